What follows belongs to an exercise in optimizing a design on an open flow for small area and a short achievable clock period; a production flow would make more cautious choices.
RTL that was checked went through simulation tests only; none was proved equivalent to the original.
The runs stand in the order in which they began. Some may have run side by side, so a run need not build on the results above it, and the first need not be the original design.
Some runs may be left out. An edit can pass the tests and still lose a function that they never use.
Only the layout flow was run in runs 2 to 11, 14, 18 and 19; the RTL was not checked for function there.
Power figures rest on the tool's default switching activity, not on a simulated workload.

===== design.v =====
module adler32 (
  input         rst_n, clk,
  input         size_valid,
  input  [31:0] size,
  input         data_start,
  input  [ 7:0] data,
  output        checksum_valid,
  output [31:0] checksum
);
  wire latch_size, upd_data, dec_cnt, clr_data;
  controller ctl( rst_n, clk, size_valid, data_start,
    last_data, checksum_valid, latch_size, upd_data,
    dec_cnt, clr_data );
  datapath datap( rst_n, clk, size, latch_size, data,
    upd_data, clr_data, dec_cnt, last_data, checksum );
endmodule
module controller (
  input      rst_n, clk,
  input      size_valid,
  input      data_start,
  input      last_data,
  output reg checksum_valid,
  output reg latch_size,
  output reg upd_data,
  output reg dec_cnt,
  output reg clr_data
);
  localparam WAIT_ON_SIZE       = 0;
  localparam WAIT_ON_DATA_START = 1;
  localparam GET_DATA           = 2;
  localparam DELIVER_CHECKSUM   = 3;
  reg [1:0] cstate, nstate;
  always @( posedge clk )
    if( !rst_n )
      cstate <= WAIT_ON_SIZE;
    else
      cstate <= nstate;
  always @*
  begin
    latch_size     <= 0;
    checksum_valid <= 0;
    upd_data       <= 0;
    dec_cnt        <= 0;
    clr_data       <= 0;
    case( cstate )
      WAIT_ON_SIZE : begin
        clr_data     <= 1;
        if( size_valid ) begin
          latch_size <= 1;
          if( data_start )
            nstate   <= GET_DATA;
          else
            nstate   <= WAIT_ON_DATA_START;
        end
        else begin
          nstate     <= WAIT_ON_SIZE;
        end
      end  
      WAIT_ON_DATA_START : begin
        clr_data <= 1;
        if( data_start )
          nstate <= GET_DATA;
        else
          nstate <= WAIT_ON_DATA_START;
      end  
      GET_DATA : begin
        upd_data <= 1;
        dec_cnt  <= 1;
        if( last_data )
          nstate <= DELIVER_CHECKSUM;
        else
          nstate <= GET_DATA;
      end  
      DELIVER_CHECKSUM : begin
        checksum_valid <= 1;
        nstate         <= WAIT_ON_SIZE;
      end  
      default: begin
        nstate <= WAIT_ON_SIZE;
      end
    endcase
  end
endmodule
module datapath (
  input         rst_n, clk,
  input  [31:0] size,
  input         latch_size,
  input  [ 7:0] data,
  input         upd_data,
  input         clr_data,
  input         dec_cnt,
  output        last_data,
  output [31:0] checksum
);
  reg  [15:0] A, B;
  reg  [31:0] size_cnt;
  wire [15:0] modulo_add_A, modulo_add_B;
  assign checksum = { B, A };
  always @( posedge clk )
    if( !rst_n )
      A <= 1;
    else
      if( clr_data )
        A <= 1;
      else
        if( upd_data )
          A <= modulo_add_A;
        else
          A <= A;
  always @( posedge clk )
    if( !rst_n )
      B <= 0;
    else
      if( clr_data )
        B <= 0;
      else
        if( upd_data )
          B <= modulo_add_B;
        else
          B <= B;
  always @( posedge clk )
    if( !rst_n )
      size_cnt <= 32'hffffffff;
    else
      if( latch_size )
        size_cnt <= size;
      else
        if( dec_cnt )
          size_cnt <= size_cnt - 1;
        else
          size_cnt <= size_cnt;
  assign last_data = ( size_cnt == 32'h00000001 );
  modulo_sum sum_A (
    A, {8'h00, data}, modulo_add_A );
  modulo_sum sum_B (
    B, modulo_add_A, modulo_add_B );
endmodule
module modulo_sum(
  input      [15:0] a, b,
  output reg [15:0] sum
);
  reg [16:0] tmp_sum;
  always @( a, b ) begin
    tmp_sum = a + b;
    if( tmp_sum >= 65521 )
      sum = tmp_sum - 65521;
    else
      sum = tmp_sum;
  end
endmodule

===== run.sh =====
#!/bin/bash
# synth_recipe.tcl (not shown) runs the flow's synth.tcl, then flattens the netlist and writes it again
# the make line also repeats each setting of config.mk as NAME=value (left out here)
make -C /OpenROAD-flow-scripts/flow DESIGN_CONFIG=/design/flow/config.mk WORK_HOME=/design/flow/orfs CLKGATE_MAP_FILE= SYNTH_SCRIPT=/design/flow/synth_recipe.tcl finish

===== config.mk =====
export PLATFORM = sky130hd
export DESIGN_NAME = adler32
export DESIGN_NICKNAME = adler32
export VERILOG_FILES = /design/flow/design.v
export SDC_FILE = /design/flow/constraint.sdc
export NUM_CORES = 4
export LEC_CHECK = 0
export CAP_MARGIN = 20
export CORE_MARGIN = 2
export CORE_UTILIZATION = 40
export SLEW_MARGIN = 20

===== constraint.sdc =====
create_clock -name core_clock -period 6.5 [get_ports {clk}]
set_input_delay 1.3000 -clock core_clock [delete_from_list [all_inputs] [get_ports {clk}]]
set_output_delay 1.3000 -clock core_clock [all_outputs]
set_load 0.01 [all_outputs]

==> results of run 1 <==
[cells in the final DEF, fill, tap and decap left out, types with 13 or more instances in the layout]
cell type,synthesis,final
clkdlybuf4s50_1,0,71
nor2_1,88,85
ha_1,32,23
buf_4,2,122
and3_1,14,13
nand2_1,70,68
xor2_1,24,20
nand3_1,25,25
nor3_1,34,31
inv_1,16,15
a21oi_1,38,35
o21ai_0,36,35
dfxtp_1,66,66
xnor2_1,25,20
[cell type report]
cell class	count	area, um2
clock buffer	10	229.0
clock inverter	6	90.09
fill	1194	5266
inverter	16	60.06
multi-input combinational	576	4217
sequential	66	1321
tap	176	220.2
timing repair buffer	202	1734
[what timing repair did]
action,4_1_cts,5_1_grt
buffers inserted,21,10
gates resized for setup,47,35
hold endpoints to repair,0,0
pin swaps,34,33
setup endpoints to repair,15,16
[worst max-delay path by stage]
stage	startpoint	end	cells past startpoint
after floorplan	data[0]	datap.B[6]$_SDFFE_PP0P_	22
after global placement	data[0]	datap.B[6]$_SDFFE_PP0P_	22
after detailed placement	data[0]	datap.B[6]$_SDFFE_PP0P_	22
after CTS	data[0]	datap.B[4]$_SDFFE_PP0P_	25
after global routing	data[0]	datap.B[8]$_SDFFE_PP0P_	23
final	data[0]	datap.B[6]$_SDFFE_PP0P_	23
[cell usage after synthesis, drive strengths merged (7+ instances only)]
master   instances
a221o            7
clkbuf          27
and3            15
a21oi           38
nor2            88
mux2i            8
and2             9
or3              7
a21o             8
nand4           10
nand2           70
ha              32
o21ai           45
o211ai          11
xor2            24
buf              8
nand2b          12
a211oi          11
nor3            35
inv             16
dfxtp           66
o2111ai         10
xnor2           28
nand3           26
[routing by layer]
metal | part of all wire | wire length (um)
met1 | 0.46 | 7783
met5 | 0 | 0
met3 | 0.040 | 679
met2 | 0.49 | 8314
met4 | 0.017 | 291
[worst register-to-register path: cells and delay by family, from the launching register on]
family                     cells  cell delay [ps]
buffers and inverters          2              220
AOI/OAI and AO/OA              6             1370
and+or+nand+nor                7             1620
xor gates and xnor gates       1              210
DFF                            1              320
adders and majority gates      4             1170
muxes                          2              580
[flip-flops by register name, summed over array words and instances (netlist names)]
name	count
datap.B	16
datap.size_cnt	32
ctl.cstate	2
datap.A	16
[cells by family after synthesis]
group	synth area share
buffers and inverters	0.03844
xor gates and xnor gates	0.08955
and+or+nand+nor	0.2808
AOI/OAI and AO/OA	0.2398
muxes	0.02133
adders and majority gates	0.08251
DFF	0.2475
[metrics by stage]
step | utilization | setup TNS (ps) | hold WS, ps
3_3_place_gp | 0.5255 | -8012 | 488.8
2_1_floorplan | - | 0 | 469.2
5_1_grt | 0.5991 | -414.4 | 558.5
6_report | 0.5991 | 0 | 515.9
4_1_cts | 0.5792 | 0 | 524.9
3_5_place_dp | 0.5255 | -8057 | 506.8
[power breakdown]
part,leakage (nW),internal (mW),total [mW],switching (mW)
Sequential,0.540,0.424,0.442,0.0186
Clock,0.153,0.337,0.535,0.198
Combinational,2.49,0.145,0.290,0.145
Total,3.19,0.906,1.27,0.361
==> results.json, run 1 <==
{
  "die_y_um": 119.5,
  "die_width_um": 119.5,
  "dp_slack_ps": -627.1,
  "dieArea_um2": 14280,
  "globalplace.congestion": 0.9069,
  "cp_data_arrival_time_ps": 6610,
  "busiest_layer": "met2",
  "path_delay_family": "simple AND/OR/NAND/NOR gates",
  "drt_first_pass_iters": 5,
  "core-area_um2": 13140,
  "cts_tree": "done",
  "power_mw": 1.267,
  "clock-root-buffer": "clkbuf_16",
  "clk_pin_slew_ps": 60,
  "seq_area_frac_synth": 0.2475,
  "hold_start": "datap.A[0]$_SDFFE_PP1P_",
  "numCtsBuffers": 9,
  "cap_violations": 0,
  "ys_async_sr_fraction": 0,
  "vias": 5776,
  "instances_no_fill": 1052,
  "std_cell_rows": 42,
  "port_buffers": 76,
  "slew_viol_final": 0,
  "synth_cell_type_count": 77,
  "crit_type": "primary input to register",
  "clk_latency_ps": 350,
  "avgSynthCellArea_um2": 7.702,
  "initial_utilization": 0.4063,
  "leakagePower_nw": 3.187,
  "path_cells": "dlymetal6s2s_1 > ha_2 > fa_2 > a211oi_4 > o211ai_1 > mux2i_1 > o21ai_2 > nor3b_4 > a31oi_4 > xnor2_2 > ha_2 > inv_2 > fa_2 > nand3b_1 > buf_6 > a211oi_4 > or3_4 > and3_4 > nand4_4 > or4_4 > o21ai_4 > mux2_4 > nand2_1",
  "grt_pass1_vias": 5616,
  "synth.area.top_cells": "dfxtp_1 (25%), ha_1 (7.5%), nor2_1 (6.2%), nand2_1 (4.9%), xnor2_1 (4.1%)",
  "fin_area_um2": 7871,
  "grt.total_usage": 0.2365,
  "layout_setup_ws_ps": 176.0,
  "global_route.overflow_total": 0,
  "min_path_type": "register to register",
  "finalHoldViolCount": 0,
  "gr-usage-met2": 0.3986,
  "hold_buffers": 0,
  "period_minus_slack_ps": 6324,
  "synth_ff_type": "dfxtp_1",
  "syn-instance-count": 693,
  "syn_to_final_growth_pct": 47.47,
  "yosys.area.top_type": "dfxtp_1",
  "ant_nets": 0,
  "status": "finished clean",
  "clk_path_buf_depth": 2,
  "cp_slowest_cell": "or4_4",
  "grt_pass1_wl_um": 27260,
  "hold_depth": 2,
  "post-synth-top-area-fraction": 0.2475,
  "drt_iter0_drc": 348,
  "drc": 0,
  "grt_antenna_before_repair": 0,
  "r2r_slack_ps": 940,
  "path_buf_inv": 3,
  "synth-edff-count": 0,
  "start_kind": "primary input",
  "min_to": "datap.A[0]$_SDFFE_PP1P_",
  "drive_gt1_frac": 0.2557,
  "ios": 77,
  "r2r-start": "datap.A[0]$_SDFFE_PP1P_",
  "wl_per_cell_um": 16.23,
  "htree_num_levels": 3,
  "reg2reg_to": "datap.B[6]$_SDFFE_PP0P_",
  "grt_max_degree": 37,
  "dp_cells": 1007,
  "reg2regPathDepth": 22,
  "finalSetupViolCount": 0,
  "critPathCaptureType": "register",
  "detailed_place.area_um2": 6904,
  "tightest_slew_ps": 1015,
  "fin_crit_sh": 0.9729,
  "grtUsageMet1": 0.3097,
  "vias_per_cell": 5.490,
  "met3_usage": 0.04040,
  "vdd_drop_max_mv": 0.1117,
  "skew_ps": 5.746,
  "dpl.hpwl_um": 12150,
  "synth_area_um2": 5338,
  "wirelength_um": 17070,
  "critPathRequiredTime_ps": 6790,
  "p_per_area_nw_per_um2": 161.0,
  "layout.nets": 949,
  "ys_seq_elements": 66,
  "crit_fanout": 7,
  "ys.warnings.count": 4,
  "cts_sinks": 66,
  "n_antenna_cell": 0,
  "max_stage_delay_ps": 590,
  "max_clock_freq_mhz": 158.1,
  "synthesis.nets": 771,
  "max-slew-margin-rel": 0.3218
}
==> run 2, diff against run 1 <==
==> design.v (replaced) <==
module adler32 (
  input         rst_n, clk,
  input         size_valid,
  input  [31:0] size,
  input         data_start,
  input  [ 7:0] data,
  output        checksum_valid,
  output [31:0] checksum
);
  wire busy, in_data, last_data;
  controller ctl( rst_n, clk, size_valid, data_start,
    last_data, checksum_valid, busy, in_data );
  datapath datap( clk, size, busy, data, in_data, last_data, checksum );
endmodule
module controller (
  input      rst_n, clk,
  input      size_valid,
  input      data_start,
  input      last_data,
  output reg checksum_valid,
  output     busy,
  output reg in_data
);
  reg wait_ds;
  wire idle = ~(wait_ds | in_data | checksum_valid);
  wire go   = idle & size_valid;
  assign busy = wait_ds | in_data;
  always @( posedge clk ) begin
    wait_ds        <= rst_n & ( go & ~data_start | wait_ds & ~data_start );
    in_data        <= rst_n & ( ( go | wait_ds ) & data_start | in_data & ~last_data );
    checksum_valid <= rst_n & in_data & last_data;
  end
endmodule
module datapath (
  input         clk,
  input  [31:0] size,
  input         busy,
  input  [ 7:0] data,
  input         in_data,
  output        last_data,
  output [31:0] checksum
);
  reg  [15:0] A, B;
  reg  [31:0] size_cnt;
  assign checksum  = { B, A };
  assign last_data = ( size_cnt == 32'h00000001 );
  always @( posedge clk )
    if( !busy )
      size_cnt <= size;
    else if( in_data )
      size_cnt <= size_cnt - 1'b1;
  wire [16:0] ab   = A + B;
  wire [16:0] ab15 = A + B + 17'd15;
  wire [15:0] P    = ab15[16] ? ab15[15:0] : ab[15:0];
  wire [15:0] nA, nB;
  modadd8 addA ( A, data, nA );    
  modadd8 addB ( P, data, nB );    
  always @( posedge clk ) begin
    A <= in_data ? nA : 16'd1;
    B <= in_data ? nB : 16'd0;
  end
endmodule
module modadd8 (
  input  [15:0] x,
  input  [ 7:0] d,
  output [15:0] y
);
  wire [8:0] lo  = x[7:0] + d;           
  wire [8:0] lo2 = lo[7:0] + 9'd15;      
  wire       c   = lo[8];
  wire       c2  = lo2[8];
  wire       hff = &x[15:8];
  wire       hfe = ( x[15:8] == 8'hfe );
  wire       wrap = hff & ( c | c2 ) | hfe & c & c2;
  wire [7:0] hi  = x[15:8] + c;
  assign y = wrap ? { 8'h00, lo2[7:0] } : { hi, lo[7:0] };
endmodule
==> run 2 against run 1 <==
Flip-flop and latch count up 1. Sequential power up 23%. Largest power group is now sequential cells. Total power up 22%. Routed wire length down 11%. Highest routed layer unchanged. Hold slack better by 78 ps. Clock skew about the same. Cell count down 13%.
==> results.json, run 2 <==
{
  "status": "finished clean",
  "n_antenna_cell": 0,
  "globalplace.congestion": 0.9274,
  "start_kind": "register",
  "hold_ws_ps": 593.9,
  "max_clock_freq_mhz": 166.9,
  "critPathCaptureType": "register",
  "die_width_um": 123.1,
  "grt_max_degree": 65,
  "clock-root-buffer": "clkbuf_16",
  "largest_reg_flops": 32,
  "critPathRequiredTime_ps": 6720,
  "ys_async_sr_fraction": 0,
  "vias": 5210,
  "cp_slowest_cell": "fa_1",
  "period_minus_slack_ps": 5990,
  "avgSynthCellArea_um2": 8.655,
  "path_cells": "ha_1 > inv_1 > fa_1 > nand2b_1 > a21o_1 > a21o_1 > a211oi_1 > o2111ai_2 > nor4_4 > xnor2_2 > xnor2_1 > ha_1 > inv_1 > fa_1 > ha_1 > and3_1 > or2_2 > nor3_1 > o311a_1 > a21o_1 > o211a_2 > nand2_2 > and3_1",
  "dieArea_um2": 15140,
  "synth_cell_type_count": 74,
  "synth_area_um2": 5669,
  "reg_top3": "datap.size_cnt x32, datap.A x16, datap.B x16",
  "synth.area.top_cells": "edfxtp_1 (17%), dfxtp_1 (12%), ha_1 (9.3%), xnor2_1 (7.4%), a21oi_1 (5.6%)",
  "power_mw": 1.546,
  "cts_tree": "done",
  "path_delay_family": "compound AO/OA/AOI/OAI gates",
  "global_route.overflow_total": 0,
  "synthesis.nets": 744,
  "drive_gt1_frac": 0.07123,
  "ys.warnings.count": 2,
  "ios": 77,
  "rsz0062_at_grt": "false",
  "synth-edff-count": 32,
  "vdd_drop_max_mv": 0.1107,
  "grt_pass1_vias": 4978,
  "port_buffers": 76,
  "dpl.hpwl_um": 11820,
  "core-area_um2": 13880,
  "clk_latency_ps": 340,
  "grt_pass1_wl_um": 24280,
  "grt.total_usage": 0.2035,
  "p_per_area_nw_per_um2": 223.5,
  "wirelength_um": 15200,
  "r2r_slack_ps": 510,
  "cap_violations": 0,
  "syn_to_final_growth_pct": 22.00,
  "fill_cells": 1321,
  "dp_slack_ps": 477.9,
  "skew_ps": 5.457,
  "leakagePower_nw": 2.715,
  "initial_utilization": 0.4084,
  "fin_crit_sh": 0.9216,
  "drt_first_pass_iters": 5,
  "numCtsBuffers": 9,
  "vias_per_cell": 5.725,
  "min_path_type": "register to register",
  "slew_viol_final": 0,
  "syn-instance-count": 655,
  "crit_fanout": 15,
  "tightest_slew_ps": 870.6,
  "ys_seq_elements": 67,
  "seq_area_frac_synth": 0.2931,
  "htree_num_levels": 3,
  "final_cell_mix": "clkdlybuf4s50_1 (76), nor2_1 (75), a21oi_1 (63), xnor2_1 (47), ha_1 (42)",
  "path_buf_inv": 2,
  "post-synth-top-area-fraction": 0.1695,
  "finalSetupViolCount": 0,
  "clk_path_buf_depth": 2,
  "ant_nets": 0,
  "synth_ff_type": "dfxtp_1",
  "max-slew-margin-rel": 0.4188,
  "drt_iter0_drc": 256,
  "regMostFlops": "datap.size_cnt",
  "synth_commonest_cells": "nor2_1 (75), a21oi_1 (63), xnor2_1 (48), ha_1 (42), nand2_1 (36)",
  "drc": 0,
  "grt_antenna_before_repair": 0,
  "finalHoldViolCount": 0,
  "layout_setup_ws_ps": 509.5,
  "yosys.area.top_type": "edfxtp_1",
  "std_cell_rows": 43,
  "clk_pin_slew_ps": 60,
  "cp_data_arrival_time_ps": 6210,
  "synth.most_common_cell": "nor2_1",
  "max_stage_delay_ps": 490,
  "wl_per_cell_um": 16.71,
  "layout.cells.most_common": "clkdlybuf4s50_1",
  "cts_sinks": 67,
  "fin_tns_setup_ps": 0,
  "die_y_um": 123.1,
  "fin_util": 0.4983,
  "layout.nets": 814,
  "crit_type": "register to register"
}
-- run 2: changes by cell type after synthesis, moves of 13 or more --
cell,previous run,this run
a21oi_1,38,63
clkbuf_1,27,12
dfxtp_1,66,35
edfxtp_1,0,32
nand2_1,70,36
nor2_1,88,75
nor3_1,34,15
o21ai_0,36,13
xnor2_1,25,48
-- run 2: worst paths after layout --
kind,start,to,cells after the start
worst max-delay path,datap.A[0]$_SDFF_PN1_,datap.B[9]$_SDFF_PP0_,23
worst min register to register,ctl.wait_ds$_DFF_P_,ctl.wait_ds$_DFF_P_,2
worst max register to register,datap.A[0]$_SDFF_PN1_,datap.B[9]$_SDFF_PP0_,23
worst min-delay path,ctl.wait_ds$_DFF_P_,ctl.wait_ds$_DFF_P_,2
-- run 2: area by class of cell --
type                            count  area [um2]  area share
Clock buffer                       10       250.2     0.03618
Clock inverter                      6       70.07     0.01013
Inverter                           25       93.84     0.01357
Multi-Input combinational cell    539        3802      0.5497
Sequential cell                    67        1662      0.2402
Tap cell                          180       225.2     0.03256
Timing Repair Buffer               83       813.3      0.1176
-- run 2: through the flow --
stage,area (um2),std cells
finish,6917,910
floorplan,5669,655
global placement,6571,892
global route,6917,910
detailed placement,6571,892
CTS,6892,908
-- run 2: worst register-to-register path: cells and delay by family (launching register included) --
kind	cells	cell delay (ps)
AND/OR/NAND/NOR	7	1650
buffers and inverters	2	120
adder cells (fa/ha/maj)	5	1580
XOR/XNOR	2	410
flip-flops	1	360
AO/OA/AOI/OAI	7	1780
-- run 2: timing repair --
| action | CTS | global route |
|---|---|---|
| gates resized for setup | 0 | 1 |
| setup endpoints to repair | 0 | 12 |
| hold buffers | 0 | 0 |
| setup buffers | 0 | 2 |
-- run 2: cells by family (layout without fill, tap and decap cells) --
family,Yosys count,after routing,synth area share
XOR/XNOR,71,71,0.1137
adder cells (fa/ha/maj),45,45,0.1033
AND/OR/NAND/NOR,236,236,0.2169
flip-flops,67,67,0.2931
AO/OA/AOI/OAI,181,181,0.2245
multiplexers,6,6,0.01059
buffers and inverters,49,124,0.03796
-- run 2: per-layer routing --
layer  share of wire  vias to the layer above  track usage
li1                -                     2599            -
met2            0.47                      139       0.3343
met5               0                        -            0
met1            0.46                     2444       0.2709
met3           0.044                       28      0.02721
met4           0.023                        0      0.08026
-- run 2: report_power, final --
part / internal, mW / switching [mW] / total (mW)
clock network: 0.324 / 0.197 / 0.520
logic: 0.214 / 0.266 / 0.480
registers: 0.497 / 0.0483 / 0.545
==> run 3, diff against run 2 <==
--- a/config.mk
+++ b/config.mk
@@ -10,2 +10,3 @@
 export CORE_UTILIZATION = 40
+export SETUP_SLACK_MARGIN = 3.0
 export SLEW_MARGIN = 20
==> run 3 against run 2 <==
Cell count up 3.7%. Sequential share of layout area down 2.6 points. Clock power up 1%. Combinational power up 41%. Critical endpoint is now datap.B[2]$_SDFF_PN0_. Total power up 13%. Sequential power up 0.9%. Still clean. Largest cell class unchanged. Non-clock buffer count up 32. Global-route usage up 1.6 points. Setup slack better by 500 ps. Critical path type unchanged.
==> results.json, run 3 <==
{
  "status": "finished clean",
  "clock-root-buffer": "clkbuf_16",
  "largest_reg_flops": 32,
  "synth_commonest_cells": "nor2_1 (75), a21oi_1 (63), xnor2_1 (48), ha_1 (42), nand2_1 (36)",
  "rsz0062_at_grt": "true",
  "cap_violations": 0,
  "drt_iter0_drc": 440,
  "critPathCaptureType": "register",
  "yosys.area.top_type": "edfxtp_1",
  "tightest_slew_ps": 882.6,
  "global_route.overflow_total": 0,
  "leakagePower_nw": 2.990,
  "vias_per_cell": 5.771,
  "crit_type": "register to register",
  "drive_gt1_frac": 0.2277,
  "hold_depth": 2,
  "cts_sinks": 67,
  "cp-startpoint": "datap.B[1]$_SDFF_PN0_",
  "final_cell_mix": "clkdlybuf4s50_1 (75), nor2_1 (73), a21oi_1 (47), xnor2_1 (41), nand2_1 (34)",
  "ys.warnings.count": 2,
  "finalHoldViolCount": 0,
  "die_width_um": 123.1,
  "finalSetupViolCount": 0,
  "slew_viol_final": 0,
  "instances_no_fill": 944,
  "dieArea_um2": 15140,
  "ant_nets": 0,
  "cts_tree": "done",
  "start_kind": "register",
  "ys_async_sr_fraction": 0,
  "cp_data_arrival_time_ps": 5730,
  "globalplace.congestion": 0.9674,
  "synth.most_common_cell": "nor2_1",
  "core-area_um2": 13880,
  "skew_ps": 5.126,
  "port_buffers": 76,
  "r2r-start": "datap.B[1]$_SDFF_PN0_",
  "numCtsBuffers": 9,
  "period_minus_slack_ps": 5486,
  "critPathRequiredTime_ps": 6750,
  "reg2regPathDepth": 26,
  "synth.area.top_cells": "edfxtp_1 (17%), dfxtp_1 (12%), ha_1 (9.3%), xnor2_1 (7.4%), a21oi_1 (5.6%)",
  "hold_start": "ctl.wait_ds$_DFF_P_",
  "n_antenna_cell": 0,
  "layout.cells.most_common": "clkdlybuf4s50_1",
  "wirelength_um": 16910,
  "fin_crit_sh": 0.8440,
  "die_y_um": 123.1,
  "vias": 5448,
  "fin_area_um2": 7802,
  "drc": 0,
  "grt_antenna_before_repair": 0,
  "synth_area_um2": 5669,
  "min_path_type": "register to register",
  "wl_per_cell_um": 17.91,
  "ys_seq_elements": 67,
  "dpl.hpwl_um": 12380,
  "power_mw": 1.754,
  "avgSynthCellArea_um2": 8.655,
  "max_clock_freq_mhz": 182.3,
  "layout.nets": 848,
  "dp_cells": 888,
  "clk_pin_slew_ps": 60,
  "seq_area_frac_synth": 0.2931,
  "reg_top3": "datap.size_cnt x32, datap.A x16, datap.B x16",
  "clk_latency_ps": 340,
  "regMostFlops": "datap.size_cnt",
  "post-synth-top-area-fraction": 0.1695,
  "htree_num_levels": 3,
  "initial_utilization": 0.4084,
  "max-slew-margin-rel": 0.4108,
  "crit_fanout": 8,
  "vdd_drop_max_mv": 0.1336,
  "grt_max_degree": 65,
  "synthesis.nets": 744,
  "ios": 77,
  "clk_path_buf_depth": 2,
  "grt.total_usage": 0.2195,
  "std_cell_rows": 43,
  "detailed_place.area_um2": 6665,
  "grt_pass1_wl_um": 25940,
  "syn_to_final_growth_pct": 37.63,
  "synth_cell_type_count": 74,
  "synth_ff_type": "dfxtp_1",
  "grt_pass1_vias": 5098,
  "hold_buffers": 0,
  "synth-edff-count": 32,
  "drt_first_pass_iters": 5,
  "fin_tns_setup_ps": 0,
  "syn-instance-count": 655,
  "p_per_area_nw_per_um2": 224.8
}
## run 3: through the flow
step | util | hold WS [ps] | setup slack, ps
finish | 0.5621 | 590.1 | 1014
global route | 0.5621 | 619.6 | 807.7
CTS | 0.5240 | 586.8 | 1121
detailed placement | 0.4802 | 576.9 | 729.3
global placement | 0.4802 | 565.6 | 720.7
floorplan | - | 504.4 | 1484
## run 3: cell type report
class	instances	area, um2
clock buffers	9	225.2
repair buffers	115	1072
inverters	25	93.84
flip-flops and latches	67	1670
fillers	1257	6078
multi-input cells	541	4423
clock inverters	7	92.59
well taps	180	225.2
## run 3: what timing repair did
item,CTS,global route
resized for setup,33,66
endpoints found under the setup margin,32,32
cloned,1,1
buffers inserted,17,20
pin swaps,30,35
## run 3: kinds of logic (layout without fill, tap and decap cells)
group / after synthesis / after routing / share of synthesized area
compound gates: 181 / 183 / 0.2245
fa+ha+maj: 45 / 45 / 0.1033
buf+inv: 49 / 156 / 0.03796
mux: 6 / 6 / 0.01059
xor+xnor: 71 / 71 / 0.1137
simple gates: 236 / 236 / 0.2169
flops: 67 / 67 / 0.2931
## run 3: where the power goes
group | internal [mW] | total, mW | switching [mW]
clock network | 0.335 | 0.526 | 0.191
logic | 0.327 | 0.678 | 0.351
registers | 0.497 | 0.550 | 0.0527
total | 1.16 | 1.75 | 0.595
## run 3: path summary, 6_finish.rpt
check	slack (ps)	endpoint
max	1010	datap.B[2]$_SDFF_PN0_
min	590	ctl.wait_ds$_DFF_P_
max reg2reg	1010	datap.B[2]$_SDFF_PN0_
min reg2reg	590	ctl.wait_ds$_DFF_P_
## run 3: metal layers
metal / up-vias / global-route usage / part of all wire
met5: - / 0 / 0
li1: 2656 / - / -
met4: 0 / 0.06747 / 0.026
met3: 32 / 0.03644 / 0.044
met1: 2608 / 0.2945 / 0.46
met2: 152 / 0.3619 / 0.47
## run 3: worst max-delay path, stage by stage (launching register included)
cell	delay, ps
dfxtp_1	410
inv_1	100
fa_2	380
nand2b_4	180
a21o_4	240
buf_6	120
a221oi_4	260
or2_4	190
nand3_4	80
nor4_4	370
xnor2_2	160
buf_6	160
mux2i_4	250
buf_6	130
ha_4	180
a21o_1	190
a21oi_2	150
buf_4	150
xnor2_4	80
and3_4	180
or2_4	260
nor3_4	170
o311a_1	210
a21o_1	190
o211a_4	240
nand3_2	90
mux2i_2	250
==> run 4, diff against run 3 <==
--- a/design.v
+++ b/design.v
@@ -51,5 +51,11 @@
       size_cnt <= size_cnt - 1'b1;
-  wire [16:0] ab   = A + B;
-  wire [16:0] ab15 = A + B + 17'd15;
-  wire [15:0] P    = ab15[16] ? ab15[15:0] : ab[15:0];
+  wire [15:0] k15 = 16'h000f;
+  wire [15:0] ab, ab15;
+  wire        ab_co, ab15_co;
+  wire [15:0] cs_s = A ^ B ^ k15;
+  wire [16:0] cs_c = { ( A & B ) | ( ( A | B ) & k15 ), 1'b0 };
+  ksadd #(16) add_ab   ( A, B, ab, ab_co );
+  ksadd #(16) add_ab15 ( cs_s, cs_c[15:0], ab15, ab15_co );
+  wire        sel = ab15_co | cs_c[16];
+  wire [15:0] P   = sel ? ab15 : ab;
   wire [15:0] nA, nB;
@@ -67,11 +73,65 @@
 );
-  wire [8:0] lo  = x[7:0] + d;           
-  wire [8:0] lo2 = lo[7:0] + 9'd15;      
-  wire       c   = lo[8];
-  wire       c2  = lo2[8];
-  wire       hff = &x[15:8];
-  wire       hfe = ( x[15:8] == 8'hfe );
-  wire       wrap = hff & ( c | c2 ) | hfe & c & c2;
-  wire [7:0] hi  = x[15:8] + c;
-  assign y = wrap ? { 8'h00, lo2[7:0] } : { hi, lo[7:0] };
+  wire [7:0] lo, s15, hi1;
+  wire       c, c15, hi1_co;
+  wire [7:0] k   = 8'h0f;
+  wire [7:0] cs_s = x[7:0] ^ d ^ k;
+  wire [8:0] cs_c = { ( x[7:0] & d ) | ( ( x[7:0] | d ) & k ), 1'b0 };
+  ksadd #(8) add_lo  ( x[7:0], d, lo, c );
+  ksadd #(8) add_l15 ( cs_s, cs_c[7:0], s15, c15 );
+  inc   #(8) inc_hi  ( x[15:8], hi1 );
+  wire       ge256 = c15 | cs_c[8];
+  wire       ge512 = c15 & cs_c[8];
+  wire       hff   = &x[15:8];
+  wire       hfe   = ( x[15:8] == 8'hfe );
+  wire       wrap  = hff & ge256 | hfe & ge512;
+  wire [7:0] hi    = c ? hi1 : x[15:8];
+  assign y = wrap ? { 8'h00, s15 } : { hi, lo };
 endmodule
+module ksadd #( parameter W = 16 ) (
+  input  [W-1:0] a, b,
+  output [W-1:0] s,
+  output         co
+);
+  localparam L = $clog2( W );
+  wire [W-1:0] g [0:L];
+  wire [W-1:0] p [0:L];
+  assign g[0] = a & b;
+  assign p[0] = a ^ b;
+  genvar i, j;
+  generate
+    for( j = 0; j < L; j = j + 1 ) begin : lvl
+      for( i = 0; i < W; i = i + 1 ) begin : bt
+        if( i >= ( 1 << j ) ) begin : mrg
+          assign g[j+1][i] = g[j][i] | p[j][i] & g[j][i-(1<<j)];
+          assign p[j+1][i] = p[j][i] & p[j][i-(1<<j)];
+        end else begin : pas
+          assign g[j+1][i] = g[j][i];
+          assign p[j+1][i] = p[j][i];
+        end
+      end
+    end
+  endgenerate
+  assign s  = p[0] ^ { g[L][W-2:0], 1'b0 };
+  assign co = g[L][W-1];
+endmodule
+module inc #( parameter W = 8 ) (
+  input  [W-1:0] a,
+  output [W-1:0] s
+);
+  localparam L = $clog2( W );
+  wire [W-1:0] t [0:L];
+  assign t[0] = a;
+  genvar i, j;
+  generate
+    for( j = 0; j < L; j = j + 1 ) begin : lvl
+      for( i = 0; i < W; i = i + 1 ) begin : bt
+        if( i >= ( 1 << j ) ) begin : mrg
+          assign t[j+1][i] = t[j][i] & t[j][i-(1<<j)];
+        end else begin : pas
+          assign t[j+1][i] = t[j][i];
+        end
+      end
+    end
+  endgenerate
+  assign s = a ^ { t[L][W-2:0], 1'b1 };
+endmodule
==> run 4 against run 3 <==
Synthesized cell count rose by 18%. Global-route usage fell by 0.78 points. Utilization fell by 1.2 points. Register-to-register slack improved by 530 ps. Fmax rose by 11%. Clock power rose by 5.3%. Cell count rose by 19%. Count of clock-buffer cells in the layout did not move. Flip-flop and latch count did not move. Synthesized area rose by 18%. Sequential power barely moved. Largest cell class unchanged.
==> results.json, run 4 <==
{
  "layout.nets": 1040,
  "dieArea_um2": 17790,
  "wirelength_um": 18810,
  "start_kind": "register",
  "final_cell_mix": "clkdlybuf4s50_1 (69), inv_1 (67), nor2_1 (67), ha_1 (59), xnor2_1 (58)",
  "synth_commonest_cells": "inv_1 (83), ha_1 (77), nor2_1 (77), xnor2_1 (59), a21oi_1 (57)",
  "global_route.overflow_total": 0,
  "htree_num_levels": 3,
  "power_mw": 1.976,
  "seq_area_frac_synth": 0.2482,
  "m1WireLength_um": 8698,
  "grt.total_usage": 0.2118,
  "ys_async_sr_fraction": 0,
  "vdd_drop_max_mv": 0.1360,
  "largest_reg_flops": 32,
  "grt_max_degree": 65,
  "critPathCaptureType": "register",
  "crit_fanout": 5,
  "grt_pass1_vias": 6079,
  "grt_antenna_before_repair": 0,
  "ios": 77,
  "clk_path_buf_depth": 2,
  "clock-root-buffer": "clkbuf_16",
  "clk_latency_ps": 350,
  "wl_met2_um": 8965,
  "wl_per_cell_um": 16.77,
  "synth.area.top_cells": "ha_1 (14%), edfxtp_1 (14%), dfxtp_1 (10%), xnor2_1 (7.7%), fa_1 (6.6%)",
  "rsz0062_at_grt": "true",
  "finalSetupViolCount": 0,
  "syn_to_final_growth_pct": 35.25,
  "dp_slack_ps": 1085,
  "fin_tns_setup_ps": 0,
  "core-area_um2": 16470,
  "vias_per_cell": 5.283,
  "regMostFlops": "datap.size_cnt",
  "max-slew-margin-rel": 0.5738,
  "drive_gt1_frac": 0.2140,
  "cap_violations": 0,
  "dpl.hpwl_um": 14050,
  "period_minus_slack_ps": 4953,
  "synthesis.nets": 918,
  "drt_iter0_drc": 273,
  "drc": 0,
  "tightest_slew_ps": 639.3,
  "synth_area_um2": 6695,
  "syn-instance-count": 775,
  "synth-edff-count": 32,
  "p_per_area_nw_per_um2": 218.2,
  "crit_type": "register to register",
  "cts_sinks": 67,
  "synth_ff_type": "dfxtp_1",
  "min_path_type": "register to register",
  "avgSynthCellArea_um2": 8.639,
  "synth_cell_type_count": 74,
  "cts_tree": "done",
  "ys_seq_elements": 67,
  "vias": 5927,
  "synth.most_common_cell": "inv_1",
  "globalplace.congestion": 0.8850,
  "std_cell_rows": 47,
  "ys.warnings.count": 5,
  "drt_first_pass_iters": 4,
  "top_layer_used": "met4",
  "grt_pass1_wl_um": 29960,
  "post-synth-top-area-fraction": 0.1439,
  "finalHoldViolCount": 0,
  "layout_setup_ws_ps": 1547,
  "die_y_um": 133.4,
  "die_width_um": 133.4,
  "fin_crit_sh": 0.7620,
  "numCtsBuffers": 9,
  "n_antenna_cell": 0,
  "skew_ps": 12.33,
  "dr_wl_met3_um": 733,
  "max_clock_freq_mhz": 201.9,
  "critPathRequiredTime_ps": 6720,
  "initial_utilization": 0.4066,
  "yosys.area.top_type": "ha_1",
  "port_buffers": 76,
  "slew_viol_final": 0,
  "layout.cells.most_common": "clkdlybuf4s50_1",
  "reg_top3": "datap.size_cnt x32, datap.A x16, datap.B x16",
  "clk_pin_slew_ps": 70,
  "status": "finished clean",
  "ant_nets": 0,
  "cp_data_arrival_time_ps": 5180,
  "leakagePower_nw": 3.587
}
run 4: final cells by class:
cell class                      count  area (um2)
Inverter                           84       336.6
Tap cell                          220       275.3
Clock buffer                        9       225.2
Timing Repair Buffer              129        1255
Clock inverter                      7       106.4
Fill cell                        1475        7411
Sequential cell                    67        1690
Multi-Input combinational cell    606        5166
run 4: per-layer routing:
| layer | vias to the layer above | track usage |
|---|---|---|
| li1 | 2947 | - |
| met1 | 2816 | 0.2760 |
| met2 | 139 | 0.3548 |
| met3 | 25 | 0.03349 |
| met4 | 0 | 0.07920 |
| met5 | - | 0 |
run 4: worst paths after layout:
check | startpoint | end | slack [ps] | cells after the start
max | datap.A[4]$_SDFF_PN0_ | datap.B[15]$_SDFF_PP0_ | 1550 | 20
min | ctl.wait_ds$_DFF_P_ | ctl.wait_ds$_DFF_P_ | 530 | 2
max reg2reg | datap.A[4]$_SDFF_PN0_ | datap.B[15]$_SDFF_PP0_ | 1550 | 20
min reg2reg | ctl.wait_ds$_DFF_P_ | ctl.wait_ds$_DFF_P_ | 530 | 2
run 4: worst max-delay path: stages, from the launching register on:
cell and delay, ps:
dfxtp_2 400, ha_1 220, inv_1 80, fa_2 590, nor3b_1 90, o21ba_2 220
o31a_4 360, a211oi_4 320, buf_12 170, xnor2_4 120, ha_2 220, inv_2 40
fa_2 370, o21ai_4 160, a31oi_4 110, o21ba_4 220, or4b_4 510, a2bb2o_4 220
and3_4 200, nand3_2 60, nor3b_2 160
run 4: cell families after synthesis:
logic type / share of synthesized area
multiplexers: 0.01663
AND/OR/NAND/NOR: 0.1820
buffers and inverters: 0.05812
XOR/XNOR: 0.1099
adder cells (fa/ha/maj): 0.2097
flip-flops: 0.2482
AO/OA/AOI/OAI: 0.1755
run 4: report_power, final:
part	internal, mW	switching, mW
combinational	0.424	0.451
clock	0.343	0.212
sequential	0.498	0.0481
run 4: what timing repair did:
action,4_1_cts,5_1_grt
gates resized for setup,52,76
pin swaps,20,39
gates cloned,2,0
endpoints found under the setup margin,32,32
hold buffers,0,0
buffers inserted,24,23
run 4: per-stage QoR:
step                      cell area (um2)  std cells  hold slack (ps)    util
after floorplan                      6914        775            489.6       -
after global placement               7886       1057            506.5  0.4790
after detailed placement             7886       1057            516.4  0.4790
after CTS                            8610       1099            526.6  0.5229
after global routing                 9055       1122            553.3  0.5499
final                                9055       1122            527.2  0.5499
==> run 5, diff against run 4 <==
--- a/design.v
+++ b/design.v
@@ -51,14 +51,30 @@
       size_cnt <= size_cnt - 1'b1;
-  wire [15:0] k15 = 16'h000f;
-  wire [15:0] ab, ab15;
-  wire        ab_co, ab15_co;
-  wire [15:0] cs_s = A ^ B ^ k15;
-  wire [16:0] cs_c = { ( A & B ) | ( ( A | B ) & k15 ), 1'b0 };
-  ksadd #(16) add_ab   ( A, B, ab, ab_co );
-  ksadd #(16) add_ab15 ( cs_s, cs_c[15:0], ab15, ab15_co );
-  wire        sel = ab15_co | cs_c[16];
-  wire [15:0] P   = sel ? ab15 : ab;
   wire [15:0] nA, nB;
-  modadd8 addA ( A, data, nA );    
-  modadd8 addB ( P, data, nB );    
+  modadd8 addA ( A, data, nA );
+  wire [7:0] E;
+  wire       Ec;
+  ksadd #(8) add_e ( A[7:0], B[7:0], 1'b0, E, Ec );
+  wire [7:0] S0, S1, S2;         
+  wire       S0c, S1c, S2c;      
+  ksadd #(8) add_s0 ( A[15:8], B[15:8], Ec,   S0, S0c );
+  ksadd #(8) add_s1 ( A[15:8], B[15:8], 1'b1, S1, S1c );   
+  wire [8:0] Sp  = { S0c, S0 };
+  wire [9:0] Sp1 = Sp + 10'd1;
+  wire [9:0] Sp2 = Sp + 10'd2;
+  wire [9:0] Z0 = E + data;
+  wire [9:0] Z1 = E + data + 10'd15;
+  wire [9:0] Z2 = E + data + 10'd30;
+  function [9:0] pick;    
+    input [1:0] q;
+    input [9:0] a0, a1, a2;
+    pick = q[1] ? a2 : q[0] ? a1 : a0;
+  endfunction
+  wire [9:0] H0 = pick( Z0[9:8], { 1'b0, Sp }, Sp1, Sp2 );
+  wire [9:0] H1 = pick( Z1[9:8], { 1'b0, Sp }, Sp1, Sp2 );
+  wire [9:0] H2 = pick( Z2[9:8], { 1'b0, Sp }, Sp1, Sp2 );
+  wire       ge2 = H2[9];
+  wire       ge1 = H1[9] | H1[8];
+  assign nB = ge2 ? { H2[7:0], Z2[7:0] } :
+              ge1 ? { H1[7:0], Z1[7:0] } :
+                    { H0[7:0], Z0[7:0] };
   always @( posedge clk ) begin
@@ -73,20 +89,14 @@
 );
-  wire [7:0] lo, s15, hi1;
-  wire       c, c15, hi1_co;
-  wire [7:0] k   = 8'h0f;
-  wire [7:0] cs_s = x[7:0] ^ d ^ k;
-  wire [8:0] cs_c = { ( x[7:0] & d ) | ( ( x[7:0] | d ) & k ), 1'b0 };
-  ksadd #(8) add_lo  ( x[7:0], d, lo, c );
-  ksadd #(8) add_l15 ( cs_s, cs_c[7:0], s15, c15 );
-  inc   #(8) inc_hi  ( x[15:8], hi1 );
-  wire       ge256 = c15 | cs_c[8];
-  wire       ge512 = c15 & cs_c[8];
-  wire       hff   = &x[15:8];
-  wire       hfe   = ( x[15:8] == 8'hfe );
-  wire       wrap  = hff & ge256 | hfe & ge512;
-  wire [7:0] hi    = c ? hi1 : x[15:8];
-  assign y = wrap ? { 8'h00, s15 } : { hi, lo };
+  wire [8:0] lo  = x[7:0] + d;
+  wire [9:0] s15 = x[7:0] + d + 10'd15;
+  wire       hff  = &x[15:8];
+  wire       hfe  = ( x[15:8] == 8'hfe );
+  wire       wrap = hff & ( s15[9] | s15[8] ) | hfe & s15[9];
+  wire [7:0] hi1  = x[15:8] + 1'b1;
+  wire [7:0] hi   = lo[8] ? hi1 : x[15:8];
+  assign y = wrap ? { 8'h00, s15[7:0] } : { hi, lo[7:0] };
 endmodule
-module ksadd #( parameter W = 16 ) (
+module ksadd #( parameter W = 8 ) (
   input  [W-1:0] a, b,
+  input          ci,
   output [W-1:0] s,
@@ -98,3 +108,3 @@
   assign g[0] = a & b;
-  assign p[0] = a ^ b;
+  assign p[0] = a | b;
   genvar i, j;
@@ -113,25 +123,5 @@
   endgenerate
-  assign s  = p[0] ^ { g[L][W-2:0], 1'b0 };
-  assign co = g[L][W-1];
+  wire [W:0] c = { g[L] | p[L] & { W{ci} }, ci };
+  assign s  = ( a ^ c[W-1:0] ) ^ b;
+  assign co = c[W];
 endmodule
-module inc #( parameter W = 8 ) (
-  input  [W-1:0] a,
-  output [W-1:0] s
-);
-  localparam L = $clog2( W );
-  wire [W-1:0] t [0:L];
-  assign t[0] = a;
-  genvar i, j;
-  generate
-    for( j = 0; j < L; j = j + 1 ) begin : lvl
-      for( i = 0; i < W; i = i + 1 ) begin : bt
-        if( i >= ( 1 << j ) ) begin : mrg
-          assign t[j+1][i] = t[j][i] & t[j][i-(1<<j)];
-        end else begin : pas
-          assign t[j+1][i] = t[j][i];
-        end
-      end
-    end
-  endgenerate
-  assign s = a ^ { t[L][W-2:0], 1'b1 };
-endmodule
--- a/config.mk
+++ b/config.mk
@@ -10,3 +10,2 @@
 export CORE_UTILIZATION = 40
-export SETUP_SLACK_MARGIN = 3.0
 export SLEW_MARGIN = 20
==> run 5 against run 4 <==
Routed wire length shrank 15%. Critical path depth grew 3. Total power shrank 13%. Hold slack gained 67 ps. Combinational power shrank 31%. Flip-flop and latch count is the same. Still clean. Synthesized cell count shrank 7.1%. Clock skew shrank 5.8 ps. Count of clock-buffer cells in the layout is the same. Synthesized area shrank 11%. Sequential power grew 1%. First-iteration DRC count grew 15%.
==> results.json, run 5 <==
{
  "status": "finished clean",
  "multiInputGateArea_um2": 4071,
  "slew_viol_final": 0,
  "critPathCaptureType": "register",
  "crit_fanout": 9,
  "fin_tns_setup_ps": 0,
  "std_cell_rows": 44,
  "ys_seq_elements": 67,
  "grt_pass1_wl_um": 27010,
  "max_stage_delay_ps": 590,
  "synth-edff-count": 32,
  "seqPwrFrac": 0.322,
  "synthesis.nets": 810,
  "hold_buffers": 0,
  "synth.area.top_cells": "edfxtp_1 (16%), dfxtp_1 (12%), xnor2_1 (8.9%), ha_1 (7.9%), nor2_1 (6.9%)",
  "htree_num_levels": 3,
  "min_path_type": "register to register",
  "clk_latency_ps": 340,
  "path_cells": "ha_1 > inv_1 > maj3_1 > o21ai_0 > maj3_1 > a21oi_1 > nor2_1 > maj3_1 > maj3_1 > xnor2_1 > ha_1 > o21a_1 > a22o_1 > a31o_1 > nor4_1 > o211a_2 > o31ai_2 > a32o_1 > nor4_4 > or2_1 > a21oi_1 > a311o_1 > o22ai_1",
  "clock-root-buffer": "clkbuf_16",
  "combinationalPowerShare": 0.350,
  "skew_ps": 6.500,
  "regArea_um2": 1662,
  "ios": 77,
  "rsz0062_at_grt": "false",
  "vias_per_cell": 5.622,
  "n_antenna_cell": 0,
  "drc": 0,
  "global_route.overflow_total": 0,
  "ys_async_sr_fraction": 0,
  "ys.warnings.count": 3,
  "post_cts_resized": 0,
  "power_mw": 1.722,
  "clk_path_buf_depth": 2,
  "cts_sinks": 67,
  "globalplace.congestion": 0.8557,
  "critPathRequiredTime_ps": 6760,
  "grt_max_degree": 65,
  "initial_utilization": 0.4103,
  "die_width_um": 126.3,
  "vdd_drop_max_mv": 0.1232,
  "syn-instance-count": 720,
  "p_sw_mw": 0.5870,
  "finalSetupViolCount": 0,
  "yosys.area.top_type": "edfxtp_1",
  "fin_util": 0.4953,
  "seq_area_frac_synth": 0.2776,
  "synth_area_um2": 5986,
  "cap_violations": 0,
  "final_cell_mix": "nor2_1 (110), clkdlybuf4s50_1 (76), xnor2_1 (61), a21oi_1 (49), nand2_1 (47)",
  "cp_data_arrival_time_ps": 6280,
  "dieArea_um2": 15960,
  "post-synth-top-area-fraction": 0.1605,
  "core-area_um2": 14590,
  "cts_tree": "done",
  "clk_pin_slew_ps": 60,
  "p_int_mw": 1.135,
  "tightest_slew_ps": 875.2,
  "p_per_area_nw_per_um2": 238.3,
  "syn_to_final_growth_pct": 20.71,
  "start_kind": "register",
  "drt_iter0_drc": 314,
  "dpl.hpwl_um": 12520,
  "avgSynthCellArea_um2": 8.314,
  "drt_first_pass_iters": 5,
  "synth.most_common_cell": "nor2_1",
  "wl_per_cell_um": 16.51,
  "numCtsBuffers": 9,
  "largest_reg_flops": 32,
  "synth_ff_type": "dfxtp_1",
  "max-slew-margin-rel": 0.4073,
  "layout.nets": 875,
  "swShare": 0.3409,
  "grt_antenna_before_repair": 0,
  "cts_setup_buffers": 0,
  "crit_top_cell": "maj3_1",
  "grt.total_usage": 0.2079,
  "drive_gt1_frac": 0.05443,
  "regMostFlops": "datap.size_cnt",
  "period_minus_slack_ps": 6015,
  "vias": 5476,
  "die_y_um": 126.3,
  "reg_top3": "datap.size_cnt x32, datap.A x16, datap.B x16",
  "max_clock_freq_mhz": 166.2,
  "synth_commonest_cells": "nor2_1 (110), xnor2_1 (61), a21oi_1 (49), nand2_1 (47)",
  "layout.cells.most_common": "nor2_1",
  "synth_cell_type_count": 81,
  "fin_crit_sh": 0.9254,
  "cp_slowest_cell": "nor4_1",
  "wirelength_um": 16080,
  "finalHoldViolCount": 0,
  "clock_power_share": 0.328,
  "leakagePower_nw": 2.616,
  "grt_pass1_vias": 5555,
  "fill_cells": 1382,
  "crit_type": "register to register",
  "port_buffers": 76,
  "ant_nets": 0
}
run 5: worst paths after layout:
| check | from | cells after the start | to | slack [ps] |
|---|---|---|---|---|
| worst min register to register | ctl.wait_ds$_DFF_P_ | 2 | ctl.wait_ds$_DFF_P_ | 590 |
| worst max-delay path | datap.A[0]$_SDFF_PN1_ | 23 | datap.B[9]$_SDFF_PN0_ | 480 |
| worst min-delay path | ctl.wait_ds$_DFF_P_ | 2 | ctl.wait_ds$_DFF_P_ | 590 |
| worst max register to register | datap.A[0]$_SDFF_PN1_ | 23 | datap.B[9]$_SDFF_PN0_ | 480 |
run 5: cell families (layout without fill, tap and decap cells):
| logic type | Yosys count | count (layout) | synth area share |
|---|---|---|---|
| mux | 9 | 9 | 0.01547 |
| simple gates | 270 | 270 | 0.2199 |
| fa+ha+maj | 52 | 52 | 0.1162 |
| buf+inv | 63 | 133 | 0.04348 |
| compound gates | 176 | 176 | 0.2046 |
| flops | 67 | 67 | 0.2776 |
| xor+xnor | 83 | 83 | 0.1227 |
run 5: worst max-delay path, delay by kind of cell (launching register included):
kind                     cells  cell delay [ps]
adder cells (fa/ha/maj)      6             1810
flip-flops                   1              340
XOR/XNOR                     1              140
buffers and inverters        1               90
AND/OR/NAND/NOR              4             1410
AO/OA/AOI/OAI               11             2160
run 5: layout make-up:
type,instances,share of cell area
flip-flops and latches,67,0.2300
repair buffers,78,0.1074
well taps,184,0.03186
multi-input cells,590,0.5635
clock inverters,7,0.01593
clock buffers,9,0.03117
inverters,39,0.02026
run 5: per-layer routing:
layer | vias to the layer above | global-route usage | share of wire
met5 | - | 0 | 0
met4 | 0 | 0.07951 | 0.020
li1 | 2722 | - | -
met3 | 21 | 0.03332 | 0.047
met1 | 2601 | 0.2653 | 0.45
met2 | 132 | 0.3542 | 0.48
run 5: power by group through the flow:
stage	sequential [mW]	clock, mW	combinational [mW]
final	0.554	0.565	0.603
after global routing	0.562	0.595	0.676
after CTS	0.554	0.578	0.601
after detailed placement	0.562	0	0.597
after global placement	0.560	0	0.587
after floorplan	0.551	0	0.450
run 5: through the flow:
stage          instance area [um2]  worst slack, ps  cells  hold WS (ps)
2_1_floorplan                 5986             1096    720         541.7
3_5_place_dp                  6883            567.9    958         572.2
3_3_place_gp                  6883            691.8    958         563.6
6_report                      7226            484.7    974         593.9
4_1_cts                       7223            538.9    974         587.2
5_1_grt                       7226            66.78    974         639.3
==> run 6, diff against run 5 <==
--- a/design.v
+++ b/design.v
@@ -47,34 +47,38 @@
   always @( posedge clk )
-    if( !busy )
-      size_cnt <= size;
-    else if( in_data )
-      size_cnt <= size_cnt - 1'b1;
-  wire [15:0] nA, nB;
+    size_cnt <= busy ? size_cnt - in_data : size;
+  wire [15:0] nA;
   modadd8 addA ( A, data, nA );
-  wire [7:0] E;
-  wire       Ec;
-  ksadd #(8) add_e ( A[7:0], B[7:0], 1'b0, E, Ec );
-  wire [7:0] S0, S1, S2;         
-  wire       S0c, S1c, S2c;      
-  ksadd #(8) add_s0 ( A[15:8], B[15:8], Ec,   S0, S0c );
-  ksadd #(8) add_s1 ( A[15:8], B[15:8], 1'b1, S1, S1c );   
-  wire [8:0] Sp  = { S0c, S0 };
-  wire [9:0] Sp1 = Sp + 10'd1;
-  wire [9:0] Sp2 = Sp + 10'd2;
-  wire [9:0] Z0 = E + data;
-  wire [9:0] Z1 = E + data + 10'd15;
-  wire [9:0] Z2 = E + data + 10'd30;
-  function [9:0] pick;    
+  wire [7:0] al = A[7:0], bl = B[7:0];
+  wire [7:0] x1 = al ^ bl, g1 = al & bl;
+  wire [7:0] s1 = x1 ^ data;                      
+  wire [8:0] c1 = { g1 | ( x1 & data ), 1'b0 };
+  wire [9:0] Z0, Z1, Z2;
+  csadd #( 8'd0  ) z0 ( s1, c1, Z0 );
+  csadd #( 8'd15 ) z1 ( s1, c1, Z1 );
+  csadd #( 8'd30 ) z2 ( s1, c1, Z2 );
+  wire [9:0] S0, S1, S2, S3;
+  ks #(8) hs0 ( A[15:8], B[15:8], 1'b0, S0 );
+  ks #(8) hs1 ( A[15:8], B[15:8], 1'b1, S1 );
+  wire [7:0] x2 = A[15:8] ^ B[15:8] ^ 8'h02;
+  wire [8:0] c2 = { ( A[15:8] & B[15:8] ) | ( ( A[15:8] | B[15:8] ) & 8'h02 ), 1'b0 };
+  ks #(9) hs2 ( { 1'b0, x2 }, c2, 1'b0, S2 );
+  ks #(9) hs3 ( { 1'b0, x2 }, c2, 1'b1, S3 );
+  function [9:0] pick;
     input [1:0] q;
-    input [9:0] a0, a1, a2;
-    pick = q[1] ? a2 : q[0] ? a1 : a0;
+    input [9:0] a0, a1, a2, a3;
+    case( q )
+      2'd0: pick = a0;
+      2'd1: pick = a1;
+      2'd2: pick = a2;
+      default: pick = a3;
+    endcase
   endfunction
-  wire [9:0] H0 = pick( Z0[9:8], { 1'b0, Sp }, Sp1, Sp2 );
-  wire [9:0] H1 = pick( Z1[9:8], { 1'b0, Sp }, Sp1, Sp2 );
-  wire [9:0] H2 = pick( Z2[9:8], { 1'b0, Sp }, Sp1, Sp2 );
+  wire [9:0] H0 = pick( Z0[9:8], S0, S1, S2, S3 );
+  wire [9:0] H1 = pick( Z1[9:8], S0, S1, S2, S3 );
+  wire [9:0] H2 = pick( Z2[9:8], S0, S1, S2, S3 );
   wire       ge2 = H2[9];
   wire       ge1 = H1[9] | H1[8];
-  assign nB = ge2 ? { H2[7:0], Z2[7:0] } :
-              ge1 ? { H1[7:0], Z1[7:0] } :
-                    { H0[7:0], Z0[7:0] };
+  wire [15:0] nB = ge2 ? { H2[7:0], Z2[7:0] } :
+                   ge1 ? { H1[7:0], Z1[7:0] } :
+                         { H0[7:0], Z0[7:0] };
   always @( posedge clk ) begin
@@ -83,2 +87,13 @@
   end
+endmodule
+module csadd #( parameter [7:0] K = 8'd0 ) (
+  input  [7:0] s,
+  input  [8:0] c,
+  output [9:0] z
+);
+  wire [8:0] s2 = { c[8], s ^ c[7:0] ^ K };
+  wire [9:0] c2 = { c[8] & 1'b0, ( s & c[7:0] ) | ( ( s | c[7:0] ) & K ), 1'b0 };
+  wire [9:0] zz;
+  ks #(9) add ( s2, c2[8:0], 1'b0, zz );
+  assign z = zz;
 endmodule
@@ -98,7 +113,6 @@
 endmodule
-module ksadd #( parameter W = 8 ) (
+module ks #( parameter W = 8 ) (
   input  [W-1:0] a, b,
   input          ci,
-  output [W-1:0] s,
-  output         co
+  output [9:0]   s
 );
@@ -108,3 +122,3 @@
   assign g[0] = a & b;
-  assign p[0] = a | b;
+  assign p[0] = a ^ b;
   genvar i, j;
@@ -124,4 +138,4 @@
   wire [W:0] c = { g[L] | p[L] & { W{ci} }, ci };
-  assign s  = ( a ^ c[W-1:0] ) ^ b;
-  assign co = c[W];
+  wire [W:0] r = { c[W], p[0] ^ c[W-1:0] };
+  assign s = r;
 endmodule
==> flow/run.sh (new file) <==
#!/bin/bash
# The standard ORFS layout with two changes:
#  - Yosys's full/half-adder extraction is off (ADDER_MAP_FILE empty), so
#    ABC maps all of the arithmetic itself;
#  - ports are buffered with buf_2 instead of the default delay buffer.
set -u
export ADDER_MAP_FILE=
export BUFFER_PORTS_ARGS="-buffer_cell sky130_fd_sc_hd__buf_2"
bash standard.sh > standard.log 2>&1
==> standard.sh (new file) <==
#!/bin/bash
# synth_recipe.tcl (not shown) runs the flow's synth.tcl, then flattens the netlist and writes it again
# the make line also repeats each setting of config.mk as NAME=value (left out here)
make -C /OpenROAD-flow-scripts/flow DESIGN_CONFIG=/design/flow/config.mk WORK_HOME=/design/flow/orfs CLKGATE_MAP_FILE= SYNTH_SCRIPT=/design/flow/synth_recipe.tcl "${@:-finish}"
--- a/config.mk
+++ b/config.mk
@@ -7,2 +7,3 @@
 export LEC_CHECK = 0
+export ABC_AREA = 1
 export CAP_MARGIN = 20
@@ -10,2 +11,3 @@
 export CORE_UTILIZATION = 40
+export SETUP_SLACK_MARGIN = 2.5
 export SLEW_MARGIN = 20
removed: run.sh
==> run 6 against run 5 <==
Combinational power up 13%. Critical path depth down 3. Largest cell class unchanged. Cell count up 43%. Routed wire length up 11%. Via count up 27%.
==> results.json, run 6 <==
{
  "status": "finished clean",
  "hold_ws_ps": 474.6,
  "swShare": 0.4208,
  "drc": 0,
  "yosys.area.top_type": "dfxtp_1",
  "fin_tns_setup_ps": 0,
  "synth-edff-count": 0,
  "clock_power_share": 0.278,
  "detailed_place.area_um2": 6898,
  "layout_setup_ws_ps": 2800,
  "ys_async_sr_fraction": 0,
  "cts_tree": "done",
  "layout.nets": 1223,
  "seqPwrFrac": 0.307,
  "port_buffers": 76,
  "crit_fanout": 16,
  "period_minus_slack_ps": 3700,
  "p_per_area_nw_per_um2": 230.0,
  "p_sw_mw": 0.6936,
  "core-area_um2": 15310,
  "numCtsBuffers": 9,
  "die_y_um": 129.8,
  "clk_latency_ps": 340,
  "dpl.hpwl_um": 14170,
  "synth_commonest_cells": "nand2_1 (334), nor2_1 (142), inv_1 (114), nand3_1 (106), dfxtp_1 (67)",
  "layout.cells.most_common": "nand2_1",
  "skew_ps": 9.659,
  "syn-instance-count": 1106,
  "cts_sinks": 67,
  "synth-xor-area-share": 0.07609,
  "power_mw": 1.648,
  "clock-root-buffer": "clkbuf_16",
  "syn_to_final_growth_pct": 13.20,
  "tightest_slew_ps": 893.8,
  "drive_gt1_frac": 0.1650,
  "dp_slack_ps": 2488,
  "ys_seq_elements": 67,
  "synth_area_um2": 6331,
  "hold_buffers": 0,
  "die_width_um": 129.8,
  "drt_first_pass_iters": 7,
  "rsz0062_at_grt": "false",
  "grt_antenna_before_repair": 0,
  "std_cell_rows": 45,
  "cts_setup_buffers": 0,
  "min_path_type": "register to register",
  "clk_path_buf_depth": 2,
  "dp_cells": 1379,
  "post-synth-top-area-fraction": 0.2119,
  "synth-adder-area-share": 0,
  "largest_reg_flops": 32,
  "slew_viol_final": 0,
  "ys.warnings.count": 4,
  "dieArea_um2": 16850,
  "n_antenna_cell": 0,
  "synthMuxAreaShare": 0,
  "synth_top_family_by_area": "simple AND/OR/NAND/NOR gates",
  "grt_pass1_wl_um": 30080,
  "vdd_drop_max_mv": 0.1352,
  "p_int_mw": 0.9548,
  "cp_data_arrival_time_ps": 3890,
  "regMostFlops": "datap.size_cnt",
  "vias": 6965,
  "finalHoldViolCount": 0,
  "globalplace.congestion": 0.9235,
  "max-slew-margin-rel": 0.4005,
  "max_clock_freq_mhz": 270.3,
  "final_cell_mix": "nand2_1 (334), nor2_1 (141), inv_1 (114), nand3_1 (106), buf_2 (76)",
  "synth_ff_type": "dfxtp_1",
  "ios": 77,
  "synth_cell_type_count": 44,
  "vias_per_cell": 5.000,
  "wl_per_cell_um": 12.83,
  "cap_violations": 0,
  "post_cts_resized": 0,
  "synth_compound_area_frac": 0.1097,
  "synth_simple_gate_area_share": 0.5038,
  "grt_pass1_vias": 6465,
  "crit_type": "primary input to register",
  "htree_num_levels": 3,
  "clk_pin_slew_ps": 60,
  "fin_util": 0.4680,
  "synth.area.top_cells": "dfxtp_1 (21%), nand2_1 (20%), nor2_1 (8.4%), nand3_1 (8.4%), inv_1 (6.8%)",
  "synth.most_common_cell": "nand2_1",
  "wirelength_um": 17870,
  "drt_iter0_drc": 618,
  "start_kind": "primary input",
  "global_route.overflow_total": 0,
  "combinationalPowerShare": 0.415,
  "reg_top3": "datap.size_cnt x32, datap.A x16, datap.B x16",
  "fin_crit_sh": 0.5692,
  "seq_area_frac_synth": 0.2119,
  "critPathRequiredTime_ps": 6690,
  "initial_utilization": 0.4134,
  "avgSynthCellArea_um2": 5.724,
  "critPathCaptureType": "register",
  "grt_max_degree": 35,
  "instances_no_fill": 1393,
  "leakagePower_nw": 3.790,
  "ant_nets": 0,
  "grt.total_usage": 0.2210,
  "synthesis.nets": 1150,
  "fin_area_um2": 7167,
  "finalSetupViolCount": 0
}
==> run 6: cell types whose count changed after synthesis, sizes merged, moves of 38 or more <==
cell	delta
inv	+102
xnor2	-51
nand3	+97
nor2	+53
nand2	+321
ha	-38
==> run 6: layer usage <==
| layer | part of all wire | track usage | routed length [um] | up-vias |
|---|---|---|---|---|
| met3 | 0.056 | 0.03403 | 1004 | 28 |
| met5 | 0 | 0 | 0 | - |
| met1 | 0.47 | 0.2920 | 8413 | 3034 |
| met2 | 0.45 | 0.3677 | 8038 | 213 |
| met4 | 0.023 | 0.07653 | 417 | 0 |
| li1 | - | - | - | 3690 |
==> run 6: worst paths after layout <==
path,depth (start not counted),slack [ps],from,endpoint
setup / recovery,20,2800,data[1],datap.B[8]$_SDFF_PN0_
hold / removal,2,470,datap.size_cnt[5]$_DFF_P_,datap.size_cnt[5]$_DFF_P_
setup reg to reg,19,3470,datap.A[1]$_SDFF_PN0_,datap.B[8]$_SDFF_PN0_
hold reg to reg,2,470,datap.size_cnt[5]$_DFF_P_,datap.size_cnt[5]$_DFF_P_
==> run 6: worst max-delay path, cell delays in order <==
cell and delay, ps:
buf_2 130, inv_1 60, o21ai_1 210, nand3_1 200, nand2_1 130, nand2_1 60
nand2_1 110, nand2_1 90, nand2_1 100, nand2_1 70, nand2_2 90, nand2_1 90
nand2_4 190, inv_2 150, nand2_2 230, nand3_4 250, nand2_2 210, nor2_1 50
nor2_1 90, nor2_1 50
==> run 6: logic make-up after synthesis <==
kind of cell | count (synthesis)
and+or+nand+nor | 709
AOI/OAI and AO/OA | 118
buffers and inverters | 157
xor gates and xnor gates | 55
DFF | 67
==> run 6: area by class of cell <==
cell class / instances / area [um2]
multi-input combinational: 882 / 4368
clock inverter: 2 / 12.51
timing repair buffer: 78 / 395.4
tap: 211 / 264.0
fill: 1698 / 8148
sequential: 67 / 1341
inverter: 141 / 529.3
clock buffer: 12 / 256.5
==> run 6: power groups by stage <==
stage | registers [mW] | clock network, mW | logic (mW)
6_report | 0.507 | 0.458 | 0.684
2_1_floorplan | 0.510 | 0 | 0.524
3_5_place_dp | 0.515 | 0 | 0.676
4_1_cts | 0.507 | 0.466 | 0.680
3_3_place_gp | 0.516 | 0 | 0.675
5_1_grt | 0.515 | 0.485 | 0.779
==> run 7, diff against run 6 <==
--- a/config.mk
+++ b/config.mk
@@ -11,3 +11,2 @@
 export CORE_UTILIZATION = 40
-export SETUP_SLACK_MARGIN = 2.5
 export SLEW_MARGIN = 20
==> run 7 against run 6 <==
Still clean. Synthesized area stayed put. First-iteration DRC count unchanged. Routed wire length is the same.
==> results.json, run 7 <==
{
  "synth_cell_type_count": 44,
  "period_minus_slack_ps": 3700,
  "syn-instance-count": 1106,
  "leakagePower_nw": 3.790,
  "seqPwrFrac": 0.307,
  "largest_reg_flops": 32,
  "n_antenna_cell": 0,
  "reg_top3": "datap.size_cnt x32, datap.A x16, datap.B x16",
  "cp_slowest_cell": "nand3_4",
  "hold_buffers": 0,
  "path_cells": "buf_2 > inv_1 > o21ai_1 > nand3_1 > nand2_1 > nand2_1 > nand2_1 > nand2_1 > nand2_1 > nand2_1 > nand2_2 > nand2_1 > nand2_4 > inv_2 > nand2_2 > nand3_4 > nand2_2 > nor2_1 > nor2_1 > nor2_1",
  "hold_depth": 2,
  "ys_seq_elements": 67,
  "fin_crit_sh": 0.5692,
  "synth_ff_type": "dfxtp_1",
  "drive_gt1_frac": 0.1650,
  "layout.cells.most_common": "nand2_1",
  "clk_pin_slew_ps": 60,
  "avgSynthCellArea_um2": 5.724,
  "crit_top_cell": "nand2_1",
  "drt_first_pass_iters": 7,
  "wl_per_cell_um": 12.83,
  "regMostFlops": "datap.size_cnt",
  "crit_fanout": 16,
  "slew_viol_final": 0,
  "synth-edff-count": 0,
  "combinationalPowerShare": 0.415,
  "drt_iter0_drc": 618,
  "finalSetupViolCount": 0,
  "die_y_um": 129.8,
  "std_cell_rows": 45,
  "wirelength_um": 17870,
  "clk_path_buf_depth": 2,
  "seq_area_frac_synth": 0.2119,
  "max-slew-margin-rel": 0.4005,
  "grt_pass1_vias": 6465,
  "synth.most_common_cell": "nand2_1",
  "grt.total_usage": 0.2210,
  "global_route.overflow_total": 0,
  "cts_sinks": 67,
  "clock-root-buffer": "clkbuf_16",
  "p_per_area_nw_per_um2": 230.0,
  "ios": 77,
  "critPathCaptureType": "register",
  "initial_utilization": 0.4134,
  "vias": 6965,
  "swShare": 0.4208,
  "fill_cells": 1698,
  "vdd_drop_max_mv": 0.1352,
  "cts_setup_buffers": 0,
  "p_int_mw": 0.9548,
  "cts_tree": "done",
  "power_mw": 1.648,
  "synth_area_um2": 6331,
  "min_path_type": "register to register",
  "numCtsBuffers": 9,
  "skew_ps": 9.659,
  "drc": 0,
  "grt_max_degree": 35,
  "clock_power_share": 0.278,
  "cp_data_arrival_time_ps": 3890,
  "finalHoldViolCount": 0,
  "max_clock_freq_mhz": 270.3,
  "ant_nets": 0,
  "layout.nets": 1223,
  "tightest_slew_ps": 893.8,
  "status": "finished clean",
  "reg2regPathDepth": 19,
  "synth.area.top_cells": "dfxtp_1 (21%), nand2_1 (20%), nor2_1 (8.4%), nand3_1 (8.4%), inv_1 (6.8%)",
  "fin_tns_setup_ps": 0,
  "clk_latency_ps": 340,
  "die_width_um": 129.8,
  "syn_to_final_growth_pct": 13.20,
  "crit_type": "primary input to register",
  "globalplace.congestion": 0.9235,
  "grt_pass1_wl_um": 30080,
  "multiInputGateArea_um2": 4368,
  "start_kind": "primary input",
  "vias_per_cell": 5.000,
  "ys.warnings.count": 4,
  "regArea_um2": 1341,
  "core-area_um2": 15310,
  "critPathRequiredTime_ps": 6690,
  "dieArea_um2": 16850,
  "rsz0062_at_grt": "false",
  "yosys.area.top_type": "dfxtp_1",
  "dpl.hpwl_um": 14170,
  "fin_util": 0.4680,
  "post_cts_resized": 0,
  "synthesis.nets": 1150,
  "final_cell_mix": "nand2_1 (334), nor2_1 (141), inv_1 (114), nand3_1 (106), buf_2 (76)",
  "ys_async_sr_fraction": 0,
  "grt_antenna_before_repair": 0,
  "htree_num_levels": 3,
  "p_sw_mw": 0.6936,
  "max_stage_delay_ps": 250,
  "port_buffers": 76,
  "cap_violations": 0,
  "post-synth-top-area-fraction": 0.2119,
  "synth_commonest_cells": "nand2_1 (334), nor2_1 (142), inv_1 (114), nand3_1 (106), dfxtp_1 (67)"
}
==> run 7: cell counts in the layout (fill, tap and decap cells not counted) <==
Identical to the previous run, type by type.
==> run 7: power groups by stage <==
stage / sequential [mW] / clock (mW) / combinational, mW
floorplan: 0.510 / 0 / 0.524
global placement: 0.516 / 0 / 0.675
detailed placement: 0.515 / 0 / 0.676
CTS: 0.507 / 0.466 / 0.680
global route: 0.515 / 0.485 / 0.779
finish: 0.507 / 0.458 / 0.684
==> run 7: cell families after synthesis <==
logic type | count (synthesis) | synth area share
simple gates | 709 | 0.5038
buf+inv | 157 | 0.09862
flops | 67 | 0.2119
compound gates | 118 | 0.1097
xor+xnor | 55 | 0.07609
==> run 7: area by class of cell <==
class | instances | share of cell area
Timing Repair Buffer | 78 | 0.05517
Inverter | 141 | 0.07385
Multi-Input combinational cell | 882 | 0.6095
Tap cell | 211 | 0.03684
Clock buffer | 12 | 0.03579
Clock inverter | 2 | 0.001746
Sequential cell | 67 | 0.1872
==> run 7: through the flow <==
stage          hold slack, ps  instance area, um2  worst slack [ps]  cells
2_1_floorplan           446.7                6331              3398   1106
3_3_place_gp            462.7                6898              2577   1379
3_5_place_dp            472.4                6898              2488   1379
4_1_cts                 477.8                7167              2831   1393
5_1_grt                 505.0                7167              2507   1393
6_report                474.6                7167              2800   1393
==> run 7: metal layers <==
| metal | GRT usage | routed length (um) |
|---|---|---|
| met5 | 0 | 0 |
| met4 | 0.07653 | 417 |
| met3 | 0.03403 | 1004 |
| met2 | 0.3677 | 8038 |
| met1 | 0.2920 | 8413 |
==> run 7: worst paths after layout <==
check | startpoint | endpoint | slack [ps]
setup / recovery | data[1] | datap.B[8]$_SDFF_PN0_ | 2800
hold / removal | datap.size_cnt[5]$_DFF_P_ | datap.size_cnt[5]$_DFF_P_ | 470
setup reg to reg | datap.A[1]$_SDFF_PN0_ | datap.B[8]$_SDFF_PN0_ | 3470
hold reg to reg | datap.size_cnt[5]$_DFF_P_ | datap.size_cnt[5]$_DFF_P_ | 470
==> run 7: worst max-delay path: cells and delay by family <==
| family | cells | cell delay [ps] |
|---|---|---|
| buf+inv | 3 | 340 |
| simple gates | 16 | 2010 |
| compound gates | 1 | 210 |
==> run 8, diff against run 7 <==
--- a/design.v
+++ b/design.v
@@ -104,4 +104,7 @@
 );
-  wire [8:0] lo  = x[7:0] + d;
-  wire [9:0] s15 = x[7:0] + d + 10'd15;
+  wire [9:0] lo, s15;
+  ks #(8) add_lo ( x[7:0], d, 1'b0, lo );
+  wire [7:0] cs_s = x[7:0] ^ d ^ 8'h0f;
+  wire [8:0] cs_c = { ( x[7:0] & d ) | ( ( x[7:0] | d ) & 8'h0f ), 1'b0 };
+  ks #(9) add_15 ( { 1'b0, cs_s }, cs_c, 1'b0, s15 );
   wire       hff  = &x[15:8];
==> run 8 against run 7 <==
Still clean. Count of clock-buffer cells in the layout fell by 3. Clock skew rose by 3.2 ps. Routed wire length fell by 6.1%. Setup slack got worse by 210 ps. Total power fell by 2.4%. Critical path type unchanged. Critical endpoint is now datap.B[1]$_SDFF_PN0_.
==> results.json, run 8 <==
{
  "synthesis.nets": 1134,
  "period_minus_slack_ps": 3912,
  "ys.warnings.count": 4,
  "leakagePower_nw": 3.735,
  "path_delay_family": "simple AND/OR/NAND/NOR gates",
  "htree_num_levels": 3,
  "reg2reg_to": "datap.B[1]$_SDFF_PN0_",
  "instances_no_fill": 1355,
  "synth_commonest_cells": "nand2_1 (350), nor2_1 (140), inv_1 (131), nand3_1 (97), dfxtp_1 (67)",
  "cts_setup_buffers": 0,
  "core-area_um2": 15150,
  "ys_async_sr_fraction": 0,
  "crit_cells": 18,
  "dp_cells": 1339,
  "wl_per_cell_um": 12.39,
  "start_kind": "primary input",
  "max-slew-margin-rel": 0.5100,
  "min_path_type": "register to register",
  "seq_area_frac_synth": 0.2177,
  "avgSynthCellArea_um2": 5.653,
  "reg2regPathDepth": 17,
  "n_antenna_cell": 0,
  "synth_cell_type_count": 46,
  "fin_crit_sh": 0.6018,
  "yosys.area.top_type": "dfxtp_1",
  "critPathRequiredTime_ps": 6740,
  "ant_nets": 0,
  "die_width_um": 128.1,
  "cp_slowest_cell": "nand3_2",
  "cts_sinks": 67,
  "cap_violations": 0,
  "final_cell_mix": "nand2_1 (350), nor2_1 (139), inv_1 (131), nand3_1 (97), buf_2 (76)",
  "vdd_drop_max_mv": 0.1174,
  "global_route.overflow_total": 0,
  "path_buf_inv": 3,
  "grt_pass1_wl_um": 28080,
  "wirelength_um": 16790,
  "skew_ps": 12.84,
  "r2r_slack_ps": 3220,
  "fin_util": 0.4643,
  "cts_tree": "done",
  "finalSetupViolCount": 0,
  "clk_pin_slew_ps": 60,
  "grt_max_degree": 39,
  "setup.worst_path.end": "datap.B[1]$_SDFF_PN0_",
  "drt_first_pass_iters": 6,
  "port_buffers": 76,
  "post-synth-top-area-fraction": 0.2177,
  "initial_utilization": 0.4069,
  "layout.cells.most_common": "nand2_1",
  "numCtsBuffers": 9,
  "post_cts_resized": 0,
  "synth.area.top_cells": "dfxtp_1 (22%), nand2_1 (21%), nor2_1 (8.5%), inv_1 (8.0%), nand3_1 (7.9%)",
  "path_cells": "buf_2 > inv_1 > o21ai_1 > nand3_1 > nand3_1 > nand2_1 > a21oi_1 > nand2_1 > nand2_2 > nand2_1 > nand2_2 > inv_1 > nand2_1 > nand3_2 > nand2_1 > nand3_1 > nand2_1 > nor2_1",
  "syn-instance-count": 1090,
  "ios": 77,
  "crit_type": "primary input to register",
  "layout.nets": 1206,
  "drt_iter0_drc": 345,
  "rsz0062_at_grt": "false",
  "r2r-start": "datap.A[3]$_SDFF_PN0_",
  "slew_viol_final": 0,
  "cp-startpoint": "data[3]",
  "regMostFlops": "datap.size_cnt",
  "dieArea_um2": 16410,
  "dpl.hpwl_um": 13280,
  "vias_per_cell": 4.908,
  "fin_tns_setup_ps": 0,
  "crit_top_cell": "nand2_1",
  "critPathCaptureType": "register",
  "synth-edff-count": 0,
  "p_per_area_nw_per_um2": 228.9,
  "tightest_slew_ps": 730.6,
  "syn_to_final_growth_pct": 14.11,
  "crit_fanout": 21,
  "die_y_um": 128.1,
  "clk_latency_ps": 350,
  "max_clock_freq_mhz": 255.6,
  "grt_pass1_vias": 6006,
  "grt.total_usage": 0.2111,
  "drc": 0,
  "synth_area_um2": 6162,
  "status": "finished clean",
  "finalHoldViolCount": 0,
  "std_cell_rows": 45,
  "ys_seq_elements": 67,
  "max_stage_delay_ps": 460,
  "globalplace.congestion": 0.8848,
  "clk_path_buf_depth": 2,
  "cp_data_arrival_time_ps": 4150,
  "vias": 6651,
  "drive_gt1_frac": 0.1397,
  "grt_antenna_before_repair": 0,
  "clock-root-buffer": "clkbuf_16",
  "hold_buffers": 0,
  "synth.most_common_cell": "nand2_1",
  "largest_reg_flops": 32,
  "synth_ff_type": "dfxtp_1",
  "reg_top3": "datap.size_cnt x32, datap.A x16, datap.B x16"
}
-- run 8: cell families after synthesis --
logic type,synth area share
DFF,0.2177
xor gates and xnor gates,0.08812
buffers and inverters,0.09990
and+or+nand+nor,0.4938
AOI/OAI and AO/OA,0.1005
-- run 8: how the worst min path moves through the flow --
stage / from / end / slack, ps / depth (start not counted)
after global placement: datap.size_cnt[3]$_DFF_P_ / datap.size_cnt[3]$_DFF_P_ / 470 / 2
after detailed placement: datap.size_cnt[3]$_DFF_P_ / datap.size_cnt[3]$_DFF_P_ / 470 / 2
after CTS: datap.size_cnt[3]$_DFF_P_ / datap.size_cnt[3]$_DFF_P_ / 480 / 2
final: datap.size_cnt[3]$_DFF_P_ / datap.size_cnt[3]$_DFF_P_ / 470 / 2
after floorplan: datap.size_cnt[5]$_DFF_P_ / datap.size_cnt[5]$_DFF_P_ / 450 / 2
after global routing: datap.size_cnt[5]$_DFF_P_ / datap.size_cnt[5]$_DFF_P_ / 500 / 2
-- run 8: metrics by stage --
stage	hold WS, ps	instance area (um2)	setup slack [ps]	power [mW]
after CTS	477.0	7032	2670	1.617
final	470.0	7032	2588	1.610
after global placement	466.7	6701	2457	1.055
after global routing	499.3	7032	2279	1.721
after detailed placement	465.5	6701	2321	1.054
after floorplan	447.1	6162	3396	0.9261
-- run 8: worst reg2reg max path, cell delays in order, from the launching register on --
cell,delay [ps]
dfxtp_1,440
nand2_1,120
o21ai_1,160
nand3_1,240
nand3_1,200
nand2_1,120
a21oi_1,140
nand2_1,80
nand2_2,80
nand2_1,70
nand2_2,230
inv_1,110
nand2_1,300
nand3_2,460
nand2_1,220
nand3_1,80
nand2_1,60
nor2_1,40
-- run 8: power breakdown --
group | internal (mW) | switching [mW]
Sequential | 0.451 | 0.0436
Clock | 0.343 | 0.216
Combinational | 0.187 | 0.369
Total | 0.981 | 0.628
-- run 8: cell type report --
class	count	area, um2
Fill cell	1663	8114
Multi-Input combinational cell	866	4208
Sequential cell	67	1341
Inverter	141	529.3
Timing Repair Buffer	77	387.9
Tap cell	188	235.2
Clock buffer	9	225.2
Clock inverter	7	105.1
-- run 8: per-layer routing --
layer	share of wire	up-vias	track usage	wire length (um)
met5	0	-	0	0
met4	0.029	0	0.08791	486
met3	0.038	31	0.02504	635
met2	0.44	143	0.3444	7434
met1	0.49	2863	0.2827	8232
li1	-	3614	-	-
==> run 9, diff against run 8 <==
--- a/config.mk
+++ b/config.mk
@@ -11,2 +11,3 @@
 export CORE_UTILIZATION = 40
+export SETUP_SLACK_MARGIN = 3.0
 export SLEW_MARGIN = 20
==> run 9 against run 8 <==
Still clean. Critical path depth rose by 2. Setup slack improved by 610 ps. Non-clock buffer count rose by 7. Final area rose by 3.4%. Synthesized area did not move. Routed wire length rose by 3.2%. Total power rose by 1.6%. Cell count rose by 0.74%. Clock skew rose by 0.69 ps. Critical endpoint is now datap.B[5]$_SDFF_PN0_. Largest cell class unchanged. Highest routed layer unchanged.
==> results.json, run 9 <==
{
  "status": "finished clean",
  "layout_setup_ws_ps": 3197,
  "grt_pass1_vias": 6024,
  "synth.area.top_cells": "dfxtp_1 (22%), nand2_1 (21%), nor2_1 (8.5%), inv_1 (8.0%), nand3_1 (7.9%)",
  "slew_viol_final": 0,
  "synth_commonest_cells": "nand2_1 (350), nor2_1 (140), inv_1 (131), nand3_1 (97), dfxtp_1 (67)",
  "critPathRequiredTime_ps": 6740,
  "tightest_slew_ps": 731.7,
  "synthesis.nets": 1134,
  "drive_gt1_frac": 0.1589,
  "clk_pin_slew_ps": 60,
  "leakagePower_nw": 3.845,
  "layout.nets": 1216,
  "post-synth-top-area-fraction": 0.2177,
  "p_int_mw": 0.9903,
  "fin_tns_setup_ps": 0,
  "hold_ws_ps": 470.0,
  "global_route.overflow_total": 0,
  "wirelength_um": 17330,
  "std_cell_rows": 45,
  "swShare": 0.3945,
  "port_buffers": 76,
  "period_minus_slack_ps": 3303,
  "n_antenna_cell": 0,
  "skew_ps": 13.52,
  "vias_per_cell": 4.990,
  "regMostFlops": "datap.size_cnt",
  "synth_cell_type_count": 46,
  "grtUsageMet1": 0.2855,
  "seq_area_frac_synth": 0.2177,
  "hold_start": "datap.size_cnt[3]$_DFF_P_",
  "max-slew-margin-rel": 0.5092,
  "instances_no_fill": 1365,
  "start_kind": "primary input",
  "cp-startpoint": "data[2]",
  "syn-instance-count": 1090,
  "min_path_type": "register to register",
  "die_width_um": 128.1,
  "crit_top_cell": "nand2_1",
  "syn_to_final_growth_pct": 17.99,
  "clk_latency_ps": 350,
  "cts_sinks": 67,
  "seqPwrFrac": 0.303,
  "regArea_um2": 1341,
  "max_stage_delay_ps": 250,
  "cp_data_arrival_time_ps": 3550,
  "dp_cells": 1339,
  "grt_max_degree": 39,
  "vias": 6812,
  "r2r-start": "ctl.in_data$_DFF_P_",
  "critPathCaptureType": "register",
  "cts_tree": "done",
  "busiest_layer": "met2",
  "path_buf_inv": 3,
  "synth_area_um2": 6162,
  "grt_pass1_wl_um": 28230,
  "globalplace.congestion": 0.8848,
  "ys_async_sr_fraction": 0,
  "p_per_area_nw_per_um2": 224.9,
  "fill_cells": 1637,
  "dieArea_um2": 16410,
  "initial_utilization": 0.4069,
  "grt.total_usage": 0.2125,
  "dp_slack_ps": 2321,
  "core-area_um2": 15150,
  "ant_nets": 0,
  "largest_reg_flops": 32,
  "dpl.hpwl_um": 13280,
  "p_sw_mw": 0.6452,
  "crit_type": "primary input to register",
  "grt_antenna_before_repair": 0,
  "vdd_drop_max_mv": 0.1186,
  "synth_ff_type": "dfxtp_1",
  "layout.cells.most_common": "nand2_1",
  "met3_usage": 0.02504,
  "fin_crit_sh": 0.5082,
  "finalSetupViolCount": 0,
  "clock_power_share": 0.342,
  "rsz0062_at_grt": "true",
  "gr-usage-met2": 0.3460,
  "clock-root-buffer": "clkbuf_16",
  "reg_top3": "datap.size_cnt x32, datap.A x16, datap.B x16",
  "yosys.area.top_type": "dfxtp_1",
  "avgSynthCellArea_um2": 5.653,
  "numCtsBuffers": 9,
  "ios": 77,
  "synth-edff-count": 0,
  "drc": 0,
  "power_mw": 1.635,
  "drt_iter0_drc": 481,
  "synth.most_common_cell": "nand2_1",
  "ys.warnings.count": 4,
  "path_delay_family": "simple AND/OR/NAND/NOR gates",
  "drt_first_pass_iters": 5,
  "combinationalPowerShare": 0.355,
  "crit_fanout": 14,
  "die_y_um": 128.1,
  "cp_slowest_cell": "nand3_4",
  "final_cell_mix": "nand2_1 (346), nor2_1 (138), inv_1 (131), nand3_1 (94), buf_2 (76)",
  "max_clock_freq_mhz": 302.7,
  "wl_per_cell_um": 12.69,
  "cap_violations": 0,
  "multiInputGateArea_um2": 4385,
  "finalHoldViolCount": 0,
  "clk_path_buf_depth": 2,
  "htree_num_levels": 3,
  "path_cells": "buf_2 > inv_1 > o21ai_2 > nand3_2 > nand2_2 > nand2_1 > nand2_2 > nand3_1 > nand2_2 > nand2_1 > nand2_1 > nand2_1 > nand2_4 > nand3_4 > nand3_4 > nor2_1 > nor2_1 > nand2_1 > nand2_1 > inv_1",
  "ys_seq_elements": 67
}
-- run 9: worst register-to-register path, stage by stage, from the launching register on --
cell and delay [ps]:
dfxtp_1 670, inv_2 370, nor2_1 170, inv_1 80, or2_1 280, nor2_2 160
inv_2 90, nor2_1 180, nand4_1 170, nor2_1 250, nand3_1 160, nor4_1 290
xor2_1 180, nand2_1 60, nand2_1 70
-- run 9: routing by layer --
layer	up-vias	part of all wire
li1	3643	-
met4	0	0.027
met5	-	0
met1	2956	0.48
met3	31	0.049
met2	182	0.44
-- run 9: repair_timing --
item	CTS	global route
endpoints found under the setup margin	23	27
buffers inserted	0	7
gates cloned	1	2
pin swaps	1	4
resized for setup	5	29
hold buffers	0	0
-- run 9: logic make-up after synthesis --
kind of cell,Yosys count,synth area share
compound gates,109,0.1005
xor+xnor,62,0.08812
buf+inv,157,0.09990
flops,67,0.2177
simple gates,695,0.4938
-- run 9: area by class of cell --
type / instances / area share
multi-input combinational: 869 / 0.6032
clock buffer: 9 / 0.03098
sequential: 67 / 0.1845
clock inverter: 7 / 0.01446
timing repair buffer: 84 / 0.06109
tap: 188 / 0.03235
inverter: 141 / 0.07348
-- run 9: worst paths after layout --
check,end,slack [ps],cells past startpoint
hold reg to reg,datap.size_cnt[3]$_DFF_P_,470,2
setup reg to reg,datap.size_cnt[31]$_DFF_P_,3260,14
setup / recovery,datap.B[5]$_SDFF_PN0_,3200,20
hold / removal,datap.size_cnt[3]$_DFF_P_,470,2
-- run 9: power groups by stage --
stage | registers (mW) | clock network [mW] | logic (mW)
global route | 0.502 | 0.585 | 0.658
global placement | 0.504 | 0 | 0.551
CTS | 0.495 | 0.569 | 0.553
floorplan | 0.496 | 0 | 0.430
finish | 0.495 | 0.560 | 0.581
detailed placement | 0.504 | 0 | 0.551
-- run 9: stage by stage --
| stage | area, um2 | util |
|---|---|---|
| finish | 7271 | 0.4801 |
| global route | 7271 | 0.4801 |
| CTS | 7064 | 0.4664 |
| detailed placement | 6701 | 0.4425 |
| global placement | 6701 | 0.4425 |
| floorplan | 6162 | - |
==> run 10, diff against run 9 <==
--- a/design.v
+++ b/design.v
@@ -58,27 +58,14 @@
   csadd #( 8'd30 ) z2 ( s1, c1, Z2 );
-  wire [9:0] S0, S1, S2, S3;
-  ks #(8) hs0 ( A[15:8], B[15:8], 1'b0, S0 );
-  ks #(8) hs1 ( A[15:8], B[15:8], 1'b1, S1 );
-  wire [7:0] x2 = A[15:8] ^ B[15:8] ^ 8'h02;
-  wire [8:0] c2 = { ( A[15:8] & B[15:8] ) | ( ( A[15:8] | B[15:8] ) & 8'h02 ), 1'b0 };
-  ks #(9) hs2 ( { 1'b0, x2 }, c2, 1'b0, S2 );
-  ks #(9) hs3 ( { 1'b0, x2 }, c2, 1'b1, S3 );
-  function [9:0] pick;
-    input [1:0] q;
-    input [9:0] a0, a1, a2, a3;
-    case( q )
-      2'd0: pick = a0;
-      2'd1: pick = a1;
-      2'd2: pick = a2;
-      default: pick = a3;
-    endcase
-  endfunction
-  wire [9:0] H0 = pick( Z0[9:8], S0, S1, S2, S3 );
-  wire [9:0] H1 = pick( Z1[9:8], S0, S1, S2, S3 );
-  wire [9:0] H2 = pick( Z2[9:8], S0, S1, S2, S3 );
-  wire       ge2 = H2[9];
-  wire       ge1 = H1[9] | H1[8];
-  wire [15:0] nB = ge2 ? { H2[7:0], Z2[7:0] } :
-                   ge1 ? { H1[7:0], Z1[7:0] } :
-                         { H0[7:0], Z0[7:0] };
+  wire [9:0] S0 = A[15:8] + B[15:8];
+  wire [9:0] S1 = S0 + 10'd1;
+  wire [9:0] S2 = S0 + 10'd2;
+  wire [9:0] S3 = S0 + 10'd3;
+  wire [3:0] f1 = { S3[9] | S3[8], S2[9] | S2[8], S1[9] | S1[8], S0[9] | S0[8] };
+  wire [3:0] f2 = { S3[9], S2[9], S1[9], S0[9] };
+  wire       ge1 = f1[Z1[9:8]];
+  wire       ge2 = f2[Z2[9:8]];
+  wire [1:0] q  = ge2 ? Z2[9:8] : ge1 ? Z1[9:8] : Z0[9:8];
+  wire [7:0] lo = ge2 ? Z2[7:0] : ge1 ? Z1[7:0] : Z0[7:0];
+  wire [7:0] hi = q[1] ? ( q[0] ? S3[7:0] : S2[7:0] ) : ( q[0] ? S1[7:0] : S0[7:0] );
+  wire [15:0] nB = { hi, lo };
   always @( posedge clk ) begin
==> run 10 against run 9 <==
Die area shrank 6.0%. Synthesized cell count shrank 10%. Clock power shrank 12%. Global-route usage shrank 1.2 points. Routed wire length shrank 13%. Flip-flop and latch count is the same. Sequential share of layout area grew 0.65 points. Via count shrank 7.7%. First-iteration DRC count shrank 20%. Critical path depth is the same. Combinational power grew 120%. Largest cell class unchanged. Largest power group unchanged. Highest routed layer unchanged.
==> results.json, run 10 <==
{
  "status": "finished clean",
  "std_cell_rows": 43,
  "synth_ff_type": "dfxtp_1",
  "layout.nets": 1118,
  "largest_reg_flops": 32,
  "regArea_um2": 1343,
  "finalHoldViolCount": 0,
  "ys_async_sr_fraction": 0,
  "grt_pass1_wl_um": 24960,
  "crit_top_cell": "nand2_4",
  "clk_path_buf_depth": 2,
  "vias_per_cell": 4.999,
  "start_kind": "primary input",
  "tightest_slew_ps": 716.6,
  "synth.most_common_cell": "nand2_1",
  "syn_to_final_growth_pct": 21.68,
  "clk_pin_slew_ps": 60,
  "vias": 6289,
  "ant_nets": 0,
  "critPathCaptureType": "register",
  "r2r-start": "datap.A[8]$_SDFFE_PP0P_",
  "leakagePower_nw": 3.615,
  "synth_area_um2": 5778,
  "detailed_place.area_um2": 6324,
  "reg_top3": "datap.size_cnt x32, datap.A x16, datap.B x16",
  "period_minus_slack_ps": 3329,
  "max_stage_delay_ps": 240,
  "critPathRequiredTime_ps": 6730,
  "min_path_type": "register to register",
  "grt_max_degree": 30,
  "skew_ps": 4.454,
  "dpl.hpwl_um": 11350,
  "synth.area.top_cells": "dfxtp_1 (23%), nand2_1 (18%), nand3_1 (8.1%), nor2_1 (7.7%), inv_1 (7.3%)",
  "synth_top_family_by_area": "simple AND/OR/NAND/NOR gates",
  "dp_slack_ps": 2608,
  "fin_tns_setup_ps": 0,
  "fin_area_um2": 7030,
  "grt_antenna_before_repair": 0,
  "slew_viol_final": 0,
  "crit_type": "primary input to register",
  "synth_commonest_cells": "nand2_1 (272), nor2_1 (119), inv_1 (112), nand3_1 (94), dfxtp_1 (67)",
  "fin_crit_sh": 0.5121,
  "synthMuxAreaShare": 0,
  "finalSetupViolCount": 0,
  "globalplace.congestion": 0.9062,
  "synthesis.nets": 1020,
  "cp_slowest_cell": "a21oi_2",
  "synth_simple_gate_area_share": 0.4937,
  "numCtsBuffers": 9,
  "rsz0062_at_grt": "true",
  "reg2reg_to": "datap.B[14]$_SDFF_PN0_",
  "synth-xor-area-share": 0.03941,
  "p_per_area_nw_per_um2": 330.4,
  "post-synth-top-area-fraction": 0.2321,
  "dp_cells": 1222,
  "drt_first_pass_iters": 5,
  "synth_compound_area_frac": 0.1323,
  "seq_area_frac_synth": 0.2321,
  "grt.total_usage": 0.2004,
  "cap_violations": 0,
  "ys_seq_elements": 67,
  "layout_setup_ws_ps": 3171,
  "drt_iter0_drc": 383,
  "path_cells": "buf_2 > nand3_2 > nand2_2 > inv_2 > nand2_2 > inv_1 > nand3_1 > nand2_4 > a21oi_1 > nand2_1 > a21oi_2 > inv_2 > nand3_4 > nand2_4 > nand2_4 > nand3_4 > nand2_4 > nand2_1 > a21oi_1 > nor2_1",
  "ios": 77,
  "path_buf_inv": 4,
  "hold_buffers": 0,
  "drc": 0,
  "dieArea_um2": 15420,
  "layout.cells.most_common": "nand2_1",
  "synth-edff-count": 0,
  "r2r_slack_ps": 3630,
  "wl_per_cell_um": 12.04,
  "hold_start": "datap.size_cnt[5]$_DFF_P_",
  "die_y_um": 124.2,
  "initial_utilization": 0.4131,
  "multiInputGateArea_um2": 4115,
  "ys.warnings.count": 4,
  "cts_tree": "done",
  "clock-root-buffer": "clkbuf_16",
  "core-area_um2": 13990,
  "n_antenna_cell": 0,
  "synth-adder-area-share": 0,
  "cts_sinks": 67,
  "max_clock_freq_mhz": 300.4,
  "power_mw": 2.323,
  "reg2regPathDepth": 19,
  "cp_data_arrival_time_ps": 3560,
  "die_width_um": 124.2,
  "port_buffers": 76,
  "fill_cells": 1485,
  "vdd_drop_max_mv": 0.1659,
  "grt_pass1_vias": 5637,
  "global_route.overflow_total": 0,
  "yosys.area.top_type": "dfxtp_1",
  "htree_num_levels": 3,
  "max-slew-margin-rel": 0.5193,
  "drive_gt1_frac": 0.2449,
  "syn-instance-count": 976,
  "final_cell_mix": "nand2_1 (258), nor2_1 (113), inv_1 (112), nand3_1 (82), buf_2 (76)",
  "avgSynthCellArea_um2": 5.920,
  "crit_fanout": 8,
  "wirelength_um": 15150,
  "synth_cell_type_count": 49,
  "min_to": "datap.size_cnt[5]$_DFF_P_",
  "instances_no_fill": 1258,
  "regMostFlops": "datap.size_cnt",
  "path_delay_family": "simple AND/OR/NAND/NOR gates",
  "hold_depth": 2,
  "clk_latency_ps": 340
}
-- run 10: cell types whose count changed after synthesis, moves of 6 or more --
cell     before  now
inv_2         9   23
xnor2_1      15    6
a31oi_1      10   22
nor2_2       20    6
nand3_2       5   12
nand4_1      29    6
nand2_1     350  272
a21oi_1      38   44
nor3_1        9   17
xor2_1       47   20
inv_1       131  112
nor2_1      140  119
nand2_2      19   30
-- run 10: per-stage QoR --
stage	hold WS [ps]	util
after global routing	507.1	0.5026
after detailed placement	475.3	0.4521
final	478.5	0.5026
after global placement	458.4	0.4521
after floorplan	446.7	-
after CTS	483.4	0.4751
-- run 10: kinds of logic (layout without fill, tap and decap cells) --
| group | count (synthesis) | after routing |
|---|---|---|
| flops | 67 | 67 |
| compound gates | 132 | 132 |
| buf+inv | 149 | 248 |
| simple gates | 602 | 605 |
| xor+xnor | 26 | 26 |
-- run 10: repair_timing --
| item | CTS | global route |
|---|---|---|
| setup buffers | 2 | 16 |
| cloned | 0 | 3 |
| pin swaps | 0 | 12 |
| gates resized for setup | 3 | 58 |
| endpoints found under the setup margin | 4 | 26 |
-- run 10: layout make-up --
cell class | instances | share of cell area
Clock buffer | 13 | 0.03702
Clock inverter | 2 | 0.004983
Inverter | 137 | 0.07421
Multi-Input combinational cell | 763 | 0.5853
Sequential cell | 67 | 0.1910
Tap cell | 180 | 0.03203
Timing Repair Buffer | 96 | 0.07546
-- run 10: per-layer routing --
metal / global-route usage / vias up / share of wire
met1: 0.2677 / 2774 / 0.48
met3: 0.03709 / 14 / 0.051
li1: - / 3354 / -
met2: 0.3309 / 147 / 0.46
met4: 0.05337 / 0 / 0.0099
met5: 0 / - / 0
-- run 10: worst reg2reg max path: cells and delay by family (launching register included) --
family	cells	cell delay [ps]
AO/OA/AOI/OAI	1	150
buffers and inverters	2	120
flip-flops	1	350
AND/OR/NAND/NOR	16	2160
-- run 10: report_power, final --
group | internal [mW] | switching, mW
Clock | 0.315 | 0.180
Sequential | 0.473 | 0.0579
Combinational | 0.465 | 0.832
-- run 10: worst max path at each step --
stage,cells past startpoint,endpoint,from,slack (ps)
floorplan,18,datap.B[10]$_SDFF_PN0_,data[5],3260
global placement,20,datap.B[14]$_SDFF_PN0_,data[4],2630
detailed placement,22,datap.B[14]$_SDFF_PN0_,data[4],2610
CTS,22,datap.B[14]$_SDFF_PN0_,data[4],3030
global route,24,datap.B[9]$_SDFF_PN0_,data[1],2940
finish,20,datap.B[9]$_SDFF_PN0_,data[2],3170
==> run 11, diff against run 10 <==
--- a/config.mk
+++ b/config.mk
@@ -11,3 +11,3 @@
 export CORE_UTILIZATION = 40
-export SETUP_SLACK_MARGIN = 3.0
+export SETUP_SLACK_MARGIN = 3.6
 export SLEW_MARGIN = 20
==> run 11 against run 10 <==
Combinational power is 56% higher. Count of clock-buffer cells in the layout fell by 2. Routed wire length is 30% higher. Sequential share of layout area decreased by 4.0 points. Utilization rose by 14 points. Clock power about the same. Critical path type unchanged. Critical endpoint is now datap.B[15]$_SDFF_PN0_. Largest cell class unchanged. Highest routed layer unchanged.
==> results.json, run 11 <==
{
  "ios": 77,
  "avgSynthCellArea_um2": 5.920,
  "wirelength_um": 19720,
  "grt_pass1_wl_um": 29450,
  "yosys.area.top_type": "dfxtp_1",
  "numCtsBuffers": 9,
  "slew_viol_final": 0,
  "vdd_drop_max_mv": 0.1567,
  "synth-edff-count": 0,
  "globalplace.congestion": 0.9057,
  "ys.warnings.count": 4,
  "crit_fanout": 6,
  "cp_data_arrival_time_ps": 3600,
  "hold_buffers": 0,
  "leakagePower_nw": 4.365,
  "crit_type": "primary input to register",
  "grt_antenna_before_repair": 0,
  "reg2reg_to": "datap.B[15]$_SDFF_PN0_",
  "critPathCaptureType": "register",
  "synth.area.top_cells": "dfxtp_1 (23%), nand2_1 (18%), nand3_1 (8.1%), nor2_1 (7.7%), inv_1 (7.3%)",
  "ys_seq_elements": 67,
  "path_delay_family": "simple AND/OR/NAND/NOR gates",
  "reg2regPathDepth": 19,
  "path_cells": "buf_4 > inv_2 > nand3_2 > nand2_2 > a21oi_1 > nor2_4 > nand2_2 > nor3_1 > nand2_1 > o211ai_1 > nand3_4 > buf_12 > buf_4 > nand3_2 > nand3_1 > nand3_1 > a21oi_2",
  "syn-instance-count": 976,
  "seq_area_frac_synth": 0.2321,
  "r2r_slack_ps": 3420,
  "htree_num_levels": 3,
  "min_path_type": "register to register",
  "grt_max_degree": 41,
  "drive_gt1_frac": 0.4356,
  "skew_ps": 5.623,
  "critPathRequiredTime_ps": 6700,
  "cp_slowest_cell": "nor2_4",
  "synth_cell_type_count": 49,
  "post-synth-top-area-fraction": 0.2321,
  "start_kind": "primary input",
  "r2r-start": "datap.A[9]$_SDFFE_PP0P_",
  "path_buf_inv": 4,
  "synth.most_common_cell": "nand2_1",
  "fin_tns_setup_ps": 0,
  "cts_tree": "done",
  "fin_crit_sh": 0.5225,
  "vias": 7061,
  "global_route.overflow_total": 0,
  "setup.worst_path.end": "datap.B[15]$_SDFF_PN0_",
  "finalSetupViolCount": 0,
  "synth_ff_type": "dfxtp_1",
  "status": "finished clean",
  "cap_violations": 0,
  "hold_ws_ps": 470.9,
  "period_minus_slack_ps": 3396,
  "syn_to_final_growth_pct": 54.63,
  "drt_first_pass_iters": 7,
  "n_antenna_cell": 0,
  "drc": 0,
  "die_y_um": 124.2,
  "dp_slack_ps": 2560,
  "grt.total_usage": 0.2410,
  "synth_commonest_cells": "nand2_1 (272), nor2_1 (119), inv_1 (112), nand3_1 (94), dfxtp_1 (67)",
  "max_clock_freq_mhz": 294.5,
  "grt_pass1_vias": 6342,
  "dieArea_um2": 15420,
  "ant_nets": 0,
  "power_mw": 3.068,
  "die_width_um": 124.2,
  "cts_sinks": 67,
  "clk_path_buf_depth": 2,
  "clk_latency_ps": 340,
  "core-area_um2": 13990,
  "crit_cells": 17,
  "p_per_area_nw_per_um2": 343.4,
  "ys_async_sr_fraction": 0,
  "reg_top3": "datap.size_cnt x32, datap.A x16, datap.B x16",
  "layout_setup_ws_ps": 3104,
  "max-slew-margin-rel": 0.3980,
  "synthesis.nets": 1020,
  "synth_area_um2": 5778,
  "final_cell_mix": "nand2_1 (203), nor2_1 (96), inv_1 (93), buf_4 (89), buf_2 (68)",
  "drt_iter0_drc": 586,
  "clock-root-buffer": "clkbuf_16",
  "initial_utilization": 0.4131,
  "max_stage_delay_ps": 240,
  "layout.nets": 1203,
  "clk_pin_slew_ps": 60,
  "vias_per_cell": 5.254,
  "wl_per_cell_um": 14.68,
  "dpl.hpwl_um": 11850,
  "port_buffers": 76,
  "largest_reg_flops": 32,
  "cp-startpoint": "data[7]",
  "finalHoldViolCount": 0,
  "regMostFlops": "datap.size_cnt",
  "tightest_slew_ps": 897.4,
  "rsz0062_at_grt": "true",
  "std_cell_rows": 43,
  "layout.cells.most_common": "nand2_1"
}
[run 11: repair_timing]
item                                    CTS  global route
resized for setup                       175           111
cloned                                    5             0
endpoints found under the hold margin     0             0
buffers inserted                         63            39
pin swaps                                59            71
endpoints found under the setup margin   35            34
[run 11: logic make-up after synthesis]
| logic type | after synthesis | share of synthesized area |
|---|---|---|
| flops | 67 | 0.2321 |
| buf+inv | 149 | 0.1024 |
| simple gates | 602 | 0.4937 |
| compound gates | 132 | 0.1323 |
| xor+xnor | 26 | 0.03941 |
[run 11: where the power goes]
group | internal [mW] | switching (mW)
combinational | 0.789 | 1.24
sequential | 0.473 | 0.0659
clock | 0.305 | 0.192
[run 11: how the worst min path moves through the flow]
| stage | cells after the start | from | slack [ps] | to |
|---|---|---|---|---|
| global placement | 2 | datap.size_cnt[7]$_DFF_P_ | 460 | datap.size_cnt[7]$_DFF_P_ |
| global route | 2 | datap.size_cnt[7]$_DFF_P_ | 500 | datap.size_cnt[7]$_DFF_P_ |
| floorplan | 2 | datap.size_cnt[7]$_DFF_P_ | 450 | datap.size_cnt[7]$_DFF_P_ |
| CTS | 2 | datap.size_cnt[7]$_DFF_P_ | 470 | datap.size_cnt[7]$_DFF_P_ |
| finish | 2 | datap.size_cnt[7]$_DFF_P_ | 470 | datap.size_cnt[7]$_DFF_P_ |
| detailed placement | 2 | datap.size_cnt[5]$_DFF_P_ | 470 | datap.size_cnt[5]$_DFF_P_ |
[run 11: per-stage QoR]
stage / utilization / instance area (um2) / instances
after detailed placement: 0.4729 / 6615 / 1221
after global routing: 0.6387 / 8935 / 1344
after CTS: 0.5853 / 8188 / 1305
after floorplan: - / 6077 / 976
after global placement: 0.4729 / 6615 / 1221
final: 0.6387 / 8935 / 1344
[run 11: worst register-to-register path, delay by kind of cell, from the launching register on]
family,cells,cell delay (ps)
compound gates,2,290
buf+inv,3,400
flops,1,480
simple gates,14,1760
[run 11: routing by layer]
layer / share of wire / track usage / up-vias / wire length [um]
li1: - / - / 3541 / -
met1: 0.42 / 0.3006 / 3215 / 8285
met2: 0.49 / 0.4095 / 231 / 9717
met3: 0.049 / 0.04029 / 74 / 968
met4: 0.038 / 0.1011 / 0 / 752
met5: 0 / 0 / - / 0
[run 11: area by class of cell]
class                           instances  area, um2
Tap cell                              180      225.2
Fill cell                            1223       5054
Clock inverter                          5      52.55
Timing Repair Buffer                  179       1320
Timing Repair inverter                  1      8.758
Inverter                              137      574.3
Clock buffer                           11      242.7
Multi-Input combinational cell        764       5164
Sequential cell                        67       1348
==> run 12, diff against run 11 <==
--- a/design.v
+++ b/design.v
@@ -108,3 +108,3 @@
 );
-  localparam L = $clog2( W );
+  localparam L = ( W > 16 ) ? 5 : ( W > 8 ) ? 4 : ( W > 4 ) ? 3 : ( W > 2 ) ? 2 : 1;
   wire [W-1:0] g [0:L];
--- a/config.mk
+++ b/config.mk
@@ -11,3 +11,3 @@
 export CORE_UTILIZATION = 40
-export SETUP_SLACK_MARGIN = 3.6
+export SETUP_SLACK_MARGIN = 3.0
 export SLEW_MARGIN = 20
==> run 12 against run 11 <==
Combinational power down 36%. First-iteration DRC count down 35%. Routed wire length down 23%. Setup slack better by 67 ps. Clock skew down 1.2 ps. Flip-flop and latch count unchanged. Critical path depth up 3. Die area unchanged. Hold slack better by 7.6 ps. Utilization down 14 points. Count of clock-buffer cells in the layout up 2. Largest cell class unchanged.
==> results.json, run 12 <==
{
  "min_path_type": "register to register",
  "clock-root-buffer": "clkbuf_16",
  "htree_num_levels": 3,
  "final_cell_mix": "nand2_1 (258), nor2_1 (113), inv_1 (112), nand3_1 (82), buf_2 (76)",
  "drt_first_pass_iters": 5,
  "power_mw": 2.323,
  "drt_iter0_drc": 383,
  "grt_pass1_vias": 5637,
  "avgSynthCellArea_um2": 5.920,
  "largest_reg_flops": 32,
  "wirelength_um": 15150,
  "synth.area.top_cells": "dfxtp_1 (23%), nand2_1 (18%), nand3_1 (8.1%), nor2_1 (7.7%), inv_1 (7.3%)",
  "synth_area_um2": 5778,
  "start_kind": "primary input",
  "n_antenna_cell": 0,
  "status": "finished clean",
  "die_width_um": 124.2,
  "seq_area_frac_synth": 0.2321,
  "synth_commonest_cells": "nand2_1 (272), nor2_1 (119), inv_1 (112), nand3_1 (94), dfxtp_1 (67)",
  "finalSetupViolCount": 0,
  "tightest_slew_ps": 716.6,
  "dp_cells": 1222,
  "p_per_area_nw_per_um2": 330.4,
  "cp_data_arrival_time_ps": 3560,
  "grt_pass1_wl_um": 24960,
  "period_minus_slack_ps": 3329,
  "slew_viol_final": 0,
  "numCtsBuffers": 9,
  "dieArea_um2": 15420,
  "max_stage_delay_ps": 240,
  "synth_ff_type": "dfxtp_1",
  "ant_nets": 0,
  "grt_max_degree": 30,
  "cts_sinks": 67,
  "clk_path_buf_depth": 2,
  "synth.most_common_cell": "nand2_1",
  "skew_ps": 4.454,
  "hold_ws_ps": 478.5,
  "syn-instance-count": 976,
  "port_buffers": 76,
  "cp_slowest_cell": "a21oi_2",
  "ios": 77,
  "synth_cell_type_count": 49,
  "instances_no_fill": 1258,
  "vias_per_cell": 4.999,
  "max_clock_freq_mhz": 300.4,
  "crit_top_cell": "nand2_4",
  "fin_tns_setup_ps": 0,
  "path_delay_family": "simple AND/OR/NAND/NOR gates",
  "die_y_um": 124.2,
  "path_cells": "buf_2 > nand3_2 > nand2_2 > inv_2 > nand2_2 > inv_1 > nand3_1 > nand2_4 > a21oi_1 > nand2_1 > a21oi_2 > inv_2 > nand3_4 > nand2_4 > nand2_4 > nand3_4 > nand2_4 > nand2_1 > a21oi_1 > nor2_1",
  "crit_type": "primary input to register",
  "reg_top3": "datap.size_cnt x32, datap.A x16, datap.B x16",
  "max-slew-margin-rel": 0.5193,
  "critPathCaptureType": "register",
  "crit_fanout": 8,
  "layout.nets": 1118,
  "cp-startpoint": "data[2]",
  "core-area_um2": 13990,
  "regMostFlops": "datap.size_cnt",
  "clk_latency_ps": 340,
  "wl_per_cell_um": 12.04,
  "yosys.area.top_type": "dfxtp_1",
  "globalplace.congestion": 0.9062,
  "layout.cells.most_common": "nand2_1",
  "detailed_place.area_um2": 6324,
  "hold_start": "datap.size_cnt[5]$_DFF_P_",
  "syn_to_final_growth_pct": 21.68,
  "fin_area_um2": 7030,
  "critPathRequiredTime_ps": 6730,
  "drive_gt1_frac": 0.2449,
  "clk_pin_slew_ps": 60,
  "drc": 0,
  "grt.total_usage": 0.2004,
  "ys_seq_elements": 67,
  "fin_crit_sh": 0.5121,
  "cts_tree": "done",
  "std_cell_rows": 43,
  "hold_buffers": 0,
  "leakagePower_nw": 3.615,
  "ys_async_sr_fraction": 0,
  "synth-edff-count": 0,
  "cap_violations": 0,
  "global_route.overflow_total": 0,
  "rsz0062_at_grt": "true",
  "grt_antenna_before_repair": 0,
  "synthesis.nets": 1020,
  "vias": 6289,
  "post-synth-top-area-fraction": 0.2321,
  "ys.warnings.count": 4,
  "finalHoldViolCount": 0,
  "dpl.hpwl_um": 11350,
  "r2r-start": "datap.A[8]$_SDFFE_PP0P_",
  "path_buf_inv": 4,
  "vdd_drop_max_mv": 0.1659,
  "initial_utilization": 0.4131
}
-- run 12: path summary, 6_finish.rpt --
kind                          endpoint  slack (ps)  cells after the start
max              datap.B[9]$_SDFF_PN0_        3170                     20
min          datap.size_cnt[5]$_DFF_P_         480                      2
max reg2reg     datap.B[14]$_SDFF_PN0_        3630                     19
min reg2reg  datap.size_cnt[5]$_DFF_P_         480                      2
-- run 12: timing repair --
action,CTS,global route
cloned,0,3
buffers inserted,2,16
setup endpoints to repair,4,26
pin swaps,0,12
gates resized for setup,3,58
-- run 12: area by class of cell --
cell class,instances,area (um2)
fillers,1485,6958
multi-input cells,763,4115
flip-flops and latches,67,1343
repair buffers,96,530.5
inverters,137,521.8
clock buffers,13,260.3
well taps,180,225.2
clock inverters,2,35.03
-- run 12: cells by family after synthesis --
family | synth area share
AO/OA/AOI/OAI | 0.1323
AND/OR/NAND/NOR | 0.4937
buffers and inverters | 0.1024
flip-flops | 0.2321
XOR/XNOR | 0.03941
-- run 12: per-layer routing --
| layer | GRT usage | up-vias | share of wire |
|---|---|---|---|
| met5 | 0 | - | 0 |
| met4 | 0.05337 | 0 | 0.0099 |
| met3 | 0.03709 | 14 | 0.051 |
| met2 | 0.3309 | 147 | 0.46 |
| met1 | 0.2677 | 2774 | 0.48 |
| li1 | - | 3354 | - |
-- run 12: worst min-delay path: cells and delay by family (launching register included) --
| family | cells | cell delay [ps] |
|---|---|---|
| DFF | 1 | 310 |
| and+or+nand+nor | 1 | 60 |
| AOI/OAI and AO/OA | 1 | 60 |
-- run 12: power breakdown --
part | internal, mW | total [mW] | switching [mW] | leakage, nW
sequential | 0.473 | 0.531 | 0.0579 | 0.555
combinational | 0.465 | 1.30 | 0.832 | 2.91
clock | 0.315 | 0.495 | 0.180 | 0.146
total | 1.25 | 2.32 | 1.07 | 3.61
-- run 12: per-stage QoR --
step	setup slack, ps	util
after floorplan	3257	-
after global placement	2626	0.4521
after detailed placement	2608	0.4521
after CTS	3032	0.4751
after global routing	2945	0.5026
final	3171	0.5026
==> run 13, diff against run 12 <==
--- a/config.mk
+++ b/config.mk
@@ -10,4 +10,5 @@
 export CORE_MARGIN = 2
-export CORE_UTILIZATION = 40
-export SETUP_SLACK_MARGIN = 3.0
+export CORE_UTILIZATION = 65
+export CTS_BUF_LIST = sky130_fd_sc_hd__clkbuf_8
+export SETUP_SLACK_MARGIN = 3.2
 export SLEW_MARGIN = 20
==> run 13 against run 12 <==
Still clean. Synthesized cell count unchanged. Critical path depth down 1. Register-to-register slack got worse by 480 ps. Synthesized area did not move. Cell count is 3.7% lower. Combinational power increased by 41%. Setup slack worse by 370 ps. Critical path type unchanged. Largest cell class unchanged. Largest power group unchanged.
==> results.json, run 13 <==
{
  "dieArea_um2": 9660,
  "die_width_um": 98.29,
  "grt_antenna_before_repair": 0,
  "cts_sinks": 67,
  "period_minus_slack_ps": 3699,
  "clk_path_buf_depth": 2,
  "r2r-start": "datap.A[11]$_SDFFE_PP0P_",
  "wirelength_um": 22660,
  "seq_area_frac_synth": 0.2321,
  "core-area_um2": 8678,
  "tightest_slew_ps": 783.7,
  "p_sw_mw": 1.473,
  "syn-instance-count": 976,
  "ant_nets": 0,
  "largest_reg_flops": 32,
  "synth-edff-count": 0,
  "htree_num_levels": 3,
  "max_clock_freq_mhz": 270.4,
  "synthMuxAreaShare": 0,
  "dpl.hpwl_um": 11230,
  "synth_cell_type_count": 49,
  "p_per_area_nw_per_um2": 361.9,
  "fin_area_um2": 7689,
  "synth-adder-area-share": 0,
  "layout.cells.most_common": "nand2_1",
  "r2r_slack_ps": 3150,
  "hold_buffers": 0,
  "vias_per_cell": 6.407,
  "grt_max_degree": 41,
  "wl_per_cell_um": 18.72,
  "setup.worst_path.end": "datap.B[13]$_SDFF_PN0_",
  "synth-xor-area-share": 0.03941,
  "synth_simple_gate_area_share": 0.4937,
  "die_y_um": 98.29,
  "global_route.overflow_total": 0,
  "critPathRequiredTime_ps": 6770,
  "synth.area.top_cells": "dfxtp_1 (23%), nand2_1 (18%), nand3_1 (8.1%), nor2_1 (7.7%), inv_1 (7.3%)",
  "port_buffers": 76,
  "reg2regPathDepth": 17,
  "synth_commonest_cells": "nand2_1 (272), nor2_1 (119), inv_1 (112), nand3_1 (94), dfxtp_1 (67)",
  "globalplace.congestion": 0.9519,
  "regMostFlops": "datap.size_cnt",
  "cts_tree": "done",
  "finalHoldViolCount": 0,
  "synth_compound_area_frac": 0.1323,
  "instances_no_fill": 1211,
  "synth_ff_type": "dfxtp_1",
  "grt_pass1_vias": 5619,
  "std_cell_rows": 34,
  "combinationalPowerShare": 0.658,
  "n_antenna_cell": 0,
  "synth.most_common_cell": "nand2_1",
  "clk_latency_ps": 380,
  "dp_cells": 1149,
  "reg_top3": "datap.size_cnt x32, datap.A x16, datap.B x16",
  "ys.warnings.count": 4,
  "avgSynthCellArea_um2": 5.920,
  "ys_seq_elements": 67,
  "layout.nets": 1142,
  "cp-startpoint": "data[7]",
  "drt_iter0_drc": 1194,
  "ys_async_sr_fraction": 0,
  "cap_violations": 0,
  "grt.total_usage": 0.3090,
  "critPathCaptureType": "register",
  "crit_type": "primary input to register",
  "clk_pin_slew_ps": 80,
  "clock-root-buffer": "clkbuf_8",
  "p_int_mw": 1.309,
  "skew_ps": 13.10,
  "max-slew-margin-rel": 0.4743,
  "seqPwrFrac": 0.193,
  "status": "finished clean",
  "fill_cells": 485,
  "vias": 7759,
  "drc": 0,
  "synth_top_family_by_area": "simple AND/OR/NAND/NOR gates",
  "post-synth-top-area-fraction": 0.2321,
  "syn_to_final_growth_pct": 33.07,
  "clock_power_share": 0.149,
  "finalSetupViolCount": 0,
  "yosys.area.top_type": "dfxtp_1",
  "ios": 77,
  "drt_first_pass_iters": 8,
  "numCtsBuffers": 9,
  "leakagePower_nw": 3.867,
  "drive_gt1_frac": 0.3364,
  "fin_crit_sh": 0.5691,
  "start_kind": "primary input",
  "grt_pass1_wl_um": 24960,
  "synth_area_um2": 5778,
  "initial_utilization": 0.6658,
  "rsz0062_at_grt": "true",
  "fin_tns_setup_ps": 0,
  "vdd_drop_max_mv": 0.2167,
  "reg2reg_to": "datap.B[13]$_SDFF_PN0_",
  "detailed_place.area_um2": 6226,
  "final_cell_mix": "nand2_1 (221), inv_1 (104), nor2_1 (103), nand3_1 (71), buf_2 (69)",
  "crit_fanout": 7,
  "synthesis.nets": 1020,
  "slew_viol_final": 0,
  "min_path_type": "register to register",
  "cp_data_arrival_time_ps": 3970,
  "swShare": 0.5294
}
## run 13: area by class of cell
class                           count  area, um2  share of cell area
Sequential cell                    67       1343              0.1746
Tap cell                          108      135.1             0.01758
Clock buffer                        9      123.9             0.01611
Multi-Input combinational cell    763       4697              0.6109
Timing Repair Buffer              120      754.5             0.09813
Clock inverter                      7      98.84             0.01286
Inverter                          137      536.8             0.06981
## run 13: power by group through the flow
stage               Clock [mW]  Sequential (mW)  Combinational [mW]
detailed placement           0            0.539                1.12
finish                   0.414            0.538                1.83
global route             0.427            0.543                1.91
global placement             0            0.538                1.11
floorplan                    0            0.540               0.914
CTS                      0.407            0.530                1.23
## run 13: routing by layer
| layer | global-route usage | vias to the layer above | routed length, um |
|---|---|---|---|
| met5 | 0 | - | 0 |
| li1 | - | 3404 | - |
| met2 | 0.5024 | 703 | 10210 |
| met3 | 0.05727 | 242 | 2627 |
| met1 | 0.4162 | 3410 | 7936 |
| met4 | 0.09800 | 0 | 1892 |
## run 13: through the flow
step,hold WS [ps],power (mW),utilization,setup slack [ps]
2_1_floorplan,446.7,1.454,-,3257
5_1_grt,519.8,2.882,0.8860,2824
3_3_place_gp,460.7,1.646,0.7174,2576
4_1_cts,483.3,2.166,0.7695,3166
3_5_place_dp,472.5,1.657,0.7174,2538
6_report,486.5,2.783,0.8860,2801
## run 13: cell families (layout without fill, tap and decap cells)
kind of cell,Yosys count,count (layout)
DFF,67,67
xor gates and xnor gates,26,26
buffers and inverters,149,273
AOI/OAI and AO/OA,132,132
and+or+nand+nor,602,605
## run 13: how the worst min path moves through the flow
| stage | to | slack [ps] | depth (start not counted) | start |
|---|---|---|---|---|
| after floorplan | datap.size_cnt[7]$_DFF_P_ | 450 | 2 | datap.size_cnt[7]$_DFF_P_ |
| final | datap.size_cnt[5]$_DFF_P_ | 490 | 2 | datap.size_cnt[5]$_DFF_P_ |
| after CTS | datap.size_cnt[5]$_DFF_P_ | 480 | 2 | datap.size_cnt[5]$_DFF_P_ |
| after detailed placement | datap.size_cnt[5]$_DFF_P_ | 470 | 2 | datap.size_cnt[5]$_DFF_P_ |
| after global placement | datap.size_cnt[5]$_DFF_P_ | 460 | 2 | datap.size_cnt[5]$_DFF_P_ |
| after global routing | datap.size_cnt[7]$_DFF_P_ | 520 | 2 | datap.size_cnt[7]$_DFF_P_ |
## run 13: critical path, cell delays in order
cell     delay, ps
buf_4          130
nand3_1        110
nand2_1         80
nand2_1        180
nand2_1        120
nand2_2        120
nand2_4        100
nor2_4         250
a31oi_2        180
nand2_1        120
nand2_1         90
nand2_4        130
nand2_2         80
nand3_4        200
buf_6          190
nand3_4        140
inv_4          130
nand3_1        120
a21oi_1        210
## run 13: repair_timing
item                                    in CTS  in global routing
pin swaps                                    6                 61
cloned                                       2                  1
endpoints found under the setup margin      24                 33
buffers inserted                            10                 33
gates resized for setup                     31                190
==> run 14, diff against run 13 <==
--- a/design.v
+++ b/design.v
@@ -9,6 +9,6 @@
 );
-  wire busy, in_data, last_data;
+  wire busy, in_data, first, last_data;
   controller ctl( rst_n, clk, size_valid, data_start,
-    last_data, checksum_valid, busy, in_data );
-  datapath datap( clk, size, busy, data, in_data, last_data, checksum );
+    last_data, checksum_valid, busy, in_data, first );
+  datapath datap( clk, size, busy, data, in_data, first, last_data, checksum );
 endmodule
@@ -21,7 +21,9 @@
   output     busy,
-  output reg in_data
+  output reg in_data,
+  output reg first
 );
   reg wait_ds;
-  wire idle = ~(wait_ds | in_data | checksum_valid);
-  wire go   = idle & size_valid;
+  wire idle  = ~(wait_ds | in_data | checksum_valid);
+  wire go    = idle & size_valid;
+  wire start = ( go | wait_ds ) & data_start;
   assign busy = wait_ds | in_data;
@@ -29,3 +31,4 @@
     wait_ds        <= rst_n & ( go & ~data_start | wait_ds & ~data_start );
-    in_data        <= rst_n & ( ( go | wait_ds ) & data_start | in_data & ~last_data );
+    in_data        <= rst_n & ( start | in_data & ~last_data );
+    first          <= rst_n & start;
     checksum_valid <= rst_n & in_data & last_data;
@@ -39,2 +42,3 @@
   input         in_data,
+  input         first,
   output        last_data,
@@ -44,2 +48,4 @@
   reg  [31:0] size_cnt;
+  wire [15:0] Ae = first ? 16'd1 : A;
+  wire [15:0] Be = first ? 16'd0 : B;
   assign checksum  = { B, A };
@@ -49,4 +55,4 @@
   wire [15:0] nA;
-  modadd8 addA ( A, data, nA );
-  wire [7:0] al = A[7:0], bl = B[7:0];
+  modadd8 addA ( Ae, data, nA );
+  wire [7:0] al = Ae[7:0], bl = Be[7:0];
   wire [7:0] x1 = al ^ bl, g1 = al & bl;
@@ -58,3 +64,3 @@
   csadd #( 8'd30 ) z2 ( s1, c1, Z2 );
-  wire [9:0] S0 = A[15:8] + B[15:8];
+  wire [9:0] S0 = Ae[15:8] + Be[15:8];
   wire [9:0] S1 = S0 + 10'd1;
@@ -71,4 +77,4 @@
   always @( posedge clk ) begin
-    A <= in_data ? nA : 16'd1;
-    B <= in_data ? nB : 16'd0;
+    A <= nA;
+    B <= nB;
   end
--- a/config.mk
+++ b/config.mk
@@ -10,5 +10,4 @@
 export CORE_MARGIN = 2
-export CORE_UTILIZATION = 65
-export CTS_BUF_LIST = sky130_fd_sc_hd__clkbuf_8
-export SETUP_SLACK_MARGIN = 3.2
+export CORE_UTILIZATION = 40
+export SETUP_SLACK_MARGIN = 3.0
 export SLEW_MARGIN = 20
==> run 14 against run 13 <==
Still clean on timing, DRC and antenna. Flip-flop and latch count increased by 1. Routed wire length decreased by 24%. Count of clock-buffer cells in the layout unchanged. Non-clock buffer count decreased by 27. Synthesized area increased by 2.6%. Clock skew decreased by 5.3 ps. Critical path type unchanged.
==> results.json, run 14 <==
{
  "port_buffers": 76,
  "cap_violations": 0,
  "regArea_um2": 1363,
  "vias": 6639,
  "period_minus_slack_ps": 3340,
  "clock-root-buffer": "clkbuf_16",
  "fin_area_um2": 7116,
  "synthesis.nets": 1061,
  "n_antenna_cell": 0,
  "multiInputGateArea_um2": 4262,
  "synth_commonest_cells": "nand2_1 (317), nor2_1 (121), inv_1 (108), nand3_1 (104), dfxtp_1 (68)",
  "syn_to_final_growth_pct": 20.05,
  "max_clock_freq_mhz": 299.4,
  "fin_tns_setup_ps": 0,
  "std_cell_rows": 44,
  "initial_utilization": 0.4094,
  "regMostFlops": "datap.size_cnt",
  "synth-edff-count": 0,
  "min_path_type": "register to register",
  "finalHoldViolCount": 0,
  "drt_iter0_drc": 451,
  "vias_per_cell": 5.115,
  "layout_setup_ws_ps": 3160,
  "synth.most_common_cell": "nand2_1",
  "status": "finished clean",
  "cp_data_arrival_time_ps": 3580,
  "crit_fanout": 6,
  "grt_pass1_vias": 5878,
  "largest_reg_flops": 32,
  "path_cells": "buf_2 > nand3_1 > o21ai_0 > nor2_1 > nor2_4 > inv_2 > nor2_1 > nor2_2 > o21ai_1 > a21oi_2 > inv_1 > nand3_4 > nand2_4 > nand2_4 > nand3_4 > nand2_4 > nand2_1 > nand3_1 > nand2_1",
  "detailed_place.area_um2": 6442,
  "die_y_um": 125.7,
  "layout.cells.most_common": "nand2_1",
  "core-area_um2": 14480,
  "crit_type": "primary input to register",
  "skew_ps": 7.849,
  "slew_viol_final": 0,
  "cts_sinks": 68,
  "critPathCaptureType": "register",
  "ys_async_sr_fraction": 0,
  "fin_crit_sh": 0.5138,
  "die_width_um": 125.7,
  "htree_num_levels": 3,
  "grt_pass1_wl_um": 27810,
  "dieArea_um2": 15810,
  "max_stage_delay_ps": 240,
  "finalSetupViolCount": 0,
  "post-synth-top-area-fraction": 0.2297,
  "fill_cells": 1548,
  "grt_antenna_before_repair": 0,
  "clk_latency_ps": 340,
  "syn-instance-count": 1017,
  "final_cell_mix": "nand2_1 (301), nor2_1 (113), inv_1 (102), nand3_1 (93), buf_2 (76)",
  "ys_seq_elements": 68,
  "global_route.overflow_total": 0,
  "dpl.hpwl_um": 13190,
  "seq_area_frac_synth": 0.2297,
  "synth_ff_type": "dfxtp_1",
  "dp_cells": 1264,
  "globalplace.congestion": 0.9133,
  "ant_nets": 0,
  "clk_path_buf_depth": 2,
  "dp_slack_ps": 2631,
  "tightest_slew_ps": 939.9,
  "synth_area_um2": 5927,
  "synth.area.top_cells": "dfxtp_1 (23%), nand2_1 (20%), nand3_1 (8.8%), nor2_1 (7.7%), inv_1 (6.8%)",
  "r2r_slack_ps": 3330,
  "grt.total_usage": 0.2131,
  "synth_cell_type_count": 49,
  "drive_gt1_frac": 0.2235,
  "numCtsBuffers": 9,
  "yosys.area.top_type": "dfxtp_1",
  "grt_max_degree": 41,
  "hold_buffers": 0,
  "instances_no_fill": 1298,
  "crit_top_cell": "nand2_4",
  "cp_slowest_cell": "nor2_1",
  "path_delay_family": "simple AND/OR/NAND/NOR gates",
  "clk_pin_slew_ps": 60,
  "start_kind": "primary input",
  "wirelength_um": 17260,
  "ios": 77,
  "avgSynthCellArea_um2": 5.828,
  "cts_tree": "done",
  "ys.warnings.count": 4,
  "drc": 0,
  "wl_per_cell_um": 13.30,
  "path_buf_inv": 3,
  "rsz0062_at_grt": "true",
  "max-slew-margin-rel": 0.3727,
  "reg_top3": "datap.size_cnt x32, datap.A x16, datap.B x16",
  "drt_first_pass_iters": 5,
  "critPathRequiredTime_ps": 6740,
  "layout.nets": 1154
}
## run 14: changes by cell type after synthesis, sizes merged, moves of 5 or more
cell / delta
a21oi: -12
nand2: +43
inv: -11
nand3: +5
a31oi: -5
xor2: +10
xnor2: +10
nor3: -6
nand4: +5
## run 14: area by class of cell
class / count / area share
Multi-Input combinational cell: 812 / 0.5989
Sequential cell: 68 / 0.1915
Timing Repair Buffer: 93 / 0.07139
Inverter: 126 / 0.06840
Clock buffer: 9 / 0.03165
Clock inverter: 6 / 0.005803
Tap cell: 184 / 0.03235
## run 14: layer usage
layer / up-vias / wire length [um] / part of all wire / GRT usage
met5: - / 0 / 0 / 0
met4: 0 / 420 / 0.024 / 0.07124
met3: 32 / 863 / 0.050 / 0.03908
met2: 185 / 7437 / 0.43 / 0.3300
met1: 2947 / 8540 / 0.49 / 0.2987
li1: 3475 / - / - / -
## run 14: final timing paths
kind,start,endpoint,cells past startpoint
min,datap.size_cnt[3]$_DFF_P_,datap.size_cnt[3]$_DFF_P_,2
max,data[7],datap.B[11]$_DFF_P_,19
max reg2reg,ctl.first$_DFF_P_,datap.B[2]$_DFF_P_,23
min reg2reg,datap.size_cnt[3]$_DFF_P_,datap.size_cnt[3]$_DFF_P_,2
## run 14: repair_timing
item                       CTS  global route
setup endpoints to repair    9            27
setup buffers                0            16
cloned                       0             3
pin swaps                    0            15
gates resized for setup      2            69
## run 14: cells by family (layout without fill, tap and decap cells)
family	Yosys count	count (layout)	share of synthesized area
and+or+nand+nor	642	645	0.4847
adders and majority gates	1	1	0.001689
xor gates and xnor gates	46	46	0.06924
AOI/OAI and AO/OA	120	120	0.1163
DFF	68	68	0.2297
buffers and inverters	140	234	0.09837
## run 14: worst min-delay path: stages, from the launching register on
cell     delay, ps
dfxtp_1        310
nand2_1         60
a31oi_1         60
## run 14: per-stage QoR
stage	hold slack, ps	utilization
after floorplan	447.4	-
after global placement	459.4	0.4450
after detailed placement	459.2	0.4450
after CTS	470.6	0.4639
after global routing	515.6	0.4914
final	470.9	0.4914
Power of run 14 is not shown: default switching activity piles up to over one toggle a cycle in this logic, so the estimate is an artifact.
==> run 15, diff against run 14 <==
--- a/design.v
+++ b/design.v
@@ -9,6 +9,6 @@
 );
-  wire busy, in_data, first, last_data;
+  wire busy, in_data, last_data;
   controller ctl( rst_n, clk, size_valid, data_start,
-    last_data, checksum_valid, busy, in_data, first );
-  datapath datap( clk, size, busy, data, in_data, first, last_data, checksum );
+    last_data, checksum_valid, busy, in_data );
+  datapath datap( clk, size, busy, data, in_data, last_data, checksum );
 endmodule
@@ -21,9 +21,7 @@
   output     busy,
-  output reg in_data,
-  output reg first
+  output reg in_data
 );
   reg wait_ds;
-  wire idle  = ~(wait_ds | in_data | checksum_valid);
-  wire go    = idle & size_valid;
-  wire start = ( go | wait_ds ) & data_start;
+  wire idle = ~(wait_ds | in_data | checksum_valid);
+  wire go   = idle & size_valid;
   assign busy = wait_ds | in_data;
@@ -31,4 +29,3 @@
     wait_ds        <= rst_n & ( go & ~data_start | wait_ds & ~data_start );
-    in_data        <= rst_n & ( start | in_data & ~last_data );
-    first          <= rst_n & start;
+    in_data        <= rst_n & ( ( go | wait_ds ) & data_start | in_data & ~last_data );
     checksum_valid <= rst_n & in_data & last_data;
@@ -42,3 +39,2 @@
   input         in_data,
-  input         first,
   output        last_data,
@@ -48,4 +44,2 @@
   reg  [31:0] size_cnt;
-  wire [15:0] Ae = first ? 16'd1 : A;
-  wire [15:0] Be = first ? 16'd0 : B;
   assign checksum  = { B, A };
@@ -55,4 +49,4 @@
   wire [15:0] nA;
-  modadd8 addA ( Ae, data, nA );
-  wire [7:0] al = Ae[7:0], bl = Be[7:0];
+  modadd8 addA ( A, data, nA );
+  wire [7:0] al = A[7:0], bl = B[7:0];
   wire [7:0] x1 = al ^ bl, g1 = al & bl;
@@ -64,3 +58,3 @@
   csadd #( 8'd30 ) z2 ( s1, c1, Z2 );
-  wire [9:0] S0 = Ae[15:8] + Be[15:8];
+  wire [9:0] S0 = A[15:8] + B[15:8];
   wire [9:0] S1 = S0 + 10'd1;
@@ -77,4 +71,4 @@
   always @( posedge clk ) begin
-    A <= nA;
-    B <= nB;
+    A <= in_data ? nA : 16'd1;
+    B <= in_data ? nB : 16'd0;
   end
--- a/config.mk
+++ b/config.mk
@@ -11,3 +11,3 @@
 export CORE_UTILIZATION = 40
-export SETUP_SLACK_MARGIN = 3.0
+export SETUP_SLACK_MARGIN = 3.25
 export SLEW_MARGIN = 20
==> run 15 against run 14 <==
Synthesized cell count fell by 4.0%. Fmax about the same. Largest cell class unchanged. First-iteration DRC count down 8.2%. Utilization grew 7.3 points. Routed wire length shrank 4.3%. Still clean. Setup slack barely moved. Final area rose by 11%.
==> results.json, run 15 <==
{
  "skew_ps": 4.212,
  "drt_iter0_drc": 414,
  "synth_cell_type_count": 49,
  "synth_ff_type": "dfxtp_1",
  "final_cell_mix": "nand2_1 (220), nor2_1 (105), inv_1 (104), buf_2 (69), dfxtp_1 (66)",
  "hold_start": "datap.size_cnt[5]$_DFF_P_",
  "critPathCaptureType": "register",
  "max-slew-margin-rel": 0.4677,
  "clk_pin_slew_ps": 60,
  "post-synth-top-area-fraction": 0.2321,
  "drc": 0,
  "globalplace.congestion": 0.9062,
  "clock-root-buffer": "clkbuf_16",
  "syn_to_final_growth_pct": 36.53,
  "finalHoldViolCount": 0,
  "drt_first_pass_iters": 7,
  "ios": 77,
  "crit_top_cell": "nand2_4",
  "p_sw_mw": 1.274,
  "vdd_drop_max_mv": 0.1780,
  "drive_gt1_frac": 0.3342,
  "hold_depth": 2,
  "port_buffers": 76,
  "p_per_area_nw_per_um2": 339.7,
  "cp_data_arrival_time_ps": 3580,
  "regMostFlops": "datap.size_cnt",
  "busiest_layer": "met2",
  "fin_crit_sh": 0.5138,
  "grt_max_degree": 30,
  "ant_nets": 0,
  "htree_num_levels": 3,
  "finalSetupViolCount": 0,
  "syn-instance-count": 976,
  "max_stage_delay_ps": 220,
  "crit_fanout": 8,
  "r2r-start": "datap.A[3]$_SDFF_PN0_",
  "largest_reg_flops": 32,
  "clk_path_buf_depth": 2,
  "min_to": "datap.size_cnt[5]$_DFF_P_",
  "synth_area_um2": 5778,
  "tightest_slew_ps": 793.5,
  "cts_sinks": 67,
  "grt_pass1_vias": 5756,
  "synth-xor-area-share": 0.03941,
  "dpl.hpwl_um": 11350,
  "start_kind": "primary input",
  "numCtsBuffers": 9,
  "fin_tns_setup_ps": 0,
  "dieArea_um2": 15420,
  "ys.warnings.count": 4,
  "synth_simple_gate_area_share": 0.4937,
  "wirelength_um": 16520,
  "initial_utilization": 0.4131,
  "std_cell_rows": 43,
  "layout.nets": 1138,
  "leakagePower_nw": 3.906,
  "wl_per_cell_um": 12.92,
  "clk_latency_ps": 340,
  "synth-edff-count": 0,
  "ys_async_sr_fraction": 0,
  "synth_compound_area_frac": 0.1323,
  "min_path_type": "register to register",
  "cts_tree": "done",
  "seq_area_frac_synth": 0.2321,
  "ys_seq_elements": 67,
  "cp_slowest_cell": "a21oi_4",
  "die_y_um": 124.2,
  "cap_violations": 0,
  "critPathRequiredTime_ps": 6740,
  "power_mw": 2.680,
  "fill_cells": 1353,
  "seqPwrFrac": 0.198,
  "vias": 6523,
  "grtUsageMet1": 0.2708,
  "synth.most_common_cell": "nand2_1",
  "path_cells": "buf_8 > inv_4 > o21ai_4 > nand3_4 > inv_1 > nand3_4 > nand2_4 > nor2_4 > a21oi_4 > nand3_4 > nand2_4 > nand2_4 > nand3_4 > nand2_4 > nand2_4 > nand3_4 > nand2_4 > nand2_1 > a21oi_1 > nor2_1",
  "synthMuxAreaShare": 0,
  "rsz0062_at_grt": "true",
  "grt_antenna_before_repair": 0,
  "gr-usage-met2": 0.3354,
  "reg2reg_to": "datap.B[9]$_SDFF_PN0_",
  "r2r_slack_ps": 3580,
  "grt.total_usage": 0.2042,
  "vias_per_cell": 5.104,
  "combinationalPowerShare": 0.616,
  "die_width_um": 124.2,
  "max_clock_freq_mhz": 299.4,
  "n_antenna_cell": 0,
  "status": "finished clean",
  "met3_usage": 0.03892,
  "synth_commonest_cells": "nand2_1 (272), nor2_1 (119), inv_1 (112), nand3_1 (94), dfxtp_1 (67)",
  "synth_top_family_by_area": "simple AND/OR/NAND/NOR gates",
  "p_int_mw": 1.406,
  "layout.cells.most_common": "nand2_1",
  "yosys.area.top_type": "dfxtp_1",
  "slew_viol_final": 0,
  "core-area_um2": 13990,
  "swShare": 0.4754,
  "clock_power_share": 0.186,
  "reg2regPathDepth": 23,
  "period_minus_slack_ps": 3340,
  "crit_type": "primary input to register",
  "reg_top3": "datap.size_cnt x32, datap.A x16, datap.B x16",
  "synthesis.nets": 1020,
  "synth.area.top_cells": "dfxtp_1 (23%), nand2_1 (18%), nand3_1 (8.1%), nor2_1 (7.7%), inv_1 (7.3%)",
  "grt_pass1_wl_um": 25430,
  "avgSynthCellArea_um2": 5.920,
  "synth-adder-area-share": 0,
  "global_route.overflow_total": 0
}
==> run 15: critical path, delay by kind of cell <==
kind / cells / cell delay, ps
simple gates: 14 / 1480
compound gates: 3 / 530
buf+inv: 3 / 250
==> run 15: cell type report <==
cell class / count / area, um2 / share of cell area
Multi-Input combinational cell: 762 / 4720 / 0.5983
Clock inverter: 2 / 35.03 / 0.004441
Timing Repair Buffer: 117 / 764.5 / 0.09691
Sequential cell: 67 / 1345 / 0.1705
Clock buffer: 13 / 260.3 / 0.03299
Tap cell: 180 / 225.2 / 0.02855
Inverter: 137 / 539.3 / 0.06836
==> run 15: worst max-delay path by stage <==
| stage | start | end | slack [ps] |
|---|---|---|---|
| after floorplan | data[5] | datap.B[10]$_SDFF_PN0_ | 3260 |
| after global placement | data[4] | datap.B[14]$_SDFF_PN0_ | 2630 |
| after detailed placement | data[4] | datap.B[14]$_SDFF_PN0_ | 2610 |
| after CTS | data[7] | datap.B[10]$_SDFF_PN0_ | 3250 |
| after global routing | data[3] | datap.B[9]$_SDFF_PN0_ | 3030 |
| final | data[5] | datap.B[9]$_SDFF_PN0_ | 3160 |
==> run 15: through the flow <==
stage / std cells / worst slack [ps] / hold WS (ps) / instance area, um2 / utilization
2_1_floorplan: 976 / 3257 / 446.7 / 5778 / -
3_3_place_gp: 1222 / 2626 / 458.4 / 6324 / 0.4521
3_5_place_dp: 1222 / 2608 / 475.3 / 6324 / 0.4521
4_1_cts: 1249 / 3252 / 483.4 / 6864 / 0.4907
5_1_grt: 1278 / 3030 / 507.1 / 7889 / 0.5640
6_report: 1278 / 3160 / 478.9 / 7889 / 0.5640
==> run 15: kinds of logic after synthesis <==
logic type	count (synthesis)
compound gates	132
simple gates	602
buf+inv	149
xor+xnor	26
flops	67
==> run 15: power by group through the flow <==
| stage | sequential, mW | combinational (mW) | clock [mW] |
|---|---|---|---|
| floorplan | 0.540 | 0.914 | 0 |
| global placement | 0.539 | 1.13 | 0 |
| detailed placement | 0.539 | 1.12 | 0 |
| CTS | 0.530 | 1.24 | 0.512 |
| global route | 0.542 | 1.81 | 0.524 |
| finish | 0.531 | 1.65 | 0.498 |
==> run 15: timing repair <==
action / 4_1_cts / 5_1_grt
pin swaps: 9 / 57
buffers inserted: 11 / 28
gates resized for setup: 35 / 200
cloned: 1 / 1
setup endpoints to repair: 20 / 34
hold buffers: 0 / 0
==> run 15: routing by layer <==
| metal | vias up | share of wire | wire [um] |
|---|---|---|---|
| met1 | 2953 | 0.45 | 7436 |
| met4 | 0 | 0.019 | 313 |
| li1 | 3396 | - | - |
| met3 | 25 | 0.054 | 890 |
| met5 | - | 0 | 0 |
| met2 | 149 | 0.48 | 7874 |
==> run 16, diff against run 15 <==
--- a/config.mk
+++ b/config.mk
@@ -11,3 +11,3 @@
 export CORE_UTILIZATION = 40
-export SETUP_SLACK_MARGIN = 3.25
+export SETUP_SLACK_MARGIN = 3.1
 export SLEW_MARGIN = 20
==> run 16 against run 15 <==
Global-route usage shrank 0.38 points. Cell count shrank 1.6%. Combinational power shrank 21%. Utilization shrank 5.7 points. Flip-flop and latch count is the same. Count of clock-buffer cells in the layout is the same. Clock skew shrank 0.91 ps. Hold slack is essentially flat. Critical endpoint unchanged. Largest power group unchanged.
==> results.json, run 16 <==
{
  "p_int_mw": 1.258,
  "largest_reg_flops": 32,
  "core-area_um2": 13990,
  "grt_antenna_before_repair": 0,
  "synth.area.top_cells": "dfxtp_1 (23%), nand2_1 (18%), nand3_1 (8.1%), nor2_1 (7.7%), inv_1 (7.3%)",
  "syn_to_final_growth_pct": 22.82,
  "swShare": 0.4613,
  "slew_viol_final": 0,
  "leakagePower_nw": 3.625,
  "synth_commonest_cells": "nand2_1 (272), nor2_1 (119), inv_1 (112), nand3_1 (94), dfxtp_1 (67)",
  "critPathRequiredTime_ps": 6730,
  "die_width_um": 124.2,
  "synth_area_um2": 5778,
  "ys.warnings.count": 4,
  "drt_iter0_drc": 435,
  "p_per_area_nw_per_um2": 329.1,
  "grt_pass1_wl_um": 24960,
  "n_antenna_cell": 0,
  "syn-instance-count": 976,
  "wirelength_um": 15260,
  "port_buffers": 76,
  "max_clock_freq_mhz": 301.3,
  "max-slew-margin-rel": 0.5179,
  "wl_per_cell_um": 12.14,
  "synthesis.nets": 1020,
  "std_cell_rows": 43,
  "dieArea_um2": 15420,
  "fin_tns_setup_ps": 0,
  "globalplace.congestion": 0.9062,
  "cts_sinks": 67,
  "synth-adder-area-share": 0,
  "yosys.area.top_type": "dfxtp_1",
  "skew_ps": 3.305,
  "dp_slack_ps": 2608,
  "die_y_um": 124.2,
  "synth.most_common_cell": "nand2_1",
  "clk_pin_slew_ps": 60,
  "synth-xor-area-share": 0.03941,
  "cp_data_arrival_time_ps": 3550,
  "synth_ff_type": "dfxtp_1",
  "ys_seq_elements": 67,
  "crit_fanout": 8,
  "start_kind": "primary input",
  "grt.total_usage": 0.2004,
  "finalSetupViolCount": 0,
  "seqPwrFrac": 0.227,
  "clk_latency_ps": 340,
  "clock_power_share": 0.212,
  "ant_nets": 0,
  "ios": 77,
  "dpl.hpwl_um": 11350,
  "avgSynthCellArea_um2": 5.920,
  "grt_max_degree": 30,
  "synth_top_family_by_area": "simple AND/OR/NAND/NOR gates",
  "min_path_type": "register to register",
  "vias": 6304,
  "fin_util": 0.5073,
  "numCtsBuffers": 9,
  "ys_async_sr_fraction": 0,
  "htree_num_levels": 3,
  "tightest_slew_ps": 718.7,
  "post-synth-top-area-fraction": 0.2321,
  "finalHoldViolCount": 0,
  "initial_utilization": 0.4131,
  "synth_compound_area_frac": 0.1323,
  "synthMuxAreaShare": 0,
  "clock-root-buffer": "clkbuf_16",
  "detailed_place.area_um2": 6324,
  "fin_crit_sh": 0.5106,
  "clk_path_buf_depth": 2,
  "seq_area_frac_synth": 0.2321,
  "combinationalPowerShare": 0.560,
  "grt_pass1_vias": 5636,
  "drt_first_pass_iters": 5,
  "layout_setup_ws_ps": 3181,
  "synth-edff-count": 0,
  "synth_cell_type_count": 49,
  "regMostFlops": "datap.size_cnt",
  "fin_area_um2": 7097,
  "period_minus_slack_ps": 3319,
  "cap_violations": 0,
  "global_route.overflow_total": 0,
  "layout.cells.most_common": "nand2_1",
  "rsz0062_at_grt": "true",
  "reg_top3": "datap.size_cnt x32, datap.A x16, datap.B x16",
  "drc": 0,
  "layout.nets": 1117,
  "crit_type": "primary input to register",
  "vias_per_cell": 5.015,
  "cts_tree": "done",
  "p_sw_mw": 1.078,
  "status": "finished clean",
  "drive_gt1_frac": 0.2516,
  "synth_simple_gate_area_share": 0.4937,
  "final_cell_mix": "nand2_1 (253), nor2_1 (112), inv_1 (112), nand3_1 (80), buf_2 (75)",
  "vdd_drop_max_mv": 0.1718,
  "critPathCaptureType": "register"
}
-- run 16: per-layer routing --
layer	up-vias	track usage	part of all wire
met5	-	0	0
met4	0	0.05197	0.014
met3	14	0.03663	0.050
met2	149	0.3316	0.46
met1	2784	0.2680	0.48
li1	3357	-	-
-- run 16: timing repair --
item	in CTS	in global routing
hold buffers	0	0
endpoints found under the setup margin	8	33
gates cloned	0	3
pin swaps	0	13
resized for setup	9	68
buffers inserted	2	15
-- run 16: cell families (layout without fill, tap and decap cells) --
logic type      after synthesis  in the layout
simple gates                602            605
buf+inv                     149            247
compound gates              132            132
flops                        67             67
xor+xnor                     26             26
-- run 16: cell type report --
cell class,instances,area [um2]
clock buffer,13,260.3
timing repair buffer,95,525.5
tap,180,225.2
inverter,137,524.3
sequential,67,1343
clock inverter,2,35.03
multi-input combinational,763,4184
fill,1478,6892
-- run 16: final timing paths --
path	start	to	slack (ps)	cells after the start
hold / removal	datap.size_cnt[5]$_DFF_P_	datap.size_cnt[5]$_DFF_P_	480	2
setup reg to reg	ctl.in_data$_DFF_P_	datap.size_cnt[31]$_DFF_P_	3630	17
setup / recovery	data[2]	datap.B[9]$_SDFF_PN0_	3180	20
hold reg to reg	datap.size_cnt[5]$_DFF_P_	datap.size_cnt[5]$_DFF_P_	480	2
-- run 16: power groups by stage --
stage          combinational (mW)  sequential [mW]  clock [mW]
4_1_cts                      1.15            0.530       0.512
2_1_floorplan               0.914            0.540           0
6_report                     1.31            0.531       0.496
3_5_place_dp                 1.12            0.539           0
3_3_place_gp                 1.13            0.539           0
5_1_grt                      1.48            0.541       0.522
-- run 16: through the flow --
stage,hold WS (ps),std cells,total power [mW]
after floorplan,446.7,976,1.454
after global placement,458.4,1222,1.674
after detailed placement,475.3,1222,1.663
after CTS,483.4,1239,2.190
after global routing,507.1,1257,2.545
final,478.8,1257,2.336
-- run 16: worst max-delay path: stages --
cell	delay [ps]
buf_2	150
nand3_4	110
nand2_2	90
inv_2	40
nand2_2	120
inv_1	80
nand3_1	110
nand2_4	90
a21oi_1	220
nand2_1	100
a21oi_2	240
inv_2	70
nand3_4	140
nand2_4	90
nand2_4	90
nand3_4	130
nand2_4	120
nand2_1	70
a21oi_1	130
nor2_1	60
==> run 17, diff against run 16 <==
--- a/config.mk
+++ b/config.mk
@@ -11,3 +11,4 @@
 export CORE_UTILIZATION = 40
-export SETUP_SLACK_MARGIN = 3.1
+export CTS_BUF_LIST = sky130_fd_sc_hd__clkbuf_4
+export SETUP_SLACK_MARGIN = 3.0
 export SLEW_MARGIN = 20
==> run 17 against run 16 <==
Clock skew increased by 5.2 ps. Sequential power about the same. Still clean. Clock power decreased by 45%. Count of clock-buffer cells in the layout decreased by 2. Synthesized area unchanged. Largest cell class unchanged. Register-to-register slack got worse by 30 ps. Critical endpoint is now datap.B[14]$_SDFF_PN0_. Combinational power decreased by 9%.
==> results.json, run 17 <==
{
  "drt_iter0_drc": 397,
  "avgSynthCellArea_um2": 5.920,
  "vias_per_cell": 4.981,
  "largest_reg_flops": 32,
  "core-area_um2": 13990,
  "cp_data_arrival_time_ps": 3610,
  "port_buffers": 76,
  "reg_top3": "datap.size_cnt x32, datap.A x16, datap.B x16",
  "max-slew-margin-rel": 0.5247,
  "htree_num_levels": 3,
  "synth_area_um2": 5778,
  "die_y_um": 124.2,
  "max_clock_freq_mhz": 307.0,
  "slew_viol_final": 0,
  "grt_pass1_vias": 5599,
  "path_buf_inv": 1,
  "layout.cells.most_common": "nand2_1",
  "cts_sinks": 67,
  "path_delay_family": "simple AND/OR/NAND/NOR gates",
  "p_per_area_nw_per_um2": 302.8,
  "synth_cell_type_count": 49,
  "grt_antenna_before_repair": 0,
  "dr_wl_met3_um": 860,
  "ys_seq_elements": 67,
  "synth.area.top_cells": "dfxtp_1 (23%), nand2_1 (18%), nand3_1 (8.1%), nor2_1 (7.7%), inv_1 (7.3%)",
  "regArea_um2": 1343,
  "std_cell_rows": 43,
  "fin_area_um2": 6581,
  "synthesis.nets": 1020,
  "final_cell_mix": "nand2_1 (270), nor2_1 (119), inv_1 (112), nand3_1 (90), buf_2 (76)",
  "numCtsBuffers": 9,
  "ys_async_sr_fraction": 0,
  "cp_slowest_cell": "a21oi_2",
  "ys.warnings.count": 4,
  "clk_path_buf_depth": 2,
  "layout_setup_ws_ps": 3242,
  "path_cells": "buf_2 > a21oi_1 > nand3_1 > nand2_1 > nor2_1 > a21oi_2 > nand2_2 > nand2_2 > nand2_2 > nand2_2 > nand2_2 > nand2_1 > nand3_2 > nand2_4 > nand2_2 > nand3_4 > nand2_4 > nand2_1 > nand3_1 > a21oi_1",
  "dp_slack_ps": 2608,
  "wirelength_um": 14690,
  "layout.nets": 1102,
  "m1WireLength_um": 7070,
  "fin_crit_sh": 0.5012,
  "finalHoldViolCount": 0,
  "crit_fanout": 12,
  "top_layer_used": "met4",
  "hold_ws_ps": 486.0,
  "min_path_type": "register to register",
  "vias": 6187,
  "seq_area_frac_synth": 0.2321,
  "drt_first_pass_iters": 7,
  "critPathRequiredTime_ps": 6850,
  "dieArea_um2": 15420,
  "drc": 0,
  "leakagePower_nw": 3.426,
  "cts_tree": "done",
  "yosys.area.top_type": "dfxtp_1",
  "clock-root-buffer": "clkbuf_4",
  "start_kind": "primary input",
  "initial_utilization": 0.4131,
  "hold_buffers": 0,
  "die_width_um": 124.2,
  "synth_commonest_cells": "nand2_1 (272), nor2_1 (119), inv_1 (112), nand3_1 (94), dfxtp_1 (67)",
  "post-synth-top-area-fraction": 0.2321,
  "skew_ps": 8.548,
  "synth_ff_type": "dfxtp_1",
  "ant_nets": 0,
  "clk_latency_ps": 440,
  "syn-instance-count": 976,
  "instances_no_fill": 1242,
  "multiInputGateArea_um2": 3944,
  "grt_max_degree": 30,
  "drive_gt1_frac": 0.2034,
  "synth-edff-count": 0,
  "fill_cells": 1538,
  "regMostFlops": "datap.size_cnt",
  "status": "finished clean",
  "clk_pin_slew_ps": 110,
  "tightest_slew_ps": 708.6,
  "period_minus_slack_ps": 3258,
  "critPathCaptureType": "register",
  "dpl.hpwl_um": 11350,
  "finalSetupViolCount": 0,
  "dp_cells": 1222,
  "max_stage_delay_ps": 210,
  "grt_pass1_wl_um": 24820,
  "vdd_drop_max_mv": 0.1467,
  "ios": 77,
  "n_antenna_cell": 0,
  "crit_type": "primary input to register",
  "globalplace.congestion": 0.9062,
  "grt.total_usage": 0.1991,
  "fin_tns_setup_ps": 0,
  "wl_per_cell_um": 11.83,
  "crit_top_cell": "nand2_2",
  "synth.most_common_cell": "nand2_1",
  "wl_met2_um": 6594,
  "rsz0062_at_grt": "true",
  "global_route.overflow_total": 0,
  "cap_violations": 0,
  "detailed_place.area_um2": 6324,
  "syn_to_final_growth_pct": 13.90
}
-- run 17: cell counts after synthesis --
No cell type changed its count.
-- run 17: timing repair --
action / CTS / global route
gates resized for setup: 0 / 20
setup buffers: 0 / 4
setup endpoints to repair: 0 / 22
-- run 17: cells by family after synthesis --
group,after synthesis,share of synthesized area
buffers and inverters,149,0.1024
and+or+nand+nor,602,0.4937
DFF,67,0.2321
AOI/OAI and AO/OA,132,0.1323
xor gates and xnor gates,26,0.03941
-- run 17: worst reg2reg max path: cells and delay by family, from the launching register on --
| kind | cells | cell delay (ps) |
|---|---|---|
| and+or+nand+nor | 16 | 2180 |
| DFF | 1 | 370 |
| AOI/OAI and AO/OA | 1 | 150 |
| buffers and inverters | 2 | 120 |
-- run 17: per-stage QoR --
| step | util | power (mW) |
|---|---|---|
| floorplan | - | 1.454 |
| global placement | 0.4521 | 1.674 |
| detailed placement | 0.4521 | 1.663 |
| CTS | 0.4610 | 1.953 |
| global route | 0.4705 | 2.199 |
| finish | 0.4705 | 1.993 |
-- run 17: layer usage --
metal | global-route usage | vias to the layer above
li1 | - | 3316
met1 | 0.2669 | 2699
met2 | 0.3272 | 158
met3 | 0.03846 | 14
met4 | 0.05126 | 0
met5 | 0 | -
-- run 17: path summary, 6_finish.rpt --
| check | cells past startpoint | start | end | slack [ps] |
|---|---|---|---|---|
| setup / recovery | 20 | data[1] | datap.B[14]$_SDFF_PN0_ | 3240 |
| hold reg to reg | 2 | datap.size_cnt[5]$_DFF_P_ | datap.size_cnt[5]$_DFF_P_ | 490 |
| setup reg to reg | 19 | datap.A[8]$_SDFFE_PP0P_ | datap.B[14]$_SDFF_PN0_ | 3600 |
| hold / removal | 2 | datap.size_cnt[5]$_DFF_P_ | datap.size_cnt[5]$_DFF_P_ | 490 |
-- run 17: final cells by class --
cell class	count	area share
well taps	180	0.03422
inverters	137	0.07890
clock buffers	11	0.01255
clock inverters	4	0.006464
flip-flops and latches	67	0.2040
multi-input cells	761	0.5992
repair buffers	82	0.06464
-- run 17: power breakdown --
part           internal, mW  switching [mW]  leakage (nW)  total [mW]
Clock                 0.121           0.154        0.0718       0.275
Combinational         0.405           0.782          2.80        1.19
Sequential            0.472          0.0581         0.555       0.530
==> run 18, diff against run 17 <==
--- a/design.v
+++ b/design.v
@@ -58,14 +58,27 @@
   csadd #( 8'd30 ) z2 ( s1, c1, Z2 );
-  wire [9:0] S0 = A[15:8] + B[15:8];
-  wire [9:0] S1 = S0 + 10'd1;
-  wire [9:0] S2 = S0 + 10'd2;
-  wire [9:0] S3 = S0 + 10'd3;
-  wire [3:0] f1 = { S3[9] | S3[8], S2[9] | S2[8], S1[9] | S1[8], S0[9] | S0[8] };
-  wire [3:0] f2 = { S3[9], S2[9], S1[9], S0[9] };
-  wire       ge1 = f1[Z1[9:8]];
-  wire       ge2 = f2[Z2[9:8]];
-  wire [1:0] q  = ge2 ? Z2[9:8] : ge1 ? Z1[9:8] : Z0[9:8];
-  wire [7:0] lo = ge2 ? Z2[7:0] : ge1 ? Z1[7:0] : Z0[7:0];
-  wire [7:0] hi = q[1] ? ( q[0] ? S3[7:0] : S2[7:0] ) : ( q[0] ? S1[7:0] : S0[7:0] );
-  wire [15:0] nB = { hi, lo };
+  wire [9:0] S0, S1, S2, S3;
+  ks #(8) hs0 ( A[15:8], B[15:8], 1'b0, S0 );
+  ks #(8) hs1 ( A[15:8], B[15:8], 1'b1, S1 );
+  wire [7:0] x2 = A[15:8] ^ B[15:8] ^ 8'h02;
+  wire [8:0] c2 = { ( A[15:8] & B[15:8] ) | ( ( A[15:8] | B[15:8] ) & 8'h02 ), 1'b0 };
+  ks #(9) hs2 ( { 1'b0, x2 }, c2, 1'b0, S2 );
+  ks #(9) hs3 ( { 1'b0, x2 }, c2, 1'b1, S3 );
+  function [9:0] pick;
+    input [1:0] q;
+    input [9:0] a0, a1, a2, a3;
+    case( q )
+      2'd0: pick = a0;
+      2'd1: pick = a1;
+      2'd2: pick = a2;
+      default: pick = a3;
+    endcase
+  endfunction
+  wire [9:0] H0 = pick( Z0[9:8], S0, S1, S2, S3 );
+  wire [9:0] H1 = pick( Z1[9:8], S0, S1, S2, S3 );
+  wire [9:0] H2 = pick( Z2[9:8], S0, S1, S2, S3 );
+  wire       ge2 = H2[9];
+  wire       ge1 = H1[9] | H1[8];
+  wire [15:0] nB = ge2 ? { H2[7:0], Z2[7:0] } :
+                   ge1 ? { H1[7:0], Z1[7:0] } :
+                         { H0[7:0], Z0[7:0] };
   always @( posedge clk ) begin
==> flow/run.sh (replaced) <==
#!/bin/bash
# The standard ORFS layout with two changes:
#  - Yosys's full/half-adder extraction is off (ADDER_MAP_FILE empty), so
#    ABC maps all of the arithmetic itself;
#  - ports are buffered with buf_1 instead of the default delay buffer.
set -u
export ADDER_MAP_FILE=
export BUFFER_PORTS_ARGS="-buffer_cell sky130_fd_sc_hd__buf_1"
bash standard.sh > standard.log 2>&1
--- a/config.mk
+++ b/config.mk
@@ -11,4 +11,3 @@
 export CORE_UTILIZATION = 40
-export CTS_BUF_LIST = sky130_fd_sc_hd__clkbuf_4
-export SETUP_SLACK_MARGIN = 3.0
+export SETUP_SLACK_MARGIN = 3.2
 export SLEW_MARGIN = 20
==> run 18 against run 17 <==
First-iteration DRC count increased by 34%. Still clean on timing, DRC and antenna. Non-clock buffer count is 18 higher. Synthesized area is 6.6% higher. Critical path type unchanged. Sequential power decreased by 6.2%. Largest cell class unchanged. Flip-flop and latch count did not move. Largest power group unchanged. Register-to-register slack worse by 60 ps.
==> results.json, run 18 <==
{
  "grt_pass1_wl_um": 29170,
  "regArea_um2": 1343,
  "n_antenna_cell": 0,
  "synth-edff-count": 0,
  "hold_buffers": 0,
  "drt_first_pass_iters": 5,
  "fin_area_um2": 7730,
  "clk_latency_ps": 350,
  "skew_ps": 11.65,
  "regMostFlops": "datap.size_cnt",
  "clk_path_buf_depth": 2,
  "cts_sinks": 67,
  "synthesis.nets": 1134,
  "max-slew-margin-rel": 0.5402,
  "drc": 0,
  "wirelength_um": 18260,
  "final_cell_mix": "nand2_1 (310), nor2_1 (125), inv_1 (123), nand3_1 (82), buf_1 (68)",
  "avgSynthCellArea_um2": 5.653,
  "ios": 77,
  "synth_simple_gate_area_share": 0.4938,
  "syn-instance-count": 1090,
  "htree_num_levels": 3,
  "layout.nets": 1235,
  "die_width_um": 128.1,
  "cp_data_arrival_time_ps": 3420,
  "synth-xor-area-share": 0.08812,
  "vdd_drop_max_mv": 0.1286,
  "clock-root-buffer": "clkbuf_16",
  "post-synth-top-area-fraction": 0.2177,
  "grt_antenna_before_repair": 0,
  "synthMuxAreaShare": 0,
  "fin_tns_setup_ps": 0,
  "max_clock_freq_mhz": 312.4,
  "cts_tree": "done",
  "critPathCaptureType": "register",
  "synth.area.top_cells": "dfxtp_1 (22%), nand2_1 (21%), nor2_1 (8.5%), inv_1 (8.0%), nand3_1 (7.9%)",
  "fin_crit_sh": 0.4924,
  "start_kind": "primary input",
  "ys_seq_elements": 67,
  "crit_fanout": 6,
  "largest_reg_flops": 32,
  "vias": 6941,
  "numCtsBuffers": 9,
  "vias_per_cell": 5.019,
  "synth.most_common_cell": "nand2_1",
  "ys_async_sr_fraction": 0,
  "p_per_area_nw_per_um2": 226.7,
  "grt_max_degree": 39,
  "synth_commonest_cells": "nand2_1 (350), nor2_1 (140), inv_1 (131), nand3_1 (97), dfxtp_1 (67)",
  "global_route.overflow_total": 0,
  "slew_viol_final": 0,
  "min_path_type": "register to register",
  "clk_pin_slew_ps": 60,
  "reg_top3": "datap.size_cnt x32, datap.A x16, datap.B x16",
  "wl_per_cell_um": 13.20,
  "synth_area_um2": 6162,
  "grt_pass1_vias": 6250,
  "r2r_slack_ps": 3540,
  "leakagePower_nw": 3.778,
  "dpl.hpwl_um": 13180,
  "dieArea_um2": 16410,
  "rsz0062_at_grt": "true",
  "layout.cells.most_common": "nand2_1",
  "synth-adder-area-share": 0,
  "status": "finished clean",
  "grt.total_usage": 0.2197,
  "die_y_um": 128.1,
  "ys.warnings.count": 4,
  "syn_to_final_growth_pct": 25.44,
  "yosys.area.top_type": "dfxtp_1",
  "synth_top_family_by_area": "simple AND/OR/NAND/NOR gates",
  "detailed_place.area_um2": 6606,
  "ant_nets": 0,
  "core-area_um2": 15150,
  "initial_utilization": 0.4069,
  "drive_gt1_frac": 0.1791,
  "crit_type": "primary input to register",
  "hold_ws_ps": 469.4,
  "period_minus_slack_ps": 3201,
  "tightest_slew_ps": 685.5,
  "critPathRequiredTime_ps": 6720,
  "multiInputGateArea_um2": 4765,
  "std_cell_rows": 45,
  "seq_area_frac_synth": 0.2177,
  "synth_cell_type_count": 46,
  "synth_ff_type": "dfxtp_1",
  "finalSetupViolCount": 0,
  "globalplace.congestion": 0.8999,
  "port_buffers": 76,
  "fill_cells": 1552,
  "cap_violations": 0,
  "drt_iter0_drc": 531,
  "synth_compound_area_frac": 0.1005,
  "finalHoldViolCount": 0
}
-- run 18: logic make-up after synthesis --
family | after synthesis
AND/OR/NAND/NOR | 695
buffers and inverters | 157
AO/OA/AOI/OAI | 109
flip-flops | 67
XOR/XNOR | 62
-- run 18: metrics by stage --
step	setup WS (ps)	std cells	utilization	total power, mW
finish	3299	1383	0.5104	1.752
floorplan	3396	1090	-	0.9261
detailed placement	2248	1339	0.4362	1.047
CTS	3202	1366	0.4765	1.664
global placement	2388	1339	0.4362	1.048
global route	3113	1383	0.5104	1.864
-- run 18: worst max-delay path, stage by stage --
cell and delay, ps:
clkbuf_2 150, nand3_2 160, nand2_2 150, nand2_4 90, nand2_4 90, nand2_2 100, nand2_4 110, nand2_1 60
nor2_2 140, nand2_4 90, nand2_2 100, nand2_2 90, nand2_4 140, o211ai_4 180, buf_4 210, nand4_1 90
nand2_1 60, nand2_1 50, nor2_1 40
-- run 18: final timing paths --
path                             start                    endpoint  depth (start not counted)
max                            data[4]      datap.B[10]$_SDFF_PN0_                         19
max reg2reg        ctl.in_data$_DFF_P_  datap.size_cnt[31]$_DFF_P_                         14
min reg2reg  datap.size_cnt[5]$_DFF_P_   datap.size_cnt[5]$_DFF_P_                          2
min          datap.size_cnt[5]$_DFF_P_   datap.size_cnt[5]$_DFF_P_                          2
-- run 18: cell type report --
cell class	count	share of cell area
clock buffer	9	0.02914
clock inverter	6	0.01473
inverter	141	0.07025
multi-input combinational	872	0.6164
sequential	67	0.1737
tap	188	0.03043
timing repair buffer	100	0.06539
-- run 18: timing repair --
item	CTS	global route
buffers inserted	8	15
pin swaps	6	35
gates cloned	4	2
gates resized for setup	30	120
setup endpoints to repair	30	37
-- run 18: per-layer routing --
metal | vias to the layer above | track usage | routed length, um
met5 | - | 0 | 0
met4 | 0 | 0.07369 | 410
met3 | 37 | 0.02838 | 1003
met2 | 212 | 0.3684 | 8525
met1 | 3002 | 0.2917 | 8320
li1 | 3690 | - | -
-- run 18: where the power goes --
part	internal, mW	total (mW)	switching, mW
clock network	0.374	0.580	0.206
logic	0.240	0.676	0.436
registers	0.451	0.497	0.0451
==> run 19, diff against run 18 <==
--- a/design.v
+++ b/design.v
@@ -9,6 +9,6 @@
 );
-  wire busy, in_data, last_data;
+  wire busy, in_data, cnt_zero;
   controller ctl( rst_n, clk, size_valid, data_start,
-    last_data, checksum_valid, busy, in_data );
-  datapath datap( clk, size, busy, data, in_data, last_data, checksum );
+    cnt_zero, checksum_valid, busy, in_data );
+  datapath datap( clk, size, busy, data, in_data, cnt_zero, checksum );
 endmodule
@@ -18,15 +18,16 @@
   input      data_start,
-  input      last_data,
-  output reg checksum_valid,
+  input      cnt_zero,
+  output     checksum_valid,
   output     busy,
-  output reg in_data
+  output     in_data
 );
-  reg wait_ds;
-  wire idle = ~(wait_ds | in_data | checksum_valid);
+  reg wait_ds, active;
+  wire idle = ~( wait_ds | active );
   wire go   = idle & size_valid;
-  assign busy = wait_ds | in_data;
+  assign busy           = wait_ds | active;
+  assign in_data        = active & ~cnt_zero;
+  assign checksum_valid = active & cnt_zero;
   always @( posedge clk ) begin
-    wait_ds        <= rst_n & ( go & ~data_start | wait_ds & ~data_start );
-    in_data        <= rst_n & ( ( go | wait_ds ) & data_start | in_data & ~last_data );
-    checksum_valid <= rst_n & in_data & last_data;
+    wait_ds <= rst_n & ( go & ~data_start | wait_ds & ~data_start );
+    active  <= rst_n & ( ( go | wait_ds ) & data_start | in_data );
   end
@@ -39,3 +40,3 @@
   input         in_data,
-  output        last_data,
+  output        cnt_zero,
   output [31:0] checksum
@@ -45,3 +46,3 @@
   assign checksum  = { B, A };
-  assign last_data = ( size_cnt == 32'h00000001 );
+  assign cnt_zero  = ( size_cnt == 32'h00000000 );
   always @( posedge clk )
@@ -58,27 +59,14 @@
   csadd #( 8'd30 ) z2 ( s1, c1, Z2 );
-  wire [9:0] S0, S1, S2, S3;
-  ks #(8) hs0 ( A[15:8], B[15:8], 1'b0, S0 );
-  ks #(8) hs1 ( A[15:8], B[15:8], 1'b1, S1 );
-  wire [7:0] x2 = A[15:8] ^ B[15:8] ^ 8'h02;
-  wire [8:0] c2 = { ( A[15:8] & B[15:8] ) | ( ( A[15:8] | B[15:8] ) & 8'h02 ), 1'b0 };
-  ks #(9) hs2 ( { 1'b0, x2 }, c2, 1'b0, S2 );
-  ks #(9) hs3 ( { 1'b0, x2 }, c2, 1'b1, S3 );
-  function [9:0] pick;
-    input [1:0] q;
-    input [9:0] a0, a1, a2, a3;
-    case( q )
-      2'd0: pick = a0;
-      2'd1: pick = a1;
-      2'd2: pick = a2;
-      default: pick = a3;
-    endcase
-  endfunction
-  wire [9:0] H0 = pick( Z0[9:8], S0, S1, S2, S3 );
-  wire [9:0] H1 = pick( Z1[9:8], S0, S1, S2, S3 );
-  wire [9:0] H2 = pick( Z2[9:8], S0, S1, S2, S3 );
-  wire       ge2 = H2[9];
-  wire       ge1 = H1[9] | H1[8];
-  wire [15:0] nB = ge2 ? { H2[7:0], Z2[7:0] } :
-                   ge1 ? { H1[7:0], Z1[7:0] } :
-                         { H0[7:0], Z0[7:0] };
+  wire [9:0] S0 = A[15:8] + B[15:8];
+  wire [9:0] S1 = S0 + 10'd1;
+  wire [9:0] S2 = S0 + 10'd2;
+  wire [9:0] S3 = S0 + 10'd3;
+  wire [3:0] f1 = { S3[9] | S3[8], S2[9] | S2[8], S1[9] | S1[8], S0[9] | S0[8] };
+  wire [3:0] f2 = { S3[9], S2[9], S1[9], S0[9] };
+  wire       ge1 = f1[Z1[9:8]];
+  wire       ge2 = f2[Z2[9:8]];
+  wire [1:0] q  = ge2 ? Z2[9:8] : ge1 ? Z1[9:8] : Z0[9:8];
+  wire [7:0] lo = ge2 ? Z2[7:0] : ge1 ? Z1[7:0] : Z0[7:0];
+  wire [7:0] hi = q[1] ? ( q[0] ? S3[7:0] : S2[7:0] ) : ( q[0] ? S1[7:0] : S0[7:0] );
+  wire [15:0] nB = { hi, lo };
   always @( posedge clk ) begin
--- a/config.mk
+++ b/config.mk
@@ -11,3 +11,3 @@
 export CORE_UTILIZATION = 40
-export SETUP_SLACK_MARGIN = 3.2
+export SETUP_SLACK_MARGIN = 3.0
 export SLEW_MARGIN = 20
==> run 19 against run 18 <==
Hold slack better by 6.8 ps. Setup slack lost 200 ps. Sequential share of layout area grew 0.74 points. Global-route usage is 1.6 points lower. Critical path depth is 1 higher. Cell count is 6.0% lower. Critical path type unchanged. Critical endpoint is now datap.B[9]$_SDFF_PP0_. Highest routed layer unchanged.
==> results.json, run 19 <==
{
  "r2r_slack_ps": 3580,
  "fin_crit_sh": 0.5238,
  "grt_max_degree": 25,
  "synth-adder-area-share": 0,
  "max-slew-margin-rel": 0.5668,
  "rsz0062_at_grt": "true",
  "cp_slowest_cell": "o21ai_4",
  "yosys.area.top_type": "dfxtp_1",
  "wirelength_um": 16870,
  "finalHoldViolCount": 0,
  "top_layer_used": "met4",
  "die_y_um": 125.8,
  "largest_reg_flops": 32,
  "synthMuxAreaShare": 0,
  "ant_nets": 0,
  "synth-edff-count": 0,
  "port_buffers": 76,
  "reg_top3": "datap.size_cnt x32, datap.A x16, datap.B x16",
  "reg2regPathDepth": 17,
  "leakagePower_nw": 3.456,
  "min_to": "datap.size_cnt[31]$_DFF_P_",
  "cts_tree": "done",
  "synth_ff_type": "dfxtp_1",
  "grt_antenna_before_repair": 0,
  "skew_ps": 6.585,
  "synth.area.top_cells": "dfxtp_1 (22%), nand2_1 (17%), nor2_1 (9.0%), inv_1 (8.4%), nand3_1 (7.5%)",
  "n_antenna_cell": 0,
  "regMostFlops": "datap.size_cnt",
  "power_mw": 2.436,
  "min_path_type": "register to register",
  "synth_compound_area_frac": 0.1306,
  "synth-xor-area-share": 0.04387,
  "m1WireLength_um": 7531,
  "grt.total_usage": 0.2039,
  "r2r-start": "datap.A[14]$_SDFFE_PP0P_",
  "synth_area_um2": 5932,
  "die_width_um": 125.8,
  "critPathCaptureType": "register",
  "cts_sinks": 66,
  "initial_utilization": 0.4081,
  "critPathRequiredTime_ps": 6740,
  "crit_top_cell": "nand2_4",
  "hold_depth": 2,
  "drive_gt1_frac": 0.2034,
  "vias": 6542,
  "core-area_um2": 14530,
  "drc": 0,
  "clock-root-buffer": "clkbuf_16",
  "grt_pass1_vias": 5665,
  "numCtsBuffers": 9,
  "syn-instance-count": 1010,
  "clk_pin_slew_ps": 60,
  "path_cells": "buf_2 > inv_2 > o21ai_4 > nand3_4 > inv_1 > nand3_2 > nand2_4 > nor2_4 > a21oi_4 > nand2_2 > nand2_4 > nand2_4 > nand2_2 > nand3_4 > nand3b_1 > nand3_4 > nand2_4 > nand2_1 > a21oi_1 > nor2_1",
  "post-synth-top-area-fraction": 0.2227,
  "finalSetupViolCount": 0,
  "clk_path_buf_depth": 2,
  "max_clock_freq_mhz": 293.7,
  "synth_simple_gate_area_share": 0.4988,
  "syn_to_final_growth_pct": 22.99,
  "ys.warnings.count": 4,
  "ys_async_sr_fraction": 0,
  "wl_met2_um": 7969,
  "fin_tns_setup_ps": 0,
  "synth_commonest_cells": "nand2_1 (267), nor2_1 (143), inv_1 (132), nand3_1 (89), dfxtp_1 (66)",
  "htree_num_levels": 3,
  "dr_wl_met3_um": 896,
  "dieArea_um2": 15820,
  "reg2reg_to": "datap.B[15]$_SDFF_PP0_",
  "drt_first_pass_iters": 5,
  "vias_per_cell": 5.032,
  "status": "finished clean",
  "clk_latency_ps": 350,
  "dp_cells": 1262,
  "start_kind": "primary input",
  "wl_per_cell_um": 12.98,
  "grt_pass1_wl_um": 26320,
  "synth_top_family_by_area": "simple AND/OR/NAND/NOR gates",
  "period_minus_slack_ps": 3405,
  "ios": 77,
  "instances_no_fill": 1300,
  "synth_cell_type_count": 50,
  "cap_violations": 0,
  "cp_data_arrival_time_ps": 3640,
  "dpl.hpwl_um": 12770,
  "ys_seq_elements": 66,
  "globalplace.congestion": 0.9645,
  "layout_setup_ws_ps": 3095,
  "fill_cells": 1536,
  "dp_slack_ps": 2456,
  "hold_start": "datap.size_cnt[31]$_DFF_P_",
  "layout.nets": 1155,
  "layout.cells.most_common": "nand2_1",
  "synthesis.nets": 1054,
  "vdd_drop_max_mv": 0.1294,
  "std_cell_rows": 44,
  "avgSynthCellArea_um2": 5.873,
  "tightest_slew_ps": 645.8,
  "p_per_area_nw_per_um2": 333.8,
  "slew_viol_final": 0,
  "final_cell_mix": "nand2_1 (247), nor2_1 (132), inv_1 (127), nand3_1 (73), buf_1 (68)",
  "drt_iter0_drc": 491,
  "synth.most_common_cell": "nand2_1",
  "global_route.overflow_total": 0,
  "seq_area_frac_synth": 0.2227,
  "crit_fanout": 5,
  "crit_type": "primary input to register",
  "max_stage_delay_ps": 200
}
-- run 19: cell count changes after synthesis, moves of 10 or more --
cell     change
nand2_1     -83
nand2_2     +19
nand4_1     -24
nor2_2      -10
xor2_1      -28
-- run 19: per-layer routing --
layer,global-route usage,up-vias
met1,0.2696,2880
met5,0,-
li1,-,3447
met4,0.09244,0
met3,0.02846,33
met2,0.3313,182
-- run 19: how the worst max path moves through the flow --
stage | startpoint | end | slack, ps | cells past startpoint
detailed placement | data[2] | datap.A[11]$_SDFFE_PP0P_ | 2460 | 21
floorplan | data[5] | datap.B[9]$_SDFF_PP0_ | 3200 | 21
finish | data[5] | datap.B[9]$_SDFF_PP0_ | 3100 | 20
CTS | data[3] | datap.B[9]$_SDFF_PP0_ | 3020 | 22
global placement | data[2] | datap.A[11]$_SDFFE_PP0P_ | 2470 | 21
global route | data[5] | datap.B[9]$_SDFF_PP0_ | 2910 | 22
-- run 19: cell families (layout without fill, tap and decap cells) --
| family | count (synthesis) | after routing |
|---|---|---|
| AND/OR/NAND/NOR | 627 | 631 |
| buffers and inverters | 160 | 262 |
| AO/OA/AOI/OAI | 129 | 129 |
| flip-flops | 66 | 66 |
| XOR/XNOR | 28 | 28 |
-- run 19: power by group --
| group | internal [mW] | switching, mW |
|---|---|---|
| combinational | 0.470 | 0.915 |
| sequential | 0.465 | 0.0579 |
| clock | 0.335 | 0.193 |
| total | 1.27 | 1.17 |
-- run 19: metrics by stage --
stage               hold WS, ps  cell area [um2]    util
floorplan                 437.3             5932       -
finish                    476.2             7296  0.5020
global route              490.5             7296  0.5020
CTS                       476.7             6764  0.4654
global placement          459.7             6412  0.4412
detailed placement        473.1             6412  0.4412
-- run 19: worst max-delay path, delay by kind of cell --
family          cells  cell delay (ps)
simple gates       14             1500
compound gates      3              520
buf+inv             3              320
-- run 19: layout make-up --
cell class,instances,area [um2],area share
Multi-Input combinational cell,788,4405,0.6038
Sequential cell,66,1321,0.1811
Inverter,150,571.8,0.07837
Timing Repair Buffer,96,447.9,0.06140
Tap cell,184,230.2,0.03156
Clock buffer,9,225.2,0.03087
Clock inverter,7,93.84,0.01286
-- run 19: repair_timing --
action	4_1_cts	5_1_grt
endpoints found under the hold margin	0	0
hold buffers	0	0
endpoints found under the setup margin	24	42
resized for setup	9	98
buffers inserted	1	17
pin swaps	3	17
gates cloned	0	4
==> run 20, diff against run 19 <==
--- a/design.v
+++ b/design.v
@@ -9,6 +9,6 @@
 );
-  wire busy, in_data, cnt_zero;
+  wire busy, in_data, last_data;
   controller ctl( rst_n, clk, size_valid, data_start,
-    cnt_zero, checksum_valid, busy, in_data );
-  datapath datap( clk, size, busy, data, in_data, cnt_zero, checksum );
+    last_data, checksum_valid, busy, in_data );
+  datapath datap( clk, size, busy, data, in_data, last_data, checksum );
 endmodule
@@ -18,16 +18,15 @@
   input      data_start,
-  input      cnt_zero,
-  output     checksum_valid,
+  input      last_data,
+  output reg checksum_valid,
   output     busy,
-  output     in_data
+  output reg in_data
 );
-  reg wait_ds, active;
-  wire idle = ~( wait_ds | active );
+  reg wait_ds;
+  wire idle = ~(wait_ds | in_data | checksum_valid);
   wire go   = idle & size_valid;
-  assign busy           = wait_ds | active;
-  assign in_data        = active & ~cnt_zero;
-  assign checksum_valid = active & cnt_zero;
+  assign busy = wait_ds | in_data;
   always @( posedge clk ) begin
-    wait_ds <= rst_n & ( go & ~data_start | wait_ds & ~data_start );
-    active  <= rst_n & ( ( go | wait_ds ) & data_start | in_data );
+    wait_ds        <= rst_n & ( go & ~data_start | wait_ds & ~data_start );
+    in_data        <= rst_n & ( ( go | wait_ds ) & data_start | in_data & ~last_data );
+    checksum_valid <= rst_n & in_data & last_data;
   end
@@ -40,3 +39,3 @@
   input         in_data,
-  output        cnt_zero,
+  output        last_data,
   output [31:0] checksum
@@ -46,3 +45,3 @@
   assign checksum  = { B, A };
-  assign cnt_zero  = ( size_cnt == 32'h00000000 );
+  assign last_data = ( size_cnt == 32'h00000001 );
   always @( posedge clk )
==> run 20 against run 19 <==
Hold slack worse by 5.9 ps. Utilization is 0.082 points lower. Cell count is 3.2% lower. Routed wire length is 10% lower. Synthesized cell count is 3.4% lower. Die area is 2.5% lower. First-iteration DRC count is 27% lower. Total power is 3.1% lower. Clock power is 3% lower. Non-clock buffer count stayed put. Count of clock-buffer cells in the layout is 2 higher. Flip-flop and latch count is 1 higher. Critical endpoint is now datap.B[14]$_SDFF_PN0_.
==> results.json, run 20 <==
{
  "globalplace.congestion": 0.9130,
  "synth.area.top_cells": "dfxtp_1 (23%), nand2_1 (18%), nand3_1 (8.1%), nor2_1 (7.7%), inv_1 (7.3%)",
  "skew_ps": 11.54,
  "path_cells": "clkbuf_2 > inv_2 > o21ai_4 > inv_2 > nand2_2 > nand2_2 > nand3_2 > nand2_1 > nor2_1 > nand3_2 > nand2_1 > nand2_1 > nand2_2 > inv_2 > nand2_2 > nand3_4 > buf_12 > nand3_4 > nand2_4 > nand2_1 > nand3_1 > a21oi_1",
  "instances_no_fill": 1258,
  "grt.total_usage": 0.2003,
  "synth_commonest_cells": "nand2_1 (272), nor2_1 (119), inv_1 (112), nand3_1 (94), dfxtp_1 (67)",
  "wl_per_cell_um": 12.04,
  "fill_cells": 1487,
  "avgSynthCellArea_um2": 5.920,
  "p_per_area_nw_per_um2": 336.7,
  "vdd_drop_max_mv": 0.1672,
  "rsz0062_at_grt": "true",
  "drc": 0,
  "dieArea_um2": 15420,
  "grt_antenna_before_repair": 0,
  "leakagePower_nw": 3.411,
  "vias": 6231,
  "global_route.overflow_total": 0,
  "ys.warnings.count": 4,
  "tightest_slew_ps": 717.6,
  "ios": 77,
  "critPathRequiredTime_ps": 6740,
  "fin_crit_sh": 0.5092,
  "max-slew-margin-rel": 0.5187,
  "layout.nets": 1119,
  "synth_area_um2": 5778,
  "cts_tree": "done",
  "max_stage_delay_ps": 180,
  "die_y_um": 124.2,
  "dp_slack_ps": 2495,
  "numCtsBuffers": 9,
  "dpl.hpwl_um": 11240,
  "clock-root-buffer": "clkbuf_16",
  "drive_gt1_frac": 0.1883,
  "die_width_um": 124.2,
  "largest_reg_flops": 32,
  "cts_sinks": 67,
  "n_antenna_cell": 0,
  "cap_violations": 0,
  "clk_latency_ps": 350,
  "yosys.area.top_type": "dfxtp_1",
  "core-area_um2": 13990,
  "syn-instance-count": 976,
  "synth_cell_type_count": 49,
  "crit_type": "primary input to register",
  "max_clock_freq_mhz": 302.1,
  "post-synth-top-area-fraction": 0.2321,
  "finalHoldViolCount": 0,
  "crit_fanout": 8,
  "grt_max_degree": 30,
  "reg_top3": "datap.size_cnt x32, datap.A x16, datap.B x16",
  "syn_to_final_growth_pct": 21.33,
  "initial_utilization": 0.4131,
  "layout.cells.most_common": "nand2_1",
  "status": "finished clean",
  "synth.most_common_cell": "nand2_1",
  "drt_first_pass_iters": 5,
  "cp_slowest_cell": "buf_12",
  "dp_cells": 1222,
  "wirelength_um": 15150,
  "ys_seq_elements": 67,
  "grt_pass1_wl_um": 24760,
  "ant_nets": 0,
  "cp_data_arrival_time_ps": 3550,
  "period_minus_slack_ps": 3310,
  "htree_num_levels": 3,
  "synth_ff_type": "dfxtp_1",
  "grt_pass1_vias": 5581,
  "std_cell_rows": 43,
  "finalSetupViolCount": 0,
  "ys_async_sr_fraction": 0,
  "synth-edff-count": 0,
  "critPathCaptureType": "register",
  "final_cell_mix": "nand2_1 (254), nor2_1 (112), inv_1 (112), nand3_1 (82), buf_1 (68)",
  "slew_viol_final": 0,
  "regMostFlops": "datap.size_cnt",
  "clk_path_buf_depth": 2,
  "start_kind": "primary input",
  "fin_tns_setup_ps": 0,
  "seq_area_frac_synth": 0.2321,
  "min_path_type": "register to register",
  "port_buffers": 76,
  "vias_per_cell": 4.953,
  "layout_setup_ws_ps": 3190,
  "synthesis.nets": 1020,
  "clk_pin_slew_ps": 50,
  "drt_iter0_drc": 359,
  "hold_buffers": 0
}
run 20: changes by cell type after synthesis, moves of 4 or more:
cell      change
nand2_1       +5
nand3b_1      -6
nand2_2       -8
nor2_2        -4
nand3_1       +5
inv_1        -20
nor2_1       -24
a31oi_1       +4
inv_2         +8
run 20: routing by layer:
layer,global-route usage,vias to the layer above,part of all wire
li1,-,3355,-
met1,0.2628,2718,0.49
met2,0.3238,137,0.45
met3,0.04167,21,0.043
met4,0.07303,0,0.018
met5,0,-,0
run 20: kinds of logic after synthesis:
kind of cell	share of synthesized area
AO/OA/AOI/OAI	0.1323
flip-flops	0.2321
XOR/XNOR	0.03941
AND/OR/NAND/NOR	0.4937
buffers and inverters	0.1024
run 20: layout make-up:
| class | count | area [um2] | share of cell area |
|---|---|---|---|
| repair buffers | 96 | 460.4 | 0.06568 |
| multi-input cells | 764 | 4163 | 0.5938 |
| clock buffers | 11 | 232.7 | 0.03320 |
| clock inverters | 3 | 65.06 | 0.009281 |
| flip-flops and latches | 67 | 1343 | 0.1915 |
| inverters | 137 | 521.8 | 0.07442 |
| well taps | 180 | 225.2 | 0.03213 |
run 20: through the flow:
step / util / hold slack (ps) / power (mW) / instance area, um2
finish: 0.5012 / 470.3 / 2.361 / 7010
global route: 0.5012 / 512.8 / 2.565 / 7010
CTS: 0.4692 / 476.0 / 2.181 / 6564
detailed placement: 0.4453 / 469.1 / 1.651 / 6228
global placement: 0.4453 / 458.6 / 1.661 / 6228
floorplan: - / 446.7 / 1.454 / 5778
run 20: critical path: cells and delay by family:
family	cells	cell delay, ps
buffers and inverters	5	480
AO/OA/AOI/OAI	2	310
AND/OR/NAND/NOR	15	1460
run 20: final timing paths:
kind	from	end	slack, ps	cells after the start
setup / recovery	data[4]	datap.B[14]$_SDFF_PN0_	3190	22
setup reg to reg	datap.A[9]$_SDFFE_PP0P_	datap.B[14]$_SDFF_PN0_	3650	20
hold / removal	datap.size_cnt[5]$_DFF_P_	datap.size_cnt[5]$_DFF_P_	470	2
hold reg to reg	datap.size_cnt[5]$_DFF_P_	datap.size_cnt[5]$_DFF_P_	470	2
run 20: timing repair:
action | in CTS | in global routing
cloned | 0 | 4
resized for setup | 6 | 75
buffers inserted | 2 | 16
pin swaps | 0 | 12
setup endpoints to repair | 8 | 29
run 20: where the power goes:
part / internal, mW / total [mW] / leakage [nW] / switching [mW]
logic: 0.475 / 1.32 / 2.71 / 0.844
registers: 0.473 / 0.532 / 0.555 / 0.0585
clock network: 0.331 / 0.510 / 0.145 / 0.179
total: 1.28 / 2.36 / 3.41 / 1.08
==> run 21, diff against run 20 <==
--- a/config.mk
+++ b/config.mk
@@ -11,2 +11,3 @@
 export CORE_UTILIZATION = 40
+export PLACE_DENSITY = 0.75
 export SETUP_SLACK_MARGIN = 3.0
==> run 21 against run 20 <==
Synthesized cell count stayed put. Still clean. Clock power about the same. Global-route usage fell by 0.56 points. Critical path depth shrank 2. Via count increased by 3.1%. Count of clock-buffer cells in the layout down 2. Register-to-register slack better by 20 ps. Sequential share of layout area up 0.39 points. Die area stayed put. Largest cell class unchanged. First-iteration DRC count is 3.9% higher. Final area down 2.1%. Synthesized area stayed put.
==> results.json, run 21 <==
{
  "ys.warnings.count": 4,
  "crit_fanout": 9,
  "fin_util": 0.4906,
  "synth_ff_type": "dfxtp_1",
  "post-synth-top-area-fraction": 0.2321,
  "port_buffers": 76,
  "max_clock_freq_mhz": 298.2,
  "ios": 77,
  "syn-instance-count": 976,
  "hold_ws_ps": 471.1,
  "drt_first_pass_iters": 7,
  "globalplace.congestion": 0.9591,
  "clock-root-buffer": "clkbuf_16",
  "clk_pin_slew_ps": 60,
  "grt.total_usage": 0.1947,
  "leakagePower_nw": 3.343,
  "wirelength_um": 14860,
  "drive_gt1_frac": 0.1707,
  "cp_slowest_cell": "a21oi_1",
  "max-slew-margin-rel": 0.5123,
  "fill_cells": 1433,
  "ys_async_sr_fraction": 0,
  "vdd_drop_max_mv": 0.1601,
  "syn_to_final_growth_pct": 18.77,
  "setup.worst_path.end": "datap.B[14]$_SDFF_PN0_",
  "tightest_slew_ps": 727.1,
  "die_width_um": 124.2,
  "synthesis.nets": 1020,
  "min_path_type": "register to register",
  "vias": 6424,
  "skew_ps": 4.252,
  "drt_iter0_drc": 373,
  "dieArea_um2": 15420,
  "finalSetupViolCount": 0,
  "r2r-start": "datap.A[9]$_SDFFE_PP0P_",
  "synth_cell_type_count": 49,
  "avgSynthCellArea_um2": 5.920,
  "vias_per_cell": 5.131,
  "global_route.overflow_total": 0,
  "hold_buffers": 0,
  "critPathCaptureType": "register",
  "cts_tree": "done",
  "hold_start": "datap.size_cnt[5]$_DFF_P_",
  "max_stage_delay_ps": 180,
  "rsz0062_at_grt": "true",
  "cts_sinks": 67,
  "std_cell_rows": 43,
  "path_cells": "clkbuf_2 > nand3_2 > nand2_2 > inv_2 > nand2_2 > nand2_2 > nand2_2 > inv_2 > a21oi_4 > inv_2 > nand2_1 > nand2_1 > nand2_1 > o211ai_1 > nand3_4 > buf_4 > nand3_4 > inv_2 > nand3_1 > a21oi_1",
  "wl_per_cell_um": 11.87,
  "reg2reg_to": "datap.B[9]$_SDFF_PN0_",
  "r2r_slack_ps": 3670,
  "grt_antenna_before_repair": 0,
  "grt_max_degree": 41,
  "synth.area.top_cells": "dfxtp_1 (23%), nand2_1 (18%), nand3_1 (8.1%), nor2_1 (7.7%), inv_1 (7.3%)",
  "cp-startpoint": "data[2]",
  "n_antenna_cell": 0,
  "path_delay_family": "simple AND/OR/NAND/NOR gates",
  "final_cell_mix": "nand2_1 (262), nor2_1 (113), inv_1 (111), nand3_1 (87), buf_1 (68)",
  "reg2regPathDepth": 19,
  "crit_type": "primary input to register",
  "grt_pass1_vias": 5482,
  "synth_area_um2": 5778,
  "grt_pass1_wl_um": 24290,
  "htree_num_levels": 3,
  "core-area_um2": 13990,
  "start_kind": "primary input",
  "ant_nets": 0,
  "yosys.area.top_type": "dfxtp_1",
  "layout_setup_ws_ps": 3147,
  "slew_viol_final": 0,
  "critPathRequiredTime_ps": 6750,
  "synth.most_common_cell": "nand2_1",
  "numCtsBuffers": 9,
  "fin_crit_sh": 0.5159,
  "drc": 0,
  "reg_top3": "datap.size_cnt x32, datap.A x16, datap.B x16",
  "ys_seq_elements": 67,
  "synth_commonest_cells": "nand2_1 (272), nor2_1 (119), inv_1 (112), nand3_1 (94), dfxtp_1 (67)",
  "clk_latency_ps": 350,
  "layout.cells.most_common": "nand2_1",
  "path_buf_inv": 6,
  "cp_data_arrival_time_ps": 3600,
  "p_per_area_nw_per_um2": 334.0,
  "fin_tns_setup_ps": 0,
  "dp_slack_ps": 2506,
  "layout.nets": 1111,
  "seq_area_frac_synth": 0.2321,
  "finalHoldViolCount": 0,
  "regMostFlops": "datap.size_cnt",
  "crit_cells": 20,
  "die_y_um": 124.2,
  "status": "finished clean",
  "cap_violations": 0,
  "clk_path_buf_depth": 2,
  "initial_utilization": 0.4131,
  "period_minus_slack_ps": 3353,
  "dpl.hpwl_um": 11180,
  "synth-edff-count": 0,
  "largest_reg_flops": 32
}
-- run 21: worst register-to-register path: cells and delay by family (launching register included) --
family	cells	cell delay, ps
AOI/OAI and AO/OA	2	320
buffers and inverters	2	210
DFF	1	470
and+or+nand+nor	15	1730
-- run 21: report_power, final --
part | switching (mW) | internal [mW] | total [mW]
combinational | 0.819 | 0.434 | 1.25
clock | 0.209 | 0.304 | 0.513
sequential | 0.0541 | 0.473 | 0.527
total | 1.08 | 1.21 | 2.29
-- run 21: what timing repair did --
action	in CTS	in global routing
pin swaps	1	8
cloned	0	3
resized for setup	9	52
setup buffers	4	7
endpoints found under the setup margin	8	26
-- run 21: worst min path at each step --
stage	to	slack (ps)	cells past startpoint
final	datap.size_cnt[5]$_DFF_P_	470	2
after CTS	datap.size_cnt[7]$_DFF_P_	470	2
after floorplan	datap.size_cnt[7]$_DFF_P_	450	2
after detailed placement	datap.size_cnt[7]$_DFF_P_	460	2
after global routing	datap.size_cnt[7]$_DFF_P_	490	2
after global placement	datap.size_cnt[5]$_DFF_P_	460	2
-- run 21: final cells by class --
class                      count  area, um2  area share
clock inverter                 7      83.83     0.01222
tap                          180      225.2     0.03282
multi-input combinational    763       4066      0.5925
inverter                     137      524.3     0.07639
timing repair buffer          89      396.6     0.05779
clock buffer                   9      225.2     0.03282
sequential                    67       1341      0.1954
-- run 21: logic make-up after synthesis --
group / after synthesis / share of synthesized area
AO/OA/AOI/OAI: 132 / 0.1323
XOR/XNOR: 26 / 0.03941
buffers and inverters: 149 / 0.1024
flip-flops: 67 / 0.2321
AND/OR/NAND/NOR: 602 / 0.4937
-- run 21: through the flow --
step | cell area, um2 | total power, mW | cells
after floorplan | 5778 | 1.454 | 976
after global placement | 6228 | 1.640 | 1222
after detailed placement | 6228 | 1.648 | 1222
after CTS | 6596 | 2.194 | 1242
after global routing | 6863 | 2.493 | 1252
final | 6863 | 2.292 | 1252
-- run 21: metal layers --
layer | vias up | GRT usage | share of wire
met5 | - | 0 | 0
met3 | 25 | 0.03800 | 0.048
li1 | 3353 | - | -
met4 | 0 | 0.06952 | 0.023
met2 | 190 | 0.3190 | 0.45
met1 | 2856 | 0.2540 | 0.48
==> run 22, diff against run 21 <==
--- a/config.mk
+++ b/config.mk
@@ -11,3 +11,3 @@
 export CORE_UTILIZATION = 40
-export PLACE_DENSITY = 0.75
+export PLACE_DENSITY = 0.9
 export SETUP_SLACK_MARGIN = 3.0
==> run 22 against run 21 <==
Total power grew 6.9%. Still clean. Die area is the same. Utilization grew 2.3 points. Routed wire length grew 14%.
==> results.json, run 22 <==
{
  "status": "finished clean",
  "multiInputGateArea_um2": 4324,
  "rsz0062_at_grt": "true",
  "dieArea_um2": 15420,
  "syn-instance-count": 976,
  "grt.total_usage": 0.2053,
  "path_buf_inv": 4,
  "crit_top_cell": "nand2_1",
  "tightest_slew_ps": 793.6,
  "grt_antenna_before_repair": 0,
  "port_buffers": 76,
  "hold_depth": 2,
  "synth.area.top_cells": "dfxtp_1 (23%), nand2_1 (18%), nand3_1 (8.1%), nor2_1 (7.7%), inv_1 (7.3%)",
  "final_cell_mix": "nand2_1 (245), inv_1 (111), nor2_1 (106), nand3_1 (79), buf_1 (68)",
  "hold_ws_ps": 481.3,
  "min_to": "datap.size_cnt[5]$_DFF_P_",
  "max-slew-margin-rel": 0.4677,
  "fill_cells": 1290,
  "cap_violations": 0,
  "syn_to_final_growth_pct": 24.38,
  "synth_ff_type": "dfxtp_1",
  "drc": 0,
  "std_cell_rows": 43,
  "max_clock_freq_mhz": 280.4,
  "initial_utilization": 0.4131,
  "clk_path_buf_depth": 2,
  "grt_max_degree": 41,
  "r2r_slack_ps": 3350,
  "reg_top3": "datap.size_cnt x32, datap.A x16, datap.B x16",
  "synth.most_common_cell": "nand2_1",
  "cp_slowest_cell": "o21ai_0",
  "grt_pass1_vias": 5890,
  "skew_ps": 5.988,
  "crit_fanout": 8,
  "reg2reg_to": "datap.size_cnt[31]$_DFF_P_",
  "cts_sinks": 67,
  "start_kind": "primary input",
  "synth_commonest_cells": "nand2_1 (272), nor2_1 (119), inv_1 (112), nand3_1 (94), dfxtp_1 (67)",
  "drt_iter0_drc": 471,
  "avgSynthCellArea_um2": 5.920,
  "regArea_um2": 1341,
  "global_route.overflow_total": 0,
  "fin_tns_setup_ps": 0,
  "cp_data_arrival_time_ps": 3770,
  "synthesis.nets": 1020,
  "synth_cell_type_count": 49,
  "ys.warnings.count": 4,
  "clk_pin_slew_ps": 60,
  "fin_crit_sh": 0.5487,
  "ios": 77,
  "path_delay_family": "simple AND/OR/NAND/NOR gates",
  "leakagePower_nw": 3.455,
  "slew_viol_final": 0,
  "synth_area_um2": 5778,
  "layout.nets": 1123,
  "core-area_um2": 13990,
  "wl_per_cell_um": 13.37,
  "power_mw": 2.451,
  "dpl.hpwl_um": 11340,
  "period_minus_slack_ps": 3567,
  "r2r-start": "ctl.in_data$_DFF_P_",
  "synth-edff-count": 0,
  "vias_per_cell": 5.369,
  "ys_seq_elements": 67,
  "path_cells": "clkbuf_2 > inv_2 > o21ai_4 > inv_2 > nand2_4 > nand2_2 > nand2_1 > nand2_2 > o21ai_0 > a21oi_1 > nand2_1 > xor2_1 > inv_1 > nand3_2 > nand3_4 > nand2_4 > nand2_1 > nand3_1 > a21oi_1",
  "regMostFlops": "datap.size_cnt",
  "ant_nets": 0,
  "crit_type": "primary input to register",
  "vdd_drop_max_mv": 0.1715,
  "largest_reg_flops": 32,
  "max_stage_delay_ps": 340,
  "htree_num_levels": 3,
  "seq_area_frac_synth": 0.2321,
  "grt_pass1_wl_um": 25670,
  "cts_tree": "done",
  "die_width_um": 124.2,
  "die_y_um": 124.2,
  "min_path_type": "register to register",
  "vias": 6786,
  "drt_first_pass_iters": 5,
  "globalplace.congestion": 0.9154,
  "critPathCaptureType": "register",
  "layout.cells.most_common": "nand2_1",
  "ys_async_sr_fraction": 0,
  "wirelength_um": 16890,
  "p_per_area_nw_per_um2": 341.1,
  "critPathRequiredTime_ps": 6710,
  "numCtsBuffers": 9,
  "drive_gt1_frac": 0.2140,
  "yosys.area.top_type": "dfxtp_1",
  "reg2regPathDepth": 17,
  "hold_start": "datap.size_cnt[5]$_DFF_P_",
  "clk_latency_ps": 350,
  "finalHoldViolCount": 0,
  "clock-root-buffer": "clkbuf_16",
  "finalSetupViolCount": 0,
  "post-synth-top-area-fraction": 0.2321,
  "n_antenna_cell": 0
}
run 22: per-stage QoR:
step / worst slack (ps) / instance area [um2] / utilization / std cells
floorplan: 3257 / 5778 / - / 976
global placement: 2577 / 6221 / 0.4447 / 1221
detailed placement: 2523 / 6221 / 0.4447 / 1221
CTS: 3008 / 6575 / 0.4700 / 1244
global route: 2818 / 7187 / 0.5138 / 1264
finish: 2933 / 7187 / 0.5138 / 1264
run 22: routing by layer:
layer | track usage | wire, um
met5 | 0 | 0
met4 | 0.08357 | 669
met3 | 0.05037 | 1256
met2 | 0.3453 | 7982
met1 | 0.2503 | 6986
run 22: tightest hold or removal path, delay by kind of cell (launching register included):
kind             cells  cell delay (ps)
flip-flops           1              320
AO/OA/AOI/OAI        1               60
AND/OR/NAND/NOR      1               60
run 22: power by group:
| part | internal, mW | switching, mW | leakage [nW] | total [mW] |
|---|---|---|---|---|
| Combinational | 0.507 | 0.937 | 2.77 | 1.44 |
| Clock | 0.263 | 0.212 | 0.129 | 0.476 |
| Sequential | 0.473 | 0.0588 | 0.555 | 0.531 |
| Total | 1.24 | 1.21 | 3.46 | 2.45 |
run 22: kinds of logic after synthesis:
group / synth area share
AND/OR/NAND/NOR: 0.4937
buffers and inverters: 0.1024
AO/OA/AOI/OAI: 0.1323
flip-flops: 0.2321
XOR/XNOR: 0.03941
run 22: worst max-delay path by stage:
stage	start	end	cells after the start
after floorplan	data[5]	datap.B[10]$_SDFF_PN0_	18
after global placement	data[4]	datap.B[15]$_SDFF_PN0_	20
after detailed placement	data[5]	datap.B[9]$_SDFF_PN0_	20
after CTS	data[4]	datap.B[15]$_SDFF_PN0_	21
after global routing	data[4]	datap.B[9]$_SDFF_PN0_	20
final	data[4]	datap.B[15]$_SDFF_PN0_	19
run 22: repair_timing:
item / 4_1_cts / 5_1_grt
setup buffers: 7 / 17
cloned: 0 / 3
gates resized for setup: 4 / 121
pin swaps: 2 / 28
hold buffers: 0 / 0
endpoints found under the setup margin: 10 / 31
run 22: cell type report:
type	instances	area share
Sequential cell	67	0.1866
Tap cell	180	0.03134
Clock buffer	9	0.03134
Multi-Input combinational cell	763	0.6017
Inverter	137	0.07295
Timing Repair Buffer	101	0.06807
Clock inverter	7	0.008008
==> run 23, diff against run 22 <==
--- a/design.v
+++ b/design.v
@@ -54,6 +54,7 @@
   wire [8:0] c1 = { g1 | ( x1 & data ), 1'b0 };
-  wire [9:0] Z0, Z1, Z2;
-  csadd #( 8'd0  ) z0 ( s1, c1, Z0 );
-  csadd #( 8'd15 ) z1 ( s1, c1, Z1 );
-  csadd #( 8'd30 ) z2 ( s1, c1, Z2 );
+  wire [7:0] L0, L1, L2;
+  wire [2:0] T0, T1, T2;
+  zsum #( 8'd0  ) z0 ( s1, c1, L0, T0 );
+  zsum #( 8'd15 ) z1 ( s1, c1, L1, T1 );
+  zsum #( 8'd30 ) z2 ( s1, c1, L2, T2 );
   wire [9:0] S0 = A[15:8] + B[15:8];
@@ -64,7 +65,7 @@
   wire [3:0] f2 = { S3[9], S2[9], S1[9], S0[9] };
-  wire       ge1 = f1[Z1[9:8]];
-  wire       ge2 = f2[Z2[9:8]];
-  wire [1:0] q  = ge2 ? Z2[9:8] : ge1 ? Z1[9:8] : Z0[9:8];
-  wire [7:0] lo = ge2 ? Z2[7:0] : ge1 ? Z1[7:0] : Z0[7:0];
-  wire [7:0] hi = q[1] ? ( q[0] ? S3[7:0] : S2[7:0] ) : ( q[0] ? S1[7:0] : S0[7:0] );
+  wire ge1 = f1[0] | T1[0] & f1[1] | T1[1] & f1[2] | T1[2] & f1[3];
+  wire ge2 = f2[0] | T2[0] & f2[1] | T2[1] & f2[2] | T2[2] & f2[3];
+  wire [2:0] T  = ge2 ? T2 : ge1 ? T1 : T0;
+  wire [7:0] lo = ge2 ? L2 : ge1 ? L1 : L0;
+  wire [7:0] hi = T[2] ? S3[7:0] : T[1] ? S2[7:0] : T[0] ? S1[7:0] : S0[7:0];
   wire [15:0] nB = { hi, lo };
@@ -75,12 +76,17 @@
 endmodule
-module csadd #( parameter [7:0] K = 8'd0 ) (
+module zsum #( parameter [7:0] K = 8'd0 ) (
   input  [7:0] s,
   input  [8:0] c,
-  output [9:0] z
+  output [7:0] lo,
+  output [2:0] t
 );
-  wire [8:0] s2 = { c[8], s ^ c[7:0] ^ K };
-  wire [9:0] c2 = { c[8] & 1'b0, ( s & c[7:0] ) | ( ( s | c[7:0] ) & K ), 1'b0 };
-  wire [9:0] zz;
-  ks #(9) add ( s2, c2[8:0], 1'b0, zz );
-  assign z = zz;
+  wire [7:0] s2 = s ^ c[7:0] ^ K;
+  wire [8:0] c2 = { ( s & c[7:0] ) | ( ( s | c[7:0] ) & K ), 1'b0 };
+  wire [9:0] r;
+  ks #(8) add ( s2, c2[7:0], 1'b0, r );
+  wire       c8 = r[8];
+  assign lo = r[7:0];
+  assign t  = { c[8] & c2[8] & c8,
+                c[8] & c2[8] | c[8] & c8 | c2[8] & c8,
+                c[8] | c2[8] | c8 };
 endmodule
@@ -95,6 +101,8 @@
   wire [8:0] cs_c = { ( x[7:0] & d ) | ( ( x[7:0] | d ) & 8'h0f ), 1'b0 };
-  ks #(9) add_15 ( { 1'b0, cs_s }, cs_c, 1'b0, s15 );
+  ks #(8) add_15 ( cs_s, cs_c[7:0], 1'b0, s15 );
+  wire       ge256 = cs_c[8] | s15[8];
+  wire       ge512 = cs_c[8] & s15[8];
   wire       hff  = &x[15:8];
   wire       hfe  = ( x[15:8] == 8'hfe );
-  wire       wrap = hff & ( s15[9] | s15[8] ) | hfe & s15[9];
+  wire       wrap = hff & ge256 | hfe & ge512;
   wire [7:0] hi1  = x[15:8] + 1'b1;
--- a/config.mk
+++ b/config.mk
@@ -11,4 +11,4 @@
 export CORE_UTILIZATION = 40
-export PLACE_DENSITY = 0.9
-export SETUP_SLACK_MARGIN = 3.0
+export PLACE_DENSITY = 0.75
+export SETUP_SLACK_MARGIN = 3.15
 export SLEW_MARGIN = 20
==> run 23 against run 22 <==
Critical endpoint is now datap.B[3]$_SDFF_PN0_. Clock skew is 2.3 ps higher. Fmax is 10% higher. Sequential power is 3.8% lower. Critical path depth is 1 lower. Largest power group unchanged. Final area is 1.9% lower. Sequential share of layout area is 0.41 points higher. Flip-flop and latch count stayed put.
==> results.json, run 23 <==
{
  "status": "finished clean",
  "core-area_um2": 13990,
  "vdd_drop_max_mv": 0.1690,
  "layout.cells.most_common": "nand2_1",
  "synth.most_common_cell": "nand2_1",
  "hold_buffers": 0,
  "clk_latency_ps": 350,
  "crit_fanout": 9,
  "max_stage_delay_ps": 220,
  "global_route.overflow_total": 0,
  "synth_area_um2": 5794,
  "hold_ws_ps": 467.3,
  "port_buffers": 76,
  "grt.total_usage": 0.1844,
  "clock-root-buffer": "clkbuf_16",
  "layout.nets": 1120,
  "fin_util": 0.5040,
  "drt_iter0_drc": 326,
  "min_path_type": "register to register",
  "path_buf_inv": 4,
  "rsz0062_at_grt": "true",
  "period_minus_slack_ps": 3241,
  "ys_async_sr_fraction": 0,
  "clk_path_buf_depth": 2,
  "wl_per_cell_um": 11.75,
  "avgSynthCellArea_um2": 5.913,
  "die_width_um": 124.4,
  "post-synth-top-area-fraction": 0.2315,
  "finalSetupViolCount": 0,
  "path_delay_family": "simple AND/OR/NAND/NOR gates",
  "fin_tns_setup_ps": 0,
  "drc": 0,
  "grt_pass1_vias": 5594,
  "power_mw": 1.761,
  "regMostFlops": "datap.size_cnt",
  "hold_depth": 2,
  "dpl.hpwl_um": 10930,
  "ant_nets": 0,
  "critPathCaptureType": "register",
  "max-slew-margin-rel": 0.5749,
  "vias_per_cell": 5.036,
  "grt_antenna_before_repair": 0,
  "vias": 6350,
  "layout_setup_ws_ps": 3259,
  "skew_ps": 8.333,
  "cp_slowest_cell": "a21oi_4",
  "wirelength_um": 14820,
  "numCtsBuffers": 9,
  "start_kind": "primary input",
  "crit_type": "primary input to register",
  "ios": 77,
  "synth_commonest_cells": "nand2_1 (275), nor2_1 (125), inv_1 (124), nand3_1 (73), dfxtp_1 (67)",
  "p_per_area_nw_per_um2": 249.7,
  "ys.warnings.count": 3,
  "synthesis.nets": 1024,
  "drt_first_pass_iters": 7,
  "path_cells": "clkbuf_2 > inv_2 > o21ai_2 > nand3_2 > nand2_4 > nor2_1 > nand2_1 > nand2_2 > a21boi_4 > nand3_4 > a21oi_4 > nand3_4 > buf_12 > inv_4 > nand3_1 > o31ai_2 > nand2_1 > a21oi_1",
  "grt_pass1_wl_um": 24190,
  "critPathRequiredTime_ps": 6750,
  "leakagePower_nw": 3.439,
  "cts_sinks": 67,
  "initial_utilization": 0.4142,
  "htree_num_levels": 3,
  "syn_to_final_growth_pct": 21.68,
  "syn-instance-count": 980,
  "fin_crit_sh": 0.4986,
  "crit_cells": 18,
  "dieArea_um2": 15460,
  "seq_area_frac_synth": 0.2315,
  "synth_cell_type_count": 50,
  "synth-edff-count": 0,
  "largest_reg_flops": 32,
  "cap_violations": 0,
  "synth.area.top_cells": "dfxtp_1 (23%), nand2_1 (18%), nor2_1 (8.1%), inv_1 (8.0%), nand3_1 (6.3%)",
  "tightest_slew_ps": 637.0,
  "max_clock_freq_mhz": 308.6,
  "n_antenna_cell": 0,
  "drive_gt1_frac": 0.1822,
  "reg_top3": "datap.size_cnt x32, datap.A x16, datap.B x16",
  "slew_viol_final": 0,
  "cp_data_arrival_time_ps": 3490,
  "globalplace.congestion": 0.9170,
  "std_cell_rows": 43,
  "grt_max_degree": 38,
  "final_cell_mix": "nand2_1 (252), inv_1 (122), nor2_1 (120), buf_1 (68), dfxtp_1 (66)",
  "die_y_um": 124.4,
  "dp_slack_ps": 2628,
  "ys_seq_elements": 67,
  "yosys.area.top_type": "dfxtp_1",
  "clk_pin_slew_ps": 50,
  "finalHoldViolCount": 0,
  "reg2regPathDepth": 15,
  "cts_tree": "done",
  "synth_ff_type": "dfxtp_1"
}
==> run 23: changes by cell type after synthesis, sizes merged, moves of 4 or more <==
cell | previous run | this run
or2 | 10 | 6
inv | 136 | 152
nor3 | 20 | 16
o21ai | 46 | 53
a31oi | 22 | 18
nand3 | 110 | 81
xor2 | 20 | 29
nor2 | 130 | 139
nand4 | 7 | 16
==> run 23: timing repair <==
| action | 4_1_cts | 5_1_grt |
|---|---|---|
| endpoints found under the setup margin | 25 | 34 |
| resized for setup | 6 | 87 |
| pin swaps | 5 | 30 |
| gates cloned | 0 | 0 |
| setup buffers | 5 | 13 |
==> run 23: final cells by class <==
cell class / count / area (um2)
multi-input cells: 751 / 4100
flip-flops and latches: 67 / 1345
repair buffers: 95 / 476.7
inverters: 152 / 583.1
clock inverters: 4 / 73.82
clock buffers: 12 / 246.5
well taps: 180 / 225.2
fillers: 1373 / 6938
==> run 23: worst reg2reg max path, cell delays in order, from the launching register on <==
cell and delay (ps):
dfxtp_1 520, nand2_2 140, o21ai_4 250, nand2_2 90
nand2_4 100, xnor2_4 170, nand2_1 190, nor2_4 190
nand2_1 130, nor4_1 260, nand3_1 120, a21oi_1 330
nand3b_1 170, nand3_1 80, nand2_1 60, inv_1 40
==> run 23: cells by family (layout without fill, tap and decap cells) <==
kind of cell              after synthesis  after routing  synth area share
AOI/OAI and AO/OA                     132            132            0.1378
xor gates and xnor gates               37             37           0.06046
buffers and inverters                 162            263            0.1093
DFF                                    67             67            0.2315
and+or+nand+nor                       582            582            0.4610
==> run 23: where the power goes <==
part	internal, mW	switching (mW)
registers	0.460	0.0514
logic	0.262	0.453
clock network	0.346	0.188
total	1.07	0.692
==> run 23: worst paths after layout <==
path                                  start                         to  slack (ps)
setup reg to reg    datap.A[8]$_SDFFE_PP0P_     datap.B[13]$_SDFF_PN0_        3570
hold / removal    datap.size_cnt[5]$_DFF_P_  datap.size_cnt[5]$_DFF_P_         470
setup / recovery                    data[3]      datap.B[3]$_SDFF_PN0_        3260
hold reg to reg   datap.size_cnt[5]$_DFF_P_  datap.size_cnt[5]$_DFF_P_         470
==> run 23: routing by layer <==
| metal | wire length, um | GRT usage |
|---|---|---|
| met5 | 0 | 0 |
| met4 | 371 | 0.06940 |
| met3 | 904 | 0.03866 |
| met2 | 7008 | 0.3166 |
| met1 | 6532 | 0.2261 |
==> run 23: metrics by stage <==
stage | area (um2) | cells
global route | 7051 | 1261
detailed placement | 6255 | 1227
finish | 7051 | 1261
CTS | 6641 | 1248
floorplan | 5794 | 980
global placement | 6255 | 1227
==> run 24, diff against run 23 <==
--- a/config.mk
+++ b/config.mk
@@ -12,3 +12,3 @@
 export PLACE_DENSITY = 0.75
-export SETUP_SLACK_MARGIN = 3.15
+export SETUP_SLACK_MARGIN = 3.0
 export SLEW_MARGIN = 20
==> run 24 against run 23 <==
Flip-flop and latch count unchanged. Sequential share of layout area up 0.82 points. Sequential power about the same. Global-route usage down 0.10 points. Register-to-register slack worse by 80 ps. Largest cell class unchanged.
==> results.json, run 24 <==
{
  "status": "finished clean",
  "grt.total_usage": 0.1834,
  "globalplace.congestion": 0.9170,
  "max-slew-margin-rel": 0.5649,
  "final_cell_mix": "nand2_1 (268), inv_1 (124), nor2_1 (123), nand3_1 (71), buf_1 (69)",
  "path_delay_family": "simple AND/OR/NAND/NOR gates",
  "reg_top3": "datap.size_cnt x32, datap.A x16, datap.B x16",
  "fin_util": 0.4824,
  "post-synth-top-area-fraction": 0.2315,
  "clk_latency_ps": 340,
  "grt_antenna_before_repair": 0,
  "initial_utilization": 0.4142,
  "path_cells": "clkbuf_2 > a21boi_2 > nand3_1 > nand2_2 > nor2_4 > buf_12 > a21oi_4 > nand2_2 > nand2_2 > nand3_4 > a21oi_4 > nand3_4 > buf_4 > inv_4 > nand3_1 > o31ai_2 > nand2_1 > a21oi_1",
  "leakagePower_nw": 3.310,
  "layout.nets": 1108,
  "grt_max_degree": 38,
  "critPathCaptureType": "register",
  "wirelength_um": 14120,
  "cp_data_arrival_time_ps": 3580,
  "max_clock_freq_mhz": 300.4,
  "dr_wl_met3_um": 770,
  "synthesis.nets": 1024,
  "skew_ps": 8.136,
  "crit_type": "primary input to register",
  "synth_cell_type_count": 50,
  "setup.worst_path.end": "datap.B[3]$_SDFF_PN0_",
  "grt_pass1_wl_um": 24050,
  "period_minus_slack_ps": 3328,
  "ys.warnings.count": 3,
  "syn_to_final_growth_pct": 16.45,
  "crit_fanout": 9,
  "clock-root-buffer": "clkbuf_16",
  "start_kind": "primary input",
  "drt_first_pass_iters": 5,
  "rsz0062_at_grt": "true",
  "synth_ff_type": "dfxtp_1",
  "cp-startpoint": "data[2]",
  "tightest_slew_ps": 651.9,
  "clk_pin_slew_ps": 50,
  "r2r-start": "ctl.in_data$_DFF_P_",
  "numCtsBuffers": 9,
  "slew_viol_final": 0,
  "drive_gt1_frac": 0.1384,
  "port_buffers": 76,
  "ios": 77,
  "synth.area.top_cells": "dfxtp_1 (23%), nand2_1 (18%), nor2_1 (8.1%), inv_1 (8.0%), nand3_1 (6.3%)",
  "crit_cells": 18,
  "grt_pass1_vias": 5569,
  "vdd_drop_max_mv": 0.1688,
  "fin_crit_sh": 0.5121,
  "p_per_area_nw_per_um2": 250.7,
  "ys_seq_elements": 67,
  "cts_tree": "done",
  "finalHoldViolCount": 0,
  "regMostFlops": "datap.size_cnt",
  "synth.most_common_cell": "nand2_1",
  "synth-edff-count": 0,
  "wl_met2_um": 6614,
  "std_cell_rows": 43,
  "critPathRequiredTime_ps": 6750,
  "n_antenna_cell": 0,
  "cap_violations": 0,
  "ys_async_sr_fraction": 0,
  "dieArea_um2": 15460,
  "drc": 0,
  "m1WireLength_um": 6454,
  "global_route.overflow_total": 0,
  "min_path_type": "register to register",
  "avgSynthCellArea_um2": 5.913,
  "path_buf_inv": 4,
  "instances_no_fill": 1249,
  "core-area_um2": 13990,
  "wl_per_cell_um": 11.30,
  "ant_nets": 0,
  "cp_slowest_cell": "a21oi_4",
  "layout.cells.most_common": "nand2_1",
  "syn-instance-count": 980,
  "dp_cells": 1227,
  "layout_setup_ws_ps": 3172,
  "hold_ws_ps": 468.1,
  "htree_num_levels": 3,
  "synth_area_um2": 5794,
  "vias_per_cell": 4.990,
  "die_width_um": 124.4,
  "max_stage_delay_ps": 220,
  "reg2reg_to": "datap.size_cnt[25]$_DFF_P_",
  "reg2regPathDepth": 18,
  "fin_tns_setup_ps": 0,
  "regArea_um2": 1343,
  "dp_slack_ps": 2628,
  "r2r_slack_ps": 3490,
  "die_y_um": 124.4,
  "hold_buffers": 0,
  "top_layer_used": "met4",
  "crit_top_cell": "nand2_2",
  "cts_sinks": 67,
  "synth_commonest_cells": "nand2_1 (275), nor2_1 (125), inv_1 (124), nand3_1 (73), dfxtp_1 (67)",
  "dpl.hpwl_um": 10930,
  "clk_path_buf_depth": 2,
  "fill_cells": 1429,
  "seq_area_frac_synth": 0.2315,
  "largest_reg_flops": 32,
  "multiInputGateArea_um2": 3923,
  "finalSetupViolCount": 0,
  "drt_iter0_drc": 312,
  "vias": 6233,
  "yosys.area.top_type": "dfxtp_1"
}
## run 24: cell counts after synthesis
No cell type changed its count.
## run 24: cells by family after synthesis
group           share of synthesized area
flops                              0.2315
simple gates                       0.4610
xor+xnor                          0.06046
buf+inv                            0.1093
compound gates                     0.1378
## run 24: metrics by stage
stage / power (mW) / cell area (um2)
after floorplan: 0.9968 / 5794
after global placement: 1.115 / 6255
after detailed placement: 1.120 / 6255
after CTS: 1.662 / 6583
after global routing: 1.819 / 6748
final: 1.692 / 6748
## run 24: worst min-delay path by stage
stage / from / endpoint / slack [ps] / cells after the start
2_1_floorplan: datap.size_cnt[5]$_DFF_P_ / datap.size_cnt[5]$_DFF_P_ / 450 / 2
3_3_place_gp: datap.size_cnt[5]$_DFF_P_ / datap.size_cnt[5]$_DFF_P_ / 460 / 2
3_5_place_dp: datap.size_cnt[5]$_DFF_P_ / datap.size_cnt[5]$_DFF_P_ / 460 / 2
4_1_cts: datap.size_cnt[5]$_DFF_P_ / datap.size_cnt[5]$_DFF_P_ / 470 / 2
5_1_grt: datap.size_cnt[5]$_DFF_P_ / datap.size_cnt[5]$_DFF_P_ / 490 / 2
6_report: datap.size_cnt[5]$_DFF_P_ / datap.size_cnt[5]$_DFF_P_ / 470 / 2
## run 24: worst register-to-register path, cell delays in order (launching register included)
cell and delay [ps]:
dfxtp_2 620, nand2_1 170, nor2_1 140, inv_2 70
nor2_1 160, inv_2 90, nor2_4 140, inv_2 80
nor2_1 150, inv_2 80, nor2_4 130, nand4_1 190
nor4_1 270, nand2_1 110, nor3_2 170, nand2_1 100
o21ai_1 130, nand3_1 80, nand2_1 80
## run 24: metal layers
layer  vias up  track usage
met5         -            0
li1       3300            -
met3        22      0.03866
met1      2746       0.2251
met4         0      0.06940
met2       165       0.3144
## run 24: power breakdown
group | total, mW | switching [mW] | internal [mW] | leakage (nW)
Clock | 0.535 | 0.188 | 0.347 | 0.157
Combinational | 0.647 | 0.418 | 0.229 | 2.60
Sequential | 0.510 | 0.0507 | 0.460 | 0.555
## run 24: layout make-up
cell class                 instances  area share
inverter                         152     0.08567
multi-input combinational        751      0.5813
timing repair buffer              83     0.05322
clock buffer                      12     0.03653
sequential                        67      0.1990
clock inverter                     4     0.01094
tap                              180     0.03338
## run 24: what timing repair did
action	4_1_cts	5_1_grt
setup buffers	1	5
gates resized for setup	0	35
endpoints found under the setup margin	1	31
pin swaps	1	7
==> run 25, diff against run 24 <==
--- a/config.mk
+++ b/config.mk
@@ -12,3 +12,3 @@
 export PLACE_DENSITY = 0.75
-export SETUP_SLACK_MARGIN = 3.0
+export SETUP_SLACK_MARGIN = 2.85
 export SLEW_MARGIN = 20
==> run 25 against run 24 <==
Combinational power down 5.1%. Cell count down 0.32%. Still clean on timing, DRC and antenna. Clock skew barely moved. Critical path depth unchanged. Sequential share of layout area grew 0.36 points. Utilization decreased by 0.87 points. Flip-flop and latch count unchanged. Final area down 1.8%. Via count is 0.45% lower. Register-to-register slack is essentially flat. Total power down 1.9%.
==> results.json, run 25 <==
{
  "busiest_layer": "met2",
  "detailed_place.area_um2": 6255,
  "wirelength_um": 14040,
  "reg_top3": "datap.size_cnt x32, datap.A x16, datap.B x16",
  "synth_compound_area_frac": 0.1378,
  "dpl.hpwl_um": 10930,
  "cap_violations": 0,
  "yosys.area.top_type": "dfxtp_1",
  "synth_cell_type_count": 50,
  "synth_area_um2": 5794,
  "drt_iter0_drc": 316,
  "skew_ps": 8.507,
  "drive_gt1_frac": 0.1146,
  "syn-instance-count": 980,
  "layout.nets": 1104,
  "p_sw_mw": 0.6453,
  "period_minus_slack_ps": 3467,
  "hold_start": "datap.size_cnt[5]$_DFF_P_",
  "synth_top_family_by_area": "simple AND/OR/NAND/NOR gates",
  "ant_nets": 0,
  "cp_slowest_cell": "o21ai_1",
  "n_antenna_cell": 0,
  "crit_fanout": 8,
  "ys_seq_elements": 67,
  "max_stage_delay_ps": 400,
  "htree_num_levels": 3,
  "min_to": "datap.size_cnt[5]$_DFF_P_",
  "fin_util": 0.4737,
  "tightest_slew_ps": 643.1,
  "path_delay_family": "simple AND/OR/NAND/NOR gates",
  "global_route.overflow_total": 0,
  "synth_simple_gate_area_share": 0.4610,
  "clk_pin_slew_ps": 60,
  "max-slew-margin-rel": 0.5708,
  "synth.area.top_cells": "dfxtp_1 (23%), nand2_1 (18%), nor2_1 (8.1%), inv_1 (8.0%), nand3_1 (6.3%)",
  "hold_buffers": 0,
  "fin_area_um2": 6626,
  "cp_data_arrival_time_ps": 3700,
  "avgSynthCellArea_um2": 5.913,
  "post-synth-top-area-fraction": 0.2315,
  "cts_sinks": 67,
  "largest_reg_flops": 32,
  "start_kind": "primary input",
  "fill_cells": 1449,
  "final_cell_mix": "nand2_1 (274), nor2_1 (125), inv_1 (124), buf_1 (75), nand3_1 (73)",
  "vdd_drop_max_mv": 0.1682,
  "finalSetupViolCount": 0,
  "drc": 0,
  "leakagePower_nw": 3.248,
  "regMostFlops": "datap.size_cnt",
  "critPathRequiredTime_ps": 6740,
  "grt_pass1_vias": 5558,
  "finalHoldViolCount": 0,
  "synth-adder-area-share": 0,
  "synth_ff_type": "dfxtp_1",
  "clock_power_share": 0.323,
  "wl_per_cell_um": 11.28,
  "hold_ws_ps": 467.4,
  "fin_tns_setup_ps": 0,
  "critPathCaptureType": "register",
  "clock-root-buffer": "clkbuf_16",
  "p_int_mw": 1.015,
  "initial_utilization": 0.4142,
  "max_clock_freq_mhz": 288.5,
  "syn_to_final_growth_pct": 14.36,
  "std_cell_rows": 43,
  "path_cells": "buf_1 > nand3_2 > nand2_1 > nand3_1 > nand2_1 > nand3_1 > nand2_2 > o21ai_1 > nand2_1 > nand2_1 > a21oi_2 > nor2_1 > nand2_1 > nand2_4 > o21ai_1 > inv_2 > a21oi_1 > nor2_1",
  "grt_antenna_before_repair": 0,
  "slew_viol_final": 0,
  "cts_tree": "done",
  "crit_type": "primary input to register",
  "synthMuxAreaShare": 0,
  "synthesis.nets": 1024,
  "ys.warnings.count": 3,
  "ios": 77,
  "crit_top_cell": "nand2_1",
  "vias": 6205,
  "reg2regPathDepth": 18,
  "combinationalPowerShare": 0.370,
  "synth-edff-count": 0,
  "clk_latency_ps": 350,
  "p_per_area_nw_per_um2": 250.6,
  "grt.total_usage": 0.1833,
  "die_width_um": 124.4,
  "core-area_um2": 13990,
  "r2r-start": "ctl.in_data$_DFF_P_",
  "min_path_type": "register to register",
  "globalplace.congestion": 0.9170,
  "path_buf_inv": 2,
  "status": "finished clean",
  "grt_max_degree": 38,
  "dieArea_um2": 15460,
  "layout.cells.most_common": "nand2_1",
  "ys_async_sr_fraction": 0,
  "synth-xor-area-share": 0.06046,
  "met3_usage": 0.03866,
  "hold_depth": 2,
  "clk_path_buf_depth": 2,
  "power_mw": 1.660,
  "gr-usage-met2": 0.3140,
  "die_y_um": 124.4,
  "seq_area_frac_synth": 0.2315,
  "port_buffers": 76,
  "reg2reg_to": "datap.size_cnt[25]$_DFF_P_",
  "seqPwrFrac": 0.307,
  "grtUsageMet1": 0.2251,
  "vias_per_cell": 4.984,
  "grt_pass1_wl_um": 24030,
  "synth_commonest_cells": "nand2_1 (275), nor2_1 (125), inv_1 (124), nand3_1 (73), dfxtp_1 (67)",
  "fin_crit_sh": 0.5333,
  "numCtsBuffers": 9,
  "synth.most_common_cell": "nand2_1",
  "r2r_slack_ps": 3480,
  "rsz0062_at_grt": "true",
  "swShare": 0.3886,
  "drt_first_pass_iters": 5
}
==> run 25: cell counts after synthesis <==
Identical to the previous run, type by type.
==> run 25: how the worst max path moves through the flow <==
stage                        from                        to  slack (ps)  cells past startpoint
after floorplan           data[1]  datap.A[14]$_SDFFE_PP0P_        3280                     17
after global placement    data[2]    datap.B[12]$_SDFF_PN0_        2710                     20
after detailed placement  data[2]  datap.A[12]$_SDFFE_PP0P_        2630                     20
after CTS                 data[2]  datap.A[12]$_SDFFE_PP0P_        2980                     20
after global routing      data[4]     datap.B[9]$_SDFF_PN0_        2820                     19
final                     data[4]     datap.B[8]$_SDFF_PN0_        3030                     18
==> run 25: repair_timing <==
action	4_1_cts	5_1_grt
endpoints found under the setup margin	0	27
resized for setup	0	10
endpoints found under the hold margin	0	0
buffers inserted	0	2
==> run 25: power groups by stage <==
stage               logic, mW  clock network (mW)  registers, mW
finish                  0.614               0.536          0.511
global route            0.702               0.565          0.519
detailed placement      0.602                   0          0.518
CTS                     0.605               0.547          0.510
global placement        0.597                   0          0.517
floorplan               0.486                   0          0.511
==> run 25: final cells by class <==
class,count,area (um2),area share
clock buffers,12,246.5,0.03720
clock inverters,4,73.82,0.01114
inverters,152,575.6,0.08686
multi-input cells,751,3854,0.5816
flip-flops and latches,67,1343,0.2026
well taps,180,225.2,0.03399
repair buffers,79,309.0,0.04664
==> run 25: worst register-to-register path: stages, from the launching register on <==
cell and delay, ps:
dfxtp_2 620, nand2_1 170, nor2_1 140, inv_2 70, nor2_1 160, inv_2 90
nor2_4 140, inv_2 80, nor2_1 150, inv_2 80, nor2_4 130, nand4_1 200
nor4_1 270, nand2_1 110, nor3_2 170, nand2_1 100, o21ai_1 130, nand3_1 80
nand2_1 80
==> run 25: cell families after synthesis <==
kind of cell / count (synthesis)
simple gates: 582
buf+inv: 162
compound gates: 132
flops: 67
xor+xnor: 37
==> run 25: stage by stage <==
step	std cells	worst slack, ps
after global routing	1245	2817
after CTS	1243	2983
after floorplan	980	3282
final	1245	3033
after global placement	1227	2715
after detailed placement	1227	2628
==> run 25: layer usage <==
| layer | part of all wire | up-vias |
|---|---|---|
| met4 | 0.022 | 0 |
| met1 | 0.46 | 2733 |
| met2 | 0.46 | 156 |
| met3 | 0.053 | 25 |
| li1 | - | 3291 |
| met5 | 0 | - |
==> run 26, diff against run 25 <==
--- a/design.v
+++ b/design.v
@@ -67,5 +67,7 @@
   wire ge2 = f2[0] | T2[0] & f2[1] | T2[1] & f2[2] | T2[2] & f2[3];
-  wire [2:0] T  = ge2 ? T2 : ge1 ? T1 : T0;
+  wire [7:0] H0 = T0[2] ? S3[7:0] : T0[1] ? S2[7:0] : T0[0] ? S1[7:0] : S0[7:0];
+  wire [7:0] H1 = T1[2] ? S3[7:0] : T1[1] ? S2[7:0] : T1[0] ? S1[7:0] : S0[7:0];
+  wire [7:0] H2 = T2[2] ? S3[7:0] : T2[1] ? S2[7:0] : T2[0] ? S1[7:0] : S0[7:0];
   wire [7:0] lo = ge2 ? L2 : ge1 ? L1 : L0;
-  wire [7:0] hi = T[2] ? S3[7:0] : T[1] ? S2[7:0] : T[0] ? S1[7:0] : S0[7:0];
+  wire [7:0] hi = ge2 ? H2 : ge1 ? H1 : H0;
   wire [15:0] nB = { hi, lo };
--- a/config.mk
+++ b/config.mk
@@ -12,3 +12,3 @@
 export PLACE_DENSITY = 0.75
-export SETUP_SLACK_MARGIN = 2.85
+export SETUP_SLACK_MARGIN = 3.0
 export SLEW_MARGIN = 20
==> run 26 against run 25 <==
Final area up 3.3%. Clock power is 5.0% higher. Sequential power decreased by 2%. Via count increased by 3.5%. Critical endpoint unchanged. Fmax grew 6.2%. Largest cell class unchanged. Die area rose by 2.5%. Critical path type unchanged. Sequential share of layout area fell by 0.65 points. Synthesized cell count up 5.5%. Synthesized area up 2.6%. Setup slack better by 200 ps. Highest routed layer unchanged.
==> results.json, run 26 <==
{
  "synth_area_um2": 5944,
  "ant_nets": 0,
  "initial_utilization": 0.4090,
  "cp_slowest_cell": "nor2_4",
  "largest_reg_flops": 32,
  "synth-edff-count": 0,
  "slew_viol_final": 0,
  "tightest_slew_ps": 900.7,
  "finalHoldViolCount": 0,
  "hold_buffers": 0,
  "period_minus_slack_ps": 3265,
  "core-area_um2": 14530,
  "numCtsBuffers": 9,
  "wirelength_um": 15710,
  "synth.most_common_cell": "nand2_1",
  "clk_path_buf_depth": 2,
  "final_cell_mix": "nand2_1 (325), nor2_1 (131), inv_1 (116), nand3_1 (101), buf_1 (73)",
  "drt_iter0_drc": 321,
  "min_path_type": "register to register",
  "start_kind": "primary input",
  "clk_latency_ps": 350,
  "cp-startpoint": "data[4]",
  "drive_gt1_frac": 0.1171,
  "synth.area.top_cells": "dfxtp_1 (23%), nand2_1 (21%), nor2_1 (8.6%), nand3_1 (8.5%), inv_1 (7.3%)",
  "layout.cells.most_common": "nand2_1",
  "regMostFlops": "datap.size_cnt",
  "clock-root-buffer": "clkbuf_16",
  "fin_tns_setup_ps": 0,
  "grt.total_usage": 0.2027,
  "post-synth-top-area-fraction": 0.2256,
  "yosys.area.top_type": "dfxtp_1",
  "hold_ws_ps": 468.8,
  "synth_ff_type": "dfxtp_1",
  "cts_tree": "done",
  "leakagePower_nw": 3.397,
  "critPathRequiredTime_ps": 6720,
  "port_buffers": 76,
  "ys.warnings.count": 3,
  "instances_no_fill": 1303,
  "ys_async_sr_fraction": 0,
  "synth_commonest_cells": "nand2_1 (333), nor2_1 (136), inv_1 (116), nand3_1 (101), dfxtp_1 (67)",
  "r2r-start": "ctl.in_data$_DFF_P_",
  "die_y_um": 125.9,
  "hold_start": "datap.size_cnt[3]$_DFF_P_",
  "grt_antenna_before_repair": 0,
  "layout.nets": 1158,
  "cap_violations": 0,
  "crit_type": "primary input to register",
  "clk_pin_slew_ps": 60,
  "p_per_area_nw_per_um2": 233.0,
  "wl_per_cell_um": 12.06,
  "path_buf_inv": 4,
  "finalSetupViolCount": 0,
  "ys_seq_elements": 67,
  "cp_data_arrival_time_ps": 3480,
  "global_route.overflow_total": 0,
  "rsz0062_at_grt": "false",
  "std_cell_rows": 44,
  "grtUsageMet1": 0.2611,
  "dieArea_um2": 15850,
  "vias": 6422,
  "crit_top_cell": "nand3_1",
  "met3_usage": 0.02931,
  "grt_pass1_vias": 6007,
  "n_antenna_cell": 0,
  "htree_num_levels": 3,
  "grt_max_degree": 36,
  "crit_fanout": 10,
  "fin_crit_sh": 0.5023,
  "die_width_um": 125.9,
  "status": "finished clean",
  "seq_area_frac_synth": 0.2256,
  "max-slew-margin-rel": 0.3989,
  "max_clock_freq_mhz": 306.3,
  "r2r_slack_ps": 3460,
  "dp_cells": 1278,
  "busiest_layer": "met2",
  "path_cells": "buf_1 > inv_1 > o21ai_1 > nand3_1 > inv_1 > nand3_1 > nand2_1 > inv_1 > nand2_1 > nor2_1 > nand2_2 > nand3_1 > nand3_1 > nand2_2 > nor2_4 > a21oi_1 > nand2_1 > a21oi_1",
  "syn_to_final_growth_pct": 15.18,
  "synthesis.nets": 1078,
  "drc": 0,
  "ios": 77,
  "max_stage_delay_ps": 310,
  "vias_per_cell": 4.929,
  "globalplace.congestion": 0.8907,
  "vdd_drop_max_mv": 0.1672,
  "critPathCaptureType": "register",
  "reg_top3": "datap.size_cnt x32, datap.A x16, datap.B x16",
  "avgSynthCellArea_um2": 5.749,
  "syn-instance-count": 1034,
  "dpl.hpwl_um": 11950,
  "synth_cell_type_count": 46,
  "skew_ps": 4.118,
  "gr-usage-met2": 0.3365,
  "drt_first_pass_iters": 5,
  "path_delay_family": "simple AND/OR/NAND/NOR gates",
  "fill_cells": 1532,
  "cts_sinks": 67,
  "grt_pass1_wl_um": 26850
}
==> run 26: changes by cell type after synthesis, moves of 5 or more <==
cell and change:
nand4_1 -8, xnor2_1 +6, nor3_1 -8, nor2_1 +11, nand2_1 +58, xor2_1 +5, o211ai_1 +7, a31oi_1 -6
inv_1 -8, nand3_1 +28
==> run 26: area by class of cell <==
cell class	count	area, um2	share of cell area
Multi-Input combinational cell	814	4063	0.5934
Timing Repair Buffer	84	349.1	0.05099
Sequential cell	67	1343	0.1961
Clock inverter	6	95.09	0.01389
Clock buffer	10	239.0	0.03490
Tap cell	184	230.2	0.03363
Inverter	138	528.0	0.07712
==> run 26: timing repair <==
item                                    in CTS  in global routing
endpoints found under the setup margin      24                 34
hold endpoints to repair                     0                  0
gates resized for setup                      3                 25
setup buffers                                0                  8
pin swaps                                    1                  3
cloned                                       1                  0
==> run 26: path summary, 6_finish.rpt <==
kind,endpoint,cells after the start
min,datap.size_cnt[3]$_DFF_P_,2
max,datap.B[8]$_SDFF_PN0_,18
min reg2reg,datap.size_cnt[3]$_DFF_P_,2
max reg2reg,datap.size_cnt[29]$_DFF_P_,14
==> run 26: cells by family (layout without fill, tap and decap cells) <==
family                    after synthesis  in the layout  share of synthesized area
buffers and inverters                 154            238                     0.1036
DFF                                    67             67                     0.2256
AOI/OAI and AO/OA                     112            112                     0.1109
and+or+nand+nor                       652            653                     0.4820
xor gates and xnor gates               49             49                    0.07788
==> run 26: power by group <==
group / total, mW / switching (mW) / internal (mW)
clock network: 0.563 / 0.212 / 0.351
registers: 0.499 / 0.0459 / 0.453
logic: 0.533 / 0.347 / 0.186
==> run 26: per-layer routing <==
metal	vias up	share of wire
met4	0	0.030
met2	146	0.46
met3	33	0.044
li1	3443	-
met1	2800	0.46
met5	-	0
==> run 26: through the flow <==
step | utilization | setup slack, ps | total power [mW] | cell area, um2
3_3_place_gp | 0.4379 | 2434 | 1.013 | 6365
4_1_cts | 0.4623 | 3018 | 1.589 | 6719
2_1_floorplan | - | 3436 | 0.9154 | 5944
3_5_place_dp | 0.4379 | 2362 | 1.020 | 6365
5_1_grt | 0.4711 | 2969 | 1.708 | 6847
6_report | 0.4711 | 3235 | 1.595 | 6847
==> run 26: worst reg2reg max path: stages, from the launching register on <==
cell and delay [ps]:
dfxtp_2 630, inv_2 260, nor2_2 150, inv_2 50, or2_1 260, nor2_1 140, inv_2 70, nor2_1 210
inv_2 130, nor2_2 190, nand3_1 210, nor2_1 250, nand4_1 140, xor2_1 150, o21ai_1 60
==> run 27, diff against run 26 <==
--- a/config.mk
+++ b/config.mk
@@ -12,3 +12,3 @@
 export PLACE_DENSITY = 0.75
-export SETUP_SLACK_MARGIN = 3.0
+export SETUP_SLACK_MARGIN = 3.35
 export SLEW_MARGIN = 20
==> run 27 against run 26 <==
Still clean. Register-to-register slack improved by 180 ps. Hold slack about the same. Flip-flop and latch count stayed put. Combinational power up 25%. Die area is the same. Clock skew barely moved. Synthesized area did not move. Synthesized cell count unchanged. Count of clock-buffer cells in the layout stayed put. Total power rose by 8.3%. Non-clock buffer count grew 20. Setup slack improved by 160 ps. Highest routed layer unchanged.
==> results.json, run 27 <==
{
  "ys_async_sr_fraction": 0,
  "synth_area_um2": 5944,
  "hold_ws_ps": 468.9,
  "slew_viol_final": 0,
  "period_minus_slack_ps": 3104,
  "syn_to_final_growth_pct": 26.37,
  "synthesis.nets": 1078,
  "crit_type": "primary input to register",
  "combinationalPowerShare": 0.385,
  "grt_antenna_before_repair": 0,
  "power_mw": 1.728,
  "largest_reg_flops": 32,
  "skew_ps": 4.480,
  "seq_area_frac_synth": 0.2256,
  "htree_num_levels": 3,
  "regMostFlops": "datap.size_cnt",
  "dieArea_um2": 15850,
  "ys_seq_elements": 67,
  "vdd_drop_max_mv": 0.1676,
  "status": "finished clean",
  "crit_fanout": 6,
  "max_clock_freq_mhz": 322.2,
  "cap_violations": 0,
  "grt_pass1_vias": 6047,
  "rsz0062_at_grt": "true",
  "r2r-start": "ctl.in_data$_DFF_P_",
  "vias": 6771,
  "clock-root-buffer": "clkbuf_16",
  "cp_slowest_cell": "nor2_4",
  "ys.warnings.count": 3,
  "cts_sinks": 67,
  "n_antenna_cell": 0,
  "vias_per_cell": 5.110,
  "reg2reg_to": "datap.size_cnt[29]$_DFF_P_",
  "clk_pin_slew_ps": 60,
  "finalHoldViolCount": 0,
  "max-slew-margin-rel": 0.3170,
  "final_cell_mix": "nand2_1 (283), nor2_1 (119), inv_1 (110), nand3_1 (82), buf_1 (68)",
  "seqPwrFrac": 0.289,
  "numCtsBuffers": 9,
  "syn-instance-count": 1034,
  "std_cell_rows": 44,
  "die_width_um": 125.9,
  "r2r_slack_ps": 3640,
  "dpl.hpwl_um": 11950,
  "grt.total_usage": 0.2043,
  "drc": 0,
  "detailed_place.area_um2": 6365,
  "synth.most_common_cell": "nand2_1",
  "min_path_type": "register to register",
  "ant_nets": 0,
  "grt_pass1_wl_um": 27030,
  "critPathCaptureType": "register",
  "p_per_area_nw_per_um2": 230.0,
  "leakagePower_nw": 3.651,
  "synth_ff_type": "dfxtp_1",
  "global_route.overflow_total": 0,
  "p_int_mw": 1.047,
  "grt_max_degree": 36,
  "wirelength_um": 17320,
  "path_cells": "clkbuf_2 > inv_1 > o21ai_2 > nand3_2 > nand3_4 > nand2_1 > nand2_2 > inv_1 > a21oi_4 > nand3_2 > nand3_2 > nand2_2 > nor2_4 > buf_6 > nand3_1 > o211ai_2 > nand2_1 > inv_1",
  "tightest_slew_ps": 1015,
  "fin_crit_sh": 0.4775,
  "synth.area.top_cells": "dfxtp_1 (23%), nand2_1 (21%), nor2_1 (8.6%), nand3_1 (8.5%), inv_1 (7.3%)",
  "port_buffers": 76,
  "clock_power_share": 0.326,
  "drt_iter0_drc": 401,
  "max_stage_delay_ps": 220,
  "cp_data_arrival_time_ps": 3400,
  "swShare": 0.3943,
  "die_y_um": 125.9,
  "avgSynthCellArea_um2": 5.749,
  "layout.nets": 1180,
  "reg_top3": "datap.size_cnt x32, datap.A x16, datap.B x16",
  "clk_latency_ps": 350,
  "cts_tree": "done",
  "hold_depth": 2,
  "wl_per_cell_um": 13.07,
  "fin_tns_setup_ps": 0,
  "clk_path_buf_depth": 2,
  "finalSetupViolCount": 0,
  "reg2regPathDepth": 14,
  "layout.cells.most_common": "nand2_1",
  "drt_first_pass_iters": 5,
  "post-synth-top-area-fraction": 0.2256,
  "p_sw_mw": 0.6815,
  "core-area_um2": 14530,
  "synth-edff-count": 0,
  "hold_start": "datap.size_cnt[3]$_DFF_P_",
  "critPathRequiredTime_ps": 6800,
  "start_kind": "primary input",
  "yosys.area.top_type": "dfxtp_1",
  "synth_commonest_cells": "nand2_1 (333), nor2_1 (136), inv_1 (116), nand3_1 (101), dfxtp_1 (67)",
  "initial_utilization": 0.4090,
  "min_to": "datap.size_cnt[3]$_DFF_P_",
  "drive_gt1_frac": 0.2156,
  "ios": 77,
  "globalplace.congestion": 0.8907,
  "synth_cell_type_count": 46,
  "fin_area_um2": 7512
}
## run 27: cell count changes in the layout (fill, tap and decap cells not counted), moves of 6 or more
cell	delta
buf_4	+17
inv_1	-6
nand2_1	-42
nand2_2	+28
nand2_4	+13
nand3_1	-19
nand3_2	+16
nor2_1	-12
nor2_4	+9
## run 27: worst max path at each step
stage / start / end / slack [ps] / depth (start not counted)
detailed placement: data[2] / datap.B[1]$_SDFF_PN0_ / 2360 / 18
floorplan: data[4] / datap.B[14]$_SDFF_PN0_ / 3440 / 18
finish: data[5] / datap.B[4]$_SDFF_PN0_ / 3400 / 18
global placement: data[0] / datap.B[1]$_SDFF_PN0_ / 2430 / 20
CTS: data[0] / datap.B[4]$_SDFF_PN0_ / 3350 / 19
global route: data[5] / datap.B[4]$_SDFF_PN0_ / 3200 / 18
## run 27: power by group through the flow
stage | clock network (mW) | logic [mW] | registers, mW
after detailed placement | 0 | 0.514 | 0.506
final | 0.563 | 0.665 | 0.500
after global routing | 0.586 | 0.742 | 0.506
after CTS | 0.570 | 0.532 | 0.498
after global placement | 0 | 0.507 | 0.505
after floorplan | 0 | 0.417 | 0.499
## run 27: kinds of logic after synthesis
| family | share of synthesized area |
|---|---|
| AND/OR/NAND/NOR | 0.4820 |
| AO/OA/AOI/OAI | 0.1109 |
| flip-flops | 0.2256 |
| buffers and inverters | 0.1036 |
| XOR/XNOR | 0.07788 |
## run 27: per-layer routing
layer / GRT usage / part of all wire / up-vias
met2: 0.3397 / 0.48 / 218
met5: 0 / 0 / -
met3: 0.02974 / 0.057 / 45
met4: 0.09244 / 0.031 / 0
met1: 0.2624 / 0.43 / 3014
li1: - / - / 3494
## run 27: timing repair
action | in CTS | in global routing
gates resized for setup | 25 | 148
setup buffers | 9 | 19
endpoints found under the setup margin | 36 | 34
hold buffers | 0 | 0
gates cloned | 1 | 2
pin swaps | 5 | 41
## run 27: cell type report
type,instances,area (um2)
Inverter,138,538.0
Multi-Input combinational cell,815,4523
Clock buffer,10,239.0
Timing Repair Buffer,104,535.5
Tap cell,184,230.2
Clock inverter,6,95.09
Timing Repair inverter,1,6.256
Sequential cell,67,1345
Fill cell,1412,7022
## run 27: worst max-delay path: cells and delay by family
kind | cells | cell delay, ps
AO/OA/AOI/OAI | 3 | 410
buffers and inverters | 5 | 500
AND/OR/NAND/NOR | 10 | 1210
## run 27: metrics by stage
| stage | util | worst slack, ps | instances |
|---|---|---|---|
| after floorplan | - | 3436 | 1034 |
| after global placement | 0.4379 | 2434 | 1278 |
| after detailed placement | 0.4379 | 2362 | 1278 |
| after CTS | 0.4711 | 3348 | 1304 |
| after global routing | 0.5169 | 3196 | 1325 |
| final | 0.5169 | 3396 | 1325 |
==> run 28, diff against run 27 <==
--- a/config.mk
+++ b/config.mk
@@ -12,3 +12,3 @@
 export PLACE_DENSITY = 0.75
-export SETUP_SLACK_MARGIN = 3.35
+export SETUP_SLACK_MARGIN = 3.2
 export SLEW_MARGIN = 20
==> run 28 against run 27 <==
Total power is 6.8% lower. Setup slack worse by 22 ps. Via count is 4.4% lower. Highest routed layer unchanged. Hold slack hardly changed. Critical path depth is 2 lower. Synthesized cell count stayed put. Largest cell class unchanged. Synthesized area stayed put. Utilization is 3.5 points lower. Clock power hardly changed. Fmax is 0.70% lower. Still clean.
==> results.json, run 28 <==
{
  "synth_commonest_cells": "nand2_1 (333), nor2_1 (136), inv_1 (116), nand3_1 (101), dfxtp_1 (67)",
  "vias": 6472,
  "syn-instance-count": 1034,
  "p_sw_mw": 0.6138,
  "clk_pin_slew_ps": 60,
  "synth-edff-count": 0,
  "grt_antenna_before_repair": 0,
  "wl_per_cell_um": 12.14,
  "critPathRequiredTime_ps": 6720,
  "layout.cells.most_common": "nand2_1",
  "max_clock_freq_mhz": 319.9,
  "period_minus_slack_ps": 3126,
  "synth_area_um2": 5944,
  "leakagePower_nw": 3.455,
  "skew_ps": 4.768,
  "seqPwrFrac": 0.310,
  "synth.most_common_cell": "nand2_1",
  "htree_num_levels": 3,
  "hold_start": "datap.size_cnt[3]$_DFF_P_",
  "initial_utilization": 0.4090,
  "clock_power_share": 0.349,
  "min_path_type": "register to register",
  "p_int_mw": 0.9972,
  "dp_slack_ps": 2362,
  "port_buffers": 76,
  "rsz0062_at_grt": "false",
  "grt_pass1_wl_um": 26830,
  "min_to": "datap.size_cnt[3]$_DFF_P_",
  "die_y_um": 125.9,
  "combinationalPowerShare": 0.342,
  "vdd_drop_max_mv": 0.1677,
  "numCtsBuffers": 9,
  "largest_reg_flops": 32,
  "path_cells": "buf_1 > inv_1 > o21ai_2 > nand3_2 > inv_1 > nand3_2 > nand2_2 > nor2_1 > a21oi_2 > nand3_2 > nand3_1 > nand2_2 > nor2_4 > a21oi_1 > nand2_1 > a21oi_1",
  "r2r_slack_ps": 3660,
  "ios": 77,
  "clock-root-buffer": "clkbuf_16",
  "cp_slowest_cell": "nor2_4",
  "slew_viol_final": 0,
  "grtUsageMet1": 0.2611,
  "synth.area.top_cells": "dfxtp_1 (23%), nand2_1 (21%), nor2_1 (8.6%), nand3_1 (8.5%), inv_1 (7.3%)",
  "std_cell_rows": 44,
  "ys.warnings.count": 3,
  "syn_to_final_growth_pct": 17.72,
  "drt_first_pass_iters": 5,
  "cts_sinks": 67,
  "n_antenna_cell": 0,
  "ant_nets": 0,
  "reg_top3": "datap.size_cnt x32, datap.A x16, datap.B x16",
  "ys_seq_elements": 67,
  "synth_cell_type_count": 46,
  "drc": 0,
  "crit_type": "primary input to register",
  "status": "finished clean",
  "gr-usage-met2": 0.3352,
  "synth_ff_type": "dfxtp_1",
  "yosys.area.top_type": "dfxtp_1",
  "grt_pass1_vias": 6007,
  "cts_tree": "done",
  "post-synth-top-area-fraction": 0.2256,
  "max_stage_delay_ps": 310,
  "synthesis.nets": 1078,
  "drt_iter0_drc": 351,
  "layout_setup_ws_ps": 3374,
  "swShare": 0.3810,
  "layout.nets": 1160,
  "grt_max_degree": 36,
  "cp_data_arrival_time_ps": 3340,
  "global_route.overflow_total": 0,
  "reg2reg_to": "datap.size_cnt[29]$_DFF_P_",
  "cap_violations": 0,
  "drive_gt1_frac": 0.1481,
  "clk_path_buf_depth": 2,
  "tightest_slew_ps": 886.0,
  "p_per_area_nw_per_um2": 230.2,
  "avgSynthCellArea_um2": 5.749,
  "vias_per_cell": 4.959,
  "globalplace.congestion": 0.8907,
  "r2r-start": "ctl.in_data$_DFF_P_",
  "ys_async_sr_fraction": 0,
  "regMostFlops": "datap.size_cnt",
  "crit_top_cell": "nand3_2",
  "fill_cells": 1498,
  "fin_crit_sh": 0.4809,
  "dpl.hpwl_um": 11950,
  "finalHoldViolCount": 0,
  "start_kind": "primary input",
  "fin_util": 0.4815,
  "met3_usage": 0.02974,
  "max-slew-margin-rel": 0.4087,
  "grt.total_usage": 0.2025,
  "seq_area_frac_synth": 0.2256,
  "critPathCaptureType": "register",
  "clk_latency_ps": 350,
  "hold_depth": 2,
  "crit_fanout": 10,
  "path_delay_family": "simple AND/OR/NAND/NOR gates",
  "busiest_layer": "met2",
  "core-area_um2": 14530,
  "finalSetupViolCount": 0,
  "final_cell_mix": "nand2_1 (314), nor2_1 (125), inv_1 (114), nand3_1 (94), buf_1 (70)",
  "path_buf_inv": 3,
  "reg2regPathDepth": 14,
  "dieArea_um2": 15850,
  "wirelength_um": 15840,
  "die_width_um": 125.9,
  "fin_tns_setup_ps": 0
}
[run 28: cell counts after synthesis]
No cell type changed its count.
[run 28: logic make-up (layout without fill, tap and decap cells)]
group | Yosys count | after routing | share of synthesized area
buf+inv | 154 | 240 | 0.1036
flops | 67 | 67 | 0.2256
simple gates | 652 | 653 | 0.4820
xor+xnor | 49 | 49 | 0.07788
compound gates | 112 | 112 | 0.1109
[run 28: worst register-to-register path, cell delays in order, from the launching register on]
cell and delay, ps:
dfxtp_4 510, inv_2 210, nor2_2 130, inv_2 50, or2_1 260, nor2_1 140, inv_2 70, nor2_1 210
inv_2 120, nor2_2 190, nand3_1 200, nor2_1 250, nand4_1 140, xor2_1 150, o21ai_1 60
[run 28: routing by layer]
| layer | share of wire | wire [um] | vias up |
|---|---|---|---|
| li1 | - | - | 3440 |
| met2 | 0.47 | 7388 | 167 |
| met4 | 0.031 | 497 | 0 |
| met1 | 0.45 | 7157 | 2830 |
| met5 | 0 | 0 | - |
| met3 | 0.051 | 801 | 35 |
[run 28: worst max-delay path by stage]
| stage | start | end | slack [ps] | cells after the start |
|---|---|---|---|---|
| global route | data[5] | datap.B[13]$_SDFF_PN0_ | 3180 | 21 |
| finish | data[4] | datap.B[8]$_SDFF_PN0_ | 3370 | 16 |
| detailed placement | data[2] | datap.B[1]$_SDFF_PN0_ | 2360 | 18 |
| global placement | data[0] | datap.B[1]$_SDFF_PN0_ | 2430 | 20 |
| floorplan | data[4] | datap.B[14]$_SDFF_PN0_ | 3440 | 18 |
| CTS | data[0] | datap.B[14]$_SDFF_PN0_ | 3200 | 18 |
[run 28: final cells by class]
| type | count | area, um2 | area share |
|---|---|---|---|
| Clock inverter | 6 | 95.09 | 0.01359 |
| Clock buffer | 10 | 239.0 | 0.03415 |
| Timing Repair Buffer | 86 | 374.1 | 0.05346 |
| Tap cell | 184 | 230.2 | 0.03290 |
| Sequential cell | 67 | 1345 | 0.1922 |
| Inverter | 138 | 530.5 | 0.07581 |
| Multi-Input combinational cell | 814 | 4184 | 0.5979 |
[run 28: what timing repair did]
item / CTS / global route
buffers inserted: 3 / 7
gates resized for setup: 8 / 62
endpoints found under the setup margin: 28 / 33
cloned: 1 / 0
hold endpoints to repair: 0 / 0
pin swaps: 3 / 13
hold buffers: 0 / 0
[run 28: power groups by stage]
stage | Combinational [mW] | Sequential (mW) | Clock (mW)
2_1_floorplan | 0.417 | 0.499 | 0
3_3_place_gp | 0.507 | 0.505 | 0
3_5_place_dp | 0.514 | 0.506 | 0
4_1_cts | 0.522 | 0.498 | 0.570
5_1_grt | 0.634 | 0.505 | 0.586
6_report | 0.551 | 0.499 | 0.561
[run 28: through the flow]
step | total power, mW | instances | hold WS (ps) | cell area, um2
2_1_floorplan | 0.9154 | 1034 | 446.7 | 5944
3_3_place_gp | 1.013 | 1278 | 462.9 | 6365
3_5_place_dp | 1.020 | 1278 | 469.1 | 6365
4_1_cts | 1.590 | 1298 | 476.9 | 6759
5_1_grt | 1.725 | 1305 | 503.3 | 6998
6_report | 1.611 | 1305 | 468.8 | 6998
==> run 29, diff against run 28 <==
--- a/config.mk
+++ b/config.mk
@@ -11,4 +11,4 @@
 export CORE_UTILIZATION = 40
-export PLACE_DENSITY = 0.75
-export SETUP_SLACK_MARGIN = 3.2
+export PLACE_DENSITY = 0.7
+export SETUP_SLACK_MARGIN = 3.25
 export SLEW_MARGIN = 20
==> run 29 against run 28 <==
Cell count rose by 0.15%. Clock skew grew 2.7 ps. Hold slack better by 11 ps. Clock power down 11%. Count of clock-buffer cells in the layout is the same. Synthesized cell count unchanged. Synthesized area is the same. First-iteration DRC count unchanged. Total power is 1.4% lower. Combinational power increased by 7.4%. Sequential power about the same.
==> results.json, run 29 <==
{
  "grt.total_usage": 0.2002,
  "post-synth-top-area-fraction": 0.2256,
  "final_cell_mix": "nand2_1 (307), nor2_1 (123), inv_1 (112), nand3_1 (90), buf_1 (68)",
  "reg_top3": "datap.size_cnt x32, datap.A x16, datap.B x16",
  "finalHoldViolCount": 0,
  "drt_first_pass_iters": 7,
  "multiInputGateArea_um2": 4285,
  "ios": 77,
  "fin_crit_sh": 0.4789,
  "status": "finished clean",
  "grt_pass1_wl_um": 26340,
  "std_cell_rows": 44,
  "tightest_slew_ps": 881.2,
  "critPathCaptureType": "register",
  "crit_type": "primary input to register",
  "crit_fanout": 6,
  "met3_usage": 0.02761,
  "ys_async_sr_fraction": 0,
  "syn-instance-count": 1034,
  "seq_area_frac_synth": 0.2256,
  "dieArea_um2": 15850,
  "regMostFlops": "datap.size_cnt",
  "port_buffers": 76,
  "vdd_drop_max_mv": 0.1262,
  "numCtsBuffers": 9,
  "grt_antenna_before_repair": 0,
  "layout.nets": 1163,
  "syn_to_final_growth_pct": 19.07,
  "vias": 6532,
  "synth.area.top_cells": "dfxtp_1 (23%), nand2_1 (21%), nor2_1 (8.6%), nand3_1 (8.5%), inv_1 (7.3%)",
  "clock-root-buffer": "clkbuf_16",
  "cts_sinks": 67,
  "max_clock_freq_mhz": 321.2,
  "grt_pass1_vias": 5863,
  "fill_cells": 1565,
  "globalplace.congestion": 0.9323,
  "layout.cells.most_common": "nand2_1",
  "start_kind": "primary input",
  "clk_pin_slew_ps": 60,
  "synth_commonest_cells": "nand2_1 (333), nor2_1 (136), inv_1 (116), nand3_1 (101), dfxtp_1 (67)",
  "leakagePower_nw": 3.472,
  "largest_reg_flops": 32,
  "wl_per_cell_um": 12.48,
  "dpl.hpwl_um": 11990,
  "initial_utilization": 0.4090,
  "grtUsageMet1": 0.2554,
  "wirelength_um": 16320,
  "drt_iter0_drc": 351,
  "busiest_layer": "met2",
  "drc": 0,
  "htree_num_levels": 3,
  "synthesis.nets": 1078,
  "skew_ps": 7.517,
  "fin_tns_setup_ps": 0,
  "gr-usage-met2": 0.3324,
  "synth.most_common_cell": "nand2_1",
  "grt_max_degree": 36,
  "cp_data_arrival_time_ps": 3340,
  "finalSetupViolCount": 0,
  "cap_violations": 0,
  "cp_slowest_cell": "nand2_2",
  "vias_per_cell": 4.998,
  "instances_no_fill": 1307,
  "synth_cell_type_count": 46,
  "critPathRequiredTime_ps": 6730,
  "synth_ff_type": "dfxtp_1",
  "ys.warnings.count": 3,
  "p_per_area_nw_per_um2": 224.4,
  "rsz0062_at_grt": "false",
  "max_stage_delay_ps": 150,
  "die_y_um": 125.9,
  "period_minus_slack_ps": 3113,
  "regArea_um2": 1345,
  "clk_latency_ps": 350,
  "ant_nets": 0,
  "avgSynthCellArea_um2": 5.749,
  "cts_tree": "done",
  "synth_area_um2": 5944,
  "global_route.overflow_total": 0,
  "drive_gt1_frac": 0.1674,
  "yosys.area.top_type": "dfxtp_1",
  "max-slew-margin-rel": 0.4119,
  "die_width_um": 125.9,
  "crit_top_cell": "nand2_1",
  "n_antenna_cell": 0,
  "min_path_type": "register to register",
  "core-area_um2": 14530,
  "path_cells": "clkbuf_2 > nand3_1 > nand2_1 > nand2_1 > inv_1 > nand3_1 > nand2_2 > nand2_1 > nor2_2 > nand2_2 > nand2_1 > nand4_1 > nand2_2 > nor2_4 > buf_4 > o21ai_1 > nand2_1 > nor2_1 > nor2_1",
  "synth-edff-count": 0,
  "dp_cells": 1279,
  "slew_viol_final": 0,
  "ys_seq_elements": 67,
  "clk_path_buf_depth": 2
}
## run 29: metrics by stage
stage	setup slack [ps]	power (mW)	area (um2)	util	hold WS (ps)
floorplan	3436	0.9154	5944	-	446.7
global route	3216	1.695	7078	0.4870	509.2
finish	3387	1.588	7078	0.4870	479.5
detailed placement	2331	1.020	6372	0.4384	479.9
CTS	3270	1.533	6787	0.4669	488.7
global placement	2431	1.015	6372	0.4384	461.0
## run 29: routing by layer
metal / vias up / routed length, um
met3: 43 / 773
met2: 165 / 7632
li1: 3437 / -
met5: - / 0
met4: 0 / 543
met1: 2887 / 7368
## run 29: path summary, 6_finish.rpt
kind | from | end | slack, ps | cells after the start
worst max-delay path | data[3] | datap.B[11]$_SDFF_PN0_ | 3390 | 19
worst min-delay path | datap.size_cnt[5]$_DFF_P_ | datap.size_cnt[5]$_DFF_P_ | 480 | 2
worst max register to register | ctl.in_data$_DFF_P_ | datap.size_cnt[29]$_DFF_P_ | 3670 | 14
worst min register to register | datap.size_cnt[5]$_DFF_P_ | datap.size_cnt[5]$_DFF_P_ | 480 | 2
## run 29: cell families after synthesis
logic type      share of synthesized area
flops                              0.2256
buf+inv                            0.1036
compound gates                     0.1109
simple gates                       0.4820
xor+xnor                          0.07788
## run 29: final cells by class
cell class                      instances  area share
Clock buffer                           10     0.03376
Clock inverter                          5    0.007601
Inverter                              138     0.07460
Multi-Input combinational cell        814      0.6054
Sequential cell                        67      0.1900
Tap cell                              184     0.03253
Timing Repair Buffer                   89     0.05604
## run 29: report_power, final
part,switching [mW],total (mW),internal [mW],leakage [nW]
logic,0.380,0.592,0.212,2.77
clock network,0.194,0.498,0.304,0.148
registers,0.0455,0.498,0.453,0.555
total,0.620,1.59,0.969,3.47
## run 29: repair_timing
item                       4_1_cts  5_1_grt
setup endpoints to repair       31       33
pin swaps                        6       17
hold endpoints to repair         0        0
cloned                           1        0
hold buffers                     0        0
setup buffers                    8        4
resized for setup               18       78
## run 29: worst max-delay path: cells and delay by family
kind / cells / cell delay (ps)
simple gates: 15 / 1540
buf+inv: 3 / 380
compound gates: 1 / 90
==> run 30, diff against run 29 <==
--- a/config.mk
+++ b/config.mk
@@ -11,4 +11,4 @@
 export CORE_UTILIZATION = 40
-export PLACE_DENSITY = 0.7
-export SETUP_SLACK_MARGIN = 3.25
+export PLACE_DENSITY = 0.8
+export SETUP_SLACK_MARGIN = 3.2
 export SLEW_MARGIN = 20
==> run 30 against run 29 <==
Still clean. Combinational power is 3% lower. Sequential power hardly changed. First-iteration DRC count is 12% lower. Clock power is 2% lower. Flip-flop and latch count stayed put. Register-to-register slack worse by 100 ps. Synthesized cell count stayed put. Global-route usage is 0.39 points lower. Synthesized area stayed put. Routed wire length is 1.8% lower. Critical path depth is 3 lower. Critical endpoint is now datap.A[14]$_SDFFE_PP0P_. Largest cell class unchanged.
==> results.json, run 30 <==
{
  "globalplace.congestion": 0.8669,
  "crit_type": "primary input to register",
  "syn_to_final_growth_pct": 17.51,
  "synth.area.top_cells": "dfxtp_1 (23%), nand2_1 (21%), nor2_1 (8.6%), nand3_1 (8.5%), inv_1 (7.3%)",
  "avgSynthCellArea_um2": 5.749,
  "reg_top3": "datap.size_cnt x32, datap.A x16, datap.B x16",
  "cts_tree": "done",
  "syn-instance-count": 1034,
  "fin_tns_setup_ps": 0,
  "r2r_slack_ps": 3570,
  "critPathRequiredTime_ps": 6790,
  "std_cell_rows": 44,
  "vdd_drop_max_mv": 0.1852,
  "layout.cells.most_common": "nand2_1",
  "die_y_um": 125.9,
  "seq_area_frac_synth": 0.2256,
  "start_kind": "primary input",
  "core-area_um2": 14530,
  "clk_path_buf_depth": 2,
  "ys_async_sr_fraction": 0,
  "synth-adder-area-share": 0,
  "dp_slack_ps": 2364,
  "drt_first_pass_iters": 5,
  "layout_setup_ws_ps": 3317,
  "grt_antenna_before_repair": 0,
  "leakagePower_nw": 3.448,
  "n_antenna_cell": 0,
  "synth-edff-count": 0,
  "finalSetupViolCount": 0,
  "combinationalPowerShare": 0.368,
  "final_cell_mix": "nand2_1 (320), nor2_1 (127), inv_1 (115), nand3_1 (95), buf_1 (69)",
  "synth_area_um2": 5944,
  "skew_ps": 12.14,
  "fin_crit_sh": 0.4897,
  "drt_iter0_drc": 310,
  "cts_sinks": 67,
  "htree_num_levels": 3,
  "vias": 6620,
  "dpl.hpwl_um": 11880,
  "grt_pass1_wl_um": 25920,
  "critPathCaptureType": "register",
  "status": "finished clean",
  "synth_commonest_cells": "nand2_1 (333), nor2_1 (136), inv_1 (116), nand3_1 (101), dfxtp_1 (67)",
  "layout.nets": 1161,
  "largest_reg_flops": 32,
  "numCtsBuffers": 9,
  "cap_violations": 0,
  "max_clock_freq_mhz": 314.2,
  "synthesis.nets": 1078,
  "drive_gt1_frac": 0.1411,
  "post-synth-top-area-fraction": 0.2256,
  "period_minus_slack_ps": 3183,
  "dieArea_um2": 15850,
  "clk_latency_ps": 350,
  "path_cells": "buf_2 > nor2_2 > inv_1 > nand2_1 > o21ai_1 > nand2_1 > nand2_1 > nand4_1 > nand2_1 > nand2_1 > nor2_4 > nand2_1 > nor2_2 > xor2_1 > inv_1 > nor2_1",
  "max_stage_delay_ps": 220,
  "p_per_area_nw_per_um2": 223.7,
  "crit_fanout": 5,
  "tightest_slew_ps": 825.4,
  "finalHoldViolCount": 0,
  "synth.most_common_cell": "nand2_1",
  "min_path_type": "register to register",
  "vias_per_cell": 5.077,
  "synth_top_family_by_area": "simple AND/OR/NAND/NOR gates",
  "drc": 0,
  "synth-xor-area-share": 0.07788,
  "synth_simple_gate_area_share": 0.4820,
  "swShare": 0.3868,
  "slew_viol_final": 0,
  "hold_buffers": 0,
  "grt_pass1_vias": 5969,
  "yosys.area.top_type": "dfxtp_1",
  "clk_pin_slew_ps": 50,
  "rsz0062_at_grt": "true",
  "grt_max_degree": 36,
  "ios": 77,
  "grt.total_usage": 0.1964,
  "initial_utilization": 0.4090,
  "crit_top_cell": "nand2_1",
  "global_route.overflow_total": 0,
  "clock_power_share": 0.314,
  "synth_compound_area_frac": 0.1109,
  "wl_per_cell_um": 12.28,
  "wirelength_um": 16020,
  "cp_data_arrival_time_ps": 3470,
  "p_sw_mw": 0.6043,
  "port_buffers": 76,
  "regMostFlops": "datap.size_cnt",
  "ys_seq_elements": 67,
  "clock-root-buffer": "clkbuf_16",
  "synthMuxAreaShare": 0,
  "ant_nets": 0,
  "fill_cells": 1517,
  "ys.warnings.count": 3,
  "max-slew-margin-rel": 0.4491,
  "seqPwrFrac": 0.319,
  "synth_cell_type_count": 46,
  "synth_ff_type": "dfxtp_1",
  "p_int_mw": 0.9582,
  "cp_slowest_cell": "nand4_1",
  "die_width_um": 125.9
}
==> run 30: cell counts after synthesis <==
Identical to the previous run, type by type.
==> run 30: final timing paths <==
check	from	end	depth (start not counted)
worst max-delay path	data[1]	datap.A[14]$_SDFFE_PP0P_	16
worst min-delay path	datap.size_cnt[5]$_DFF_P_	datap.size_cnt[5]$_DFF_P_	2
worst max register to register	ctl.in_data$_DFF_P_	datap.size_cnt[29]$_DFF_P_	14
worst min register to register	datap.size_cnt[5]$_DFF_P_	datap.size_cnt[5]$_DFF_P_	2
==> run 30: power groups by stage <==
stage	registers, mW	logic, mW	clock network (mW)
finish	0.498	0.574	0.490
global route	0.503	0.647	0.511
CTS	0.497	0.523	0.494
detailed placement	0.505	0.514	0
global placement	0.504	0.506	0
floorplan	0.499	0.417	0
==> run 30: critical path, delay by kind of cell <==
| family | cells | cell delay [ps] |
|---|---|---|
| buffers and inverters | 3 | 350 |
| xor gates and xnor gates | 1 | 160 |
| AOI/OAI and AO/OA | 1 | 210 |
| and+or+nand+nor | 11 | 1450 |
==> run 30: routing by layer <==
layer  track usage  vias up  part of all wire
li1              -     3452                 -
met1        0.2378     2973              0.43
met2        0.3412      154              0.49
met3       0.03314       41             0.045
met4       0.08727        0             0.035
met5             0        -                 0
==> run 30: final cells by class <==
cell class,instances,area (um2),share of cell area
Timing Repair Buffer,87,405.4,0.05803
Clock buffer,11,242.7,0.03475
Clock inverter,3,40.04,0.005732
Sequential cell,67,1343,0.1922
Inverter,138,533.0,0.07630
Tap cell,184,230.2,0.03296
Multi-Input combinational cell,814,4192,0.6000
==> run 30: what timing repair did <==
action | in CTS | in global routing
buffers inserted | 3 | 7
pin swaps | 2 | 11
endpoints found under the setup margin | 24 | 37
gates cloned | 1 | 0
resized for setup | 12 | 54
==> run 30: metrics by stage <==
step	instances	cell area [um2]	hold slack (ps)	utilization	total power [mW]
2_1_floorplan	1034	5944	446.7	-	0.9154
3_3_place_gp	1279	6372	459.8	0.4384	1.010
3_5_place_dp	1279	6372	466.5	0.4384	1.019
4_1_cts	1297	6728	474.8	0.4629	1.515
5_1_grt	1304	6985	520.6	0.4806	1.661
6_report	1304	6985	473.7	0.4806	1.562
==> run 30: cells by family after synthesis <==
group | count (synthesis)
XOR/XNOR | 49
flip-flops | 67
AND/OR/NAND/NOR | 652
buffers and inverters | 154
AO/OA/AOI/OAI | 112
==> run 31, diff against run 30 <==
--- a/config.mk
+++ b/config.mk
@@ -10,5 +10,5 @@
 export CORE_MARGIN = 2
-export CORE_UTILIZATION = 40
-export PLACE_DENSITY = 0.8
-export SETUP_SLACK_MARGIN = 3.2
+export CORE_UTILIZATION = 50
+export PLACE_DENSITY = 0.75
+export SETUP_SLACK_MARGIN = 3.15
 export SLEW_MARGIN = 20
==> run 31 against run 30 <==
Still clean on timing, DRC and antenna. Fmax down 1.0%. Combinational power down 5.4%. Routed wire length down 3.5%. Register-to-register slack about the same. Via count down 2.1%. Non-clock buffer count down 2. Critical path depth up 4. Utilization up 11 points. Synthesized cell count unchanged. Clock skew down 6.2 ps. Critical path type unchanged.
==> results.json, run 31 <==
{
  "synth-edff-count": 0,
  "reg_top3": "datap.size_cnt x32, datap.A x16, datap.B x16",
  "period_minus_slack_ps": 3216,
  "status": "finished clean",
  "max-slew-margin-rel": 0.4323,
  "skew_ps": 5.918,
  "avgSynthCellArea_um2": 5.749,
  "layout.cells.most_common": "nand2_1",
  "ys_async_sr_fraction": 0,
  "rsz0062_at_grt": "true",
  "power_mw": 1.581,
  "slew_viol_final": 0,
  "synth_area_um2": 5944,
  "dpl.hpwl_um": 11720,
  "clock-root-buffer": "clkbuf_16",
  "finalSetupViolCount": 0,
  "clk_latency_ps": 330,
  "drt_iter0_drc": 356,
  "grt_pass1_wl_um": 25830,
  "min_path_type": "register to register",
  "post-synth-top-area-fraction": 0.2256,
  "crit_fanout": 5,
  "path_buf_inv": 5,
  "n_antenna_cell": 0,
  "max_stage_delay_ps": 180,
  "synth_commonest_cells": "nand2_1 (333), nor2_1 (136), inv_1 (116), nand3_1 (101), dfxtp_1 (67)",
  "max_clock_freq_mhz": 311.0,
  "initial_utilization": 0.5162,
  "synth.area.top_cells": "dfxtp_1 (23%), nand2_1 (21%), nor2_1 (8.6%), nand3_1 (8.5%), inv_1 (7.3%)",
  "wirelength_um": 15460,
  "hold_buffers": 0,
  "ys_seq_elements": 67,
  "drt_first_pass_iters": 16,
  "crit_type": "primary input to register",
  "grt_antenna_before_repair": 0,
  "largest_reg_flops": 32,
  "clk_path_buf_depth": 2,
  "layout.nets": 1160,
  "start_kind": "primary input",
  "cts_sinks": 67,
  "ant_nets": 0,
  "vias_per_cell": 5.127,
  "grt_pass1_vias": 5738,
  "grt_max_degree": 36,
  "dieArea_um2": 12780,
  "syn-instance-count": 1034,
  "die_y_um": 113.0,
  "leakagePower_nw": 3.417,
  "synth_ff_type": "dfxtp_1",
  "fin_tns_setup_ps": 0,
  "synthesis.nets": 1078,
  "crit_top_cell": "nand2_1",
  "cp_data_arrival_time_ps": 3430,
  "cap_violations": 0,
  "drc": 0,
  "drive_gt1_frac": 0.1302,
  "htree_num_levels": 3,
  "vdd_drop_max_mv": 0.1713,
  "ios": 77,
  "final_cell_mix": "nand2_1 (324), nor2_1 (131), inv_1 (114), nand3_1 (98), buf_1 (70)",
  "globalplace.congestion": 0.9539,
  "finalHoldViolCount": 0,
  "clk_pin_slew_ps": 60,
  "tightest_slew_ps": 850.6,
  "critPathCaptureType": "register",
  "die_width_um": 113.0,
  "port_buffers": 76,
  "global_route.overflow_total": 0,
  "ys.warnings.count": 3,
  "cts_tree": "done",
  "wl_per_cell_um": 12.23,
  "core-area_um2": 11520,
  "seq_area_frac_synth": 0.2256,
  "path_delay_family": "simple AND/OR/NAND/NOR gates",
  "syn_to_final_growth_pct": 15.09,
  "vias": 6480,
  "fin_crit_sh": 0.4948,
  "std_cell_rows": 39,
  "p_per_area_nw_per_um2": 231.1,
  "synth_cell_type_count": 46,
  "yosys.area.top_type": "dfxtp_1",
  "critPathRequiredTime_ps": 6720,
  "cp_slowest_cell": "nor2_2",
  "path_cells": "buf_1 > inv_1 > o21ai_2 > inv_1 > nand2_1 > nand2_1 > nand2_1 > nand2_2 > nor2_2 > a21oi_2 > buf_4 > nand2_2 > nand4_1 > nand2_2 > nor2_4 > buf_4 > nand3_1 > nand2_1 > nor2_1 > nor2_1",
  "numCtsBuffers": 9,
  "regMostFlops": "datap.size_cnt",
  "grt.total_usage": 0.2420,
  "synth.most_common_cell": "nand2_1"
}
run 31: cell counts after synthesis:
No cell type changed its count.
run 31: cell type report:
| class | instances | area, um2 |
|---|---|---|
| fillers | 1158 | 4674 |
| multi-input cells | 815 | 4096 |
| flip-flops and latches | 67 | 1343 |
| inverters | 138 | 525.5 |
| repair buffers | 85 | 372.9 |
| clock buffers | 10 | 239.0 |
| well taps | 143 | 178.9 |
| clock inverters | 6 | 86.33 |
run 31: worst paths after layout:
path | from | end | slack, ps | cells after the start
setup / recovery | data[5] | datap.B[13]$_SDFF_PN0_ | 3280 | 20
hold / removal | datap.size_cnt[5]$_DFF_P_ | datap.size_cnt[5]$_DFF_P_ | 480 | 2
setup reg to reg | ctl.in_data$_DFF_P_ | datap.size_cnt[29]$_DFF_P_ | 3560 | 14
hold reg to reg | datap.size_cnt[5]$_DFF_P_ | datap.size_cnt[5]$_DFF_P_ | 480 | 2
run 31: metal layers:
layer | track usage | part of all wire | vias up
li1 | - | - | 3436
met5 | 0 | 0 | -
met3 | 0.04017 | 0.052 | 24
met1 | 0.3111 | 0.46 | 2867
met2 | 0.4216 | 0.47 | 153
met4 | 0.06341 | 0.017 | 0
run 31: cells by family after synthesis:
| family | count (synthesis) | share of synthesized area |
|---|---|---|
| AOI/OAI and AO/OA | 112 | 0.1109 |
| and+or+nand+nor | 652 | 0.4820 |
| DFF | 67 | 0.2256 |
| xor gates and xnor gates | 49 | 0.07788 |
| buffers and inverters | 154 | 0.1036 |
run 31: power breakdown:
| group | switching (mW) | internal [mW] | total (mW) |
|---|---|---|---|
| registers | 0.0461 | 0.453 | 0.499 |
| clock network | 0.193 | 0.346 | 0.539 |
| logic | 0.351 | 0.192 | 0.543 |
run 31: tightest hold or removal path: stages, from the launching register on:
cell	delay, ps
dfxtp_1	310
nand2_1	60
a31oi_1	60
run 31: repair_timing:
item	in CTS	in global routing
pin swaps	2	6
setup endpoints to repair	24	36
gates cloned	1	1
resized for setup	7	33
setup buffers	2	6
run 31: stage by stage:
step                      instance area (um2)  hold slack [ps]  setup WS, ps  cells    util
final                                    6842            477.9          3284   1264  0.5941
after global routing                     6842            510.9          2991   1264  0.5941
after global placement                   6321            458.4          2441   1238  0.5489
after CTS                                6693            476.3          3171   1257  0.5812
after floorplan                          5944            446.7          3436   1034       -
after detailed placement                 6321            465.4          2353   1238  0.5489

[separate check: timing with driven ports]
How much do the figures lean on ideal ports? The routed layouts below were timed once more, with nothing changed but the port constraints.
Step 1 assumes that a clkbuf_16 drives the clock port and a buf_2 every other input.
Step 2 also shifts input and output timing later by t, the mid clock arrival at the registers, as if the neighbouring blocks saw the same clock.
Slacks: ideal / step 1 / step 2; pairs: ideal / step 1.
run | t (ns) | setup slack, ns | hold WS [ns] | worst setup path at the end
run 1 | 0.385 | 0.176 / 0.191 / -0.193 | 0.516 / 0.516 / 0.516 | input to register
run 2 | 0.372 | 0.510 / 0.510 / 0.510 | 0.594 / 0.594 / 0.594 | register to register
run 3 | 0.381 | 1.014 / 1.014 / 1.014 | 0.590 / 0.590 / 0.590 | register to register
run 4 | 0.383 | 1.547 / 1.547 / 1.547 | 0.527 / 0.527 / 0.527 | register to register
run 5 | 0.380 | 0.485 / 0.485 / 0.485 | 0.594 / 0.594 / 0.594 | register to register
run 6 | 0.372 | 2.800 / 2.821 / 2.449 | 0.475 / 0.475 / 0.475 | input to register
run 7 | 0.372 | 2.800 / 2.821 / 2.449 | 0.475 / 0.475 / 0.475 | input to register
run 8 | 0.388 | 2.588 / 2.609 / 2.221 | 0.470 / 0.470 / 0.470 | input to register
run 9 | 0.388 | 3.197 / 3.214 / 2.826 | 0.470 / 0.470 / 0.470 | input to register
run 10 | 0.374 | 3.171 / 3.191 / 2.817 | 0.479 / 0.479 / 0.479 | input to register
run 11 | 0.382 | 3.104 / 3.071 / 2.689 | 0.471 / 0.471 / 0.471 | input to register
run 12 | 0.374 | 3.171 / 3.191 / 2.817 | 0.479 / 0.479 / 0.479 | input to register
run 13 | 0.407 | 2.801 / 2.802 / 2.395 | 0.486 / 0.486 / 0.486 | input to register
run 14 | 0.377 | 3.160 / 3.179 / 2.802 | 0.471 / 0.471 / 0.471 | input to register
run 15 | 0.379 | 3.160 / 3.149 / 2.770 | 0.479 / 0.479 / 0.479 | input to register
run 16 | 0.375 | 3.181 / 3.201 / 2.826 | 0.479 / 0.479 / 0.479 | input to register
run 17 | 0.468 | 3.242 / 3.254 / 2.786 | 0.486 / 0.486 / 0.486 | input to register
run 18 | 0.388 | 3.299 / 3.319 / 2.931 | 0.469 / 0.469 / 0.469 | input to register
run 19 | 0.383 | 3.095 / 3.094 / 2.711 | 0.476 / 0.476 / 0.476 | input to register
run 20 | 0.382 | 3.190 / 3.205 / 2.823 | 0.470 / 0.470 / 0.470 | input to register
run 21 | 0.383 | 3.147 / 3.164 / 2.781 | 0.471 / 0.471 / 0.471 | input to register
run 22 | 0.389 | 2.933 / 2.945 / 2.557 | 0.481 / 0.481 / 0.481 | input to register
run 23 | 0.383 | 3.259 / 3.275 / 2.892 | 0.467 / 0.467 / 0.467 | input to register
run 24 | 0.381 | 3.172 / 3.191 / 2.810 | 0.468 / 0.468 / 0.468 | input to register
run 25 | 0.383 | 3.033 / 3.050 / 2.668 | 0.467 / 0.467 / 0.467 | input to register
run 26 | 0.386 | 3.235 / 3.246 / 2.860 | 0.469 / 0.469 / 0.469 | input to register
run 27 | 0.386 | 3.396 / 3.412 / 3.026 | 0.469 / 0.469 / 0.469 | input to register
run 28 | 0.385 | 3.374 / 3.385 / 3.000 | 0.469 / 0.469 / 0.469 | input to register
run 29 | 0.383 | 3.387 / 3.403 / 3.020 | 0.480 / 0.480 / 0.480 | input to register
run 30 | 0.387 | 3.317 / 3.329 / 2.942 | 0.474 / 0.474 / 0.474 | input to register
run 31 | 0.369 | 3.284 / 3.298 / 2.929 | 0.478 / 0.478 / 0.478 | input to register
Met with ideal ports but missed after step 2: setup timing in run 1. The setup slack of run 17, which loses most, moves by +0.012 ns with the drivers and by -0.456 ns with both steps.
